What follows belongs to an exercise in optimizing a design on an open flow for small area; a production flow would make more cautious choices.
Where RTL was checked, it was by simulation tests only, not by an equivalence proof against the original.
Order is by start time. A run may have started before the one above it ended, and the first run may already hold edits.
The series may have gaps, and a smaller design here may also do less where the tests do not look.
Only the layout flow was run in runs 3 to 5, 11 and 16; the RTL was not checked for function there.
No activity file was given, so power comes from the tool's default toggle rates.

`run.sh`:
```
#!/bin/bash
# synth_recipe.tcl (not shown) runs the flow's synth.tcl, then flattens the netlist and writes it again
# the make line also repeats each setting of config.mk as NAME=value (left out here)
make -C /OpenROAD-flow-scripts/flow DESIGN_CONFIG=/design/flow/config.mk WORK_HOME=/design/flow/orfs CLKGATE_MAP_FILE= SYNTH_SCRIPT=/design/flow/synth_recipe.tcl finish
```
`config.mk`:
```
export PLATFORM = sky130hd
export DESIGN_NAME = router_5p
export DESIGN_NICKNAME = router_5p
export VERILOG_FILES = /design/flow/design.v
export SDC_FILE = /design/flow/constraint.sdc
export NUM_CORES = 4
export LEC_CHECK = 0
export CAP_MARGIN = 20
export CORE_MARGIN = 2
export CORE_UTILIZATION = 40
export PLACE_DENSITY = 0.6
export SLEW_MARGIN = 20
```
`constraint.sdc`:
```
create_clock -name core_clock -period 5.0 [get_ports {clk}]
set_input_delay 1.0000 -clock core_clock [delete_from_list [all_inputs] [get_ports {clk}]]
set_output_delay 1.0000 -clock core_clock [all_outputs]
set_load 0.01 [all_outputs]
```
`design.v`:
```
`timescale 1ns / 1ps
module input_flow_control
(input val,full,
 output ret,write
 );
assign write = (full == 0 && val == 1)? 1'b1 : 1'b0;
assign ret = full;
endmodule
`timescale 1ns / 1ps
module FIFO_Buffer
#(parameter DATA_WIDTH = 8,
  parameter ADD_BIT = 2)  
(input [DATA_WIDTH-1:0] Data_in,
 input clk, rst, write, read,
 output [DATA_WIDTH-1:0] Data_out,
 output empty, full
 );
 reg [DATA_WIDTH-1:0] fifo[2**ADD_BIT-1:0]; 
 reg [ADD_BIT-1:0] rd_ptr_reg, rd_ptr_next, rd_ptr_succ;
 reg [ADD_BIT-1:0] wr_ptr_reg, wr_ptr_next, wr_ptr_succ;
 reg full_reg, full_next, empty_reg, empty_next;
 wire wr_en;
 always@(posedge clk)
	begin
		if(wr_en)
			fifo[wr_ptr_reg] <= Data_in;	
	end
assign Data_out = fifo[rd_ptr_reg];
assign wr_en = write & (~full_reg);
always@(posedge clk, posedge rst)
	begin
		if(rst)
			begin
				rd_ptr_reg <= 0;
				wr_ptr_reg <= 0;
				full_reg <= 1'b0;
				empty_reg <= 1'b1;
			end
		else
			begin
				rd_ptr_reg <= rd_ptr_next;
				wr_ptr_reg <= wr_ptr_next;
				full_reg <= full_next;
				empty_reg <= empty_next;
			end
	end
always @*
	begin
		rd_ptr_succ = rd_ptr_reg + 1;
		wr_ptr_succ = wr_ptr_reg + 1;
		wr_ptr_next = wr_ptr_reg;
		rd_ptr_next = rd_ptr_reg;
		full_next = full_reg;
		empty_next = empty_reg;
		case({write,read})
			2'b01:  
				if(~empty_reg)  
					begin
						rd_ptr_next = rd_ptr_succ;
						full_next = 1'b0;
						if(rd_ptr_succ == wr_ptr_reg)
							empty_next = 1'b1;
					end
			2'b10:  
				if(~full_reg)  
					begin
						wr_ptr_next = wr_ptr_succ;
						empty_next = 1'b0;
						if(wr_ptr_succ == rd_ptr_reg)
							full_next = 1'b1;
					end
			2'b11:  
				begin 
					rd_ptr_next = rd_ptr_succ;
					wr_ptr_next = wr_ptr_succ;
				end
		endcase
	end
assign full = full_reg;
assign empty = empty_reg;
endmodule
`timescale 1ns / 1ps
module input_controler
#(parameter DATA_WIDTH = 8,
  parameter N_REGISTER = 3,
  parameter N_ADD = 2)
(input [N_ADD-1:0] X_cur,Y_cur,
 input [DATA_WIDTH-1:0] Data_in,
 output reg [DATA_WIDTH-1:0] Data_out,
 input empty,grant,
 input clk,rst,
 output wire read,
 output reg [N_REGISTER-1:0] register
 );
wire [N_ADD-1:0] x_add_cur,y_add_cur;
reg [DATA_WIDTH-1:0] data_reg;
reg [N_ADD-1:0] x_add_des,y_add_des;
localparam [N_REGISTER-1:0] not_register = 3'b111;
assign x_add_cur = X_cur;
assign y_add_cur = Y_cur;
always@(posedge clk, posedge rst)
	begin
		if(rst)
			begin
				Data_out <= 0;
				register <= not_register;
			end
		else
			begin
				if(empty == 0)
				begin
					data_reg = Data_in;
					x_add_des = {data_reg[1],data_reg[0]};  
					y_add_des = {data_reg[3],data_reg[2]};  
					Data_out <= data_reg;
					if(x_add_des == x_add_cur)
						begin
							if(y_add_des == y_add_cur)
								register <= 3'b000;  
							else
								begin
									if(y_add_des > y_add_cur)
										register <= 3'b011;  
									if(y_add_des < y_add_cur)
										register <= 3'b100;  
								end
						end
					else
						begin
							if(x_add_des > x_add_cur)
								register <= 3'b001;  
							if(x_add_des < x_add_cur)
								register <= 3'b010;  
						end
				end
				if(empty == 1)
					begin
						Data_out <= 0;
						register <= not_register;
					end
			end
	end
assign read = (rst == 0 && empty == 0 && grant == 1) ? 1'b1 : 1'b0;
endmodule
`timescale 1ns / 1ps
module block_input
#(parameter DATA_WIDTH = 8,
  parameter N_REGISTER = 3,
  parameter N_ADD = 2)
(
input [N_ADD-1:0] X_cur,Y_cur,   
input clk,rst,
input grant,  
input val,   
output ret,  
input [DATA_WIDTH-1:0]Data_in,  
output [DATA_WIDTH-1:0]Data_out,
output [N_REGISTER-1:0] register    
    );
wire write_wire, read_wire;
wire empty_wire,full_wire; 
wire [DATA_WIDTH-1:0]Data_bus;
input_flow_control IFC(.val(val),.full(full_wire),.ret(ret),.write(write_wire));
FIFO_Buffer BUFFER(.Data_in(Data_in),
							.clk(clk),.rst(rst),
							.write(write_wire),.read(read_wire),
							.empty(empty_wire),.full(full_wire),
							.Data_out(Data_bus));
input_controler RC(.X_cur(X_cur),.Y_cur(Y_cur),
							.Data_in(Data_bus),.Data_out(Data_out),
							.clk(clk),.rst(rst),
							.register(register),.read(read_wire),
							.empty(empty_wire),.grant(grant));
endmodule
`timescale 1ns / 1ps
module crossbar
#(parameter DATA_WIDTH = 8,
  parameter N_BIT_SEL = 3)
(input [DATA_WIDTH-1:0] In_L, In_N, In_E, In_W, In_S,
 output reg [DATA_WIDTH-1:0] Out_L, Out_N, Out_E, Out_W, Out_S,
 input[N_BIT_SEL-1:0] Select_L, Select_N,Select_E, Select_W, Select_S
    );
	always@(*)
		begin
					case(Select_L)
						3'd0: Out_L = In_L;
						3'd1: Out_L = In_N;
						3'd2: Out_L = In_E;
						3'd3: Out_L = In_S;
						3'd4: Out_L = In_W;
						default: Out_L = 0;
					endcase
					case(Select_N)
						3'd0: Out_N = In_L;
						3'd1: Out_N = In_N;
						3'd2: Out_N = In_E;
						3'd3: Out_N = In_S;
						3'd4: Out_N = In_W;
						default: Out_N = 0;
					endcase
					case(Select_W)
						3'd0: Out_W = In_L;
						3'd1: Out_W = In_N;
						3'd2: Out_W = In_E;
						3'd3: Out_W = In_S;
						3'd4: Out_W = In_W;
						default: Out_W = 0;
					endcase
					case(Select_S)
						3'd0: Out_S = In_L;
						3'd1: Out_S = In_N;
						3'd2: Out_S = In_E;
						3'd3: Out_S = In_S;
						3'd4: Out_S = In_W;
						default: Out_S = 0;
					endcase
					case(Select_E)
						3'd0: Out_E = In_L;
						3'd1: Out_E = In_N;
						3'd2: Out_E = In_E;
						3'd3: Out_E = In_S;
						3'd4: Out_E = In_W;
						default: Out_E = 0;
					endcase
		end
endmodule
`timescale 1ns / 1ps
module switch_atriber
#(parameter N_BIT_SEL = 3,
  parameter N_REGISTER = 3)
( input [N_REGISTER-1:0] request_L, request_N, request_E, request_S, request_W,
  output reg grant_L,grant_N,grant_E,grant_S,grant_W,
  input full_L, full_N, full_E, full_S, full_W,
  input clk, rst,
  output reg [N_BIT_SEL-1:0] select_L, select_N, select_E, select_S, select_W
);
reg [N_REGISTER-1:0] request[4:0];
reg [2:0] count;
reg [N_BIT_SEL-1:0] sel_L, sel_N, sel_E, sel_S, sel_W;
reg gnt_L, gnt_N, gnt_E, gnt_S, gnt_W;
localparam [N_REGISTER-1:0] OUT_L = 3'b000;
localparam [N_REGISTER-1:0] OUT_E = 3'b001;
localparam [N_REGISTER-1:0] OUT_W = 3'b010;
localparam [N_REGISTER-1:0] OUT_N = 3'b011;
localparam [N_REGISTER-1:0] OUT_S = 3'b100;
localparam [N_BIT_SEL-1:0] IN_NON = 3'd5;
localparam [N_BIT_SEL-1:0] IN_L = 3'd0;
localparam [N_BIT_SEL-1:0] IN_N = 3'd1;
localparam [N_BIT_SEL-1:0] IN_E = 3'd2;
localparam [N_BIT_SEL-1:0] IN_S = 3'd3;
localparam [N_BIT_SEL-1:0] IN_W = 3'd4;
always@*
	begin
		request[0] <= request_L;
		request[1] <= request_N;
		request[2] <= request_E;
		request[3] <= request_S;
		request[4] <= request_W;
	end
always@(posedge clk, posedge rst)
	begin
		if(rst)
			begin
				select_L <= IN_NON;
				select_N <= IN_NON;
				select_E <= IN_NON;
				select_W <= IN_NON;
				select_S <= IN_NON;
				grant_L <= 0;
				grant_N <= 0;
				grant_E <= 0;
				grant_W <= 0;
				grant_S <= 0;
				count <= 0;
			end
		else
			begin
				sel_L = select_L; sel_N = select_N; sel_E = select_E; sel_W = select_W; sel_S = select_S;
				gnt_L = grant_L; gnt_N = grant_N; gnt_E = grant_E; gnt_W = grant_W; gnt_S = grant_S;
				if(count < 5)
					begin
						if(request[count] == OUT_L)  
							begin
								case(count)
									0: sel_L = IN_L;  
									1: sel_L = IN_N;  
									2: sel_L = IN_E;  
									3: sel_L = IN_S;  
									4: sel_L = IN_W;  
									default: sel_L = IN_NON;
								endcase
							end
						 else if(request[count] == OUT_E) 
							begin
								case(count)
									0: sel_E = IN_L;  
									1: sel_E = IN_N;  
									2: sel_E = IN_E;  
									3: sel_E = IN_S;  
									4: sel_E = IN_W;  
									default: sel_E = IN_NON;
								endcase
							end
						else if(request[count] == OUT_W) 
							begin
								case(count)
									0: sel_W = IN_L;  
									1: sel_W = IN_N;  
									2: sel_W = IN_E;  
									3: sel_W = IN_S;  
									4: sel_W = IN_W;  
									default: sel_W = IN_NON;
								endcase
							end
						else if(request[count] == OUT_N) 
							begin
								case(count)
									0: sel_N = IN_L;  
									1: sel_N = IN_N;  
									2: sel_N = IN_E;  
									3: sel_N = IN_S;  
									4: sel_N = IN_W;  
									default: sel_N = IN_NON;
								endcase
							end
						else if(request[count] == OUT_S) 
							begin
								case(count)
									0: sel_S = IN_L;  
									1: sel_S = IN_N;  
									2: sel_S = IN_E;  
									3: sel_S = IN_S;  
									4: sel_S = IN_W;  
									default: sel_S = IN_NON;
								endcase
							end
						else
							begin
								sel_L = IN_NON;
								sel_N = IN_NON;
								sel_E = IN_NON;
								sel_W = IN_NON;
								sel_S = IN_NON;
							end
						if((sel_L == IN_L && full_L == 1'b0) || (sel_N == IN_L && full_N == 1'b0) || (sel_E == IN_L && full_E == 1'b0) ||
							(sel_W == IN_L && full_W == 1'b0) || (sel_S == IN_L && full_S == 1'b0))
								gnt_L = 1;
						else
								gnt_L = 0;
						if((sel_L == IN_N && full_L == 1'b0) || (sel_N == IN_N && full_N == 1'b0) || (sel_E == IN_N && full_E == 1'b0)||
							(sel_W == IN_N && full_W == 1'b0) || (sel_S == IN_N && full_S == 1'b0))
								gnt_N = 1;
						else
								gnt_N = 0;
						if((sel_L == IN_E && full_L == 1'b0) || (sel_N == IN_E && full_N == 1'b0) || (sel_E == IN_E && full_E == 1'b0) ||
							(sel_W == IN_E && full_W == 1'b0) || (sel_S == IN_E && full_S == 1'b0))							 
								gnt_E = 1;
						else
								gnt_E = 0;	
						if((sel_L == IN_W && full_L == 1'b0) || (sel_N == IN_W && full_N == 1'b0)|| (sel_E == IN_W && full_E == 1'b0) ||
							(sel_W == IN_W && full_W == 1'b0) || (sel_S == IN_W && full_S == 1'b0))
								gnt_W = 1;
						else
								gnt_W = 0;
						if((sel_L == IN_S && full_L == 1'b0) || (sel_N == IN_S && full_N == 1'b0) || (sel_E == IN_S && full_E == 1'b0) ||
							(sel_W == IN_S && full_W == 1'b0) || (sel_S == IN_S && full_S == 1'b0))
								gnt_S = 1;
						else
								gnt_S = 0;
					end
				if(count == 4)
					count <= 0;
				else
					count <= count + 1;
				select_L <= sel_L; select_N <= sel_N; select_E <= sel_E; select_W <= sel_W; select_S <= sel_S;
				grant_L <= gnt_L; grant_N <= gnt_N; grant_E <= gnt_E; grant_W <= gnt_W; grant_S <= gnt_S;
			end
	end
endmodule
`timescale 1ns / 1ps
module switch
#(parameter N_BIT_SEL = 3,
  parameter N_REGISTER = 3,
  parameter DATA_WIDTH = 8)
(input [DATA_WIDTH-1:0] In_L, In_N, In_E, In_W, In_S,
 output [DATA_WIDTH-1:0] Out_L, Out_N, Out_E, Out_W, Out_S,
 input clk, rst,
 input [N_REGISTER-1:0] request_L, request_N, request_E, request_S, request_W,
 output grant_L,grant_N,grant_E,grant_S,grant_W,
 input full_L, full_N, full_E, full_S, full_W  
    );
wire [N_BIT_SEL-1:0] select_L, select_N, select_E, select_S, select_W;
crossbar ST (.In_L(In_L),.In_N(In_N),.In_E(In_E),.In_W(In_W),.In_S(In_S),
					.Out_L(Out_L),.Out_N(Out_N),.Out_E(Out_E),.Out_W(Out_W),.Out_S(Out_S),
					.Select_L(select_L),.Select_N(select_N),.Select_E(select_E),.Select_S(select_S),.Select_W(select_W));
switch_atriber SA (.clk(clk),.rst(rst),
							.select_L(select_L),.select_N(select_N),.select_E(select_E),.select_S(select_S),.select_W(select_W),
							.request_L(request_L),.request_N(request_N),.request_E(request_E),.request_S(request_S),.request_W(request_W),
							.grant_L(grant_L),.grant_N(grant_N),.grant_E(grant_E),.grant_S(grant_S),.grant_W(grant_W),
							.full_L(full_L),.full_N(full_N),.full_E(full_E),.full_S(full_S),.full_W(full_W));
endmodule
`timescale 1ns / 1ps
module output_controller
#(parameter DATA_WIDTH = 8)
(
input ret,  
output full_ret,   
input [DATA_WIDTH-1:0] Data_in,
output [DATA_WIDTH-1:0] Data_out,
output val  
 );
assign Data_out = Data_in;
assign val = (ret == 0 && Data_in!= 0) ? 1'b1 : 1'b0;  
assign full_ret = ret;
endmodule
`timescale 1ns / 1ps
module router_5p
#(	parameter DATA_WIDTH = 8,
	parameter N_ADD = 2,
	parameter N_REGISTER = 3)
(input clk,rst,
 input [N_ADD-1:0] X_address , Y_address,
 input [DATA_WIDTH-1:0]Data_in_L, Data_in_N, Data_in_S, Data_in_E, Data_in_W,
 output [DATA_WIDTH-1:0]Data_out_L, Data_out_N, Data_out_S, Data_out_E, Data_out_W,
 input val_in_L, val_in_N, val_in_S, val_in_E, val_in_W,     
 output ret_in_L, ret_in_N, ret_in_S, ret_in_E, ret_in_W,    
 input ret_out_L, ret_out_N, ret_out_S, ret_out_E, ret_out_W,   
 output val_out_L, val_out_N, val_out_S, val_out_E, val_out_W	 
    );
wire [DATA_WIDTH-1:0] In_L, In_N, In_E, In_W, In_S;
wire [DATA_WIDTH-1:0] Out_L, Out_N, Out_E, Out_W, Out_S;
wire [N_REGISTER-1:0] request_L, request_N, request_E, request_S, request_W;
wire grant_L,grant_N,grant_E,grant_S,grant_W;
wire full_L, full_N, full_E, full_S, full_W;
switch SW(.clk(clk),.rst(rst),
				.In_L(In_L),.In_N(In_N),.In_E(In_E),.In_W(In_W),.In_S(In_S),
				.Out_L(Out_L),.Out_N(Out_N),.Out_E(Out_E),.Out_W(Out_W),.Out_S(Out_S),
				.request_L(request_L),.request_N(request_N),.request_E(request_E),.request_S(request_S),.request_W(request_W),
				.grant_L(grant_L),.grant_N(grant_N),.grant_E(grant_E),.grant_S(grant_S),.grant_W(grant_W),
				.full_L(full_L),.full_N(full_N),.full_E(full_E),.full_S(full_S),.full_W(full_W));
block_input INPUT_L(.X_cur(X_address),.Y_cur(Y_address),.clk(clk),.rst(rst),
							.Data_in(Data_in_L),.Data_out(In_L),.register(request_L),
							.grant(grant_L),.val(val_in_L),.ret(ret_in_L));
block_input INPUT_N(.X_cur(X_address),.Y_cur(Y_address),.clk(clk),.rst(rst),
							.Data_in(Data_in_N),.Data_out(In_N),.register(request_N),
							.grant(grant_N),.val(val_in_N),.ret(ret_in_N));
block_input INPUT_E(.X_cur(X_address),.Y_cur(Y_address),.clk(clk),.rst(rst),
							.Data_in(Data_in_E),.Data_out(In_E),.register(request_E),
							.grant(grant_E),.val(val_in_E),.ret(ret_in_E));
block_input INPUT_W(.X_cur(X_address),.Y_cur(Y_address),.clk(clk),.rst(rst),
							.Data_in(Data_in_W),.Data_out(In_W),.register(request_W),
							.grant(grant_W),.val(val_in_W),.ret(ret_in_W));
block_input INPUT_S(.X_cur(X_address),.Y_cur(Y_address),.clk(clk),.rst(rst),
							.Data_in(Data_in_S),.Data_out(In_S),.register(request_S),
							.grant(grant_S),.val(val_in_S),.ret(ret_in_S));
output_controller OUTPUT_L(.ret(ret_out_L),.full_ret(full_L),
								.Data_in(Out_L),.Data_out(Data_out_L),.val(val_out_L));
output_controller OUTPUT_N(.ret(ret_out_N),.full_ret(full_N),
								.Data_in(Out_N),.Data_out(Data_out_N),.val(val_out_N));
output_controller OUTPUT_E(.ret(ret_out_E),.full_ret(full_E),
								.Data_in(Out_E),.Data_out(Data_out_E),.val(val_out_E));
output_controller OUTPUT_W(.ret(ret_out_W),.full_ret(full_W),
								.Data_in(Out_W),.Data_out(Data_out_W),.val(val_out_W));
output_controller OUTPUT_S(.ret(ret_out_S),.full_ret(full_S),
								.Data_in(Out_S),.Data_out(Data_out_S),.val(val_out_S));
endmodule
```
==> results of run 1 <==
## cell type report
cell class	count	area share (%)
clock inverter	18	0.872
tap	442	3.57
clock buffer	35	4.83
inverter	54	1.32
multi-input combinational	642	33.5
timing repair buffer	113	7.17
sequential	268	48.7
## through the flow
stage / setup WS [ns] / instance area (sq um) / utilization (%) / hold WS (ns)
3_5_place_dp: 1.44 / 14600 / 45.0 / 0.514
4_1_cts: 0.877 / 15500 / 47.7 / 0.521
2_1_floorplan: 1.11 / 13100 / - / 0.469
5_1_grt: 0.703 / 15500 / 47.7 / 0.562
6_report: 0.885 / 15500 / 47.7 / 0.514
3_3_place_gp: 1.47 / 14600 / 45.0 / 0.505
## final timing paths
kind / start / endpoint / slack, ns / cells after the start
setup / recovery: SW.SA.select_W[1] / val_out_W / 0.89 / 6
hold / removal: SW.SA.count[0] / SW.SA.count[0] / 0.51 / 1
setup reg to reg: SW.SA.count[2] / SW.SA.grant_N / 1.60 / 10
hold reg to reg: SW.SA.count[0] / SW.SA.count[0] / 0.51 / 1
max in group asynchronous: rst / INPUT_W.BUFFER.empty_reg / 2.75 / 3
min in group asynchronous: rst / SW.SA.select_S[1] / 1.43 / 2
## cell usage in the layout, fill, tap and decap left out, types with 3 or more instances in the layout
| cell | count |
|---|---|
| mux4_2 | 47 |
| clkinv_2 | 4 |
| and2_1 | 20 |
| ha_1 | 45 |
| nor2b_1 | 36 |
| clkbuf_16 | 29 |
| mux2i_1 | 69 |
| nand2_1 | 83 |
| o22ai_1 | 38 |
| nor4b_1 | 3 |
| clkinv_1 | 11 |
| edfxtp_1 | 160 |
| mux2_4 | 5 |
| xnor2_1 | 18 |
| nor4_1 | 12 |
| a32oi_1 | 4 |
| a31oi_1 | 22 |
| nor3_1 | 6 |
| nor2_1 | 63 |
| o21ai_1 | 3 |
| xor2_1 | 10 |
| nand2b_1 | 8 |
| buf_4 | 8 |
| a22oi_1 | 4 |
| dfrtp_1 | 78 |
| a21oi_1 | 35 |
| inv_1 | 51 |
| a21o_1 | 5 |
| clkbuf_1 | 6 |
| nand3_1 | 8 |
| nor3b_1 | 6 |
| a211oi_1 | 5 |
| dfstp_2 | 30 |
| clkdlybuf4s50_1 | 105 |
| o22a_1 | 25 |
| o32a_1 | 4 |
| o21ai_0 | 33 |
## power by group through the flow
| stage | logic (mW) | registers (mW) | clock network, mW |
|---|---|---|---|
| finish | 4.05 | 4.12 | 2.00 |
| global placement | 3.97 | 4.16 | 0 |
| CTS | 4.05 | 4.13 | 2.04 |
| floorplan | 3.23 | 3.39 | 0 |
| detailed placement | 4.03 | 4.17 | 0 |
| global route | 4.48 | 4.23 | 2.14 |
## routing by layer
metal	up-vias	part of all wire, %	wire, um
li1	3977	-	-
met1	4159	47	14700
met2	258	46	14300
met3	51	4.8	1490
met4	0	2.0	622
met5	-	0	0
## worst max-delay path: cells and delay by family (launching register included)
kind	cells	cell delay [ns]
AND/OR/NAND/NOR	1	0.29
buffers and inverters	2	0.55
multiplexers	1	0.59
flip-flops	1	0.97
AO/OA/AOI/OAI	2	0.20
## logic make-up (layout without fill, tap and decap cells)
logic type / count (synthesis) / after routing / synth area share (%)
flip-flops: 268 / 268 / 57.4
AND/OR/NAND/NOR: 254 / 254 / 9.42
AO/OA/AOI/OAI: 189 / 189 / 9.45
multiplexers: 125 / 125 / 14.4
buffers and inverters: 107 / 220 / 3.06
adder cells (fa/ha/maj): 46 / 46 / 4.37
XOR/XNOR: 28 / 28 / 1.87
==> impl_metrics.tcl, run 1 <==
set metrics [dict create \
    wirelength_um 31100 \
    drive_above_1_share_pct 12.3 \
    critPathArrivalTime_ns 3.11 \
    p_comb_share_pct 39.9 \
    synth_seq_cells 268 \
    drt_pass1_iterations 5 \
    regArea_sq_um 7540 \
    yosysWarnings 5 \
    worstMarginPinSlew_ns 0.947 \
    vias_per_cell 5.37 \
    max_freq_mhz 243 \
    finish.net_count 1209 \
    clk_latency_ns 0.54 \
    synth_top_cell_area_share_pct 36.6 \
    maxSlewViolCount 0 \
    hold_class "register to register" \
    cp.required_ns 4.00 \
    synth_top_area_cell "edfxtp_1" \
    cts_root_buf "clkbuf_16" \
    post_cts_buffers 0 \
    cts_tree "built" \
    coreArea_sq_um 32500 \
    clkTransAtPathRegs_ns 0.06 \
    numCtsBuffers 29 \
    use_met2_pct 29.4 \
    yosysMostFrequentCell "edfxtp_1" \
    chipWidth_um 185 \
    clkPwrFrac_pct 19.6 \
    layout.cells.non_filler 1572 \
    p_total_mw 10.2 \
    wl_per_cell_um 19.8 \
    seqPwrFrac_pct 40.5 \
    syn_nets 1118 \
    grt.total_usage_pct 18.3 \
    row_count 66 \
    place_inst 1519 \
    status "finished clean" \
    grt-busiest-layer "met2" \
    die_area_sq_um 34300 \
    vdd_drop_max_mv 0.249 \
    cts_sinks 268 \
    ys_seq_area_share_pct 57.4 \
    hold_viol 0 \
    maxCapViolCount 0 \
    met1_usage_pct 26.3 \
    grt_overflow 0 \
    grt_pass1_vias 8310 \
    first_iter_violations 744 \
    use_met3_pct 2.46 \
    clockBufferDepth 3 \
    cp_slowest_stage_delay_ns 0.97 \
    critical_path_peak_fanout 23 \
    switching_power_mw 3.84 \
    setup.worst_path.class "register to output port" \
    h-tree-depth 1 \
    power.internal_mw 6.32 \
    gp_congestion 0.926 \
    power_density_nw_per_um2 656 \
    p_leak_nw 5.78 \
    clock_skew_ns 0.0176 \
    finalSetupTns_ns 0 \
    grt_pass1_wl_um 48000 \
    syn_inst 1017 \
    switching_share_pct 37.8 \
    period_needed_ns 4.11 \
    grt_max_degree 60 \
    fillCellCount 2900 \
    drtAntennaViolNets 0 \
    antenna_found_initial 0 \
    cp-start-kind "register" \
    relSlewSlack_pct 36.9 \
    synth_common_cells "edfxtp_1, nand2_1, dfrtp_1, mux2i_1, nor2_1" \
    drcViolationCount 0 \
    multi_input_area_sq_um 5190 \
    syn2layout_area_growth_pct 17.9 \
    hold_buffers 0 \
    netlist_area_sq_um 13100 \
    ioPinCount 106 \
    port_buffers 105 \
    finalCritPeriodShare_pct 82.3 \
    syn-mean-instance-area_sq_um 12.9 \
    diodes 0 \
    rsz0062_at_grt "no" \
    vias 8445 \
    synth_area_leaders "edfxtp_1, dfrtp_1, mux4_2" \
    setup_violations 0 \
    dp_hpwl_um 22600 \
    netlist-cell-type-count 55 \
    die_h_um 185 \
    start_util_pct 40.5 \
    synthArstFlopShare_pct 40.3 \
    crit_path_top_delay_cell "dfrtp_1" \
    ys.flop_type "edfxtp_1" \
    crit_path_end_kind "output port" \
    postCtsResizedCells 0 \
    cp_cell_sequence "mux4_2 > inv_1 > o21ai_0 > nor4_1 > a21oi_1 > clkdlybuf4s50_1" \
    synth_edf_count 160 \
]
==> inputs of run 2 (changes only) <==
==> design.v (replaced) <==
module FIFO_Buffer
(input clk, rst,
 input [7:0] Data_in,
 input val, grant,
 output ret,
 output [7:0] head,    
 output v              
 );
reg [7:0] m0, m1, m2, m3;
reg [1:0] p_reg;       
reg       r_reg;       
reg [1:0] wr;
reg       full, empty, v_reg;
wire [1:0] rd = p_reg + {1'b0, r_reg};
wire write = val & ~full;
wire read  = ~empty & grant;
always @(posedge clk)
	if (write)
		case (wr)
			2'd0: m0 <= Data_in;
			2'd1: m1 <= Data_in;
			2'd2: m2 <= Data_in;
			default: m3 <= Data_in;
		endcase
always @(posedge clk, posedge rst)
	if (rst) begin
		p_reg <= 0; r_reg <= 0; wr <= 0;
		full <= 1'b0; empty <= 1'b1; v_reg <= 1'b0;
	end else begin
		p_reg <= rd;
		r_reg <= read;
		v_reg <= ~empty;
		if (write) wr <= wr + 1'b1;
		if (read & ~write) begin
			full <= 1'b0;
			if (rd + 1'b1 == wr) empty <= 1'b1;
		end
		if (write & ~read) begin
			empty <= 1'b0;
			if (wr + 1'b1 == rd) full <= 1'b1;
		end
	end
assign head = (p_reg == 2'd0) ? m0 : (p_reg == 2'd1) ? m1 : (p_reg == 2'd2) ? m2 : m3;
assign v = v_reg;
assign ret = full;
endmodule
module block_input
(input [1:0] X_cur, Y_cur,
 input [3:0] addr,
 output [4:0] req
 );
wire [1:0] xd = addr[1:0];
wire [1:0] yd = addr[3:2];
wire xe = (xd == X_cur);
assign req[0] = xe & (yd == Y_cur);
assign req[1] = (xd > X_cur);
assign req[2] = (xd < X_cur);
assign req[3] = xe & (yd > Y_cur);
assign req[4] = xe & (yd < Y_cur);
endmodule
module switch
(input clk, rst,
 input [1:0] X_cur, Y_cur,
 input [7:0] In_L, In_N, In_E, In_S, In_W,
 input [4:0] v,                  
 input [4:0] full,               
 output [4:0] grant,
 output [7:0] Out_L, Out_N, Out_E, Out_S, Out_W
 );
reg [2:0] count;
reg [2:0] sel [0:4];             
reg [4:0] gnt;
wire [7:0] In [0:4];
assign In[0] = In_L; assign In[1] = In_N; assign In[2] = In_E; assign In[3] = In_S; assign In[4] = In_W;
reg [3:0] addr;
reg       rv;
always @* begin
	case (count)
		3'd0: begin addr = In_L[3:0]; rv = v[0]; end
		3'd1: begin addr = In_N[3:0]; rv = v[1]; end
		3'd2: begin addr = In_E[3:0]; rv = v[2]; end
		3'd3: begin addr = In_S[3:0]; rv = v[3]; end
		default: begin addr = In_W[3:0]; rv = v[4]; end
	endcase
end
wire [4:0] rq;                   
block_input RT(.X_cur(X_cur), .Y_cur(Y_cur), .addr(addr), .req(rq));
wire [4:0] hit = {5{rv}} & {rq[2], rq[4], rq[1], rq[3], rq[0]};
wire [4:0] dec [0:4];            
genvar o, p;
generate
	for (o = 0; o < 5; o = o + 1) begin : g_dec
		for (p = 0; p < 5; p = p + 1) begin : g_p
			assign dec[o][p] = (sel[o] == p);
		end
	end
endgenerate
reg [2:0] sel_n [0:4];
reg [4:0] gnt_n;
integer i, j;
always @* begin
	for (i = 0; i < 5; i = i + 1)
		sel_n[i] = hit[i] ? count : (rv ? sel[i] : 3'd5);
	for (j = 0; j < 5; j = j + 1) begin
		gnt_n[j] = 1'b0;
		for (i = 0; i < 5; i = i + 1)
			if (sel_n[i] == j && !full[i]) gnt_n[j] = 1'b1;
	end
end
always @(posedge clk, posedge rst)
	if (rst) begin
		count <= 0;
		gnt <= 0;
		sel[0] <= 3'd5; sel[1] <= 3'd5; sel[2] <= 3'd5; sel[3] <= 3'd5; sel[4] <= 3'd5;
	end else begin
		count <= (count == 3'd4) ? 3'd0 : count + 1'b1;
		gnt <= gnt_n;
		sel[0] <= sel_n[0]; sel[1] <= sel_n[1]; sel[2] <= sel_n[2]; sel[3] <= sel_n[3]; sel[4] <= sel_n[4];
	end
assign grant = gnt;
wire [7:0] Out [0:4];
generate
	for (o = 0; o < 5; o = o + 1) begin : g_out
		assign Out[o] = ({8{dec[o][0] & v[0]}} & In[0]) | ({8{dec[o][1] & v[1]}} & In[1]) |
		                ({8{dec[o][2] & v[2]}} & In[2]) | ({8{dec[o][3] & v[3]}} & In[3]) |
		                ({8{dec[o][4] & v[4]}} & In[4]);
	end
endgenerate
assign Out_L = Out[0]; assign Out_N = Out[1]; assign Out_E = Out[2]; assign Out_S = Out[3]; assign Out_W = Out[4];
endmodule
module router_5p
(input clk,rst,
 input [1:0] X_address , Y_address,
 input [7:0]Data_in_L, Data_in_N, Data_in_S, Data_in_E, Data_in_W,
 output [7:0]Data_out_L, Data_out_N, Data_out_S, Data_out_E, Data_out_W,
 input val_in_L, val_in_N, val_in_S, val_in_E, val_in_W,
 output ret_in_L, ret_in_N, ret_in_S, ret_in_E, ret_in_W,
 input ret_out_L, ret_out_N, ret_out_S, ret_out_E, ret_out_W,
 output val_out_L, val_out_N, val_out_S, val_out_E, val_out_W
    );
wire [7:0] In_L, In_N, In_E, In_S, In_W;
wire [4:0] v, grant;    
FIFO_Buffer INPUT_L(.clk(clk), .rst(rst), .Data_in(Data_in_L), .val(val_in_L), .grant(grant[0]), .ret(ret_in_L), .head(In_L), .v(v[0]));
FIFO_Buffer INPUT_N(.clk(clk), .rst(rst), .Data_in(Data_in_N), .val(val_in_N), .grant(grant[1]), .ret(ret_in_N), .head(In_N), .v(v[1]));
FIFO_Buffer INPUT_E(.clk(clk), .rst(rst), .Data_in(Data_in_E), .val(val_in_E), .grant(grant[2]), .ret(ret_in_E), .head(In_E), .v(v[2]));
FIFO_Buffer INPUT_S(.clk(clk), .rst(rst), .Data_in(Data_in_S), .val(val_in_S), .grant(grant[3]), .ret(ret_in_S), .head(In_S), .v(v[3]));
FIFO_Buffer INPUT_W(.clk(clk), .rst(rst), .Data_in(Data_in_W), .val(val_in_W), .grant(grant[4]), .ret(ret_in_W), .head(In_W), .v(v[4]));
switch SW(.clk(clk), .rst(rst), .X_cur(X_address), .Y_cur(Y_address),
	.In_L(In_L), .In_N(In_N), .In_E(In_E), .In_S(In_S), .In_W(In_W),
	.v(v), .full({ret_out_W, ret_out_S, ret_out_E, ret_out_N, ret_out_L}), .grant(grant),
	.Out_L(Data_out_L), .Out_N(Data_out_N), .Out_E(Data_out_E), .Out_S(Data_out_S), .Out_W(Data_out_W));
assign val_out_L = ~ret_out_L & (|Data_out_L);
assign val_out_N = ~ret_out_N & (|Data_out_N);
assign val_out_E = ~ret_out_E & (|Data_out_E);
assign val_out_S = ~ret_out_S & (|Data_out_S);
assign val_out_W = ~ret_out_W & (|Data_out_W);
endmodule
==> impl_metrics.tcl, run 2 <==
set metrics [dict create \
    regMostFlops "SW.sel" \
    numCtsBuffers 24 \
    hold_viol 0 \
    gp_congestion 0.903 \
    postCtsResizedCells 0 \
    place_inst 1277 \
    cp_slowest_stage_delay_ns 0.76 \
    wl_met2_um 13500 \
    dpl-instance-area_sq_um 12400 \
    synth_top_cell_area_share_pct 43.3 \
    setup.worst_path.class "register to output port" \
    dp_hpwl_um 21300 \
    die_area_sq_um 29100 \
    yosysMostFrequentCell "edfxtp_1" \
    multi_input_area_sq_um 4280 \
    synth_top_area_cell "edfxtp_1" \
    cts_sinks 223 \
    reg2regPathDepth 12 \
    wirelength_um 29000 \
    hold_buffers 0 \
    start_util_pct 40.9 \
    chipWidth_um 170 \
    crit_path_top_delay_cell "mux4_1" \
    critical_path_peak_fanout 9 \
    cp.required_ns 4.00 \
    row_count 60 \
    r2r_end "SW.gnt[2]" \
    diodes 0 \
    status "finished clean" \
    cts_tree "built" \
    syn2layout_area_growth_pct 19.8 \
    ys_seq_area_share_pct 57.7 \
    power_density_nw_per_um2 593 \
    largest_reg_flops 15 \
    h-tree-depth 1 \
    regArea_sq_um 6400 \
    layout_common_cells "edfxtp_1, clkdlybuf4s50_1, nand2_1, a22oi_1, dfrtp_1" \
    grt_pass1_vias 7349 \
    r2r_start "INPUT_L.p_reg[0]" \
    maxCapViolCount 0 \
    synth_seq_cells 223 \
    grt_max_degree 38 \
    drt_pass1_iterations 6 \
    synth_edf_count 160 \
    worstMarginPinSlew_ns 1.00 \
    grt_overflow 0 \
    r2r_slack_ns 0.82 \
    setup_violations 0 \
    grt_pass1_wl_um 44300 \
    hold_class "register to register" \
    cp_cell_sequence "mux4_1 > a222oi_1 > nand2_1 > nor4_1 > a21oi_1 > clkdlybuf4s50_1" \
    grt.total_usage_pct 20.2 \
    crit_path_end "val_out_L" \
    ioPinCount 106 \
    syn_nets 943 \
    wl_per_cell_um 22.0 \
    fillCellCount 2364 \
    vias_per_cell 5.67 \
    layout_commonest_cell "edfxtp_1" \
    port_buffers 105 \
    clock_skew_ns 0.0107 \
    synth_area_leaders "edfxtp_1, dfrtp_1, mux4_2" \
    relSlewSlack_pct 31.1 \
    finalSetupTns_ns 0 \
    top_layer "met5" \
    ys.flop_type "edfxtp_1" \
    drcViolationCount 0 \
    finalCritPeriodShare_pct 94.9 \
    critPathArrivalTime_ns 3.75 \
    die_h_um 170 \
    max_freq_mhz 211 \
    syn-mean-instance-area_sq_um 13.2 \
    p_leak_nw 4.91 \
    layout.cells.non_filler 1321 \
    drive_above_1_share_pct 11.0 \
    finalInstanceArea_sq_um 13300 \
    cts_root_buf "clkbuf_16" \
    maxSlewViolCount 0 \
    crit_path_end_kind "output port" \
    yosysWarnings 4 \
    clk_latency_ns 0.54 \
    syn_inst 843 \
    first_iter_violations 768 \
    post_cts_buffers 0 \
    finish.net_count 1031 \
    coreArea_sq_um 27100 \
    vias 7490 \
    cp-start-kind "register" \
    drt-met1-wl_um 12800 \
    antenna_found_initial 1 \
    crit_path_start "INPUT_S.p_reg[0]" \
    drtAntennaViolNets 0 \
    rsz0062_at_grt "no" \
    clkTransAtPathRegs_ns 0.05 \
    wl_met3_um 1930 \
    vdd_drop_max_mv 0.313 \
    period_needed_ns 4.75 \
    post-route-util_pct 49.0 \
    netlist_area_sq_um 11100 \
    clockBufferDepth 3 \
    p_total_mw 7.87 \
    synth_common_cells "edfxtp_1, nand2_1, a22oi_1, dfrtp_1, inv_1" \
    synthArstFlopShare_pct 28.3 \
    netlist-cell-type-count 56 \
]
run 2: cell count changes after synthesis, sizes merged, moves of 27 or more:
cell / change
a22oi: +66
mux2i: -61
nor2: -29
nand3: +27
o22ai: -34
dfrtp: -30
run 2: layout make-up:
cell class	instances	share of cell area, %
clock inverter	14	1.83
sequential	223	48.2
tap	372	3.50
multi-input combinational	523	32.2
inverter	48	1.36
timing repair buffer	111	8.25
clock buffer	30	4.69
run 2: logic make-up after synthesis:
family	after synthesis	synth area share, %
and+or+nand+nor	235	11.1
DFF	223	57.7
AOI/OAI and AO/OA	165	10.6
buffers and inverters	97	3.76
muxes	59	10.2
adders and majority gates	44	4.97
xor gates and xnor gates	20	1.58
run 2: worst min-delay path by stage:
stage	end	depth (start not counted)	startpoint	slack (ns)
after floorplan	INPUT_E.v_reg	1	INPUT_E.empty	0.43
after global placement	INPUT_N.v_reg	1	INPUT_N.empty	0.44
after detailed placement	INPUT_N.v_reg	1	INPUT_N.empty	0.45
after CTS	INPUT_S.v_reg	1	INPUT_S.empty	0.46
after global routing	INPUT_S.v_reg	1	INPUT_S.empty	0.48
final	INPUT_S.v_reg	1	INPUT_S.empty	0.46
run 2: routing by layer:
metal	GRT usage (%)	vias up
met5	0	-
met4	6.39	2
met3	4.30	58
met2	31.7	313
met1	28.3	3699
li1	-	3418
run 2: through the flow:
step | hold WS, ns | setup WS (ns)
3_5_place_dp | 0.450 | 0.836
5_1_grt | 0.476 | 0.181
6_report | 0.459 | 0.254
2_1_floorplan | 0.432 | 1.37
3_3_place_gp | 0.439 | 0.856
4_1_cts | 0.462 | 0.305
run 2: report_power, final:
part	switching, mW	internal (mW)	total, mW
Combinational	1.74	1.34	3.08
Clock	0.738	1.20	1.94
Sequential	0.435	2.41	2.85
Total	2.91	4.96	7.87
run 2: worst max-delay path: cells and delay by family (launching register included):
| family | cells | cell delay [ns] |
|---|---|---|
| buffers and inverters | 1 | 0.51 |
| and+or+nand+nor | 2 | 0.88 |
| AOI/OAI and AO/OA | 2 | 0.43 |
| DFF | 1 | 0.64 |
| muxes | 1 | 0.76 |
==> inputs of run 3 (changes only) <==
--- a/design.v
+++ b/design.v
@@ -12,6 +12,9 @@
 reg [1:0] wr;
-reg       full, empty, v_reg;
-wire [1:0] rd = p_reg + {1'b0, r_reg};
+reg       full, nempty, v_reg;
+wire [1:0] p_inc  = {p_reg[0], ~p_reg[1]};
+wire [1:0] rd     = r_reg ? p_inc : p_reg;
+wire [1:0] rd_inc = {rd[0], ~rd[1]};
+wire [1:0] wr_inc = {wr[0], ~wr[1]};
 wire write = val & ~full;
-wire read  = ~empty & grant;
+wire read  = nempty & grant;
 always @(posedge clk)
@@ -19,5 +22,5 @@
 		case (wr)
-			2'd0: m0 <= Data_in;
-			2'd1: m1 <= Data_in;
-			2'd2: m2 <= Data_in;
+			2'b00: m0 <= Data_in;
+			2'b01: m1 <= Data_in;
+			2'b11: m2 <= Data_in;
 			default: m3 <= Data_in;
@@ -26,4 +29,4 @@
 	if (rst) begin
-		p_reg <= 0; r_reg <= 0; wr <= 0;
-		full <= 1'b0; empty <= 1'b1; v_reg <= 1'b0;
+		p_reg <= 2'b00; r_reg <= 1'b0; wr <= 2'b00;
+		full <= 1'b0; nempty <= 1'b0; v_reg <= 1'b0;
 	end else begin
@@ -31,14 +34,14 @@
 		r_reg <= read;
-		v_reg <= ~empty;
-		if (write) wr <= wr + 1'b1;
+		v_reg <= nempty;
+		if (write) wr <= wr_inc;
 		if (read & ~write) begin
 			full <= 1'b0;
-			if (rd + 1'b1 == wr) empty <= 1'b1;
+			nempty <= (rd_inc != wr);
 		end
 		if (write & ~read) begin
-			empty <= 1'b0;
-			if (wr + 1'b1 == rd) full <= 1'b1;
+			nempty <= 1'b1;
+			full <= (wr_inc == rd);
 		end
 	end
-assign head = (p_reg == 2'd0) ? m0 : (p_reg == 2'd1) ? m1 : (p_reg == 2'd2) ? m2 : m3;
+assign head = (p_reg == 2'b00) ? m0 : (p_reg == 2'b01) ? m1 : (p_reg == 2'b11) ? m2 : m3;
 assign v = v_reg;
@@ -72,15 +75,12 @@
 reg [4:0] gnt;
+function [4:0] dec;              
+	input [2:0] c;
+	dec = {c[2] & ~c[1], c[1] & ~c[0], c[2] & c[0], ~c[2] & c[1], ~c[1] & c[0]};
+endfunction
 wire [7:0] In [0:4];
 assign In[0] = In_L; assign In[1] = In_N; assign In[2] = In_E; assign In[3] = In_S; assign In[4] = In_W;
-reg [3:0] addr;
-reg       rv;
-always @* begin
-	case (count)
-		3'd0: begin addr = In_L[3:0]; rv = v[0]; end
-		3'd1: begin addr = In_N[3:0]; rv = v[1]; end
-		3'd2: begin addr = In_E[3:0]; rv = v[2]; end
-		3'd3: begin addr = In_S[3:0]; rv = v[3]; end
-		default: begin addr = In_W[3:0]; rv = v[4]; end
-	endcase
-end
+wire [4:0] cp = dec(count);
+wire [3:0] addr = ({4{cp[0]}} & In_L[3:0]) | ({4{cp[1]}} & In_N[3:0]) | ({4{cp[2]}} & In_E[3:0]) |
+                  ({4{cp[3]}} & In_S[3:0]) | ({4{cp[4]}} & In_W[3:0]);
+wire rv = |(cp & v);
 wire [4:0] rq;                   
@@ -88,3 +88,4 @@
 wire [4:0] hit = {5{rv}} & {rq[2], rq[4], rq[1], rq[3], rq[0]};
-wire [4:0] dec [0:4];            
+wire [4:0] ds [0:4];             
+wire [4:0] dsT [0:4];            
 genvar o, p;
@@ -92,4 +93,5 @@
 	for (o = 0; o < 5; o = o + 1) begin : g_dec
+		assign ds[o] = dec(sel[o]);
 		for (p = 0; p < 5; p = p + 1) begin : g_p
-			assign dec[o][p] = (sel[o] == p);
+			assign dsT[p][o] = ds[o][p];
 		end
@@ -97,23 +99,23 @@
 endgenerate
-reg [2:0] sel_n [0:4];
-reg [4:0] gnt_n;
-integer i, j;
-always @* begin
-	for (i = 0; i < 5; i = i + 1)
-		sel_n[i] = hit[i] ? count : (rv ? sel[i] : 3'd5);
-	for (j = 0; j < 5; j = j + 1) begin
-		gnt_n[j] = 1'b0;
-		for (i = 0; i < 5; i = i + 1)
-			if (sel_n[i] == j && !full[i]) gnt_n[j] = 1'b1;
+wire [4:0] keep = ~full & ~hit;
+wire       hnew = |(hit & ~full);
+wire [4:0] gnt_n;
+generate
+	for (p = 0; p < 5; p = p + 1) begin : g_gnt
+		assign gnt_n[p] = rv & ((cp[p] & hnew) | (|(keep & dsT[p])));
 	end
-end
+endgenerate
 always @(posedge clk, posedge rst)
 	if (rst) begin
-		count <= 0;
+		count <= 3'b001;
 		gnt <= 0;
-		sel[0] <= 3'd5; sel[1] <= 3'd5; sel[2] <= 3'd5; sel[3] <= 3'd5; sel[4] <= 3'd5;
+		sel[0] <= 0; sel[1] <= 0; sel[2] <= 0; sel[3] <= 0; sel[4] <= 0;
 	end else begin
-		count <= (count == 3'd4) ? 3'd0 : count + 1'b1;
+		count <= {count[1:0], ~(count[2] & count[1])};
 		gnt <= gnt_n;
-		sel[0] <= sel_n[0]; sel[1] <= sel_n[1]; sel[2] <= sel_n[2]; sel[3] <= sel_n[3]; sel[4] <= sel_n[4];
+		sel[0] <= hit[0] ? count : {3{rv}} & sel[0];
+		sel[1] <= hit[1] ? count : {3{rv}} & sel[1];
+		sel[2] <= hit[2] ? count : {3{rv}} & sel[2];
+		sel[3] <= hit[3] ? count : {3{rv}} & sel[3];
+		sel[4] <= hit[4] ? count : {3{rv}} & sel[4];
 	end
@@ -123,5 +125,5 @@
 	for (o = 0; o < 5; o = o + 1) begin : g_out
-		assign Out[o] = ({8{dec[o][0] & v[0]}} & In[0]) | ({8{dec[o][1] & v[1]}} & In[1]) |
-		                ({8{dec[o][2] & v[2]}} & In[2]) | ({8{dec[o][3] & v[3]}} & In[3]) |
-		                ({8{dec[o][4] & v[4]}} & In[4]);
+		wire [4:0] e = ds[o] & v;
+		assign Out[o] = ({8{e[0]}} & In[0]) | ({8{e[1]}} & In[1]) | ({8{e[2]}} & In[2]) |
+		                ({8{e[3]}} & In[3]) | ({8{e[4]}} & In[4]);
 	end
--- a/config.mk
+++ b/config.mk
@@ -10,2 +10,3 @@
 export CORE_UTILIZATION = 40
+export CTS_BUF_LIST = sky130_fd_sc_hd__clkbuf_4
 export PLACE_DENSITY = 0.6
==> impl_metrics.tcl, run 3 <==
set metrics [dict create \
    r2r_end "SW.gnt[1]" \
    layout.cells.non_filler 1479 \
    syn-mean-instance-area_sq_um 12.1 \
    drcViolationCount 0 \
    wl_per_cell_um 24.3 \
    ioPinCount 106 \
    reg2regPathDepth 11 \
    syn_inst 921 \
    chipWidth_um 171 \
    synth_edf_count 160 \
    wirelength_um 36000 \
    preCtsSetupSlack_ns 0.745 \
    yosysMostFrequentCell "edfxtp_1" \
    maxSlewViolCount 0 \
    post_cts_buffers 0 \
    gp_congestion 0.989 \
    netlist_area_sq_um 11100 \
    h-tree-depth 2 \
    grt.total_usage_pct 24.9 \
    cts_sinks 223 \
    largest_reg_flops 15 \
    cp.required_ns 4.00 \
    grt_pass1_wl_um 54000 \
    finish.net_count 1120 \
    regMostFlops "SW.sel" \
    start_util_pct 40.3 \
    clock_skew_ns 0.0342 \
    timing.final.ws_setup_ns 0.107 \
    clkTransAtPathRegs_ns 0.06 \
    r2r_start "INPUT_W.p_reg[0]" \
    power_density_nw_per_um2 706 \
    port_buffers 105 \
    ys_seq_area_share_pct 57.3 \
    drive_above_1_share_pct 15.7 \
    cp_slowest_stage_delay_ns 0.88 \
    r2r_slack_ns 1.04 \
    worstMarginPinSlew_ns 0.902 \
    p_leak_nw 5.03 \
    synth_top_cell_area_share_pct 43.1 \
    hold_class "register to register" \
    yosysWarnings 3 \
    maxCapViolCount 0 \
    grt_max_degree 37 \
    setup_violations 0 \
    antenna_found_initial 1 \
    finalCritPeriodShare_pct 97.9 \
    cts_root_buf "clkbuf_4" \
    finalSetupTns_ns 0 \
    critical_path_peak_fanout 23 \
    min_path_cells 0 \
    first_iter_violations 1080 \
    layout_commonest_cell "edfxtp_1" \
    max_freq_mhz 204 \
    hold_viol 0 \
    hp-start "INPUT_E.nempty" \
    synth_seq_cells 223 \
    layout_common_cells "edfxtp_1, clkdlybuf4s50_1, nand2_1, clkbuf_4, o22ai_1" \
    synth_common_cells "edfxtp_1, nand2_1, o22ai_1, dfrtp_1" \
    row_count 61 \
    coreArea_sq_um 27600 \
    clockBufferDepth 3 \
    critPathArrivalTime_ns 3.89 \
    drt_pass1_iterations 5 \
    hold_buffers 0 \
    cp-start-kind "register" \
    synthArstFlopShare_pct 28.3 \
    syn2layout_area_growth_pct 20.1 \
    cts_tree "built" \
    synth_top_area_cell "edfxtp_1" \
    vias_per_cell 5.97 \
    cp_cell_sequence "nand4bb_1 > o22ai_1 > a211oi_1 > nand2_1 > nor4_1 > a21oi_1 > clkdlybuf4s50_1" \
    dp_hpwl_um 26900 \
    netlist-cell-type-count 60 \
    crit_path_end_kind "output port" \
    clk_latency_ns 0.70 \
    synth_area_leaders "edfxtp_1, dfrtp_1, mux2i_1" \
    vdd_drop_max_mv 0.398 \
    hold-path-endpoint "INPUT_E.v_reg" \
    crit_path_top_delay_cell "dfrtp_1" \
    die_area_sq_um 29200 \
    place_inst 1373 \
    relSlewSlack_pct 38.2 \
    numCtsBuffers 58 \
    ys.flop_type "edfxtp_1" \
    vias 8827 \
    grt_overflow 0 \
    period_needed_ns 4.89 \
    status "finished clean" \
    drtAntennaViolNets 0 \
    setup.worst_path.class "register to output port" \
    grt_pass1_vias 8569 \
    die_h_um 171 \
    syn_nets 986 \
]
-- run 3: cell count changes after synthesis, moves of 23 or more --
cell	before	now
o22ai_1	6	63
mux2i_1	12	57
ha_1	44	9
a22oi_1	70	37
a211oi_1	1	25
nor2_1	34	57
-- run 3: how the worst max path moves through the flow --
stage	from	endpoint	slack (ns)	cells past startpoint
finish	INPUT_S.p_reg[1]	val_out_W	0.11	7
global route	INPUT_S.p_reg[1]	val_out_E	-0.00009	7
CTS	INPUT_L.p_reg[0]	val_out_E	0.01	8
detailed placement	INPUT_S.p_reg[0]	val_out_E	0.75	7
global placement	INPUT_S.p_reg[0]	val_out_E	0.68	7
floorplan	INPUT_L.p_reg[0]	SW.gnt[2]	1.67	14
-- run 3: layout make-up --
type                            count  area [sq um]
Sequential cell                   223          6380
Multi-Input combinational cell    608          4400
Clock buffer                       94           706
Inverter                           36           135
Clock inverter                     10          66.3
Antenna cell                        2          5.00
Tap cell                          378           473
Fill cell                        2567         14200
Timing Repair Buffer              128          1220
-- run 3: per-stage QoR --
stage / power, mW / area (sq um) / utilization, % / hold WS [ns]
2_1_floorplan: 5.63 / 11100 / - / 0.374
3_3_place_gp: 7.75 / 12600 / 45.5 / 0.384
3_5_place_dp: 7.74 / 12600 / 45.5 / 0.390
4_1_cts: 9.39 / 13400 / 48.3 / 0.395
5_1_grt: 9.95 / 13400 / 48.5 / 0.399
6_report: 9.45 / 13400 / 48.5 / 0.393
-- run 3: power breakdown --
part	switching (mW)	total [mW]	internal (mW)
logic	2.84	4.85	2.00
clock network	0.714	1.61	0.893
registers	0.522	2.99	2.47
-- run 3: kinds of logic (layout without fill, tap and decap cells) --
group	after synthesis	after routing	synth area share, %
flops	223	223	57.3
fa+ha+maj	9	9	1.01
other cells	0	2	0
simple gates	282	282	13.0
buf+inv	90	268	3.58
compound gates	216	216	13.7
xor+xnor	10	10	0.786
mux	91	91	10.6
-- run 3: layer usage --
| metal | track usage [%] | up-vias | wire length [um] |
|---|---|---|---|
| met5 | 0 | - | 0 |
| li1 | - | 3911 | - |
| met3 | 6.15 | 84 | 3630 |
| met4 | 7.70 | 0 | 1100 |
| met2 | 38.1 | 557 | 15900 |
| met1 | 35.1 | 4275 | 15300 |
-- run 3: critical path, delay by kind of cell (launching register included) --
kind,cells,cell delay [ns]
AO/OA/AOI/OAI,3,0.67
buffers and inverters,1,0.51
AND/OR/NAND/NOR,3,1.11
flip-flops,1,0.88
-- run 3: repair_timing --
item,CTS,global route
resized for setup,2,5
pin swaps,0,1
setup endpoints to repair,1,5
==> inputs of run 4 (changes only) <==
==> flow/run.sh (new file) <==
#!/bin/bash
# Standard layout, except that the port buffers use the smallest buffer cell.
set -euo pipefail
export BUFFER_PORTS_ARGS="-buffer_cell sky130_fd_sc_hd__buf_1"
bash standard.sh > standard_flow.log 2>&1
==> standard.sh (new file) <==
#!/bin/bash
# synth_recipe.tcl (not shown) runs the flow's synth.tcl, then flattens the netlist and writes it again
# the make line also repeats each setting of config.mk as NAME=value (left out here)
make -C /OpenROAD-flow-scripts/flow DESIGN_CONFIG=/design/flow/config.mk WORK_HOME=/design/flow/orfs CLKGATE_MAP_FILE= SYNTH_SCRIPT=/design/flow/synth_recipe.tcl "${@:-finish}"
--- a/config.mk
+++ b/config.mk
@@ -10,3 +10,2 @@
 export CORE_UTILIZATION = 40
-export CTS_BUF_LIST = sky130_fd_sc_hd__clkbuf_4
 export PLACE_DENSITY = 0.6
removed: run.sh
==> impl_metrics.tcl, run 4 <==
set metrics [dict create \
    status "finished clean" \
    setup.worst_path.class "register to output port" \
    drtAntennaViolNets 0 \
    synthArstFlopShare_pct 28.3 \
    regArea_sq_um 6380 \
    layout_common_cells "edfxtp_1, buf_1, nand2_1, o22ai_1, dfrtp_1" \
    layout_commonest_cell "edfxtp_1" \
    clock_skew_ns 0.0162 \
    yosysMostFrequentCell "edfxtp_1" \
    fillCellCount 2590 \
    critPathArrivalTime_ns 3.67 \
    period_needed_ns 4.67 \
    r2r_slack_ns 0.82 \
    preCtsSetupSlack_ns 0.880 \
    cts_sinks 223 \
    hold_viol 0 \
    crit_family "multiplexers" \
    synth_area_leaders "edfxtp_1, dfrtp_1, mux2i_1" \
    ys_seq_area_share_pct 57.3 \
    grt_overflow 0 \
    hold_ws_ns 0.395 \
    synth_common_cells "edfxtp_1, nand2_1, o22ai_1, dfrtp_1" \
    drcViolationCount 0 \
    gp_congestion 0.967 \
    yosysWarnings 3 \
    synth_top_area_cell "edfxtp_1" \
    cp.required_ns 4.00 \
    postCtsResizedCells 0 \
    syn_nets 986 \
    cp_slowest_stage_delay_ns 0.95 \
    p_total_mw 9.11 \
    grt_pass1_vias 8345 \
    synth_seq_cells 223 \
    multi_input_area_sq_um 4360 \
    cts_tree "built" \
    r2r_start "INPUT_S.p_reg[0]" \
    wl_per_cell_um 24.6 \
    maxCapViolCount 0 \
    h-tree-depth 1 \
    clk_latency_ns 0.54 \
    port_buffers 105 \
    clockBufferDepth 3 \
    syn2layout_area_growth_pct 14.4 \
    power_density_nw_per_um2 715 \
    grt_max_degree 34 \
    finish.net_count 1091 \
    vias_per_cell 6.09 \
    die_area_sq_um 29200 \
    finalCritPeriodShare_pct 93.3 \
    regMostFlops "SW.sel" \
    critical_path_buf_inv_count 1 \
    synth_top_cell_area_share_pct 43.1 \
    ys.flop_type "edfxtp_1" \
    syn-mean-instance-area_sq_um 12.1 \
    diodes 0 \
    max_freq_mhz 214 \
    relSlewSlack_pct 22.7 \
    p_leak_nw 4.69 \
    dp_hpwl_um 26200 \
    vdd_drop_max_mv 0.350 \
    netlist-cell-type-count 60 \
    die_h_um 171 \
    coreArea_sq_um 27600 \
    layout.cells.non_filler 1423 \
    rsz0062_at_grt "no" \
    drive_above_1_share_pct 10.3 \
    ioPinCount 106 \
    maxSlewViolCount 0 \
    cts_root_buf "clkbuf_16" \
    grt.total_usage_pct 24.2 \
    wirelength_um 35000 \
    drt_pass1_iterations 5 \
    netlist_area_sq_um 11100 \
    crit_path_top_delay_cell "mux2i_1" \
    reg2regPathDepth 12 \
    min_path_cells 0 \
    worstMarginPinSlew_ns 1.15 \
    vias 8663 \
    setup_violations 0 \
    r2r_end "SW.gnt[1]" \
    numCtsBuffers 25 \
    timing.final.ws_setup_ns 0.334 \
    hold-path-endpoint "INPUT_N.v_reg" \
    cp-start-kind "register" \
    post_cts_buffers 0 \
    critical_path_peak_fanout 14 \
    cp_cell_sequence "mux2i_1 > o22ai_1 > a2111oi_0 > nand2_1 > nor4_1 > a21oi_1 > buf_1" \
    clkTransAtPathRegs_ns 0.07 \
    hp-start "INPUT_N.nempty" \
    synth_edf_count 160 \
    syn_inst 921 \
    row_count 61 \
    grt_pass1_wl_um 52600 \
    antenna_found_initial 0 \
    first_iter_violations 998 \
    crit_path_end_kind "output port" \
    finalSetupTns_ns 0 \
    hold_buffers 0 \
    hold_class "register to register" \
    place_inst 1376 \
    chipWidth_um 171 \
    largest_reg_flops 15 \
    start_util_pct 40.3 \
]
-- run 4: metal layers --
metal / routed length [um] / part of all wire, % / track usage, %
met1: 14700 / 42 / 34.4
met2: 15200 / 43 / 36.2
met3: 3430 / 9.8 / 5.07
met4: 1620 / 4.6 / 10.4
met5: 0 / 0 / 0
-- run 4: worst max path at each step --
stage | cells past startpoint | to | slack (ns) | startpoint
finish | 7 | val_out_N | 0.33 | INPUT_S.p_reg[0]
detailed placement | 12 | SW.gnt[1] | 0.88 | INPUT_S.p_reg[0]
global placement | 12 | SW.gnt[1] | 0.96 | INPUT_L.p_reg[0]
global route | 7 | val_out_N | 0.09 | INPUT_S.p_reg[0]
floorplan | 14 | SW.gnt[2] | 1.67 | INPUT_L.p_reg[0]
CTS | 7 | val_out_N | 0.42 | INPUT_S.p_reg[0]
-- run 4: cell families after synthesis --
family | synth area share, %
compound gates | 13.7
xor+xnor | 0.786
fa+ha+maj | 1.01
buf+inv | 3.58
flops | 57.3
mux | 10.6
simple gates | 13.0
-- run 4: power by group --
group	switching (mW)	internal [mW]	leakage [nW]
combinational	2.81	1.52	2.10
clock	0.748	1.02	0.386
sequential	0.540	2.47	2.21
-- run 4: stage by stage --
step,utilization [%],area (sq um)
floorplan,-,11100
global placement,43.2,11900
detailed placement,43.2,11900
CTS,46.1,12700
global route,46.1,12700
finish,46.1,12700
-- run 4: final cells by class --
cell class / instances / share of cell area [%]
repair buffers: 132 / 4.68
clock buffers: 32 / 5.35
multi-input cells: 608 / 34.2
flip-flops and latches: 223 / 50.1
inverters: 36 / 1.06
well taps: 378 / 3.71
clock inverters: 14 / 0.884
==> inputs of run 5 (changes only) <==
==> run.sh (new file) <==
#!/bin/bash
# synth_recipe.tcl (not shown) runs the flow's synth.tcl, then flattens the netlist and writes it again
# the make line also repeats each setting of config.mk as NAME=value (left out here)
make -C /OpenROAD-flow-scripts/flow DESIGN_CONFIG=/design/flow/config.mk WORK_HOME=/design/flow/orfs CLKGATE_MAP_FILE= SYNTH_SCRIPT=/design/flow/synth_recipe.tcl finish
--- a/config.mk
+++ b/config.mk
@@ -10,2 +10,4 @@
 export CORE_UTILIZATION = 40
+export CTS_BUF_LIST = sky130_fd_sc_hd__clkbuf_8
+export CTS_CLUSTER_SIZE = 20
 export PLACE_DENSITY = 0.6
removed: flow/run.sh
removed: standard.sh
==> impl_metrics.tcl, run 5 <==
set metrics [dict create \
    status "finished clean" \
    drt_pass1_iterations 5 \
    ioPinCount 106 \
    yosysMostFrequentCell "edfxtp_1" \
    die_area_sq_um 29200 \
    start_util_pct 40.3 \
    drtAntennaViolNets 0 \
    cts_root_buf "clkbuf_8" \
    synth_edf_count 160 \
    clockBufferDepth 3 \
    reg2regPathDepth 12 \
    layout_commonest_cell "edfxtp_1" \
    cp.required_ns 4.00 \
    largest_reg_flops 15 \
    h-tree-depth 2 \
    r2r_end "SW.gnt[1]" \
    finalInstanceArea_sq_um 13500 \
    syn-mean-instance-area_sq_um 12.1 \
    finalSetupTns_ns 0 \
    synth_top_area_cell "edfxtp_1" \
    coreArea_sq_um 27600 \
    critPathArrivalTime_ns 3.80 \
    rsz0062_at_grt "no" \
    clock_skew_ns 0.0295 \
    drcViolationCount 0 \
    max_freq_mhz 209 \
    critical_path_peak_fanout 13 \
    ys.flop_type "edfxtp_1" \
    vias 8718 \
    wirelength_um 36000 \
    grt.total_usage_pct 24.9 \
    r2r_slack_ns 0.92 \
    diodes 0 \
    hold-path-endpoint "INPUT_E.v_reg" \
    netlist_area_sq_um 11100 \
    setup.worst_path.class "register to output port" \
    synth_common_cells "edfxtp_1, nand2_1, o22ai_1, dfrtp_1" \
    layout_common_cells "edfxtp_1, clkdlybuf4s50_1, nand2_1, o22ai_1, dfrtp_1" \
    worstMarginPinSlew_ns 1.09 \
    regMostFlops "SW.sel" \
    clkTransAtPathRegs_ns 0.06 \
    cts_tree "built" \
    cp-start-kind "register" \
    dp_hpwl_um 26900 \
    grt_pass1_wl_um 54100 \
    synth_seq_cells 223 \
    grt_max_degree 37 \
    r2r_start "INPUT_S.p_reg[0]" \
    syn2layout_area_growth_pct 21.0 \
    vdd_drop_max_mv 0.339 \
    vias_per_cell 6.02 \
    row_count 61 \
    grt_overflow 0 \
    synth_top_cell_area_share_pct 43.1 \
    timing.final.ws_setup_ns 0.204 \
    clk_latency_ns 0.56 \
    crit_path_end_kind "output port" \
    synth_area_leaders "edfxtp_1, dfrtp_1, mux2i_1" \
    dpl-instance-area_sq_um 12600 \
    port_buffers 105 \
    finish.net_count 1102 \
    grt_pass1_vias 8387 \
    chipWidth_um 171 \
    yosysWarnings 3 \
    maxCapViolCount 0 \
    finalCritPeriodShare_pct 95.9 \
    post-route-util_pct 48.8 \
    hold_viol 0 \
    hold_class "register to register" \
    wl_per_cell_um 24.9 \
    setup_violations 0 \
    relSlewSlack_pct 27.2 \
    synthArstFlopShare_pct 28.3 \
    netlist-cell-type-count 60 \
    preCtsSetupSlack_ns 0.745 \
    cts_sinks 223 \
    min_path_cells 0 \
    gp_congestion 0.989 \
    syn_nets 986 \
    power_density_nw_per_um2 718 \
    maxSlewViolCount 0 \
    numCtsBuffers 40 \
    ys_seq_area_share_pct 57.3 \
    period_needed_ns 4.80 \
    syn_inst 921 \
    die_h_um 171 \
    first_iter_violations 929 \
    antenna_found_initial 0 \
    hp-start "INPUT_E.nempty" \
    p_leak_nw 5.06 \
    drive_above_1_share_pct 12.3 \
]
==> run 5: cell counts after synthesis <==
Identical to the previous run, type by type.
==> run 5: layout make-up <==
cell class                      count  area, sq um
Fill cell                        2567        14100
Clock buffer                       49          674
Multi-Input combinational cell    608         4370
Timing Repair Buffer              128         1220
Sequential cell                   223         6380
Inverter                           36          135
Clock inverter                     25          216
Tap cell                          378          473
==> run 5: critical path, stage by stage (launching register included) <==
cell and delay (ns):
dfrtp_1 0.76, mux2i_2 0.55, o22ai_1 0.16, a211oi_1 0.37, nand3_1 0.23, nor4_1 0.46, a21oi_1 0.16, clkdlybuf4s50_1 0.54
==> run 5: how the worst max path moves through the flow <==
stage,cells past startpoint,end,startpoint,slack [ns]
after floorplan,14,SW.gnt[2],INPUT_L.p_reg[0],1.67
after global placement,7,val_out_E,INPUT_S.p_reg[0],0.68
after detailed placement,7,val_out_E,INPUT_S.p_reg[0],0.75
after CTS,7,val_out_E,INPUT_S.p_reg[0],0.14
after global routing,7,val_out_E,INPUT_S.p_reg[0],0.02
final,7,val_out_E,INPUT_S.p_reg[0],0.20
==> run 5: stage by stage <==
step | hold slack [ns] | power (mW) | cells
finish | 0.399 | 9.68 | 1447
global route | 0.407 | 10.2 | 1447
detailed placement | 0.390 | 7.74 | 1373
global placement | 0.384 | 7.75 | 1373
CTS | 0.399 | 9.63 | 1447
floorplan | 0.374 | 5.63 | 921
==> run 5: cells by family after synthesis <==
logic type / synth area share (%)
mux: 10.6
fa+ha+maj: 1.01
buf+inv: 3.58
flops: 57.3
simple gates: 13.0
xor+xnor: 0.786
compound gates: 13.7
==> run 5: what timing repair did <==
item	4_1_cts	5_1_grt
endpoints found under the setup margin	0	1
buffers inserted	0	0
hold buffers	0	0
resized for setup	0	3
==> run 5: power by group <==
group | switching [mW] | internal (mW) | total [mW]
clock network | 0.760 | 1.10 | 1.86
registers | 0.517 | 2.47 | 2.99
logic | 2.84 | 1.99 | 4.84
==> run 5: per-layer routing <==
metal / GRT usage (%) / part of all wire (%)
met1: 35.3 / 44
met2: 38.1 / 44
met3: 5.90 / 9.0
met4: 7.55 / 3.0
met5: 0 / 0
==> inputs of run 6 (changes only) <==
--- a/design.v
+++ b/design.v
@@ -11,8 +11,8 @@
 reg       r_reg;       
-reg [1:0] wr;
-reg       full, nempty, v_reg;
-wire [1:0] p_inc  = {p_reg[0], ~p_reg[1]};
-wire [1:0] rd     = r_reg ? p_inc : p_reg;
-wire [1:0] rd_inc = {rd[0], ~rd[1]};
-wire [1:0] wr_inc = {wr[0], ~wr[1]};
+reg [2:0] occ;
+reg       v_reg;
+wire       full   = occ[2];
+wire       nempty = |occ;
+wire [1:0] rd = p_reg + {1'b0, r_reg};
+wire [1:0] wr = rd + occ[1:0];
 wire write = val & ~full;
@@ -22,26 +22,21 @@
 		case (wr)
-			2'b00: m0 <= Data_in;
-			2'b01: m1 <= Data_in;
-			2'b11: m2 <= Data_in;
+			2'd0: m0 <= Data_in;
+			2'd1: m1 <= Data_in;
+			2'd2: m2 <= Data_in;
 			default: m3 <= Data_in;
 		endcase
+always @(posedge clk) begin
+	p_reg <= rd;
+	r_reg <= read;
+end
 always @(posedge clk, posedge rst)
 	if (rst) begin
-		p_reg <= 2'b00; r_reg <= 1'b0; wr <= 2'b00;
-		full <= 1'b0; nempty <= 1'b0; v_reg <= 1'b0;
+		occ <= 3'd0;
+		v_reg <= 1'b0;
 	end else begin
-		p_reg <= rd;
-		r_reg <= read;
 		v_reg <= nempty;
-		if (write) wr <= wr_inc;
-		if (read & ~write) begin
-			full <= 1'b0;
-			nempty <= (rd_inc != wr);
-		end
-		if (write & ~read) begin
-			nempty <= 1'b1;
-			full <= (wr_inc == rd);
-		end
+		if (write & ~read) occ <= occ + 1'b1;
+		if (read & ~write) occ <= occ - 1'b1;
 	end
-assign head = (p_reg == 2'b00) ? m0 : (p_reg == 2'b01) ? m1 : (p_reg == 2'b11) ? m2 : m3;
+assign head = (p_reg == 2'd0) ? m0 : (p_reg == 2'd1) ? m1 : (p_reg == 2'd2) ? m2 : m3;
 assign v = v_reg;
@@ -77,3 +72,3 @@
 	input [2:0] c;
-	dec = {c[2] & ~c[1], c[1] & ~c[0], c[2] & c[0], ~c[2] & c[1], ~c[1] & c[0]};
+	dec = {c[2] & ~c[1], c[1] & ~c[0], ~c[2] & c[1], ~c[1] & c[0], ~c[2] & ~c[0]};
 endfunction
@@ -108,15 +103,14 @@
 always @(posedge clk, posedge rst)
-	if (rst) begin
-		count <= 3'b001;
-		gnt <= 0;
-		sel[0] <= 0; sel[1] <= 0; sel[2] <= 0; sel[3] <= 0; sel[4] <= 0;
-	end else begin
-		count <= {count[1:0], ~(count[2] & count[1])};
-		gnt <= gnt_n;
-		sel[0] <= hit[0] ? count : {3{rv}} & sel[0];
-		sel[1] <= hit[1] ? count : {3{rv}} & sel[1];
-		sel[2] <= hit[2] ? count : {3{rv}} & sel[2];
-		sel[3] <= hit[3] ? count : {3{rv}} & sel[3];
-		sel[4] <= hit[4] ? count : {3{rv}} & sel[4];
-	end
+	if (rst)
+		count <= 3'b000;
+	else
+		count <= {count[1:0], ~(count[2] | count[1])};
+always @(posedge clk) begin
+	gnt <= gnt_n;
+	sel[0] <= hit[0] ? count : {3{~rv}} | sel[0];
+	sel[1] <= hit[1] ? count : {3{~rv}} | sel[1];
+	sel[2] <= hit[2] ? count : {3{~rv}} | sel[2];
+	sel[3] <= hit[3] ? count : {3{~rv}} | sel[3];
+	sel[4] <= hit[4] ? count : {3{~rv}} | sel[4];
+end
 assign grant = gnt;
==> flow/run.sh (new file) <==
#!/bin/bash
# Standard layout, except that the port buffers use the smallest buffer cell.
set -euo pipefail
export BUFFER_PORTS_ARGS="-buffer_cell sky130_fd_sc_hd__buf_1"
bash standard.sh > standard_flow.log 2>&1
==> standard.sh (new file) <==
#!/bin/bash
# synth_recipe.tcl (not shown) runs the flow's synth.tcl, then flattens the netlist and writes it again
# the make line also repeats each setting of config.mk as NAME=value (left out here)
make -C /OpenROAD-flow-scripts/flow DESIGN_CONFIG=/design/flow/config.mk WORK_HOME=/design/flow/orfs CLKGATE_MAP_FILE= SYNTH_SCRIPT=/design/flow/synth_recipe.tcl "${@:-finish}"
--- a/config.mk
+++ b/config.mk
@@ -9,6 +9,4 @@
 export CORE_MARGIN = 2
-export CORE_UTILIZATION = 40
-export CTS_BUF_LIST = sky130_fd_sc_hd__clkbuf_8
-export CTS_CLUSTER_SIZE = 20
-export PLACE_DENSITY = 0.6
+export CORE_UTILIZATION = 65
+export PLACE_DENSITY = 0.75
 export SLEW_MARGIN = 20
removed: run.sh
==> impl_metrics.tcl, run 6 <==
set metrics [dict create \
    synth_seq_cells 218 \
    hold_class "register to register" \
    yosysWarnings 3 \
    synth.mux.area_fraction_pct 10.2 \
    row_count 47 \
    grt_max_degree 24 \
    drive_above_1_share_pct 6.47 \
    grt_pass1_vias 8955 \
    maxCapViolCount 0 \
    synth_common_cells "edfxtp_1, mux2i_1, o22ai_1, nand2_1, nor2_1" \
    critPathArrivalTime_ns 3.73 \
    syn2layout_area_growth_pct 11.4 \
    wirelength_um 37000 \
    ys_seq_area_share_pct 54.7 \
    syn-mean-instance-area_sq_um 12.0 \
    crit_path_end_kind "output port" \
    vias_per_cell 7.43 \
    hold_viol 0 \
    h-tree-depth 1 \
    port_buffers 105 \
    finalSetupTns_ns 0 \
    diodes 0 \
    grt_pass1_wl_um 55000 \
    synth-adder-area-share_pct 3.04 \
    setup.worst_path.class "register to output port" \
    netlist_area_sq_um 11100 \
    drt_pass1_iterations 8 \
    postCtsResizedCells 0 \
    cp_cell_sequence "mux2i_1 > o32ai_1 > a211oi_1 > nand2_1 > or4_1 > o41a_1 > buf_1" \
    drcViolationCount 0 \
    cp.required_ns 4.00 \
    largest_reg_flops 15 \
    cts_sinks 218 \
    status "finished clean" \
    netlist-cell-type-count 62 \
    yosysMostFrequentCell "edfxtp_1" \
    gp_congestion 1.02 \
    grt_overflow 0 \
    post_cts_buffers 0 \
    layout_common_cells "edfxtp_1, buf_1, mux2i_1, o22ai_1, nand2_1" \
    finalCritPeriodShare_pct 94.7 \
    clockBufferDepth 3 \
    coreArea_sq_um 16600 \
    cp_slowest_stage_delay_ns 0.94 \
    vias 9329 \
    synth_top_cell_area_share_pct 43.2 \
    regMostFlops "SW.sel" \
    synth_top_area_cell "edfxtp_1" \
    synth_area_leaders "edfxtp_1, mux2i_1, dfxtp_1" \
    synth-simple-area-share_pct 12.6 \
    max_freq_mhz 211 \
    first_iter_violations 1844 \
    finalInstanceArea_sq_um 12400 \
    numCtsBuffers 21 \
    ioPinCount 106 \
    regArea_sq_um 6080 \
    clkTransAtPathRegs_ns 0.07 \
    timing.final.ws_setup_ns 0.267 \
    maxSlewViolCount 0 \
    cp-start-kind "register" \
    die_area_sq_um 18200 \
    dp_hpwl_um 26700 \
    crit_family "compound AO/OA/AOI/OAI gates" \
    chipWidth_um 135 \
    multi_input_area_sq_um 4740 \
    fillCellCount 1073 \
    antenna_found_initial 0 \
    rsz0062_at_grt "no" \
    worstMarginPinSlew_ns 1.11 \
    relSlewSlack_pct 26.1 \
    grt.total_usage_pct 40.5 \
    clk_latency_ns 0.51 \
    synth_top_family_by_area "compound AO/OA/AOI/OAI gates" \
    syn_inst 928 \
    syn_nets 1008 \
    finish.net_count 1100 \
    critical_path_peak_fanout 16 \
    clock_skew_ns 0.0132 \
    cts_tree "built" \
    synthArstFlopShare_pct 10.6 \
    post-route-util_pct 74.4 \
    crit_path_top_delay_cell "dfxtp_1" \
    preCtsSetupSlack_ns 0.820 \
    layout_commonest_cell "edfxtp_1" \
    synth_xor_area_share_pct 2.76 \
    synth_edf_count 160 \
    critical_path_buf_inv_count 1 \
    setup_violations 0 \
    synth_compound_area_share_pct 13.7 \
    dpl-instance-area_sq_um 11700 \
    ys.flop_type "edfxtp_1" \
    drtAntennaViolNets 0 \
    wl_per_cell_um 29.5 \
    hold_buffers 0 \
    start_util_pct 66.8 \
    cts_root_buf "clkbuf_16" \
    die_h_um 135 \
    period_needed_ns 4.73 \
]
run 6: final timing paths:
kind                                   from        endpoint  slack, ns  cells after the start
hold reg to reg                   SW.gnt[1]   INPUT_N.r_reg       0.49                      1
hold / removal                    SW.gnt[1]   INPUT_N.r_reg       0.49                      1
max in group asynchronous               rst  INPUT_N.occ[2]       4.14                      3
setup reg to reg           INPUT_N.p_reg[0]       SW.gnt[3]       0.62                     12
setup / recovery           INPUT_W.p_reg[0]       val_out_L       0.27                      7
min in group asynchronous               rst     SW.count[2]       0.54                      3
run 6: cell families after synthesis:
family | count (synthesis)
compound gates | 219
xor+xnor | 35
fa+ha+maj | 24
buf+inv | 78
flops | 218
mux | 103
simple gates | 251
run 6: per-layer routing:
metal	wire length [um]	GRT usage, %	up-vias	part of all wire (%)
met5	0	0	-	0
met4	1800	14.4	0	4.9
met3	5240	11.6	179	14
met2	16700	63.8	898	45
met1	13300	54.3	4415	36
li1	-	-	3837	-
run 6: metrics by stage:
stage	hold slack (ns)	std cells
2_1_floorplan	0.366	928
3_3_place_gp	0.471	1217
3_5_place_dp	0.477	1217
4_1_cts	0.491	1255
5_1_grt	0.520	1255
6_report	0.492	1255
run 6: cell type report:
type                    count  share of cell area [%]
flip-flops and latches    218                    49.1
multi-input cells         632                    38.3
clock buffers              27                    4.51
repair buffers            120                    4.09
well taps                 220                    2.22
clock inverters            11                   0.920
inverters                  27                   0.819
Power of run 6 is not shown: the default activity estimate is doubtful for this run.
==> inputs of run 7 (changes only) <==
==> flow/run.sh (replaced) <==
#!/bin/bash
# Standard layout (standard.sh) with two changes:
#  - ABC maps the logic for area: flow/abc_map.script replaces ORFS's abc_speed.script
#    in a copy of ORFS's scripts folder; the rest of the synthesis is unchanged.
#  - the port buffers use the smallest buffer cell.
set -euo pipefail
rm -rf myscripts
cp -r "$FLOW_HOME/scripts" myscripts
cp flow/abc_map.script myscripts/abc_speed.script
export SCRIPTS_DIR="$PWD/myscripts"
export BUFFER_PORTS_ARGS="-buffer_cell sky130_fd_sc_hd__buf_1"
bash standard.sh > standard_flow.log 2>&1
==> flow/abc_map.script (new file) <==
strash
dch
map -a
topo
stime -c
--- a/config.mk
+++ b/config.mk
@@ -9,4 +9,6 @@
 export CORE_MARGIN = 2
-export CORE_UTILIZATION = 65
-export PLACE_DENSITY = 0.75
+export CORE_UTILIZATION = 40
+export CTS_CLUSTER_DIAMETER = 100
+export CTS_CLUSTER_SIZE = 25
+export PLACE_DENSITY = 0.6
 export SLEW_MARGIN = 20
==> impl_metrics.tcl, run 7 <==
set metrics [dict create \
    status "finished clean" \
    hold_viol 0 \
    syn2layout_area_growth_pct 14.3 \
    wl_per_cell_um 20.3 \
    cp.required_ns 4.00 \
    maxSlewViolCount 0 \
    coreArea_sq_um 24500 \
    finalSetupTns_ns 0 \
    die_h_um 162 \
    synth_top_area_cell "edfxtp_1" \
    diodes 0 \
    largest_reg_flops 15 \
    drive_above_1_share_pct 5.81 \
    max_freq_mhz 209 \
    finish.net_count 1175 \
    port_buffers 105 \
    ys_seq_area_share_pct 60.6 \
    cp_cell_sequence "clkinv_1 > nor2_1 > clkinv_1 > o221ai_1 > nor2_1 > a21oi_1 > o211ai_1 > nor4_1 > a21oi_1 > buf_1" \
    synth_seq_cells 218 \
    relSlewSlack_pct 26.8 \
    hold_buffers 0 \
    wirelength_um 29000 \
    maxCapViolCount 0 \
    cp_slowest_stage_delay_ns 0.60 \
    syn_inst 945 \
    dp_hpwl_um 22300 \
    grt_pass1_wl_um 44100 \
    die_area_sq_um 26400 \
    postCtsResizedCells 0 \
    numCtsBuffers 12 \
    critPathArrivalTime_ns 3.79 \
    finalCritPeriodShare_pct 95.9 \
    ioPinCount 106 \
    first_iter_violations 958 \
    layout_common_cells "edfxtp_1, clkinv_1, buf_1, nand2_1, nor2_1" \
    clk_latency_ns 0.48 \
    grt_overflow 0 \
    synthArstFlopShare_pct 10.6 \
    netlist_area_sq_um 10000 \
    ys.flop_type "edfxtp_1" \
    vias 8163 \
    drcViolationCount 0 \
    yosysWarnings 3 \
    setup.worst_path.class "register to output port" \
    syn-mean-instance-area_sq_um 10.6 \
    cts_sinks 218 \
    clockBufferDepth 3 \
    hold_class "register to register" \
    cp-start-kind "register" \
    drtAntennaViolNets 0 \
    rsz0062_at_grt "no" \
    layout_commonest_cell "edfxtp_1" \
    gp_congestion 1.00 \
    row_count 57 \
    post_cts_buffers 0 \
    clkTransAtPathRegs_ns 0.10 \
    crit_path_end_kind "output port" \
    grt.total_usage_pct 21.7 \
    critical_path_peak_fanout 7 \
    setup_violations 0 \
    period_needed_ns 4.79 \
    grt_pass1_vias 7782 \
    chipWidth_um 162 \
    start_util_pct 41.0 \
    cts_tree "built" \
    crit_path_top_delay_cell "a21oi_1" \
    clock_skew_ns 0.00923 \
    antenna_found_initial 1 \
    regMostFlops "SW.sel" \
    worstMarginPinSlew_ns 1.09 \
    yosysMostFrequentCell "edfxtp_1" \
    synth_edf_count 160 \
    netlist-cell-type-count 31 \
    h-tree-depth 1 \
    synth_top_cell_area_share_pct 47.9 \
    synth_common_cells "edfxtp_1, clkinv_1, nand2_1, nor2_1, o21ai_0" \
    synth_area_leaders "edfxtp_1, dfxtp_1, dfrtp_1" \
    drt_pass1_iterations 5 \
    syn_nets 1025 \
    vias_per_cell 5.73 \
    grt_max_degree 27 \
    cts_root_buf "clkbuf_16" \
]
[run 7: worst paths after layout]
check                      slack [ns]              from              to  cells past startpoint
max in group asynchronous        4.13               rst  INPUT_S.occ[2]                      3
hold reg to reg                  0.50    INPUT_N.occ[0]  INPUT_N.occ[0]                      1
hold / removal                   0.50    INPUT_N.occ[0]  INPUT_N.occ[0]                      1
setup reg to reg                 1.07  INPUT_N.p_reg[1]       SW.gnt[1]                     17
setup / recovery                 0.21  INPUT_L.p_reg[1]       val_out_N                     10
min in group asynchronous        0.56               rst  INPUT_W.occ[2]                      3
[run 7: worst max-delay path, delay by kind of cell, from the launching register on]
family,cells,cell delay [ns]
AO/OA/AOI/OAI,4,1.30
AND/OR/NAND/NOR,3,0.95
buffers and inverters,3,0.59
flip-flops,1,0.47
[run 7: kinds of logic (layout without fill, tap and decap cells)]
family / after synthesis / count (layout) / share of synthesized area (%)
AND/OR/NAND/NOR: 293 / 293 / 12.4
buffers and inverters: 121 / 277 / 4.52
AO/OA/AOI/OAI: 264 / 264 / 16.9
XOR/XNOR: 25 / 25 / 2.18
flip-flops: 218 / 218 / 60.6
adder cells (fa/ha/maj): 24 / 24 / 3.37
[run 7: layout make-up]
cell class / count / area, sq um
Sequential cell: 218 / 6080
Tap cell: 324 / 405
Clock inverter: 1 / 8.76
Fill cell: 2315 / 13000
Clock buffer: 19 / 348
Multi-Input combinational cell: 606 / 3550
Inverter: 121 / 454
Timing Repair Buffer: 136 / 627
[run 7: through the flow]
| stage | area (sq um) | hold WS, ns | setup slack (ns) | cells | util (%) |
|---|---|---|---|---|---|
| final | 11500 | 0.497 | 0.206 | 1425 | 46.9 |
| after global routing | 11500 | 0.521 | 0.0141 | 1425 | 46.9 |
| after CTS | 11400 | 0.502 | 0.124 | 1425 | 46.8 |
| after detailed placement | 11100 | 0.474 | 0.669 | 1405 | 45.3 |
| after global placement | 11100 | 0.459 | 0.655 | 1405 | 45.3 |
| after floorplan | 10000 | 0.422 | 1.46 | 945 | - |
[run 7: metal layers]
layer | share of wire (%) | global-route usage [%] | wire length [um] | up-vias
li1 | - | - | - | 3821
met1 | 43 | 30.2 | 12300 | 3885
met2 | 45 | 33.7 | 13000 | 374
met3 | 8.1 | 3.74 | 2340 | 83
met4 | 4.3 | 9.01 | 1260 | 0
met5 | 0 | 0 | 0 | -
Power of run 7 is not shown: the default activity estimate is doubtful for this run.
==> inputs of run 8 (changes only) <==
==> flow/abc_map.script (replaced) <==
strash
&get -n
&st
&synch2
&dch -f
&put
amap
topo
--- a/config.mk
+++ b/config.mk
@@ -12,2 +12,3 @@
 export CTS_CLUSTER_SIZE = 25
+export GPL_TIMING_DRIVEN = 0
 export PLACE_DENSITY = 0.6
==> impl_metrics.tcl, run 8 <==
set metrics [dict create \
    clk_latency_ns 0.48 \
    synth_edf_count 160 \
    finalCritPeriodShare_pct 91.2 \
    antenna_found_initial 0 \
    rsz0062_at_grt "no" \
    ys.flop_type "edfxtp_1" \
    port_buffers 105 \
    synthArstFlopShare_pct 10.6 \
    cts_tree "built" \
    die_area_sq_um 25900 \
    crit_path_start "INPUT_L.p_reg[0]" \
    post_cts_buffers 0 \
    layout_commonest_cell "nor2_1" \
    clockBufferDepth 3 \
    status "finished clean" \
    finish.net_count 1069 \
    regMostFlops "SW.sel" \
    multi_input_area_sq_um 3520 \
    grt_overflow 0 \
    diodes 0 \
    synth_top_cell_area_share_pct 48.7 \
    finalSetupTns_ns 0 \
    syn-mean-instance-area_sq_um 11.4 \
    synth_common_cells "nor2_1, edfxtp_1, o22ai_1, clkinv_1, o221ai_1" \
    drive_above_1_share_pct 2.71 \
    drcViolationCount 0 \
    hold_buffers 0 \
    grt_pass1_wl_um 42300 \
    grt_pass1_vias 7539 \
    grt_max_degree 27 \
    yosysWarnings 3 \
    synth_top_area_cell "edfxtp_1" \
    postCtsResizedCells 0 \
    cts_sinks 218 \
    synth_area_leaders "edfxtp_1, dfxtp_1, nor2_1" \
    wl_per_cell_um 21.1 \
    die_h_um 161 \
    netlist_area_sq_um 9870 \
    r2r_start "INPUT_L.p_reg[0]" \
    clock_skew_ns 0.0205 \
    syn_nets 949 \
    critical_path_peak_fanout 18 \
    cp-start-kind "register" \
    grt.total_usage_pct 21.0 \
    relSlewSlack_pct 40.9 \
    setup_violations 0 \
    hp-start "SW.gnt[3]" \
    ys_seq_area_share_pct 61.6 \
    syn_inst 869 \
    critPathArrivalTime_ns 3.56 \
    hold_class "register to register" \
    vias_per_cell 5.96 \
    max_freq_mhz 219 \
    period_needed_ns 4.56 \
    drtAntennaViolNets 0 \
    cts_root_buf "clkbuf_16" \
    largest_reg_flops 15 \
    netlist-cell-type-count 30 \
    numCtsBuffers 12 \
    vias 7863 \
    maxSlewViolCount 0 \
    fillCellCount 2326 \
    cp.required_ns 4.00 \
    coreArea_sq_um 24200 \
    chipWidth_um 161 \
    dp_hpwl_um 20100 \
    wirelength_um 27800 \
    gp_congestion 0.957 \
    regArea_sq_um 6090 \
    layout_common_cells "nor2_1, edfxtp_1, buf_1, o22ai_1, clkinv_1" \
    maxCapViolCount 0 \
    drt_pass1_iterations 5 \
    syn2layout_area_growth_pct 12.1 \
    clkTransAtPathRegs_ns 0.10 \
    start_util_pct 40.7 \
    hold_viol 0 \
    h-tree-depth 1 \
    setup.worst_path.class "register to output port" \
    row_count 57 \
    synth_seq_cells 218 \
    yosysMostFrequentCell "nor2_1" \
    worstMarginPinSlew_ns 0.883 \
    crit_path_end_kind "output port" \
    first_iter_violations 833 \
    ioPinCount 106 \
]
run 8: changes by cell type in the layout (fill, tap and decap cells not counted), sizes merged, moves of 21 or more:
cell,change
nor2,+66
nand2,-91
buf,-30
clkinv,-51
o22ai,+73
o22a,+40
nor3,-25
a22oi,+23
o21ai,-49
a21oi,-26
o221ai,+21
run 8: layer usage:
layer  wire, um  GRT usage (%)
met5          0              0
met4       1020           8.12
met3       2030           3.26
met2      12900           33.6
met1      11900           28.9
run 8: worst paths after layout:
| kind | slack [ns] | cells after the start | to |
|---|---|---|---|
| min in group asynchronous | 0.52 | 2 | INPUT_W.occ[2] |
| setup / recovery | 0.44 | 10 | val_out_E |
| hold / removal | 0.48 | 1 | INPUT_S.r_reg |
| max in group asynchronous | 4.12 | 2 | INPUT_L.occ[0] |
| setup reg to reg | 0.53 | 15 | SW.gnt[3] |
| hold reg to reg | 0.48 | 1 | INPUT_S.r_reg |
run 8: cell families (layout without fill, tap and decap cells):
group / Yosys count / in the layout / synth area share, %
flip-flops: 218 / 218 / 61.6
buffers and inverters: 74 / 200 / 2.81
adder cells (fa/ha/maj): 24 / 24 / 3.42
AND/OR/NAND/NOR: 272 / 272 / 12.1
AO/OA/AOI/OAI: 281 / 281 / 20.0
run 8: area by class of cell:
| class | count | share of cell area, % |
|---|---|---|
| well taps | 324 | 3.66 |
| clock inverters | 1 | 0.0792 |
| repair buffers | 106 | 3.63 |
| flip-flops and latches | 218 | 55.0 |
| inverters | 74 | 2.69 |
| multi-input cells | 577 | 31.8 |
| clock buffers | 19 | 3.14 |
run 8: through the flow:
step	util [%]	instances	area (sq um)	hold WS, ns	worst slack, ns
after floorplan	-	869	9870	0.452	1.43
after global placement	44.0	1298	10700	0.465	0.0997
after detailed placement	44.1	1299	10700	0.466	0.142
after CTS	45.5	1319	11000	0.478	0.0188
after global routing	45.6	1319	11100	0.495	0.270
final	45.6	1319	11100	0.476	0.439
run 8: critical path: stages, from the launching register on:
cell and delay [ns]:
dfxtp_2 0.58, clkinvlp_4 0.41, a22oi_1 0.30, o22a_1 0.41, nor2_1 0.10, nor3_1 0.21
o221ai_1 0.17, or4_1 0.55, nor2_1 0.12, nor2_1 0.07, buf_1 0.17
Power of run 8 is not shown: the default activity estimate is doubtful for this run.
==> inputs of run 9 (changes only) <==
--- a/design.v
+++ b/design.v
@@ -69,3 +69,2 @@
 reg [2:0] sel [0:4];             
-reg [4:0] gnt;
 function [4:0] dec;              
@@ -94,8 +93,7 @@
 endgenerate
-wire [4:0] keep = ~full & ~hit;
-wire       hnew = |(hit & ~full);
-wire [4:0] gnt_n;
+reg [4:0] rf;
+wire [4:0] gnt_c;
 generate
 	for (p = 0; p < 5; p = p + 1) begin : g_gnt
-		assign gnt_n[p] = rv & ((cp[p] & hnew) | (|(keep & dsT[p])));
+		assign gnt_c[p] = |(rf & dsT[p]);
 	end
@@ -107,11 +105,12 @@
 		count <= {count[1:0], ~(count[2] | count[1])};
+wire [2:0] sel_d = count | {3{~rv}};
 always @(posedge clk) begin
-	gnt <= gnt_n;
-	sel[0] <= hit[0] ? count : {3{~rv}} | sel[0];
-	sel[1] <= hit[1] ? count : {3{~rv}} | sel[1];
-	sel[2] <= hit[2] ? count : {3{~rv}} | sel[2];
-	sel[3] <= hit[3] ? count : {3{~rv}} | sel[3];
-	sel[4] <= hit[4] ? count : {3{~rv}} | sel[4];
+	rf <= ~full;
+	if (hit[0] | ~rv) sel[0] <= sel_d;
+	if (hit[1] | ~rv) sel[1] <= sel_d;
+	if (hit[2] | ~rv) sel[2] <= sel_d;
+	if (hit[3] | ~rv) sel[3] <= sel_d;
+	if (hit[4] | ~rv) sel[4] <= sel_d;
 end
-assign grant = gnt;
+assign grant = gnt_c;
 wire [7:0] Out [0:4];
--- a/config.mk
+++ b/config.mk
@@ -10,4 +10,4 @@
 export CORE_UTILIZATION = 40
-export CTS_CLUSTER_DIAMETER = 100
-export CTS_CLUSTER_SIZE = 25
+export CTS_CLUSTER_DIAMETER = 120
+export CTS_CLUSTER_SIZE = 30
 export GPL_TIMING_DRIVEN = 0
==> impl_metrics.tcl, run 9 <==
set metrics [dict create \
    start_util_pct 40.4 \
    setup_violations 0 \
    diodes 0 \
    finalSetupTns_ns 0 \
    syn-mean-instance-area_sq_um 11.9 \
    multi_input_area_sq_um 3230 \
    relSlewSlack_pct 44.3 \
    status "finished clean" \
    syn2layout_area_growth_pct 11.8 \
    layout.cells.non_filler 1263 \
    coreArea_sq_um 24100 \
    drt_pass1_iterations 5 \
    h-tree-depth 1 \
    drtAntennaViolNets 0 \
    cp-start-kind "register" \
    setup.worst_path.class "register to output port" \
    numCtsBuffers 11 \
    crit_path_end_kind "output port" \
    port_buffers 105 \
    regArea_sq_um 6230 \
    fillCellCount 2256 \
    yosysWarnings 3 \
    first_iter_violations 707 \
    cts_tree "built" \
    finish.net_count 1015 \
    max_freq_mhz 208 \
    drcViolationCount 0 \
    grt_pass1_vias 7047 \
    syn_nets 897 \
    chipWidth_um 160 \
    maxSlewViolCount 0 \
    vias_per_cell 5.82 \
    vias 7349 \
    critPathArrivalTime_ns 3.80 \
    crit_path_top_delay_cell "dfxtp_1" \
    grt_overflow 0 \
    synthArstFlopShare_pct 10.6 \
    largest_reg_flops 15 \
    drive_above_1_share_pct 2.24 \
    antenna_found_initial 0 \
    cts_root_buf "clkbuf_16" \
    finalCritPeriodShare_pct 96.0 \
    layout_common_cells "edfxtp_1, nor2_1, buf_1, o22ai_1, clkinv_1" \
    netlist_area_sq_um 9750 \
    grt.total_usage_pct 20.0 \
    grt_max_degree 32 \
    cp_cell_sequence "clkinvlp_4 > a22oi_1 > o22a_1 > o221ai_1 > nor4_1 > a21oi_1 > buf_1" \
    maxCapViolCount 0 \
    period_needed_ns 4.80 \
    clkTransAtPathRegs_ns 0.11 \
    die_area_sq_um 25600 \
    die_h_um 160 \
    gp_congestion 0.920 \
    wl_per_cell_um 20.7 \
    place_inst 1246 \
    row_count 57 \
    ioPinCount 106 \
    clockBufferDepth 3 \
    wirelength_um 26100 \
    post_cts_buffers 0 \
    cp.required_ns 4.00 \
    ys_seq_area_share_pct 63.9 \
    synth_top_area_cell "edfxtp_1" \
    cp_slowest_stage_delay_ns 0.84 \
    yosysMostFrequentCell "edfxtp_1" \
    synth_edf_count 175 \
    syn_inst 817 \
    netlist-cell-type-count 24 \
    hold_viol 0 \
    hold_class "register to register" \
    worstMarginPinSlew_ns 0.832 \
    ys.flop_type "edfxtp_1" \
    cts_sinks 218 \
    synth_top_cell_area_share_pct 53.9 \
    clk_latency_ns 0.48 \
    synth_area_leaders "edfxtp_1, dfrtp_1, nor2_1" \
    critical_path_peak_fanout 19 \
    layout_commonest_cell "edfxtp_1" \
    regMostFlops "SW.sel" \
    grt_pass1_wl_um 39800 \
    synth_seq_cells 218 \
    clock_skew_ns 0.0273 \
    dp_hpwl_um 19400 \
    rsz0062_at_grt "no" \
    synth_common_cells "edfxtp_1, nor2_1, o22ai_1, clkinv_1, o22a_1" \
]
## run 9: changes by cell type after synthesis, moves of 3 or more
| cell | before | now |
|---|---|---|
| nor2_1 | 161 | 141 |
| dfxtp_1 | 35 | 20 |
| edfxtp_1 | 160 | 175 |
| nor3_1 | 34 | 22 |
| o21ai_0 | 21 | 9 |
| a31oi_1 | 2 | 11 |
| nand3_1 | 28 | 37 |
| o22ai_1 | 91 | 82 |
| nand2b_1 | 6 | 0 |
| nor2b_1 | 5 | 0 |
| o22a_1 | 40 | 45 |
| or3_1 | 5 | 0 |
| o21bai_1 | 4 | 1 |
## run 9: through the flow
| stage | util, % | hold WS [ns] | setup WS (ns) | instance area (sq um) |
|---|---|---|---|---|
| 6_report | 45.2 | 0.442 | 0.198 | 10900 |
| 4_1_cts | 45.1 | 0.441 | 0.0759 | 10900 |
| 5_1_grt | 45.2 | 0.460 | 0.0657 | 10900 |
| 3_3_place_gp | 43.8 | 0.417 | 0.579 | 10500 |
| 3_5_place_dp | 43.8 | 0.415 | 0.609 | 10500 |
| 2_1_floorplan | - | 0.402 | 1.70 | 9750 |
## run 9: logic make-up (layout without fill, tap and decap cells)
logic type,count (synthesis),after routing,share of synthesized area [%]
buffers and inverters,76,198,2.93
AO/OA/AOI/OAI,266,266,19.5
AND/OR/NAND/NOR,233,233,10.2
flip-flops,218,218,63.9
adder cells (fa/ha/maj),24,24,3.47
## run 9: routing by layer
| layer | track usage, % | vias up | routed length [um] |
|---|---|---|---|
| met5 | 0 | - | 0 |
| met4 | 6.96 | 0 | 722 |
| met3 | 3.66 | 46 | 1720 |
| met2 | 33.8 | 261 | 12500 |
| met1 | 25.9 | 3571 | 11100 |
| li1 | - | 3471 | - |
## run 9: worst paths after layout
path                                       start             end  slack (ns)  depth (start not counted)
worst max-delay path            INPUT_E.p_reg[1]       val_out_W        0.20                          7
worst min-delay path                 SW.count[0]     SW.count[1]        0.44                          0
worst max register to register  INPUT_W.p_reg[0]    SW.sel[2][0]        1.16                         10
worst min register to register       SW.count[0]     SW.count[1]        0.44                          0
max in group asynchronous                    rst  INPUT_N.occ[2]        4.01                          2
min in group asynchronous                    rst  INPUT_L.occ[2]        0.55                          2
## run 9: cell type report
type | count | area share, %
sequential | 218 | 57.2
multi-input combinational | 523 | 29.7
tap | 324 | 3.72
timing repair buffer | 105 | 3.62
inverter | 76 | 2.79
clock buffer | 16 | 2.70
clock inverter | 1 | 0.276
## run 9: worst max-delay path, delay by kind of cell (launching register included)
| kind | cells | cell delay, ns |
|---|---|---|
| buf+inv | 2 | 0.68 |
| flops | 1 | 0.84 |
| simple gates | 1 | 0.68 |
| compound gates | 4 | 1.11 |
## run 9: what timing repair did
action,4_1_cts,5_1_grt
gates resized for setup,0,8
hold buffers,0,0
endpoints found under the hold margin,0,0
setup endpoints to repair,0,3
Power of run 9 is not shown: the default activity estimate is doubtful for this run.
==> inputs of run 10 (changes only) <==
--- a/config.mk
+++ b/config.mk
@@ -10,4 +10,4 @@
 export CORE_UTILIZATION = 40
-export CTS_CLUSTER_DIAMETER = 120
-export CTS_CLUSTER_SIZE = 30
+export CTS_CLUSTER_DIAMETER = 100
+export CTS_CLUSTER_SIZE = 25
 export GPL_TIMING_DRIVEN = 0
==> impl_metrics.tcl, run 10 <==
set metrics [dict create \
    status "finished clean" \
    grt_max_degree 27 \
    clkTransAtPathRegs_ns 0.09 \
    wl_per_cell_um 20.7 \
    ys_seq_area_share_pct 63.9 \
    crit_path_top_delay_cell "dfxtp_1" \
    critPathArrivalTime_ns 3.81 \
    yosysMostFrequentCell "edfxtp_1" \
    synth_area_leaders "edfxtp_1, dfrtp_1, nor2_1" \
    cp-start-kind "register" \
    wirelength_um 26200 \
    synth_edf_count 175 \
    cp_slowest_stage_delay_ns 0.83 \
    clockBufferDepth 3 \
    ys.flop_type "edfxtp_1" \
    rsz0062_at_grt "no" \
    gp_congestion 0.920 \
    setup_violations 0 \
    regMostFlops "SW.sel" \
    clk_latency_ns 0.48 \
    synth_seq_cells 218 \
    hold_viol 0 \
    syn_nets 897 \
    yosysWarnings 3 \
    hold-path-endpoint "SW.count[1]" \
    antenna_found_initial 0 \
    diodes 0 \
    layout_commonest_cell "edfxtp_1" \
    synth_top_cell_area_share_pct 53.9 \
    hold_class "register to register" \
    maxSlewViolCount 0 \
    cp_cell_sequence "clkinvlp_4 > o22ai_1 > o22a_1 > o221ai_1 > nor4_1 > a21oi_1 > buf_1" \
    r2r_end "SW.sel[2][0]" \
    die_area_sq_um 25600 \
    place_inst 1246 \
    grt_pass1_vias 7110 \
    synth_top_area_cell "edfxtp_1" \
    cts_sinks 218 \
    period_needed_ns 4.81 \
    reg2regPathDepth 10 \
    r2r_start "INPUT_W.p_reg[0]" \
    clock_skew_ns 0.0170 \
    h-tree-depth 1 \
    chipWidth_um 160 \
    row_count 57 \
    ioPinCount 106 \
    drtAntennaViolNets 0 \
    synth_common_cells "edfxtp_1, nor2_1, o22ai_1, clkinv_1, o22a_1" \
    numCtsBuffers 12 \
    drcViolationCount 0 \
    netlist-cell-type-count 24 \
    maxCapViolCount 0 \
    layout_common_cells "edfxtp_1, nor2_1, buf_1, o22ai_1, clkinv_1" \
    syn_inst 817 \
    finalSetupTns_ns 0 \
    start_util_pct 40.4 \
    layout.cells.non_filler 1266 \
    critical_path_peak_fanout 19 \
    cp.required_ns 4.00 \
    grt.total_usage_pct 20.1 \
    finish.net_count 1016 \
    first_iter_violations 722 \
    coreArea_sq_um 24100 \
    drt_pass1_iterations 5 \
    vias 7335 \
    cts_root_buf "clkbuf_16" \
    min_path_cells 0 \
    max_freq_mhz 208 \
    cts_tree "built" \
    synthArstFlopShare_pct 10.6 \
    crit_path_end_kind "output port" \
    syn2layout_area_growth_pct 12.1 \
    grt_pass1_wl_um 40000 \
    hold_buffers 0 \
    vias_per_cell 5.79 \
    syn-mean-instance-area_sq_um 11.9 \
    drive_above_1_share_pct 2.44 \
    dp_hpwl_um 19400 \
    netlist_area_sq_um 9750 \
    port_buffers 105 \
    setup.worst_path.class "register to output port" \
    largest_reg_flops 15 \
    r2r_slack_ns 1.17 \
    worstMarginPinSlew_ns 0.838 \
    relSlewSlack_pct 43.9 \
    die_h_um 160 \
    hp-start "SW.count[0]" \
    grt_overflow 0 \
    finalCritPeriodShare_pct 96.3 \
]
## run 10: changes by cell type in the layout (fill, tap and decap cells not counted), sizes merged
cell,delta
clkbuf,+3
clkinv,-1
inv,+1
## run 10: critical path, delay by kind of cell (launching register included)
| family | cells | cell delay [ns] |
|---|---|---|
| AND/OR/NAND/NOR | 1 | 0.71 |
| flip-flops | 1 | 0.83 |
| AO/OA/AOI/OAI | 4 | 1.09 |
| buffers and inverters | 2 | 0.69 |
## run 10: timing repair
| action | in CTS | in global routing |
|---|---|---|
| resized for setup | 0 | 8 |
| buffers inserted | 0 | 0 |
| setup endpoints to repair | 0 | 4 |
## run 10: cell type report
type | count | area [sq um]
Tap cell | 324 | 405
Sequential cell | 218 | 6230
Fill cell | 2252 | 13200
Multi-Input combinational cell | 523 | 3230
Timing Repair Buffer | 105 | 394
Clock buffer | 19 | 348
Inverter | 76 | 304
Clock inverter | 1 | 8.76
## run 10: kinds of logic (layout without fill, tap and decap cells)
group	count (synthesis)	in the layout	synth area share, %
simple gates	233	233	10.2
buf+inv	76	201	2.93
fa+ha+maj	24	24	3.47
compound gates	266	266	19.5
flops	218	218	63.9
## run 10: how the worst max path moves through the flow
stage,start,end,slack [ns]
2_1_floorplan,INPUT_E.p_reg[1],val_out_E,1.70
3_3_place_gp,INPUT_N.p_reg[0],val_out_W,0.58
3_5_place_dp,INPUT_L.p_reg[0],val_out_W,0.61
4_1_cts,INPUT_L.p_reg[0],val_out_W,0.07
5_1_grt,INPUT_E.p_reg[1],val_out_W,0.07
6_report,INPUT_E.p_reg[1],val_out_W,0.19
## run 10: routing by layer
metal  routed length, um  GRT usage, %  up-vias
li1                    -             -     3476
met1               11200          26.2     3522
met2               12400          33.6      269
met3                1590          3.35       68
met4                1020          8.27        0
met5                   0             0        -
## run 10: per-stage QoR
step | hold slack (ns) | instance area [sq um] | utilization, % | setup slack, ns
2_1_floorplan | 0.402 | 9750 | - | 1.70
3_3_place_gp | 0.417 | 10500 | 43.8 | 0.579
3_5_place_dp | 0.415 | 10500 | 43.8 | 0.609
4_1_cts | 0.438 | 10900 | 45.2 | 0.0700
5_1_grt | 0.458 | 10900 | 45.3 | 0.0655
6_report | 0.434 | 10900 | 45.3 | 0.186
Power of run 10 is not shown: the default activity estimate is doubtful for this run.
==> inputs of run 11 (changes only) <==
--- a/design.v
+++ b/design.v
@@ -11,8 +11,8 @@
 reg       r_reg;       
-reg [2:0] occ;
-reg       v_reg;
-wire       full   = occ[2];
-wire       nempty = |occ;
-wire [1:0] rd = p_reg + {1'b0, r_reg};
-wire [1:0] wr = rd + occ[1:0];
+reg [1:0] wr;
+reg       full, nempty, v_reg;
+wire [1:0] rd     = r_reg ? {p_reg[0], ~p_reg[1]} : p_reg;
+wire [1:0] rd_inc = {rd[0], ~rd[1]};
+wire [1:0] wp     = nempty ? wr : rd;
+wire [1:0] wp_inc = {wp[0], ~wp[1]};
 wire write = val & ~full;
@@ -21,6 +21,6 @@
 	if (write)
-		case (wr)
-			2'd0: m0 <= Data_in;
-			2'd1: m1 <= Data_in;
-			2'd2: m2 <= Data_in;
+		case (wp)
+			2'b00: m0 <= Data_in;
+			2'b01: m1 <= Data_in;
+			2'b11: m2 <= Data_in;
 			default: m3 <= Data_in;
@@ -30,2 +30,3 @@
 	r_reg <= read;
+	wr <= write ? wp_inc : wp;
 end
@@ -33,10 +34,15 @@
 	if (rst) begin
-		occ <= 3'd0;
-		v_reg <= 1'b0;
+		full <= 1'b0; nempty <= 1'b0; v_reg <= 1'b0;
 	end else begin
 		v_reg <= nempty;
-		if (write & ~read) occ <= occ + 1'b1;
-		if (read & ~write) occ <= occ - 1'b1;
+		if (read & ~write) begin
+			full <= 1'b0;
+			nempty <= (rd_inc != wr);
+		end
+		if (write & ~read) begin
+			nempty <= 1'b1;
+			full <= (wp_inc == rd);
+		end
 	end
-assign head = (p_reg == 2'd0) ? m0 : (p_reg == 2'd1) ? m1 : (p_reg == 2'd2) ? m2 : m3;
+assign head = (p_reg == 2'b00) ? m0 : (p_reg == 2'b01) ? m1 : (p_reg == 2'b11) ? m2 : m3;
 assign v = v_reg;
--- a/flow/run.sh
+++ b/flow/run.sh
@@ -5,2 +5,3 @@
 #  - the port buffers use the smallest buffer cell.
+#  - adders are left to ABC (no ADDER_MAP_FILE), as the rest of the logic.
 set -euo pipefail
@@ -11,2 +12,3 @@
 export BUFFER_PORTS_ARGS="-buffer_cell sky130_fd_sc_hd__buf_1"
+export ADDER_MAP_FILE=""
 bash standard.sh > standard_flow.log 2>&1
--- a/config.mk
+++ b/config.mk
@@ -10,4 +10,4 @@
 export CORE_UTILIZATION = 40
-export CTS_CLUSTER_DIAMETER = 100
-export CTS_CLUSTER_SIZE = 25
+export CTS_CLUSTER_DIAMETER = 120
+export CTS_CLUSTER_SIZE = 30
 export GPL_TIMING_DRIVEN = 0
==> impl_metrics.tcl, run 11 <==
set metrics [dict create \
    status "finished clean" \
    port_buffers 105 \
    gp_congestion 0.900 \
    cts_root_buf "clkbuf_16" \
    r2r_end "SW.sel[3][2]" \
    period_needed_ns 4.74 \
    synth_area_leaders "edfxtp_1, o22ai_1, dfxtp_1" \
    grt_overflow 0 \
    chipWidth_um 159 \
    cts_tree "built" \
    grt.total_usage_pct 20.3 \
    drive_above_1_share_pct 2.22 \
    layout.cells.non_filler 1266 \
    syn2layout_area_growth_pct 11.7 \
    wl_per_cell_um 20.8 \
    cts_sinks 223 \
    synth_common_cells "edfxtp_1, nor2_1, o22ai_1, clkinv_1, a22oi_1" \
    layout_commonest_cell "edfxtp_1" \
    coreArea_sq_um 23600 \
    max_freq_mhz 211 \
    synth_edf_count 175 \
    start_util_pct 40.9 \
    yosysWarnings 3 \
    die_area_sq_um 25400 \
    die_h_um 159 \
    min_path_cells 0 \
    ys.flop_type "edfxtp_1" \
    cp.required_ns 4.00 \
    drtAntennaViolNets 0 \
    hold_buffers 0 \
    syn_inst 825 \
    place_inst 1249 \
    synth_top_cell_area_share_pct 54.4 \
    antenna_found_initial 0 \
    crit_family "compound AO/OA/AOI/OAI gates" \
    regMostFlops "SW.sel" \
    dp_hpwl_um 19300 \
    layout_common_cells "edfxtp_1, nor2_1, o22ai_1, buf_1, clkinv_1" \
    ioPinCount 106 \
    maxCapViolCount 0 \
    multi_input_area_sq_um 3040 \
    hold-path-endpoint "INPUT_S.v_reg" \
    critical_path_buf_inv_count 2 \
    synthArstFlopShare_pct 8.07 \
    clk_latency_ns 0.46 \
    grt_max_degree 32 \
    drcViolationCount 0 \
    hold_class "register to register" \
    hp-start "INPUT_S.nempty" \
    finalCritPeriodShare_pct 94.9 \
    reg2regPathDepth 9 \
    critical_path_peak_fanout 18 \
    hold_viol 0 \
    vias_per_cell 5.93 \
    clock_skew_ns 0.0183 \
    grt_pass1_vias 7145 \
    row_count 56 \
    yosysMostFrequentCell "edfxtp_1" \
    finalSetupTns_ns 0 \
    critPathArrivalTime_ns 3.74 \
    finish.net_count 999 \
    cp_slowest_stage_delay_ns 0.79 \
    clkTransAtPathRegs_ns 0.11 \
    crit_path_top_delay_cell "dfxtp_1" \
    ys_seq_area_share_pct 65.2 \
    setup.worst_path.class "register to output port" \
    critPathMostFrequentCell "o22ai_1" \
    synth_top_area_cell "edfxtp_1" \
    r2r_slack_ns 1.08 \
    drt_pass1_iterations 5 \
    synth_seq_cells 223 \
    first_iter_violations 741 \
    fillCellCount 2192 \
    maxSlewViolCount 0 \
    syn-mean-instance-area_sq_um 11.7 \
    r2r_start "INPUT_E.p_reg[0]" \
    diodes 0 \
    clockBufferDepth 3 \
    worstMarginPinSlew_ns 0.887 \
    crit_path_end_kind "output port" \
    setup_violations 0 \
    grt_pass1_wl_um 40700 \
    cp_cell_sequence "clkinv_2 > o22ai_1 > o22a_1 > o22ai_1 > nor2_1 > o221ai_1 > nor4_1 > a21oi_1 > buf_1" \
    h-tree-depth 1 \
    largest_reg_flops 15 \
    rsz0062_at_grt "no" \
    syn_nets 881 \
    regArea_sq_um 6310 \
    vias 7506 \
    cp-start-kind "register" \
    numCtsBuffers 11 \
    wirelength_um 26300 \
    netlist-cell-type-count 26 \
    netlist_area_sq_um 9670 \
    relSlewSlack_pct 40.5 \
]
run 11: cell count changes after synthesis, moves of 8 or more:
cell	previous run	this run
o22ai_1	82	111
dfxtp_1	20	30
a21oi_1	31	14
clkinv_1	76	88
ha_1	19	0
o21ai_0	9	17
nand3_1	37	25
a31oi_1	11	2
run 11: layout make-up:
type                    instances  share of cell area, %
clock buffers                  16                   2.72
clock inverters                 1                  0.185
inverters                      88                   3.19
multi-input cells             514                   28.2
flip-flops and latches        223                   58.4
well taps                     319                   3.69
repair buffers                105                   3.65
run 11: worst max-delay path by stage:
stage / cells past startpoint / startpoint / to / slack [ns]
3_3_place_gp: 9 / INPUT_S.p_reg[0] / val_out_W / 0.45
3_5_place_dp: 9 / INPUT_S.p_reg[0] / val_out_W / 0.48
2_1_floorplan: 8 / INPUT_L.p_reg[0] / val_out_N / 1.68
4_1_cts: 9 / INPUT_L.p_reg[0] / val_out_W / 0.008
5_1_grt: 9 / INPUT_E.p_reg[0] / val_out_S / 0.002
6_report: 9 / INPUT_N.p_reg[1] / val_out_L / 0.26
run 11: cell families (layout without fill, tap and decap cells):
family	after synthesis	in the layout	share of synthesized area (%)
AOI/OAI and AO/OA	289	289	21.5
and+or+nand+nor	225	225	9.85
DFF	223	223	65.2
buffers and inverters	88	210	3.42
run 11: through the flow:
stage               area (sq um)  setup WS, ns  util, %  hold WS [ns]
finish                     10800         0.257     45.8         0.453
global route               10800       0.00186     45.8         0.469
CTS                        10800       0.00783     45.7         0.451
detailed placement         10500         0.480     44.3         0.423
global placement           10500         0.452     44.3         0.420
floorplan                   9670          1.68        -         0.403
run 11: timing repair:
item,CTS,global route
buffers inserted,0,0
endpoints found under the setup margin,1,5
resized for setup,2,6
cloned,0,0
run 11: layer usage:
layer  vias up  routed length [um]  global-route usage, %
met3        50                1690                   3.15
met2       282               12300                   32.9
met4         0                 827                   6.61
li1       3532                   -                      -
met1      3642               11500                   28.2
met5         -                   0                  0.568
Power of run 11 is not shown: the default activity estimate is doubtful for this run.
==> inputs of run 12 (changes only) <==
--- a/design.v
+++ b/design.v
@@ -11,8 +11,8 @@
 reg       r_reg;       
-reg [1:0] wr;
-reg       full, nempty, v_reg;
-wire [1:0] rd     = r_reg ? {p_reg[0], ~p_reg[1]} : p_reg;
-wire [1:0] rd_inc = {rd[0], ~rd[1]};
-wire [1:0] wp     = nempty ? wr : rd;
-wire [1:0] wp_inc = {wp[0], ~wp[1]};
+reg [2:0] occ;
+reg       v_reg;
+wire       full   = occ[2];
+wire       nempty = |occ;
+wire [1:0] rd = p_reg + {1'b0, r_reg};
+wire [1:0] wr = rd + occ[1:0];
 wire write = val & ~full;
@@ -21,6 +21,6 @@
 	if (write)
-		case (wp)
-			2'b00: m0 <= Data_in;
-			2'b01: m1 <= Data_in;
-			2'b11: m2 <= Data_in;
+		case (wr)
+			2'd0: m0 <= Data_in;
+			2'd1: m1 <= Data_in;
+			2'd2: m2 <= Data_in;
 			default: m3 <= Data_in;
@@ -30,3 +30,2 @@
 	r_reg <= read;
-	wr <= write ? wp_inc : wp;
 end
@@ -34,15 +33,10 @@
 	if (rst) begin
-		full <= 1'b0; nempty <= 1'b0; v_reg <= 1'b0;
+		occ <= 3'd0;
+		v_reg <= 1'b0;
 	end else begin
 		v_reg <= nempty;
-		if (read & ~write) begin
-			full <= 1'b0;
-			nempty <= (rd_inc != wr);
-		end
-		if (write & ~read) begin
-			nempty <= 1'b1;
-			full <= (wp_inc == rd);
-		end
+		if (write & ~read) occ <= occ + 1'b1;
+		if (read & ~write) occ <= occ - 1'b1;
 	end
-assign head = (p_reg == 2'b00) ? m0 : (p_reg == 2'b01) ? m1 : (p_reg == 2'b11) ? m2 : m3;
+assign head = (p_reg == 2'd0) ? m0 : (p_reg == 2'd1) ? m1 : (p_reg == 2'd2) ? m2 : m3;
 assign v = v_reg;
==> impl_metrics.tcl, run 12 <==
set metrics [dict create \
    finalCritPeriodShare_pct 94.3 \
    row_count 56 \
    drtAntennaViolNets 0 \
    synth.mux.area_fraction_pct 0 \
    critical_path_buf_inv_count 2 \
    drt_pass1_iterations 6 \
    rsz0062_at_grt "no" \
    regArea_sq_um 6230 \
    place_inst 1241 \
    vias_per_cell 5.95 \
    max_freq_mhz 212 \
    dp_hpwl_um 19400 \
    synth_xor_area_share_pct 0 \
    synth_top_area_cell "edfxtp_1" \
    synth_seq_cells 218 \
    cp-start-kind "register" \
    wl_per_cell_um 21.0 \
    synth_top_cell_area_share_pct 54.6 \
    layout_commonest_cell "edfxtp_1" \
    ioPinCount 106 \
    critical_path_peak_fanout 19 \
    synth_compound_area_share_pct 21.6 \
    netlist-cell-type-count 25 \
    clk_latency_ns 0.47 \
    syn-mean-instance-area_sq_um 11.8 \
    cp.required_ns 4.00 \
    multi_input_area_sq_um 3180 \
    cts_root_buf "clkbuf_16" \
    netlist_area_sq_um 9630 \
    worstMarginPinSlew_ns 0.909 \
    hold_ws_ns 0.515 \
    grt.total_usage_pct 20.2 \
    drcViolationCount 0 \
    cp_slowest_stage_delay_ns 0.82 \
    cp_cell_sequence "clkinv_2 > a22oi_1 > o22a_1 > o22ai_1 > nor2_1 > o221ai_1 > nor4_1 > a21oi_1 > buf_1" \
    numCtsBuffers 11 \
    yosysWarnings 3 \
    grt_pass1_wl_um 40400 \
    first_iter_violations 669 \
    period_needed_ns 4.72 \
    synth-simple-area-share_pct 11.1 \
    regMostFlops "SW.sel" \
    yosysMostFrequentCell "edfxtp_1" \
    critPathArrivalTime_ns 3.72 \
    synth_common_cells "edfxtp_1, nor2_1, o22ai_1, clkinv_1" \
    grt_pass1_vias 7046 \
    crit_path_end_kind "output port" \
    grt_overflow 0 \
    setup.worst_path.class "register to output port" \
    largest_reg_flops 15 \
    hold_class "register to register" \
    antenna_found_initial 0 \
    synthArstFlopShare_pct 10.6 \
    finish.net_count 991 \
    setup_violations 0 \
    clockBufferDepth 3 \
    clkTransAtPathRegs_ns 0.10 \
    layout_common_cells "edfxtp_1, nor2_1, buf_1, o22ai_1, clkinv_1" \
    chipWidth_um 159 \
    gp_congestion 0.915 \
    synth-adder-area-share_pct 0 \
    ys.flop_type "edfxtp_1" \
    synth_area_leaders "edfxtp_1, dfrtp_1, nor2_1" \
    syn_nets 873 \
    diodes 0 \
    die_area_sq_um 25300 \
    cts_sinks 218 \
    h-tree-depth 1 \
    syn_inst 817 \
    maxSlewViolCount 0 \
    clock_skew_ns 0.0294 \
    fillCellCount 2224 \
    finalSetupTns_ns 0 \
    layout.cells.non_filler 1258 \
    drive_above_1_share_pct 2.45 \
    synth_edf_count 175 \
    crit_path_top_delay_cell "dfxtp_1" \
    status "finished clean" \
    synth_top_family_by_area "compound AO/OA/AOI/OAI gates" \
    maxCapViolCount 0 \
    preCtsSetupSlack_ns 0.407 \
    relSlewSlack_pct 38.6 \
    cts_tree "built" \
    ys_seq_area_share_pct 64.7 \
    start_util_pct 40.9 \
    syn2layout_area_growth_pct 12.0 \
    grt_max_degree 32 \
    coreArea_sq_um 23500 \
    crit_family "compound AO/OA/AOI/OAI gates" \
    die_h_um 159 \
    wirelength_um 26500 \
    hold_viol 0 \
    vias 7485 \
    timing.final.ws_setup_ns 0.284 \
    port_buffers 105 \
]
## run 12: logic make-up after synthesis
family                 after synthesis
buffers and inverters               67
AO/OA/AOI/OAI                      282
flip-flops                         218
AND/OR/NAND/NOR                    250
## run 12: cell type report
class / count / share of cell area, %
Clock inverter: 1 / 0.278
Tap cell: 319 / 3.70
Sequential cell: 218 / 57.8
Inverter: 67 / 2.43
Multi-Input combinational cell: 532 / 29.5
Clock buffer: 16 / 2.72
Timing Repair Buffer: 105 / 3.65
## run 12: per-layer routing
layer / wire [um] / up-vias / GRT usage, %
met5: 0 / - / 0
met2: 12400 / 289 / 32.7
met1: 11800 / 3641 / 28.6
li1: - / 3508 / -
met4: 639 / 0 / 5.74
met3: 1590 / 47 / 2.60
## run 12: path summary, 6_finish.rpt
check                                      start        endpoint  slack (ns)  depth (start not counted)
worst max-delay path            INPUT_N.p_reg[0]       val_out_E        0.28                          9
worst min-delay path              INPUT_S.occ[1]  INPUT_S.occ[1]        0.52                          1
worst max register to register  INPUT_E.p_reg[0]    SW.sel[0][2]        1.10                          9
worst min register to register    INPUT_S.occ[1]  INPUT_S.occ[1]        0.52                          1
max in group asynchronous                    rst  INPUT_S.occ[1]        4.05                          2
min in group asynchronous                    rst   INPUT_W.v_reg        0.55                          2
## run 12: metrics by stage
step	cell area, sq um	utilization [%]
2_1_floorplan	9630	-
3_3_place_gp	10400	44.3
3_5_place_dp	10400	44.3
4_1_cts	10800	45.7
5_1_grt	10800	45.8
6_report	10800	45.8
## run 12: repair_timing
action / 4_1_cts / 5_1_grt
hold buffers: 0 / 0
gates cloned: 0 / 0
setup buffers: 0 / 0
gates resized for setup: 3 / 3
endpoints found under the setup margin: 1 / 4
Power of run 12 is not shown: the default activity estimate is doubtful for this run.
==> inputs of run 13 (changes only) <==
--- a/flow/run.sh
+++ b/flow/run.sh
@@ -13,2 +13,3 @@
 export ADDER_MAP_FILE=""
+export CTS_ARGS="-sink_clustering_enable -repair_clock_nets -sink_clustering_size 30 -sink_clustering_max_diameter 120 -dont_use_dummy_load"
 bash standard.sh > standard_flow.log 2>&1
==> impl_metrics.tcl, run 13 <==
set metrics [dict create \
    clock_skew_ns 0.0560 \
    clk_latency_ns 0.47 \
    largest_reg_flops 15 \
    r2r_end "SW.sel[0][2]" \
    port_buffers 105 \
    grt.total_usage_pct 20.2 \
    ys_seq_area_share_pct 64.7 \
    row_count 56 \
    cp-start-kind "register" \
    wl_per_cell_um 21.1 \
    worstMarginPinSlew_ns 0.914 \
    grt_pass1_vias 7017 \
    die_area_sq_um 25300 \
    critPathArrivalTime_ns 3.71 \
    syn_inst 817 \
    syn2layout_area_growth_pct 11.5 \
    post_cts_buffers 0 \
    netlist_area_sq_um 9630 \
    synth_top_area_cell "edfxtp_1" \
    setup.worst_path.class "register to output port" \
    start_util_pct 40.9 \
    syn-mean-instance-area_sq_um 11.8 \
    chipWidth_um 159 \
    diodes 0 \
    grt_max_degree 31 \
    vias 7434 \
    maxSlewViolCount 0 \
    drcViolationCount 0 \
    finalCritPeriodShare_pct 94.2 \
    drive_above_1_share_pct 2.36 \
    crit_path_end_kind "output port" \
    grt_pass1_wl_um 40400 \
    drtAntennaViolNets 0 \
    dp_hpwl_um 19400 \
    r2r_slack_ns 1.11 \
    crit_path_top_delay_cell "dfxtp_1" \
    finish.net_count 991 \
    reg2regPathDepth 9 \
    hold-path-endpoint "INPUT_S.occ[1]" \
    vias_per_cell 5.94 \
    first_iter_violations 722 \
    setup_violations 0 \
    synth_top_cell_area_share_pct 54.6 \
    period_needed_ns 4.71 \
    drt_pass1_iterations 6 \
    cp.required_ns 4.00 \
    yosysWarnings 3 \
    ys.flop_type "edfxtp_1" \
    cts_root_buf "clkbuf_16" \
    synthArstFlopShare_pct 10.6 \
    wirelength_um 26400 \
    min_path_cells 1 \
    clkTransAtPathRegs_ns 0.10 \
    critical_path_peak_fanout 19 \
    layout_common_cells "edfxtp_1, nor2_1, buf_1, o22ai_1, clkinv_1" \
    netlist-cell-type-count 25 \
    synth_edf_count 175 \
    maxCapViolCount 0 \
    coreArea_sq_um 23500 \
    numCtsBuffers 11 \
    synth_seq_cells 218 \
    synth_common_cells "edfxtp_1, nor2_1, o22ai_1, clkinv_1" \
    max_freq_mhz 212 \
    grt_overflow 0 \
    ioPinCount 106 \
    synth_area_leaders "edfxtp_1, dfrtp_1, nor2_1" \
    yosysMostFrequentCell "edfxtp_1" \
    regMostFlops "SW.sel" \
    status "finished clean" \
    cp_cell_sequence "clkinv_2 > a22oi_1 > o22a_1 > o22ai_1 > nor2_1 > o221ai_1 > nor4_1 > a21oi_1 > buf_1" \
    hold_viol 0 \
    syn_nets 873 \
    rsz0062_at_grt "no" \
    relSlewSlack_pct 38.3 \
    die_h_um 159 \
    cp_slowest_stage_delay_ns 0.81 \
    clockBufferDepth 3 \
    gp_congestion 0.915 \
    r2r_start "INPUT_E.p_reg[0]" \
    cts_tree "built" \
    layout_commonest_cell "edfxtp_1" \
    hp-start "INPUT_S.occ[1]" \
    antenna_found_initial 0 \
    hold_class "register to register" \
    h-tree-depth 1 \
    cts_sinks 218 \
    finalSetupTns_ns 0 \
]
## run 13: cell count changes in the layout (fill, tap and decap cells not counted), sizes merged
cell    delta
clkbuf     -5
clkinv     -1
## run 13: metal layers
| layer | part of all wire, % | vias to the layer above | global-route usage (%) |
|---|---|---|---|
| li1 | - | 3501 | - |
| met1 | 44 | 3602 | 28.4 |
| met2 | 47 | 284 | 32.6 |
| met3 | 6.4 | 47 | 2.79 |
| met4 | 2.6 | 0 | 6.16 |
| met5 | 0 | - | 0 |
## run 13: final cells by class
class,count,area (sq um)
repair buffers,105,394
clock buffers,11,275
well taps,319,399
multi-input cells,532,3180
fillers,2221,12800
flip-flops and latches,218,6230
inverters,67,263
## run 13: cell families after synthesis
kind of cell,count (synthesis),share of synthesized area [%]
buf+inv,67,2.61
compound gates,282,21.6
flops,218,64.7
simple gates,250,11.1
## run 13: repair_timing
| item | CTS | global route |
|---|---|---|
| pin swaps | 0 | 0 |
| setup endpoints to repair | 1 | 4 |
| hold buffers | 0 | 0 |
| resized for setup | 3 | 3 |
| hold endpoints to repair | 0 | 0 |
## run 13: through the flow
stage	worst slack, ns	instance area [sq um]	instances	util [%]	hold slack [ns]
CTS	0.0656	10700	1252	45.5	0.513
finish	0.289	10700	1252	45.6	0.508
detailed placement	0.407	10400	1241	44.3	0.499
global route	0.0205	10700	1252	45.6	0.542
floorplan	1.70	9630	817	-	0.458
global placement	0.484	10400	1241	44.3	0.487
## run 13: worst max-delay path by stage
| stage | endpoint | slack, ns | from | depth (start not counted) |
|---|---|---|---|---|
| finish | val_out_E | 0.29 | INPUT_N.p_reg[0] | 9 |
| CTS | val_out_E | 0.07 | INPUT_W.p_reg[0] | 7 |
| global route | val_out_E | 0.02 | INPUT_L.p_reg[1] | 9 |
| global placement | val_out_E | 0.48 | INPUT_L.p_reg[1] | 9 |
| detailed placement | val_out_E | 0.41 | INPUT_N.p_reg[0] | 9 |
| floorplan | val_out_E | 1.70 | INPUT_L.p_reg[1] | 8 |
## run 13: worst max-delay path, delay by kind of cell (launching register included)
family	cells	cell delay [ns]
buffers and inverters	2	0.58
and+or+nand+nor	2	0.75
AOI/OAI and AO/OA	5	1.10
DFF	1	0.81
Power of run 13 is not shown: the default activity estimate is doubtful for this run.
==> inputs of run 14 (changes only) <==
--- a/flow/run.sh
+++ b/flow/run.sh
@@ -13,3 +13,3 @@
 export ADDER_MAP_FILE=""
-export CTS_ARGS="-sink_clustering_enable -repair_clock_nets -sink_clustering_size 30 -sink_clustering_max_diameter 120 -dont_use_dummy_load"
+export CTS_ARGS="-sink_clustering_enable -repair_clock_nets -sink_clustering_size 30 -sink_clustering_max_diameter 120 -dont_use_dummy_load -root_buf sky130_fd_sc_hd__clkbuf_4"
 bash standard.sh > standard_flow.log 2>&1
==> impl_metrics.tcl, run 14 <==
set metrics [dict create \
    wirelength_um 26500 \
    h-tree-depth 1 \
    netlist_area_sq_um 9630 \
    synth_edf_count 175 \
    regArea_sq_um 6230 \
    critical_path_buf_inv_count 2 \
    hold_viol 0 \
    grt_max_degree 31 \
    coreArea_sq_um 23500 \
    post_cts_buffers 0 \
    synth_top_cell_area_share_pct 54.6 \
    cts_root_buf "clkbuf_4" \
    critical_path_peak_fanout 19 \
    cp_cell_sequence "clkinv_2 > a22oi_1 > o22a_1 > o22ai_1 > nor2_1 > o221ai_1 > nor4_1 > a21oi_1 > buf_1" \
    finalSetupTns_ns 0 \
    layout.cells.non_filler 1253 \
    met1_usage_pct 28.4 \
    die_h_um 159 \
    worstMarginPinSlew_ns 0.922 \
    use_met3_pct 2.68 \
    synth_area_leaders "edfxtp_1, dfrtp_1, nor2_1" \
    cts_sinks 218 \
    crit_path_end_kind "output port" \
    yosysMostFrequentCell "edfxtp_1" \
    syn2layout_area_growth_pct 11.0 \
    die_area_sq_um 25300 \
    syn_nets 873 \
    drtAntennaViolNets 0 \
    cp.required_ns 4.00 \
    synth_common_cells "edfxtp_1, nor2_1, o22ai_1, clkinv_1" \
    clkTransAtPathRegs_ns 0.11 \
    netlist-cell-type-count 25 \
    layout_common_cells "edfxtp_1, nor2_1, buf_1, o22ai_1, clkinv_1" \
    regMostFlops "SW.sel" \
    first_iter_violations 700 \
    r2r_start "INPUT_E.p_reg[0]" \
    cp-start-kind "register" \
    drive_above_1_share_pct 2.36 \
    multi_input_area_sq_um 3190 \
    setup_violations 0 \
    syn_inst 817 \
    crit_family "compound AO/OA/AOI/OAI gates" \
    largest_reg_flops 15 \
    ys_seq_area_share_pct 64.7 \
    syn-mean-instance-area_sq_um 11.8 \
    place_inst 1241 \
    fillCellCount 2230 \
    grt-busiest-layer "met2" \
    use_met2_pct 32.8 \
    drcViolationCount 0 \
    max_freq_mhz 210 \
    cts_tree "built" \
    grt_overflow 0 \
    rsz0062_at_grt "no" \
    dp_hpwl_um 19400 \
    clockBufferDepth 3 \
    hold_class "input pin to async pin" \
    relSlewSlack_pct 37.7 \
    clock_skew_ns 0.0667 \
    yosysWarnings 3 \
    clk_latency_ns 0.60 \
    crit_path_start "INPUT_N.p_reg[0]" \
    row_count 56 \
    layout_commonest_cell "edfxtp_1" \
    period_needed_ns 4.76 \
    gp_congestion 0.915 \
    port_buffers 105 \
    maxSlewViolCount 0 \
    maxCapViolCount 0 \
    grt_pass1_vias 7022 \
    wl_per_cell_um 21.2 \
    grt_pass1_wl_um 40400 \
    finish.net_count 991 \
    cp_slowest_stage_delay_ns 0.81 \
    vias_per_cell 5.97 \
    finalCritPeriodShare_pct 95.1 \
    grt.total_usage_pct 20.2 \
    antenna_found_initial 1 \
    start_util_pct 40.9 \
    hold_ws_ns 0.417 \
    critPathArrivalTime_ns 3.76 \
    synth_seq_cells 218 \
    crit_path_top_delay_cell "dfxtp_1" \
    ioPinCount 106 \
    drt_pass1_iterations 7 \
    status "finished clean" \
    ys.flop_type "edfxtp_1" \
    setup.worst_path.class "register to output port" \
    synthArstFlopShare_pct 10.6 \
    vias 7478 \
    numCtsBuffers 11 \
    synth_top_area_cell "edfxtp_1" \
    chipWidth_um 159 \
]
==> run 14: area by class of cell <==
type,count,share of cell area [%]
clock buffer,11,2.08
inverter,67,2.41
multi-input combinational,532,29.8
sequential,218,58.3
timing repair buffer,105,3.69
tap,319,3.73
antenna,1,0.0234
==> run 14: kinds of logic (layout without fill, tap and decap cells) <==
| logic type | count (synthesis) | after routing | synth area share [%] |
|---|---|---|---|
| simple gates | 250 | 250 | 11.1 |
| flops | 218 | 218 | 64.7 |
| buf+inv | 67 | 183 | 2.61 |
| compound gates | 282 | 282 | 21.6 |
| other cells | 0 | 1 | 0 |
==> run 14: worst paths after layout <==
check                      cells after the start        endpoint  slack [ns]
max                                            9       val_out_S        0.24
min                                            2   INPUT_W.v_reg        0.42
max reg2reg                                    9    SW.sel[3][2]        1.23
min reg2reg                                    1  INPUT_S.occ[1]        0.52
max in group asynchronous                      2  INPUT_S.occ[1]        4.18
min in group core_clock                        1  INPUT_S.occ[1]        0.52
==> run 14: timing repair <==
| action | 4_1_cts | 5_1_grt |
|---|---|---|
| gates cloned | 0 | 0 |
| hold buffers | 0 | 0 |
| setup endpoints to repair | 3 | 1 |
| gates resized for setup | 5 | 1 |
==> run 14: routing by layer <==
layer,up-vias,routed length [um]
met4,0,533
met3,35,1500
met5,-,0
met2,270,12600
li1,3491,-
met1,3682,11900
==> run 14: per-stage QoR <==
step,setup WS [ns],util [%],cell area [sq um]
2_1_floorplan,1.70,-,9630
3_3_place_gp,0.484,44.3,10400
3_5_place_dp,0.407,44.3,10400
4_1_cts,0.0525,45.3,10700
5_1_grt,0.0266,45.4,10700
6_report,0.243,45.4,10700
Power of run 14 is not shown: the default activity estimate is doubtful for this run.
==> inputs of run 15 (changes only) <==
--- a/flow/run.sh
+++ b/flow/run.sh
@@ -1,3 +1,3 @@
 #!/bin/bash
-# Standard layout (standard.sh) with two changes:
+# Standard layout (standard.sh) with these changes:
 #  - ABC maps the logic for area: flow/abc_map.script replaces ORFS's abc_speed.script
@@ -6,2 +6,3 @@
 #  - adders are left to ABC (no ADDER_MAP_FILE), as the rest of the logic.
+#  - clock tree: clusters of up to 30 sinks within 120 um, a clkbuf_4 root, no dummy loads.
 set -euo pipefail
==> impl_metrics.tcl, run 15 <==
set metrics [dict create \
    status "finished clean" \
    r2r_start "INPUT_E.p_reg[0]" \
    cp.required_ns 4.00 \
    synth_edf_count 175 \
    cts_tree "built" \
    synth_area_leaders "edfxtp_1, dfrtp_1, nor2_1" \
    grt_max_degree 31 \
    rsz0062_at_grt "no" \
    syn2layout_area_growth_pct 11.0 \
    post-route-util_pct 45.4 \
    r2r_slack_ns 1.23 \
    die_h_um 159 \
    hold_viol 0 \
    coreArea_sq_um 23500 \
    crit_path_end_kind "output port" \
    row_count 56 \
    critPathArrivalTime_ns 3.76 \
    die_area_sq_um 25300 \
    setup.worst_path.class "register to output port" \
    worstMarginPinSlew_ns 0.922 \
    synth_common_cells "edfxtp_1, nor2_1, o22ai_1, clkinv_1" \
    antenna_found_initial 1 \
    synth_top_area_cell "edfxtp_1" \
    grt.total_usage_pct 20.2 \
    first_iter_violations 700 \
    timing.final.ws_setup_ns 0.243 \
    yosysMostFrequentCell "edfxtp_1" \
    critical_path_peak_fanout 19 \
    hold_ws_ns 0.417 \
    vias_per_cell 5.97 \
    maxCapViolCount 0 \
    netlist-cell-type-count 25 \
    largest_reg_flops 15 \
    yosysWarnings 3 \
    setup_violations 0 \
    clock_skew_ns 0.0667 \
    drtAntennaViolNets 0 \
    finish.net_count 991 \
    syn-mean-instance-area_sq_um 11.8 \
    h-tree-depth 1 \
    reg2regPathDepth 9 \
    wl_per_cell_um 21.2 \
    ioPinCount 106 \
    clk_latency_ns 0.60 \
    wirelength_um 26500 \
    syn_nets 873 \
    post_cts_buffers 0 \
    ys_seq_area_share_pct 64.7 \
    numCtsBuffers 11 \
    chipWidth_um 159 \
    ys.flop_type "edfxtp_1" \
    grt_pass1_wl_um 40400 \
    layout_commonest_cell "edfxtp_1" \
    relSlewSlack_pct 37.7 \
    clkTransAtPathRegs_ns 0.11 \
    regMostFlops "SW.sel" \
    layout_common_cells "edfxtp_1, nor2_1, buf_1, o22ai_1, clkinv_1" \
    dp_hpwl_um 19400 \
    start_util_pct 40.9 \
    period_needed_ns 4.76 \
    grt_pass1_vias 7022 \
    clockBufferDepth 3 \
    drcViolationCount 0 \
    cts_sinks 218 \
    max_freq_mhz 210 \
    port_buffers 105 \
    syn_inst 817 \
    synthArstFlopShare_pct 10.6 \
    finalCritPeriodShare_pct 95.1 \
    gp_congestion 0.915 \
    cts_root_buf "clkbuf_4" \
    netlist_area_sq_um 9630 \
    preCtsSetupSlack_ns 0.407 \
    drive_above_1_share_pct 2.36 \
    drt_pass1_iterations 7 \
    r2r_end "SW.sel[3][2]" \
    maxSlewViolCount 0 \
    synth_top_cell_area_share_pct 54.6 \
    cp-start-kind "register" \
    synth_seq_cells 218 \
    finalSetupTns_ns 0 \
    hold_class "input pin to async pin" \
    vias 7478 \
    grt_overflow 0 \
    crit_path_start "INPUT_N.p_reg[0]" \
]
-- run 15: repair_timing --
| item | 4_1_cts | 5_1_grt |
|---|---|---|
| hold buffers | 0 | 0 |
| resized for setup | 5 | 1 |
| cloned | 0 | 0 |
| setup endpoints to repair | 3 | 1 |
-- run 15: how the worst max path moves through the flow --
stage	end	cells after the start
2_1_floorplan	val_out_E	8
3_3_place_gp	val_out_E	9
3_5_place_dp	val_out_E	9
4_1_cts	val_out_E	9
5_1_grt	val_out_W	9
6_report	val_out_S	9
-- run 15: cell families after synthesis --
kind of cell,share of synthesized area (%)
AND/OR/NAND/NOR,11.1
buffers and inverters,2.61
flip-flops,64.7
AO/OA/AOI/OAI,21.6
-- run 15: layer usage --
| layer | track usage, % | part of all wire [%] |
|---|---|---|
| met1 | 28.4 | 45 |
| met4 | 5.91 | 2.0 |
| met2 | 32.8 | 47 |
| met3 | 2.68 | 5.7 |
| met5 | 0 | 0 |
-- run 15: through the flow --
step           cells  instance area (sq um)
6_report        1253                  10700
2_1_floorplan    817                   9630
4_1_cts         1252                  10700
5_1_grt         1253                  10700
3_5_place_dp    1241                  10400
3_3_place_gp    1241                  10400
-- run 15: critical path: stages, from the launching register on --
cell and delay [ns]:
dfxtp_1 0.81, clkinv_2 0.43, a22oi_1 0.27, o22a_1 0.32
o22ai_1 0.14, nor2_1 0.12, o221ai_1 0.20, nor4_1 0.51
a21oi_1 0.16, buf_1 0.19
-- run 15: layout make-up --
type,count,area [sq um]
sequential,218,6230
timing repair buffer,105,394
tap,319,399
inverter,67,258
antenna,1,2.50
multi-input combinational,532,3190
clock buffer,11,223
fill,2230,12800
Power of run 15 is not shown: the default activity estimate is doubtful for this run.
==> inputs of run 16 (changes only) <==
--- a/design.v
+++ b/design.v
@@ -11,8 +11,8 @@
 reg       r_reg;       
-reg [2:0] occ;
-reg       v_reg;
-wire       full   = occ[2];
-wire       nempty = |occ;
-wire [1:0] rd = p_reg + {1'b0, r_reg};
-wire [1:0] wr = rd + occ[1:0];
+reg [1:0] wr;
+reg       full, nempty, v_reg;
+wire [1:0] rd     = r_reg ? {p_reg[0], ~p_reg[1]} : p_reg;
+wire [1:0] rd_inc = {rd[0], ~rd[1]};
+wire [1:0] wp     = nempty ? wr : rd;
+wire [1:0] wp_inc = {wp[0], ~wp[1]};
 wire write = val & ~full;
@@ -21,6 +21,6 @@
 	if (write)
-		case (wr)
-			2'd0: m0 <= Data_in;
-			2'd1: m1 <= Data_in;
-			2'd2: m2 <= Data_in;
+		case (wp)
+			2'b00: m0 <= Data_in;
+			2'b01: m1 <= Data_in;
+			2'b11: m2 <= Data_in;
 			default: m3 <= Data_in;
@@ -30,2 +30,3 @@
 	r_reg <= read;
+	wr <= write ? wp_inc : wp;
 end
@@ -33,10 +34,15 @@
 	if (rst) begin
-		occ <= 3'd0;
-		v_reg <= 1'b0;
+		full <= 1'b0; nempty <= 1'b0; v_reg <= 1'b0;
 	end else begin
 		v_reg <= nempty;
-		if (write & ~read) occ <= occ + 1'b1;
-		if (read & ~write) occ <= occ - 1'b1;
+		if (read & ~write) begin
+			full <= 1'b0;
+			nempty <= (rd_inc != wr);
+		end
+		if (write & ~read) begin
+			nempty <= 1'b1;
+			full <= (wp_inc == rd);
+		end
 	end
-assign head = (p_reg == 2'd0) ? m0 : (p_reg == 2'd1) ? m1 : (p_reg == 2'd2) ? m2 : m3;
+assign head = (p_reg == 2'b00) ? m0 : (p_reg == 2'b01) ? m1 : (p_reg == 2'b11) ? m2 : m3;
 assign v = v_reg;
==> impl_metrics.tcl, run 16 <==
set metrics [dict create \
    die_h_um 159 \
    vias_per_cell 5.93 \
    layout_commonest_cell "edfxtp_1" \
    post_cts_buffers 0 \
    antenna_found_initial 1 \
    die_area_sq_um 25400 \
    start_util_pct 40.9 \
    h-tree-depth 1 \
    status "finished clean" \
    grt_pass1_vias 7125 \
    yosysWarnings 3 \
    cts_sinks 223 \
    drt_pass1_iterations 5 \
    critical_path_peak_fanout 19 \
    setup_violations 0 \
    grt_max_degree 31 \
    syn_nets 881 \
    clock_skew_ns 0.0440 \
    regMostFlops "SW.sel" \
    netlist-cell-type-count 26 \
    clockBufferDepth 3 \
    hold_class "input pin to async pin" \
    netlist_area_sq_um 9670 \
    synth_compound_area_share_pct 21.5 \
    syn_inst 825 \
    row_count 56 \
    clkTransAtPathRegs_ns 0.11 \
    synth_top_family_by_area "compound AO/OA/AOI/OAI gates" \
    grt_overflow 0 \
    drive_above_1_share_pct 2.34 \
    setup.worst_path.class "register to output port" \
    finalSetupTns_ns 0 \
    chipWidth_um 159 \
    grt.total_usage_pct 20.3 \
    hold_buffers 0 \
    wirelength_um 26300 \
    worstMarginPinSlew_ns 0.903 \
    synth-adder-area-share_pct 0 \
    rsz0062_at_grt "no" \
    synth_edf_count 175 \
    cts_tree "built" \
    wl_met2_um 12200 \
    relSlewSlack_pct 39.4 \
    synth.mux.area_fraction_pct 0 \
    wl_per_cell_um 20.8 \
    clk_latency_ns 0.60 \
    synth_top_area_cell "edfxtp_1" \
    gp_congestion 0.900 \
    maxCapViolCount 0 \
    dp_hpwl_um 19300 \
    port_buffers 105 \
    ys.flop_type "edfxtp_1" \
    finish.net_count 999 \
    numCtsBuffers 11 \
    largest_reg_flops 15 \
    syn-mean-instance-area_sq_um 11.7 \
    synthArstFlopShare_pct 8.07 \
    synth_area_leaders "edfxtp_1, o22ai_1, dfxtp_1" \
    crit_path_end_kind "output port" \
    synth_common_cells "edfxtp_1, nor2_1, o22ai_1, clkinv_1, a22oi_1" \
    ioPinCount 106 \
    cp-start-kind "register" \
    period_needed_ns 4.74 \
    layout_common_cells "edfxtp_1, nor2_1, o22ai_1, buf_1, clkinv_1" \
    max_freq_mhz 211 \
    drcViolationCount 0 \
    top_layer "met4" \
    synth_xor_area_share_pct 0 \
    grt_pass1_wl_um 40600 \
    drtAntennaViolNets 0 \
    critPathArrivalTime_ns 3.74 \
    yosysMostFrequentCell "edfxtp_1" \
    finalCritPeriodShare_pct 94.7 \
    first_iter_violations 806 \
    cts_root_buf "clkbuf_4" \
    coreArea_sq_um 23600 \
    synth_top_cell_area_share_pct 54.4 \
    ys_seq_area_share_pct 65.2 \
    drt-met1-wl_um 11400 \
    synth_seq_cells 223 \
    syn2layout_area_growth_pct 10.8 \
    synth-simple-area-share_pct 9.85 \
    wl_met3_um 1810 \
    maxSlewViolCount 0 \
    cp.required_ns 4.00 \
    vias 7484 \
    hold_viol 0 \
]
## run 16: changes by cell type after synthesis, sizes merged, moves of 6 or more
cell / delta
clkinv: +21
nand2: -9
o21ai: -8
o21a: -8
o22ai: +28
o221a: -10
nor2: -6
dfxtp: +10
or3: -9
## run 16: path summary, 6_finish.rpt
path / slack [ns] / endpoint / cells after the start / from
min reg2reg: 0.45 / INPUT_S.v_reg / 0 / INPUT_S.nempty
max reg2reg: 1.24 / SW.sel[3][0] / 9 / INPUT_E.p_reg[0]
max in group asynchronous: 4.14 / SW.count[2] / 2 / rst
max: 0.26 / val_out_L / 7 / INPUT_E.p_reg[0]
min: 0.42 / INPUT_W.v_reg / 2 / rst
min in group core_clock: 0.45 / INPUT_S.v_reg / 0 / INPUT_S.nempty
## run 16: timing repair
action,CTS,global route
hold endpoints to repair,0,0
gates resized for setup,5,5
endpoints found under the setup margin,2,2
## run 16: layout make-up
cell class	count	area (sq um)
Inverter	88	337
Fill cell	2202	12900
Multi-Input combinational cell	514	3040
Sequential cell	223	6310
Tap cell	319	399
Clock buffer	11	223
Timing Repair Buffer	105	394
Antenna cell	2	5.00
## run 16: worst max-delay path: stages (launching register included)
cell and delay, ns:
dfxtp_1 0.83, clkinv_2 0.44, o22ai_1 0.27, o22a_1 0.33, o221ai_1 0.24, nor4_1 0.59
a21oi_1 0.24, buf_1 0.19
## run 16: kinds of logic (layout without fill, tap and decap cells)
group / Yosys count / after routing
and+or+nand+nor: 225 / 225
AOI/OAI and AO/OA: 289 / 289
buffers and inverters: 88 / 204
other: 0 / 2
DFF: 223 / 223
## run 16: stage by stage
stage	setup WS [ns]	std cells	hold slack [ns]	utilization (%)	cell area, sq um
floorplan	1.68	825	0.403	-	9670
global placement	0.452	1249	0.420	44.3	10500
detailed placement	0.480	1249	0.423	44.3	10500
CTS	0.0736	1260	0.427	45.3	10700
global route	0.0434	1262	0.469	45.4	10700
finish	0.264	1262	0.416	45.4	10700
## run 16: per-layer routing
metal	track usage, %	vias to the layer above
met5	0	-
met4	6.61	0
met3	3.33	49
met2	32.5	306
met1	28.3	3604
li1	-	3525
Power of run 16 is not shown: the default activity estimate is doubtful for this run.
==> inputs of run 17 (changes only) <==
--- a/design.v
+++ b/design.v
@@ -11,8 +11,8 @@
 reg       r_reg;       
-reg [1:0] wr;
-reg       full, nempty, v_reg;
-wire [1:0] rd     = r_reg ? {p_reg[0], ~p_reg[1]} : p_reg;
-wire [1:0] rd_inc = {rd[0], ~rd[1]};
-wire [1:0] wp     = nempty ? wr : rd;
-wire [1:0] wp_inc = {wp[0], ~wp[1]};
+reg [2:0] occ;
+reg       v_reg;
+wire       full   = occ[2];
+wire       nempty = |occ;
+wire [1:0] rd = p_reg + {1'b0, r_reg};
+wire [1:0] wr = rd + occ[1:0];
 wire write = val & ~full;
@@ -21,28 +21,22 @@
 	if (write)
-		case (wp)
-			2'b00: m0 <= Data_in;
-			2'b01: m1 <= Data_in;
-			2'b11: m2 <= Data_in;
+		case (wr)
+			2'd0: m0 <= Data_in;
+			2'd1: m1 <= Data_in;
+			2'd2: m2 <= Data_in;
 			default: m3 <= Data_in;
 		endcase
-always @(posedge clk) begin
-	p_reg <= rd;
-	r_reg <= read;
-	wr <= write ? wp_inc : wp;
-end
 always @(posedge clk, posedge rst)
 	if (rst) begin
-		full <= 1'b0; nempty <= 1'b0; v_reg <= 1'b0;
+		p_reg <= 2'd0;
+		r_reg <= 1'b0;
+		occ <= 3'd0;
+		v_reg <= 1'b0;
 	end else begin
+		p_reg <= rd;
+		r_reg <= read;
 		v_reg <= nempty;
-		if (read & ~write) begin
-			full <= 1'b0;
-			nempty <= (rd_inc != wr);
-		end
-		if (write & ~read) begin
-			nempty <= 1'b1;
-			full <= (wp_inc == rd);
-		end
+		if (write & ~read) occ <= occ + 1'b1;
+		if (read & ~write) occ <= occ - 1'b1;
 	end
-assign head = (p_reg == 2'b00) ? m0 : (p_reg == 2'b01) ? m1 : (p_reg == 2'b11) ? m2 : m3;
+assign head = (p_reg == 2'd0) ? m0 : (p_reg == 2'd1) ? m1 : (p_reg == 2'd2) ? m2 : m3;
 assign v = v_reg;
==> impl_metrics.tcl, run 17 <==
set metrics [dict create \
    status "finished clean" \
    r2r_end "SW.sel[2][1]" \
    regArea_sq_um 6310 \
    synth-adder-area-share_pct 0 \
    ioPinCount 106 \
    numCtsBuffers 11 \
    relSlewSlack_pct 33.0 \
    first_iter_violations 756 \
    maxCapViolCount 0 \
    synth_common_cells "edfxtp_1, nor2_1, o22ai_1, clkinv_1, a22oi_1" \
    hold_ws_ns 0.177 \
    cp_slowest_stage_delay_ns 0.59 \
    syn2layout_area_growth_pct 11.2 \
    netlist_area_sq_um 9720 \
    critPathArrivalTime_ns 3.83 \
    ys.flop_type "edfxtp_1" \
    start_util_pct 40.3 \
    finalCritPeriodShare_pct 96.5 \
    wl_per_cell_um 20.7 \
    h-tree-depth 1 \
    critical_path_buf_inv_count 2 \
    synthArstFlopShare_pct 17.4 \
    dp_hpwl_um 19300 \
    grt_max_degree 38 \
    coreArea_sq_um 24100 \
    clock_skew_ns 0.0795 \
    vias 7357 \
    r2r_start "INPUT_L.p_reg[1]" \
    layout_commonest_cell "edfxtp_1" \
    cp_num_cells 10 \
    port_buffers 105 \
    synth_xor_area_share_pct 0 \
    clkTransAtPathRegs_ns 0.11 \
    setup_violations 0 \
    crit_path_start "INPUT_L.p_reg[1]" \
    drtAntennaViolNets 0 \
    gp_congestion 0.909 \
    grt_pass1_vias 6828 \
    hold_buffers 0 \
    rsz0062_at_grt "no" \
    syn-mean-instance-area_sq_um 11.9 \
    maxSlewViolCount 0 \
    cts_tree "built" \
    drive_above_1_share_pct 2.89 \
    yosysMostFrequentCell "edfxtp_1" \
    crit_path_top_delay_cell "dfrtp_2" \
    synth_compound_area_share_pct 21.5 \
    netlist-cell-type-count 27 \
    wirelength_um 26000 \
    crit_path_end_kind "output port" \
    critPathMostFrequentCell "nor2_1" \
    chipWidth_um 160 \
    fillCellCount 2308 \
    max_freq_mhz 207 \
    r2r_slack_ns 1.15 \
    synth.mux.area_fraction_pct 0 \
    finalSetupTns_ns 0 \
    grt_pass1_wl_um 39700 \
    drt_pass1_iterations 5 \
    synth-simple-area-share_pct 11.1 \
    synth_top_cell_area_share_pct 54.1 \
    die_area_sq_um 25600 \
    multi_input_area_sq_um 3200 \
    syn_inst 816 \
    cp-start-kind "register" \
    worstMarginPinSlew_ns 0.992 \
    layout_common_cells "edfxtp_1, nor2_1, buf_1, o22ai_1, clkinv_1" \
    synth_top_family_by_area "compound AO/OA/AOI/OAI gates" \
    hold_viol 0 \
    yosysWarnings 3 \
    row_count 57 \
    finish.net_count 991 \
    ys_seq_area_share_pct 64.9 \
    syn_nets 872 \
    synth_edf_count 175 \
    vias_per_cell 5.85 \
    cp.required_ns 4.00 \
    largest_reg_flops 15 \
    critical_path_peak_fanout 18 \
    reg2regPathDepth 8 \
    grt.total_usage_pct 20.0 \
    synth_top_area_cell "edfxtp_1" \
    drcViolationCount 0 \
    crit_path_end "val_out_S" \
    crit_family "simple AND/OR/NAND/NOR gates" \
    die_h_um 160 \
    hold_class "input pin to async pin" \
    setup.worst_path.class "register to output port" \
    cts_root_buf "clkbuf_4" \
    synth_area_leaders "edfxtp_1, dfrtp_1, nor2_1" \
    clk_latency_ns 0.63 \
    synth_seq_cells 218 \
    cts_sinks 218 \
    period_needed_ns 4.83 \
    regMostFlops "SW.sel" \
    cp_cell_sequence "clkinv_2 > o22ai_1 > o22a_1 > nor2_1 > nor3_1 > o221ai_1 > or4_1 > nor2_1 > nor2_1 > buf_1" \
    clockBufferDepth 3 \
    grt_overflow 0 \
    antenna_found_initial 1 \
]
-- run 17: cell types whose count changed after synthesis, moves of 10 or more --
cell,change
o22ai_1,-29
dfxtp_1,-25
clkinv_1,-24
dfrtp_1,+20
nand2_1,+10
o21a_1,+10
o221a_1,+10
or3_1,+10
-- run 17: kinds of logic (layout without fill, tap and decap cells) --
family	count (synthesis)	in the layout
AOI/OAI and AO/OA	282	282
and+or+nand+nor	252	252
DFF	218	218
buffers and inverters	64	181
other	0	1
-- run 17: layer usage --
| metal | GRT usage (%) | up-vias | wire, um |
|---|---|---|---|
| met3 | 3.58 | 34 | 2020 |
| met2 | 32.0 | 299 | 12000 |
| li1 | - | 3498 | - |
| met5 | 0 | - | 0 |
| met1 | 28.4 | 3526 | 11500 |
| met4 | 4.91 | 0 | 518 |
-- run 17: repair_timing --
action / in CTS / in global routing
setup endpoints to repair: 4 / 2
pin swaps: 0 / 0
gates resized for setup: 6 / 5
setup buffers: 0 / 0
cloned: 0 / 0
-- run 17: how the worst min path moves through the flow --
stage                     slack (ns)  depth (start not counted)        endpoint
after floorplan                 0.46                          0     SW.count[1]
after global placement          0.49                          0     SW.count[2]
after detailed placement        0.51                          0     SW.count[2]
after CTS                       0.16                          2  INPUT_L.occ[2]
after global routing            0.16                          2  INPUT_L.occ[2]
final                           0.18                          2  INPUT_L.occ[2]
-- run 17: layout make-up --
class	instances	area share, %
inverter	64	2.29
multi-input combinational	534	29.6
sequential	218	58.4
timing repair buffer	106	3.83
tap	324	3.75
antenna	1	0.0232
clock buffer	11	2.06
-- run 17: worst reg2reg max path, cell delays in order, from the launching register on --
cell	delay [ns]
dfrtp_2	0.59
clkinv_2	0.32
o22ai_1	0.24
o22a_1	0.40
o22ai_1	0.13
a2111oi_1	0.86
a22oi_1	0.27
o221a_1	0.20
o21ai_0	0.47
-- run 17: per-stage QoR --
step / setup WS [ns] / area [sq um] / instances / utilization, %
after floorplan: 1.43 / 9720 / 816 / -
after detailed placement: 0.420 / 10500 / 1246 / 43.7
final: 0.173 / 10800 / 1258 / 44.8
after CTS: 0.0225 / 10800 / 1257 / 44.7
after global placement: 0.444 / 10500 / 1245 / 43.6
after global routing: 0.119 / 10800 / 1258 / 44.8
Power of run 17 is not shown: the default activity estimate is doubtful for this run.
==> inputs of run 18 (changes only) <==
--- a/design.v
+++ b/design.v
@@ -27,6 +27,8 @@
 		endcase
+always @(posedge clk) begin
+	p_reg <= rd;
+	r_reg <= read;
+end
 always @(posedge clk, posedge rst)
 	if (rst) begin
-		p_reg <= 2'd0;
-		r_reg <= 1'b0;
 		occ <= 3'd0;
@@ -34,4 +36,2 @@
 	end else begin
-		p_reg <= rd;
-		r_reg <= read;
 		v_reg <= nempty;
==> flow/abc_map.script (replaced) <==
strash
&get -n
&st
&synch2
&dch
&put
amap
topo
==> impl_metrics.tcl, run 18 <==
set metrics [dict create \
    status "finished clean" \
    cts_root_buf "clkbuf_4" \
    first_iter_violations 834 \
    synth_common_cells "edfxtp_1, nor2_1, o22ai_1, clkinv_1, a22oi_1" \
    postCtsResizedCells 3 \
    cts_tree "built" \
    die_area_sq_um 25300 \
    gp_congestion 0.862 \
    port_buffers 105 \
    wl_per_cell_um 20.8 \
    netlist_area_sq_um 9610 \
    clk_latency_ns 0.63 \
    timing.final.ws_setup_ns 0.163 \
    synth_top_cell_area_share_pct 54.7 \
    finalSetupTns_ns 0 \
    dpl-instance-area_sq_um 10400 \
    hold_viol 0 \
    hold_class "input pin to async pin" \
    dp_hpwl_um 19400 \
    synthArstFlopShare_pct 10.6 \
    regMostFlops "SW.sel" \
    start_util_pct 40.8 \
    layout_commonest_cell "edfxtp_1" \
    drcViolationCount 0 \
    setup.worst_path.class "register to output port" \
    grt_pass1_wl_um 40100 \
    chipWidth_um 159 \
    coreArea_sq_um 23500 \
    period_needed_ns 4.84 \
    cts_sinks 218 \
    ys.flop_type "edfxtp_1" \
    setup_violations 0 \
    clock_skew_ns 0.0554 \
    synth_area_leaders "edfxtp_1, dfrtp_1, nor2_1" \
    vias 7397 \
    max_freq_mhz 207 \
    synth_seq_cells 218 \
    synth_edf_count 175 \
    layout_common_cells "edfxtp_1, nor2_1, buf_1, o22ai_1, clkinv_1" \
    clkTransAtPathRegs_ns 0.12 \
    numCtsBuffers 11 \
    ioPinCount 106 \
    syn_nets 875 \
    rsz0062_at_grt "no" \
    maxSlewViolCount 0 \
    h-tree-depth 1 \
    finish.net_count 993 \
    synth_top_area_cell "edfxtp_1" \
    cp_cell_sequence "clkinv_2 > a22oi_1 > a22o_1 > o22ai_1 > nor2_1 > o221ai_1 > nor4_1 > a21oi_1 > buf_1" \
    die_h_um 159 \
    drtAntennaViolNets 0 \
    finalCritPeriodShare_pct 96.7 \
    finalInstanceArea_sq_um 10700 \
    syn-mean-instance-area_sq_um 11.7 \
    worstMarginPinSlew_ns 0.914 \
    grt_overflow 0 \
    critPathArrivalTime_ns 3.84 \
    fillCellCount 2215 \
    crit_path_end_kind "output port" \
    drt_pass1_iterations 5 \
    ys_seq_area_share_pct 64.8 \
    largest_reg_flops 15 \
    hold_buffers 0 \
    grt.total_usage_pct 20.2 \
    post_cts_buffers 0 \
    grt_max_degree 31 \
    crit_path_top_delay_cell "dfxtp_1" \
    netlist-cell-type-count 26 \
    drive_above_1_share_pct 2.25 \
    relSlewSlack_pct 38.3 \
    cp-start-kind "register" \
    antenna_found_initial 1 \
    preCtsSetupSlack_ns 0.659 \
    syn_inst 819 \
    cp.required_ns 4.00 \
    maxCapViolCount 0 \
    clockBufferDepth 3 \
    grt_pass1_vias 7130 \
    yosysWarnings 3 \
    cp_slowest_stage_delay_ns 0.77 \
    wirelength_um 26200 \
    vias_per_cell 5.89 \
    syn2layout_area_growth_pct 10.9 \
    row_count 56 \
    yosysMostFrequentCell "edfxtp_1" \
    critical_path_peak_fanout 18 \
]
-- run 18: changes by cell type after synthesis, sizes merged, moves of 4 or more --
cell,delta
dfrtp,-15
a21oi,+6
a22o,+40
dfxtp,+15
a31o,-5
nand2,+9
o21ai,+7
o22a,-38
nor2,-11
a31oi,+4
o21a,-10
-- run 18: through the flow --
stage / instances / util [%] / hold slack [ns]
after global routing: 1256 / 45.3 / 0.458
after floorplan: 819 / - / 0.440
after CTS: 1254 / 45.2 / 0.460
after detailed placement: 1243 / 44.2 / 0.482
after global placement: 1243 / 44.2 / 0.498
final: 1256 / 45.3 / 0.394
-- run 18: path summary, 6_finish.rpt --
check,startpoint,cells after the start,slack (ns),endpoint
max,INPUT_L.p_reg[1],9,0.16,val_out_S
min,rst,2,0.39,INPUT_L.v_reg
min reg2reg,SW.count[0],0,0.51,SW.count[1]
min in group core_clock,SW.count[0],0,0.51,SW.count[1]
max reg2reg,INPUT_E.p_reg[0],9,1.15,SW.sel[0][1]
max in group asynchronous,rst,2,4.17,INPUT_L.occ[0]
-- run 18: kinds of logic after synthesis --
group / after synthesis / synth area share (%)
buf+inv: 65 / 2.54
simple gates: 253 / 11.2
flops: 218 / 64.8
compound gates: 283 / 21.4
-- run 18: per-layer routing --
layer	vias up	part of all wire (%)	GRT usage (%)	wire, um
met1	3554	43	27.5	11100
met5	-	0	0.189	0
li1	3514	-	-	-
met2	290	47	32.9	12300
met3	39	7.5	3.52	1970
met4	0	2.8	6.74	732
-- run 18: final cells by class --
| class | count | area, sq um | area share, % |
|---|---|---|---|
| sequential | 218 | 6230 | 58.5 |
| multi-input combinational | 536 | 3140 | 29.5 |
| tap | 319 | 399 | 3.75 |
| timing repair buffer | 105 | 394 | 3.70 |
| inverter | 65 | 255 | 2.40 |
| clock buffer | 11 | 223 | 2.09 |
| antenna | 2 | 5.00 | 0.0470 |
-- run 18: worst max-delay path: cells and delay by family (launching register included) --
family          cells  cell delay [ns]
flops               1             0.77
buf+inv             2             0.60
compound gates      5             1.19
simple gates        2             0.64
Power of run 18 is not shown: the default activity estimate is doubtful for this run.
==> inputs of run 19 (changes only) <==
--- a/design.v
+++ b/design.v
@@ -11,8 +11,8 @@
 reg       r_reg;       
-reg [2:0] occ;
-reg       v_reg;
-wire       full   = occ[2];
-wire       nempty = |occ;
-wire [1:0] rd = p_reg + {1'b0, r_reg};
-wire [1:0] wr = rd + occ[1:0];
+reg [1:0] wr;
+reg       full, nempty, v_reg;
+wire [1:0] p_inc  = {p_reg[0], ~p_reg[1]};
+wire [1:0] rd     = r_reg ? p_inc : p_reg;
+wire [1:0] rd_inc = {rd[0], ~rd[1]};
+wire [1:0] wr_inc = {wr[0], ~wr[1]};
 wire write = val & ~full;
@@ -22,21 +22,26 @@
 		case (wr)
-			2'd0: m0 <= Data_in;
-			2'd1: m1 <= Data_in;
-			2'd2: m2 <= Data_in;
+			2'b00: m0 <= Data_in;
+			2'b01: m1 <= Data_in;
+			2'b11: m2 <= Data_in;
 			default: m3 <= Data_in;
 		endcase
-always @(posedge clk) begin
-	p_reg <= rd;
-	r_reg <= read;
-end
 always @(posedge clk, posedge rst)
 	if (rst) begin
-		occ <= 3'd0;
-		v_reg <= 1'b0;
+		p_reg <= 2'b00; r_reg <= 1'b0; wr <= 2'b00;
+		full <= 1'b0; nempty <= 1'b0; v_reg <= 1'b0;
 	end else begin
+		p_reg <= rd;
+		r_reg <= read;
 		v_reg <= nempty;
-		if (write & ~read) occ <= occ + 1'b1;
-		if (read & ~write) occ <= occ - 1'b1;
+		if (write) wr <= wr_inc;
+		if (read & ~write) begin
+			full <= 1'b0;
+			nempty <= (rd_inc != wr);
+		end
+		if (write & ~read) begin
+			nempty <= 1'b1;
+			full <= (wr_inc == rd);
+		end
 	end
-assign head = (p_reg == 2'd0) ? m0 : (p_reg == 2'd1) ? m1 : (p_reg == 2'd2) ? m2 : m3;
+assign head = (p_reg == 2'b00) ? m0 : (p_reg == 2'b01) ? m1 : (p_reg == 2'b11) ? m2 : m3;
 assign v = v_reg;
==> impl_metrics.tcl, run 19 <==
set metrics [dict create \
    status "finished clean" \
    r2r_start "INPUT_E.p_reg[0]" \
    critical_path_peak_fanout 18 \
    numCtsBuffers 11 \
    antenna_found_initial 1 \
    hold_buffers 0 \
    top_layer "met4" \
    reg2regPathDepth 9 \
    post_cts_buffers 0 \
    drcViolationCount 0 \
    syn_inst 785 \
    synth_area_leaders "edfxtp_1, dfrtp_1, o22ai_1" \
    clockBufferDepth 3 \
    max_freq_mhz 207 \
    syn2layout_area_growth_pct 11.0 \
    cts_tree "built" \
    maxSlewViolCount 0 \
    synth_top_cell_area_share_pct 54.8 \
    first_iter_violations 974 \
    coreArea_sq_um 23500 \
    chipWidth_um 159 \
    r2r_end "SW.sel[3][0]" \
    crit_path_end_kind "output port" \
    drtAntennaViolNets 0 \
    wl_per_cell_um 21.9 \
    cp.required_ns 4.00 \
    die_h_um 159 \
    worstMarginPinSlew_ns 0.899 \
    finalCritPeriodShare_pct 96.7 \
    layout_commonest_cell "edfxtp_1" \
    netlist-cell-type-count 29 \
    synth_top_area_cell "edfxtp_1" \
    r2r_slack_ns 1.24 \
    finish.net_count 960 \
    drt-met1-wl_um 11300 \
    gp_congestion 0.959 \
    drive_above_1_share_pct 2.22 \
    critPathArrivalTime_ns 3.83 \
    relSlewSlack_pct 39.8 \
    grt_overflow 0 \
    grt.total_usage_pct 20.5 \
    port_buffers 105 \
    setup_violations 0 \
    grt_max_degree 31 \
    hold_class "input pin to async pin" \
    drt_pass1_iterations 6 \
    synth_seq_cells 223 \
    cts_sinks 223 \
    ys_seq_area_share_pct 67.0 \
    maxCapViolCount 0 \
    syn_nets 841 \
    finalSetupTns_ns 0 \
    setup.worst_path.class "register to output port" \
    grt_pass1_vias 6921 \
    wl_met3_um 2350 \
    regMostFlops "SW.sel" \
    ys.flop_type "edfxtp_1" \
    cp-start-kind "register" \
    vias_per_cell 6.00 \
    grt_pass1_wl_um 40200 \
    syn-mean-instance-area_sq_um 12.2 \
    clock_skew_ns 0.0611 \
    netlist_area_sq_um 9590 \
    layout_common_cells "edfxtp_1, nor2_1, buf_1, o22ai_1, clkinv_1" \
    row_count 56 \
    start_util_pct 40.8 \
    clkTransAtPathRegs_ns 0.11 \
    period_needed_ns 4.83 \
    wirelength_um 26800 \
    clk_latency_ns 0.61 \
    fillCellCount 2246 \
    largest_reg_flops 15 \
    rsz0062_at_grt "no" \
    yosysMostFrequentCell "edfxtp_1" \
    synth_edf_count 175 \
    hold_viol 0 \
    ioPinCount 106 \
    crit_path_start "INPUT_N.p_reg[1]" \
    wl_met2_um 12400 \
    dp_hpwl_um 19600 \
    die_area_sq_um 25200 \
    yosysWarnings 3 \
    cts_root_buf "clkbuf_4" \
    synthArstFlopShare_pct 19.3 \
    synth_common_cells "edfxtp_1, nor2_1, o22ai_1, clkinv_1" \
    vias 7335 \
    h-tree-depth 1 \
]
==> run 19: worst max-delay path by stage <==
stage                     cells past startpoint  slack [ns]        end
after detailed placement                      9        0.60  val_out_L
after global routing                          9        0.02  val_out_E
after global placement                        9        0.55  val_out_L
final                                         9        0.17  val_out_S
after floorplan                               8        1.71  val_out_E
after CTS                                     9        0.05  val_out_L
==> run 19: cell families (layout without fill, tap and decap cells) <==
kind of cell    count (synthesis)  after routing  share of synthesized area (%)
other cells                     0              1                              0
flops                         223            223                           67.0
simple gates                  236            236                           10.4
compound gates                268            268                           20.3
buf+inv                        58            175                           2.27
==> run 19: worst max-delay path: stages, from the launching register on <==
cell	delay, ns
dfrtp_1	0.77
clkinv_2	0.42
a22oi_1	0.27
a22o_1	0.39
o22ai_1	0.14
nor2_1	0.10
o221ai_1	0.20
nor4_1	0.54
a21oi_1	0.22
buf_1	0.17
==> run 19: area by class of cell <==
cell class / instances / area [sq um] / area share (%)
Sequential cell: 223 / 6430 / 60.4
Multi-Input combinational cell: 504 / 2950 / 27.7
Timing Repair Buffer: 106 / 414 / 3.89
Tap cell: 319 / 399 / 3.75
Inverter: 58 / 228 / 2.14
Clock buffer: 11 / 223 / 2.09
Antenna cell: 1 / 2.50 / 0.0235
==> run 19: per-stage QoR <==
| stage | hold slack, ns | instances | setup WS [ns] | area (sq um) | util, % |
|---|---|---|---|---|---|
| after CTS | 0.313 | 1221 | 0.0501 | 10600 | 45.2 |
| after detailed placement | 0.380 | 1210 | 0.599 | 10400 | 44.2 |
| after global placement | 0.368 | 1209 | 0.547 | 10400 | 44.1 |
| after floorplan | 0.361 | 785 | 1.71 | 9590 | - |
| after global routing | 0.347 | 1222 | 0.0222 | 10700 | 45.2 |
| final | 0.339 | 1222 | 0.166 | 10700 | 45.2 |
==> run 19: layer usage <==
| metal | vias up | global-route usage (%) |
|---|---|---|
| met5 | - | 0 |
| met4 | 0 | 6.12 |
| met3 | 59 | 3.92 |
| met2 | 354 | 33.0 |
| met1 | 3544 | 28.3 |
| li1 | 3378 | - |
==> run 19: timing repair <==
item	CTS	global route
endpoints found under the setup margin	4	5
resized for setup	4	3
pin swaps	0	0
Power of run 19 is not shown: the default activity estimate is doubtful for this run.

[separate check: timing with driven ports]
How much do the figures lean on ideal ports? The routed layouts below were timed once more, with nothing changed but the port constraints.
Step 1 (the two cells are an assumption about what drives the block):
set clk [get_ports {clk}]
set_driving_cell -lib_cell sky130_fd_sc_hd__clkbuf_16 $clk
set_driving_cell -lib_cell sky130_fd_sc_hd__buf_2 [delete_from_list [all_inputs] $clk]
Step 2 times the ports against the registers' clock, not the clock port: input delays grow and output delays shrink by t, the midpoint of the rising clock arrivals with the driver on.
Slacks: ideal / step 1 / step 2; pairs: ideal / step 1.
run	t (ns)	setup slack, ns	cell pins on the clock port's net
run 1	0.579	0.885 / 0.839 / 1.418	1
run 2	0.579	0.254 / 0.206 / 0.785	1
run 3	0.732	0.107 / 0.061 / 0.793	1
run 4	0.580	0.334 / 0.282 / 0.825	1
run 5	0.589	0.204 / 0.157 / 0.746	1
run 6	0.550	0.267 / 0.223 / 0.619	1
run 7	0.520	0.206 / 0.160 / 0.680	1
run 8	0.524	0.439 / 0.390 / 0.531	1
run 9	0.516	0.198 / 0.148 / 0.664	1
run 10	0.524	0.186 / 0.134 / 0.659	1
run 11	0.508	0.257 / 0.211 / 0.719	1
run 12	0.506	0.284 / 0.237 / 0.743	1
run 13	0.489	0.289 / 0.243 / 0.732	1
run 14	0.611	0.243 / 0.205 / 0.816	1
run 15	0.611	0.243 / 0.205 / 0.816	1
run 16	0.626	0.264 / 0.226 / 0.852	1
run 17	0.632	0.173 / 0.134 / 0.766	1
run 18	0.647	0.163 / 0.122 / 0.769	1
run 19	0.625	0.166 / 0.122 / 0.747	1
After both steps setup and hold are still met in every run listed.
